Context: an optimization exercise on an open-source flow, tuned for small area and a short achievable clock period. The choices shown serve that exercise and are no tape-out recipe.
Where RTL was checked, it was by simulation tests only, not by an equivalence proof against the original.
Runs are listed by start time; runs that overlapped did not see each other's results, and the first one shown may already differ from the original design.
Not every run is shown, and edits may drop behaviour that the tests do not exercise.
For runs 1 to 4 and 10, only the layout was checked, not whether the RTL still works.

## flow/design.v

```verilog
`default_nettype none
module fpu_s0 (
    input  logic [4:0] ea,
    input  logic [4:0] eb,
    output logic [4:0] d,
    output logic       e_gt,
    output logic       e_eq
);
    logic [4:0] dab, dba;
    gt5 uecmp(.x(ea), .y(eb), .gt(e_gt));
    sub5 uda(.x(ea), .y(~eb), .s(dab));
    sub5 udb(.x(eb), .y(~ea), .s(dba));
    assign e_eq = ea == eb;
    assign d = e_gt ? dab : dba;
endmodule
module fpu_s1 (
    input  logic [15:0] a,
    input  logic [15:0] b,
    input  logic        sub,
    input  logic [4:0]  d,
    input  logic        e_gt,
    input  logic        e_eq,
    output logic [14:0] sum,
    output logic        gsel,
    output logic [11:0] m0,
    output logic [12:0] m1,
    output logic        c8,
    output logic        st
);
    logic m_gt;
    logic [9:0] ma, mb, msx, mg, ms_eq;
    logic [12:0] shx, sh;
    logic stx, eff_sub;
    logic [14:0] ext_g, ext_s, sum_p, sum_m;
    assign ma = a[9:0];
    assign mb = b[9:0];
    gt10 ucmp(.x(ma), .y(mb), .gt(m_gt));
    assign gsel = e_gt | (e_eq & m_gt);
    assign msx = e_gt ? mb : ma;
    assign shx = {1'b1, msx, 2'b00} >> d;
    always_comb begin
        stx = d > 5'd10;
        for (int j = 0; j < 8; j++)
            if (msx[j] && d > j + 2) stx = 1'b1;
    end
    assign ms_eq = m_gt ? mb : ma;
    assign mg = e_eq ? (m_gt ? ma : mb) : (e_gt ? ma : mb);
    assign sh = e_eq ? {1'b1, ms_eq, 2'b00} : shx;
    assign ext_g = {2'b01, mg, 3'b000};
    assign ext_s = {1'b0, sh, stx};
    add15 uadd(.x(ext_g), .y(ext_s), .s(sum_p));
    sub15 usub(.x(ext_g), .y(~ext_s), .s(sum_m));
    assign eff_sub = a[15] ^ b[15] ^ sub;
    assign sum = eff_sub ? sum_m : sum_p;
    logic [21:0] r0, r1;
    logic [8:0] lo;
    mul_tree mt(.a(ma), .b(mb), .r0, .r1);
    assign lo = {1'b0, r0[7:0]} + {1'b0, r1[7:0]};
    assign c8 = lo[8];
    assign st = |lo[7:0];
    assign m0 = r0[19:8];
    assign m1 = r1[20:8];
endmodule
module fpu_s2 (
    input  logic [15:0] a,
    input  logic [15:0] b,
    input  logic        op_mul,
    input  logic        op_sub,
    input  logic [14:0] sum,
    input  logic        gsel,
    input  logic [11:0] m0,
    input  logic [12:0] m1,
    input  logic        c8,
    input  logic        st,
    output logic [15:0] y
);
    logic sa, sb, sbx;
    logic [4:0] ea, eb, eg;
    logic a_e1, b_e1, a_nan, b_nan, a_inf, b_inf, a_0, b_0;
    logic sg;
    assign sa = a[15];
    assign sb = b[15];
    assign sbx = sb ^ op_sub;
    assign ea = a[14:10];
    assign eb = b[14:10];
    assign a_e1 = &ea;
    assign b_e1 = &eb;
    assign a_nan = a_e1 & (|a[9:0]);
    assign b_nan = b_e1 & (|b[9:0]);
    assign a_inf = a_e1 & ~(|a[9:0]);
    assign b_inf = b_e1 & ~(|b[9:0]);
    assign a_0 = ~(|ea);
    assign b_0 = ~(|eb);
    logic [3:0] nsh;
    logic [14:0] w;
    logic [5:0] exp_a, exp_a1;
    logic [9:0] mt_a, mi_a;
    logic [14:0] mag_add;
    logic ru_a, carry_a, ovf_a, unf_a, cancel;
    assign eg = gsel ? ea : eb;
    assign sg = gsel ? sa : sbx;
    always_comb begin
        nsh = 4'd12;
        for (int i = 2; i <= 14; i++)
            if (sum[i]) nsh = 4'(14 - i);
    end
    assign w = sum << nsh;
    assign exp_a  = {1'b0, eg} + 6'd1 - {2'b00, nsh};
    assign exp_a1 = {1'b0, eg} + 6'd2 - {2'b00, nsh};
    assign ru_a = w[3] & (w[4] | w[2] | w[1] | w[0]);
    assign mt_a = w[13:4];
    inc10 uinca(.x(mt_a), .s(mi_a));
    assign carry_a = ru_a & (&mt_a);
    assign ovf_a = sum[14] & (eg == 5'd30);
    assign unf_a = {1'b0, nsh} > eg;
    assign cancel = sum == 15'd0;
    assign mag_add = unf_a ? 15'd0 :
                     ovf_a ? 15'h7C00 :
                     carry_a ? {exp_a1[4:0], 10'd0} :
                     {exp_a[4:0], ru_a ? mi_a : mt_a};
    logic [13:0] prod;
    logic p21, ru_h, ru_l, carry_h, carry_l;
    logic [9:0] m_h, m_l, mi_h, mi_l;
    logic [14:0] mag_h, mag_l, mag_mul;
    add14 uprod(.x({2'b01, m0}), .y({1'b0, m1}), .ci(c8), .s(prod));
    assign p21 = prod[13];
    assign m_h = prod[12:3];
    assign m_l = prod[11:2];
    inc10 uinch(.x(m_h), .s(mi_h));
    inc10 uincl(.x(m_l), .s(mi_l));
    assign ru_h = prod[2] & (prod[1] | st | prod[5]);
    assign ru_l = prod[1] & (prod[0] | st | prod[4]);
    assign carry_h = ru_h & (&m_h);
    assign carry_l = ru_l & (&m_l);
    logic [5:0] xe;
    logic [4:0] xe13, xe14, xe15;
    logic [14:0] hc, hn, lc, ln;
    assign xe = {1'b0, ea} + {1'b0, eb};
    assign xe13 = 5'(xe - 6'd13);
    assign xe14 = 5'(xe - 6'd14);
    assign xe15 = 5'(xe - 6'd15);
    assign hc = (xe >= 6'd29) ? 15'h3C00 : (xe <= 6'd13) ? 15'd0 : {xe13, 10'd0};
    assign hn = (xe <= 6'd14) ? 15'd0 : (xe >= 6'd45) ? 15'h7C00 : {xe14, 10'd0};
    assign lc = (xe >= 6'd30) ? 15'h3C00 : (xe <= 6'd14) ? 15'd0 : {xe14, 10'd0};
    assign ln = (xe <= 6'd15) ? 15'd0 : (xe >= 6'd46) ? 15'h7C00 : {xe15, 10'd0};
    logic hn_norm, ln_norm;
    assign hn_norm = (xe > 6'd14) & (xe < 6'd45);
    assign ln_norm = (xe > 6'd15) & (xe < 6'd46);
    assign mag_h = carry_h ? hc : {hn[14:10], hn_norm ? (ru_h ? mi_h : m_h) : 10'd0};
    assign mag_l = carry_l ? lc : {ln[14:10], ln_norm ? (ru_l ? mi_l : m_l) : 10'd0};
    assign mag_mul = p21 ? mag_h : mag_l;
    logic nan_r, inf_r, sel_a, sel_b, zero_r, sgn_r;
    logic [14:0] mag;
    assign nan_r = a_nan | b_nan | (~op_mul & a_inf & b_inf & (sa ^ sbx));
    assign inf_r = a_inf | b_inf;
    assign sel_a = ~op_mul & ~a_0 & b_0;
    assign sel_b = ~op_mul & a_0 & ~b_0;
    assign zero_r = op_mul ? (a_0 | b_0) : ((a_0 & b_0) | cancel);
    assign mag = nan_r  ? 15'h7FFF :
                 inf_r  ? 15'h7C00 :
                 sel_a  ? a[14:0] :
                 sel_b  ? b[14:0] :
                 zero_r ? 15'd0 :
                 op_mul ? mag_mul : mag_add;
    assign sgn_r = nan_r  ? 1'b1 :
                   inf_r  ? (op_mul ? sa ^ sb : (a_inf ? sa : sbx)) :
                   sel_a  ? sa ^ op_sub :
                   sel_b  ? sbx :
                   zero_r ? 1'b0 :
                   op_mul ? sa ^ sb : sg;
    assign y = {sgn_r, mag};
endmodule
module mul_tree (input logic [9:0] a, input logic [9:0] b, output logic [21:0] r0, output logic [21:0] r1);
    logic pp_0_0, pp_0_1, pp_0_2, pp_0_3, pp_0_4, pp_0_5, pp_0_6, pp_0_7, pp_0_8, pp_0_9, pp_1_0, pp_1_1, pp_1_2, pp_1_3, pp_1_4, pp_1_5, pp_1_6, pp_1_7, pp_1_8, pp_1_9, pp_2_0, pp_2_1, pp_2_2, pp_2_3, pp_2_4, pp_2_5, pp_2_6, pp_2_7, pp_2_8, pp_2_9, pp_3_0, pp_3_1, pp_3_2, pp_3_3, pp_3_4, pp_3_5, pp_3_6, pp_3_7, pp_3_8, pp_3_9, pp_4_0, pp_4_1, pp_4_2, pp_4_3, pp_4_4, pp_4_5, pp_4_6, pp_4_7, pp_4_8, pp_4_9, pp_5_0, pp_5_1, pp_5_2, pp_5_3, pp_5_4, pp_5_5, pp_5_6, pp_5_7, pp_5_8, pp_5_9, pp_6_0, pp_6_1, pp_6_2, pp_6_3, pp_6_4, pp_6_5, pp_6_6, pp_6_7, pp_6_8, pp_6_9, pp_7_0, pp_7_1, pp_7_2, pp_7_3, pp_7_4, pp_7_5, pp_7_6, pp_7_7, pp_7_8, pp_7_9, pp_8_0, pp_8_1, pp_8_2, pp_8_3, pp_8_4, pp_8_5, pp_8_6, pp_8_7, pp_8_8, pp_8_9, pp_9_0, pp_9_1, pp_9_2, pp_9_3, pp_9_4, pp_9_5, pp_9_6, pp_9_7, pp_9_8, pp_9_9, t1, t2, t3, t4, t5, t6, t7, t8, t9, t10, t11, t12, t13, t14, t15, t16, t17, t18, t19, t20, t21, t22, t23, t24, t25, t26, t27, t28, t29, t30, t31, t32, t33, t34, t35, t36, t37, t38, t39, t40, t41, t42, t43, t44, t45, t46, t47, t48, t49, t50, t51, t52, t53, t54, t55, t56, t57, t58, t59, t60, t61, t62, t63, t64, t65, t66, t67, t68, t69, t70, t71, t72, t73, t74, t75, t76, t77, t78, t79, t80, t81, t82, t83, t84, t85, t86, t87, t88, t89, t90, t91, t92, t93, t94, t95, t96, t97, t98, t99, t100, t101, t102, t103, t104, t105, t106, t107, t108, t109, t110, t111, t112, t113, t114, t115, t116, t117, t118, t119, t120, t121, t122, t123, t124, t125, t126, t127, t128, t129, t130, t131, t132, t133, t134, t135, t136, t137, t138, t139, t140, t141, t142, t143, t144, t145, t146, t147, t148, t149, t150, t151, t152, t153, t154, t155, t156, t157, t158, t159, t160, t161, t162, t163, t164, t165, t166, t167, t168, t169, t170, t171, t172, t173, t174, t175, t176, t177, t178, t179, t180;
    assign pp_0_0 = a[0] & b[0];
    assign pp_0_1 = a[0] & b[1];
    assign pp_0_2 = a[0] & b[2];
    assign pp_0_3 = a[0] & b[3];
    assign pp_0_4 = a[0] & b[4];
    assign pp_0_5 = a[0] & b[5];
    assign pp_0_6 = a[0] & b[6];
    assign pp_0_7 = a[0] & b[7];
    assign pp_0_8 = a[0] & b[8];
    assign pp_0_9 = a[0] & b[9];
    assign pp_1_0 = a[1] & b[0];
    assign pp_1_1 = a[1] & b[1];
    assign pp_1_2 = a[1] & b[2];
    assign pp_1_3 = a[1] & b[3];
    assign pp_1_4 = a[1] & b[4];
    assign pp_1_5 = a[1] & b[5];
    assign pp_1_6 = a[1] & b[6];
    assign pp_1_7 = a[1] & b[7];
    assign pp_1_8 = a[1] & b[8];
    assign pp_1_9 = a[1] & b[9];
    assign pp_2_0 = a[2] & b[0];
    assign pp_2_1 = a[2] & b[1];
    assign pp_2_2 = a[2] & b[2];
    assign pp_2_3 = a[2] & b[3];
    assign pp_2_4 = a[2] & b[4];
    assign pp_2_5 = a[2] & b[5];
    assign pp_2_6 = a[2] & b[6];
    assign pp_2_7 = a[2] & b[7];
    assign pp_2_8 = a[2] & b[8];
    assign pp_2_9 = a[2] & b[9];
    assign pp_3_0 = a[3] & b[0];
    assign pp_3_1 = a[3] & b[1];
    assign pp_3_2 = a[3] & b[2];
    assign pp_3_3 = a[3] & b[3];
    assign pp_3_4 = a[3] & b[4];
    assign pp_3_5 = a[3] & b[5];
    assign pp_3_6 = a[3] & b[6];
    assign pp_3_7 = a[3] & b[7];
    assign pp_3_8 = a[3] & b[8];
    assign pp_3_9 = a[3] & b[9];
    assign pp_4_0 = a[4] & b[0];
    assign pp_4_1 = a[4] & b[1];
    assign pp_4_2 = a[4] & b[2];
    assign pp_4_3 = a[4] & b[3];
    assign pp_4_4 = a[4] & b[4];
    assign pp_4_5 = a[4] & b[5];
    assign pp_4_6 = a[4] & b[6];
    assign pp_4_7 = a[4] & b[7];
    assign pp_4_8 = a[4] & b[8];
    assign pp_4_9 = a[4] & b[9];
    assign pp_5_0 = a[5] & b[0];
    assign pp_5_1 = a[5] & b[1];
    assign pp_5_2 = a[5] & b[2];
    assign pp_5_3 = a[5] & b[3];
    assign pp_5_4 = a[5] & b[4];
    assign pp_5_5 = a[5] & b[5];
    assign pp_5_6 = a[5] & b[6];
    assign pp_5_7 = a[5] & b[7];
    assign pp_5_8 = a[5] & b[8];
    assign pp_5_9 = a[5] & b[9];
    assign pp_6_0 = a[6] & b[0];
    assign pp_6_1 = a[6] & b[1];
    assign pp_6_2 = a[6] & b[2];
    assign pp_6_3 = a[6] & b[3];
    assign pp_6_4 = a[6] & b[4];
    assign pp_6_5 = a[6] & b[5];
    assign pp_6_6 = a[6] & b[6];
    assign pp_6_7 = a[6] & b[7];
    assign pp_6_8 = a[6] & b[8];
    assign pp_6_9 = a[6] & b[9];
    assign pp_7_0 = a[7] & b[0];
    assign pp_7_1 = a[7] & b[1];
    assign pp_7_2 = a[7] & b[2];
    assign pp_7_3 = a[7] & b[3];
    assign pp_7_4 = a[7] & b[4];
    assign pp_7_5 = a[7] & b[5];
    assign pp_7_6 = a[7] & b[6];
    assign pp_7_7 = a[7] & b[7];
    assign pp_7_8 = a[7] & b[8];
    assign pp_7_9 = a[7] & b[9];
    assign pp_8_0 = a[8] & b[0];
    assign pp_8_1 = a[8] & b[1];
    assign pp_8_2 = a[8] & b[2];
    assign pp_8_3 = a[8] & b[3];
    assign pp_8_4 = a[8] & b[4];
    assign pp_8_5 = a[8] & b[5];
    assign pp_8_6 = a[8] & b[6];
    assign pp_8_7 = a[8] & b[7];
    assign pp_8_8 = a[8] & b[8];
    assign pp_8_9 = a[8] & b[9];
    assign pp_9_0 = a[9] & b[0];
    assign pp_9_1 = a[9] & b[1];
    assign pp_9_2 = a[9] & b[2];
    assign pp_9_3 = a[9] & b[3];
    assign pp_9_4 = a[9] & b[4];
    assign pp_9_5 = a[9] & b[5];
    assign pp_9_6 = a[9] & b[6];
    assign pp_9_7 = a[9] & b[7];
    assign pp_9_8 = a[9] & b[8];
    assign pp_9_9 = a[9] & b[9];
    assign t1 = pp_0_9 ^ pp_1_8;
    assign t2 = pp_0_9 & pp_1_8;
    fa3 u_t3 (.x(a[0]), .y(pp_1_9), .z(pp_2_8), .s(t3), .c(t4));
    assign t5 = pp_3_7 ^ pp_4_6;
    assign t6 = pp_3_7 & pp_4_6;
    fa3 u_t7 (.x(a[1]), .y(pp_2_9), .z(pp_3_8), .s(t7), .c(t8));
    assign t9 = pp_4_7 ^ pp_5_6;
    assign t10 = pp_4_7 & pp_5_6;
    fa3 u_t11 (.x(a[2]), .y(pp_3_9), .z(pp_4_8), .s(t11), .c(t12));
    assign t13 = pp_0_6 ^ pp_1_5;
    assign t14 = pp_0_6 & pp_1_5;
    fa3 u_t15 (.x(pp_0_7), .y(pp_1_6), .z(pp_2_5), .s(t15), .c(t16));
    assign t17 = pp_3_4 ^ pp_4_3;
    assign t18 = pp_3_4 & pp_4_3;
    fa3 u_t19 (.x(pp_0_8), .y(pp_1_7), .z(pp_2_6), .s(t19), .c(t20));
    fa3 u_t21 (.x(pp_3_5), .y(pp_4_4), .z(pp_5_3), .s(t21), .c(t22));
    assign t23 = pp_6_2 ^ pp_7_1;
    assign t24 = pp_6_2 & pp_7_1;
    fa3 u_t25 (.x(pp_2_7), .y(pp_3_6), .z(pp_4_5), .s(t25), .c(t26));
    fa3 u_t27 (.x(pp_5_4), .y(pp_6_3), .z(pp_7_2), .s(t27), .c(t28));
    fa3 u_t29 (.x(pp_8_1), .y(pp_9_0), .z(t1), .s(t29), .c(t30));
    fa3 u_t31 (.x(pp_5_5), .y(pp_6_4), .z(pp_7_3), .s(t31), .c(t32));
    fa3 u_t33 (.x(pp_8_2), .y(pp_9_1), .z(b[0]), .s(t33), .c(t34));
    fa3 u_t35 (.x(t2), .y(t3), .z(t5), .s(t35), .c(t36));
    fa3 u_t37 (.x(pp_6_5), .y(pp_7_4), .z(pp_8_3), .s(t37), .c(t38));
    fa3 u_t39 (.x(pp_9_2), .y(b[1]), .z(t4), .s(t39), .c(t40));
    fa3 u_t41 (.x(t6), .y(t7), .z(t9), .s(t41), .c(t42));
    fa3 u_t43 (.x(pp_5_7), .y(pp_6_6), .z(pp_7_5), .s(t43), .c(t44));
    fa3 u_t45 (.x(pp_8_4), .y(pp_9_3), .z(b[2]), .s(t45), .c(t46));
    fa3 u_t47 (.x(t8), .y(t10), .z(t11), .s(t47), .c(t48));
    fa3 u_t49 (.x(a[3]), .y(pp_4_9), .z(pp_5_8), .s(t49), .c(t50));
    fa3 u_t51 (.x(pp_6_7), .y(pp_7_6), .z(pp_8_5), .s(t51), .c(t52));
    fa3 u_t53 (.x(pp_9_4), .y(b[3]), .z(t12), .s(t53), .c(t54));
    fa3 u_t55 (.x(a[4]), .y(pp_5_9), .z(pp_6_8), .s(t55), .c(t56));
    fa3 u_t57 (.x(pp_7_7), .y(pp_8_6), .z(pp_9_5), .s(t57), .c(t58));
    fa3 u_t59 (.x(a[5]), .y(pp_6_9), .z(pp_7_8), .s(t59), .c(t60));
    assign t61 = pp_0_4 ^ pp_1_3;
    assign t62 = pp_0_4 & pp_1_3;
    fa3 u_t63 (.x(pp_0_5), .y(pp_1_4), .z(pp_2_3), .s(t63), .c(t64));
    assign t65 = pp_3_2 ^ pp_4_1;
    assign t66 = pp_3_2 & pp_4_1;
    fa3 u_t67 (.x(pp_2_4), .y(pp_3_3), .z(pp_4_2), .s(t67), .c(t68));
    fa3 u_t69 (.x(pp_5_1), .y(pp_6_0), .z(t13), .s(t69), .c(t70));
    fa3 u_t71 (.x(pp_5_2), .y(pp_6_1), .z(pp_7_0), .s(t71), .c(t72));
    fa3 u_t73 (.x(t14), .y(t15), .z(t17), .s(t73), .c(t74));
    fa3 u_t75 (.x(pp_8_0), .y(t16), .z(t18), .s(t75), .c(t76));
    fa3 u_t77 (.x(t19), .y(t21), .z(t23), .s(t77), .c(t78));
    fa3 u_t79 (.x(t20), .y(t22), .z(t24), .s(t79), .c(t80));
    fa3 u_t81 (.x(t25), .y(t27), .z(t29), .s(t81), .c(t82));
    fa3 u_t83 (.x(t26), .y(t28), .z(t30), .s(t83), .c(t84));
    fa3 u_t85 (.x(t31), .y(t33), .z(t35), .s(t85), .c(t86));
    fa3 u_t87 (.x(t32), .y(t34), .z(t36), .s(t87), .c(t88));
    fa3 u_t89 (.x(t37), .y(t39), .z(t41), .s(t89), .c(t90));
    fa3 u_t91 (.x(t38), .y(t40), .z(t42), .s(t91), .c(t92));
    fa3 u_t93 (.x(t43), .y(t45), .z(t47), .s(t93), .c(t94));
    fa3 u_t95 (.x(t44), .y(t46), .z(t48), .s(t95), .c(t96));
    fa3 u_t97 (.x(t49), .y(t51), .z(t53), .s(t97), .c(t98));
    fa3 u_t99 (.x(b[4]), .y(t50), .z(t52), .s(t99), .c(t100));
    fa3 u_t101 (.x(t54), .y(t55), .z(t57), .s(t101), .c(t102));
    fa3 u_t103 (.x(pp_8_7), .y(pp_9_6), .z(b[5]), .s(t103), .c(t104));
    fa3 u_t105 (.x(t56), .y(t58), .z(t59), .s(t105), .c(t106));
    fa3 u_t107 (.x(a[6]), .y(pp_7_9), .z(pp_8_8), .s(t107), .c(t108));
    fa3 u_t109 (.x(pp_9_7), .y(b[6]), .z(t60), .s(t109), .c(t110));
    fa3 u_t111 (.x(a[7]), .y(pp_8_9), .z(pp_9_8), .s(t111), .c(t112));
    assign t113 = pp_0_3 ^ pp_1_2;
    assign t114 = pp_0_3 & pp_1_2;
    fa3 u_t115 (.x(pp_2_2), .y(pp_3_1), .z(pp_4_0), .s(t115), .c(t116));
    fa3 u_t117 (.x(pp_5_0), .y(t62), .z(t63), .s(t117), .c(t118));
    fa3 u_t119 (.x(t64), .y(t66), .z(t67), .s(t119), .c(t120));
    fa3 u_t121 (.x(t68), .y(t70), .z(t71), .s(t121), .c(t122));
    fa3 u_t123 (.x(t72), .y(t74), .z(t75), .s(t123), .c(t124));
    fa3 u_t125 (.x(t76), .y(t78), .z(t79), .s(t125), .c(t126));
    fa3 u_t127 (.x(t80), .y(t82), .z(t83), .s(t127), .c(t128));
    fa3 u_t129 (.x(t84), .y(t86), .z(t87), .s(t129), .c(t130));
    fa3 u_t131 (.x(t88), .y(t90), .z(t91), .s(t131), .c(t132));
    fa3 u_t133 (.x(t92), .y(t94), .z(t95), .s(t133), .c(t134));
    fa3 u_t135 (.x(t96), .y(t98), .z(t99), .s(t135), .c(t136));
    fa3 u_t137 (.x(t100), .y(t102), .z(t103), .s(t137), .c(t138));
    fa3 u_t139 (.x(t104), .y(t106), .z(t107), .s(t139), .c(t140));
    fa3 u_t141 (.x(b[7]), .y(t108), .z(t110), .s(t141), .c(t142));
    fa3 u_t143 (.x(a[8]), .y(pp_9_9), .z(b[8]), .s(t143), .c(t144));
    assign t145 = pp_0_2 ^ pp_1_1;
    assign t146 = pp_0_2 & pp_1_1;
    fa3 u_t147 (.x(pp_2_1), .y(pp_3_0), .z(t113), .s(t147), .c(t148));
    fa3 u_t149 (.x(t61), .y(t114), .z(t115), .s(t149), .c(t150));
    fa3 u_t151 (.x(t65), .y(t116), .z(t117), .s(t151), .c(t152));
    fa3 u_t153 (.x(t69), .y(t118), .z(t119), .s(t153), .c(t154));
    fa3 u_t155 (.x(t73), .y(t120), .z(t121), .s(t155), .c(t156));
    fa3 u_t157 (.x(t77), .y(t122), .z(t123), .s(t157), .c(t158));
    fa3 u_t159 (.x(t81), .y(t124), .z(t125), .s(t159), .c(t160));
    fa3 u_t161 (.x(t85), .y(t126), .z(t127), .s(t161), .c(t162));
    fa3 u_t163 (.x(t89), .y(t128), .z(t129), .s(t163), .c(t164));
    fa3 u_t165 (.x(t93), .y(t130), .z(t131), .s(t165), .c(t166));
    fa3 u_t167 (.x(t97), .y(t132), .z(t133), .s(t167), .c(t168));
    fa3 u_t169 (.x(t101), .y(t134), .z(t135), .s(t169), .c(t170));
    fa3 u_t171 (.x(t105), .y(t136), .z(t137), .s(t171), .c(t172));
    fa3 u_t173 (.x(t109), .y(t138), .z(t139), .s(t173), .c(t174));
    fa3 u_t175 (.x(t111), .y(t140), .z(t141), .s(t175), .c(t176));
    fa3 u_t177 (.x(t112), .y(t142), .z(t143), .s(t177), .c(t178));
    fa3 u_t179 (.x(a[9]), .y(b[9]), .z(t144), .s(t179), .c(t180));
    assign r0 = {1'b0, 1'b1, t178, t176, t174, t172, t170, t168, t166, t164, t162, t160, t158, t156, t154, t152, t150, t148, t146, pp_2_0, pp_0_1, pp_0_0};
    assign r1 = {1'b0, t180, t179, t177, t175, t173, t171, t169, t167, t165, t163, t161, t159, t157, t155, t153, t151, t149, t147, t145, pp_1_0, 1'b0};
endmodule
module fa3 (input logic x, y, z, output logic s, c);
    assign s = x ^ y ^ z;
    assign c = (x & y) | (x & z) | (y & z);
endmodule
module gt10 (input logic [9:0] x, input logic [9:0] y, output logic gt);
    logic [9:0] p, g;
    logic G1, P1, G2, P2, G3, P3, G4, P4, G5, P5, G6, P6, G7, P7, G8, P8, G9, P9;
    assign p = ~(x ^ y);
    assign g = x & ~y;
    pg_cell u1 (.gh(g[1]), .ph(p[1]), .gl(g[0]), .pl(p[0]), .go(G1), .po(P1));
    pg_cell u2 (.gh(g[3]), .ph(p[3]), .gl(g[2]), .pl(p[2]), .go(G2), .po(P2));
    pg_cell u3 (.gh(g[5]), .ph(p[5]), .gl(g[4]), .pl(p[4]), .go(G3), .po(P3));
    pg_cell u4 (.gh(g[7]), .ph(p[7]), .gl(g[6]), .pl(p[6]), .go(G4), .po(P4));
    pg_cell u5 (.gh(g[9]), .ph(p[9]), .gl(g[8]), .pl(p[8]), .go(G5), .po(P5));
    pg_cell u6 (.gh(G2), .ph(P2), .gl(G1), .pl(P1), .go(G6), .po(P6));
    pg_cell u7 (.gh(G4), .ph(P4), .gl(G3), .pl(P3), .go(G7), .po(P7));
    pg_cell u8 (.gh(G7), .ph(P7), .gl(G6), .pl(P6), .go(G8), .po(P8));
    pg_g u9 (.gh(G5), .ph(P5), .gl(G8), .go(G9));
    assign gt = G9;
endmodule
module gt5 (input logic [4:0] x, input logic [4:0] y, output logic gt);
    logic [4:0] p, g;
    logic G1, P1, G2, P2, G3, P3, G4, P4;
    assign p = ~(x ^ y);
    assign g = x & ~y;
    pg_cell u1 (.gh(g[1]), .ph(p[1]), .gl(g[0]), .pl(p[0]), .go(G1), .po(P1));
    pg_cell u2 (.gh(g[3]), .ph(p[3]), .gl(g[2]), .pl(p[2]), .go(G2), .po(P2));
    pg_cell u3 (.gh(G2), .ph(P2), .gl(G1), .pl(P1), .go(G3), .po(P3));
    pg_g u4 (.gh(g[4]), .ph(p[4]), .gl(G3), .go(G4));
    assign gt = G4;
endmodule
module sub5 (input logic [4:0] x, input logic [4:0] y, output logic [4:0] s);
    logic [4:0] p, g;
    logic G1, P1, G2, P2, G3, P3, G4, P4, G5, P5;
    assign p = x ^ y;
    assign g = x & y;
    logic g0c;
    assign g0c = x[0] | y[0];
    pg_cell u1 (.gh(g[1]), .ph(p[1]), .gl(g0c), .pl(p[0]), .go(G1), .po(P1));
    pg_cell u2 (.gh(g[3]), .ph(p[3]), .gl(g[2]), .pl(p[2]), .go(G2), .po(P2));
    pg_g u3 (.gh(g[2]), .ph(p[2]), .gl(G1), .go(G3));
    pg_cell u4 (.gh(G2), .ph(P2), .gl(G1), .pl(P1), .go(G4), .po(P4));
    pg_g u5 (.gh(g[4]), .ph(p[4]), .gl(G4), .go(G5));
    assign s = p ^ {G4, G3, G1, g0c, 1'b1};
endmodule
module add15 (input logic [14:0] x, input logic [14:0] y, output logic [14:0] s);
    logic [14:0] p, g;
    logic G1, P1, G2, P2, G3, P3, G4, P4, G5, P5, G6, P6, G7, P7, G8, P8, G9, P9, G10, P10, G11, P11, G12, P12, G13, P13, G14, P14, G15, P15, G16, P16, G17, P17, G18, P18, G19, P19, G20, P20, G21, P21, G22, P22, G23, P23, G24, P24, G25, P25, G26, P26, G27, P27, G28, P28;
    assign p = x ^ y;
    assign g = x & y;
    pg_cell u1 (.gh(g[1]), .ph(p[1]), .gl(g[0]), .pl(p[0]), .go(G1), .po(P1));
    pg_cell u2 (.gh(g[3]), .ph(p[3]), .gl(g[2]), .pl(p[2]), .go(G2), .po(P2));
    pg_cell u3 (.gh(g[5]), .ph(p[5]), .gl(g[4]), .pl(p[4]), .go(G3), .po(P3));
    pg_cell u4 (.gh(g[7]), .ph(p[7]), .gl(g[6]), .pl(p[6]), .go(G4), .po(P4));
    pg_cell u5 (.gh(g[9]), .ph(p[9]), .gl(g[8]), .pl(p[8]), .go(G5), .po(P5));
    pg_cell u6 (.gh(g[11]), .ph(p[11]), .gl(g[10]), .pl(p[10]), .go(G6), .po(P6));
    pg_cell u7 (.gh(g[13]), .ph(p[13]), .gl(g[12]), .pl(p[12]), .go(G7), .po(P7));
    pg_g u8 (.gh(g[2]), .ph(p[2]), .gl(G1), .go(G8));
    pg_cell u9 (.gh(G2), .ph(P2), .gl(G1), .pl(P1), .go(G9), .po(P9));
    pg_cell u10 (.gh(g[6]), .ph(p[6]), .gl(G3), .pl(P3), .go(G10), .po(P10));
    pg_cell u11 (.gh(G4), .ph(P4), .gl(G3), .pl(P3), .go(G11), .po(P11));
    pg_cell u12 (.gh(g[10]), .ph(p[10]), .gl(G5), .pl(P5), .go(G12), .po(P12));
    pg_cell u13 (.gh(G6), .ph(P6), .gl(G5), .pl(P5), .go(G13), .po(P13));
    pg_cell u14 (.gh(g[14]), .ph(p[14]), .gl(G7), .pl(P7), .go(G14), .po(P14));
    pg_g u15 (.gh(g[4]), .ph(p[4]), .gl(G9), .go(G15));
    pg_g u16 (.gh(G3), .ph(P3), .gl(G9), .go(G16));
    pg_g u17 (.gh(G10), .ph(P10), .gl(G9), .go(G17));
    pg_cell u18 (.gh(G11), .ph(P11), .gl(G9), .pl(P9), .go(G18), .po(P18));
    pg_cell u19 (.gh(g[12]), .ph(p[12]), .gl(G13), .pl(P13), .go(G19), .po(P19));
    pg_cell u20 (.gh(G7), .ph(P7), .gl(G13), .pl(P13), .go(G20), .po(P20));
    pg_cell u21 (.gh(G14), .ph(P14), .gl(G13), .pl(P13), .go(G21), .po(P21));
    pg_g u22 (.gh(g[8]), .ph(p[8]), .gl(G18), .go(G22));
    pg_g u23 (.gh(G5), .ph(P5), .gl(G18), .go(G23));
    pg_g u24 (.gh(G12), .ph(P12), .gl(G18), .go(G24));
    pg_g u25 (.gh(G13), .ph(P13), .gl(G18), .go(G25));
    pg_g u26 (.gh(G19), .ph(P19), .gl(G18), .go(G26));
    pg_g u27 (.gh(G20), .ph(P20), .gl(G18), .go(G27));
    pg_g u28 (.gh(G21), .ph(P21), .gl(G18), .go(G28));
    assign s = p ^ {G27, G26, G25, G24, G23, G22, G18, G17, G16, G15, G9, G8, G1, g[0], 1'b0};
endmodule
module sub15 (input logic [14:0] x, input logic [14:0] y, output logic [14:0] s);
    logic [14:0] p, g;
    logic G1, P1, G2, P2, G3, P3, G4, P4, G5, P5, G6, P6, G7, P7, G8, P8, G9, P9, G10, P10, G11, P11, G12, P12, G13, P13, G14, P14, G15, P15, G16, P16, G17, P17, G18, P18, G19, P19, G20, P20, G21, P21, G22, P22, G23, P23, G24, P24, G25, P25, G26, P26, G27, P27, G28, P28;
    assign p = x ^ y;
    assign g = x & y;
    logic g0c;
    assign g0c = x[0] | y[0];
    pg_cell u1 (.gh(g[1]), .ph(p[1]), .gl(g0c), .pl(p[0]), .go(G1), .po(P1));
    pg_cell u2 (.gh(g[3]), .ph(p[3]), .gl(g[2]), .pl(p[2]), .go(G2), .po(P2));
    pg_cell u3 (.gh(g[5]), .ph(p[5]), .gl(g[4]), .pl(p[4]), .go(G3), .po(P3));
    pg_cell u4 (.gh(g[7]), .ph(p[7]), .gl(g[6]), .pl(p[6]), .go(G4), .po(P4));
    pg_cell u5 (.gh(g[9]), .ph(p[9]), .gl(g[8]), .pl(p[8]), .go(G5), .po(P5));
    pg_cell u6 (.gh(g[11]), .ph(p[11]), .gl(g[10]), .pl(p[10]), .go(G6), .po(P6));
    pg_cell u7 (.gh(g[13]), .ph(p[13]), .gl(g[12]), .pl(p[12]), .go(G7), .po(P7));
    pg_g u8 (.gh(g[2]), .ph(p[2]), .gl(G1), .go(G8));
    pg_cell u9 (.gh(G2), .ph(P2), .gl(G1), .pl(P1), .go(G9), .po(P9));
    pg_cell u10 (.gh(g[6]), .ph(p[6]), .gl(G3), .pl(P3), .go(G10), .po(P10));
    pg_cell u11 (.gh(G4), .ph(P4), .gl(G3), .pl(P3), .go(G11), .po(P11));
    pg_cell u12 (.gh(g[10]), .ph(p[10]), .gl(G5), .pl(P5), .go(G12), .po(P12));
    pg_cell u13 (.gh(G6), .ph(P6), .gl(G5), .pl(P5), .go(G13), .po(P13));
    pg_cell u14 (.gh(g[14]), .ph(p[14]), .gl(G7), .pl(P7), .go(G14), .po(P14));
    pg_g u15 (.gh(g[4]), .ph(p[4]), .gl(G9), .go(G15));
    pg_g u16 (.gh(G3), .ph(P3), .gl(G9), .go(G16));
    pg_g u17 (.gh(G10), .ph(P10), .gl(G9), .go(G17));
    pg_cell u18 (.gh(G11), .ph(P11), .gl(G9), .pl(P9), .go(G18), .po(P18));
    pg_cell u19 (.gh(g[12]), .ph(p[12]), .gl(G13), .pl(P13), .go(G19), .po(P19));
    pg_cell u20 (.gh(G7), .ph(P7), .gl(G13), .pl(P13), .go(G20), .po(P20));
    pg_cell u21 (.gh(G14), .ph(P14), .gl(G13), .pl(P13), .go(G21), .po(P21));
    pg_g u22 (.gh(g[8]), .ph(p[8]), .gl(G18), .go(G22));
    pg_g u23 (.gh(G5), .ph(P5), .gl(G18), .go(G23));
    pg_g u24 (.gh(G12), .ph(P12), .gl(G18), .go(G24));
    pg_g u25 (.gh(G13), .ph(P13), .gl(G18), .go(G25));
    pg_g u26 (.gh(G19), .ph(P19), .gl(G18), .go(G26));
    pg_g u27 (.gh(G20), .ph(P20), .gl(G18), .go(G27));
    pg_g u28 (.gh(G21), .ph(P21), .gl(G18), .go(G28));
    assign s = p ^ {G27, G26, G25, G24, G23, G22, G18, G17, G16, G15, G9, G8, G1, g0c, 1'b1};
endmodule
module add14 (input logic [13:0] x, input logic [13:0] y, input logic ci, output logic [13:0] s);
    logic [13:0] p, g;
    logic G1, P1, G2, P2, G3, P3, G4, P4, G5, P5, G6, P6, G7, P7, G8, P8, G9, P9, G10, P10, G11, P11, G12, P12, G13, P13, G14, P14, G15, P15, G16, P16, G17, P17, G18, P18, G19, P19, G20, P20, G21, P21, G22, P22, G23, P23, G24, P24, G25, P25;
    assign p = x ^ y;
    assign g = x & y;
    logic g0c;
    pg_g u_cin (.gh(g[0]), .ph(p[0]), .gl(ci), .go(g0c));
    pg_cell u1 (.gh(g[1]), .ph(p[1]), .gl(g0c), .pl(p[0]), .go(G1), .po(P1));
    pg_cell u2 (.gh(g[3]), .ph(p[3]), .gl(g[2]), .pl(p[2]), .go(G2), .po(P2));
    pg_cell u3 (.gh(g[5]), .ph(p[5]), .gl(g[4]), .pl(p[4]), .go(G3), .po(P3));
    pg_cell u4 (.gh(g[7]), .ph(p[7]), .gl(g[6]), .pl(p[6]), .go(G4), .po(P4));
    pg_cell u5 (.gh(g[9]), .ph(p[9]), .gl(g[8]), .pl(p[8]), .go(G5), .po(P5));
    pg_cell u6 (.gh(g[11]), .ph(p[11]), .gl(g[10]), .pl(p[10]), .go(G6), .po(P6));
    pg_cell u7 (.gh(g[13]), .ph(p[13]), .gl(g[12]), .pl(p[12]), .go(G7), .po(P7));
    pg_g u8 (.gh(g[2]), .ph(p[2]), .gl(G1), .go(G8));
    pg_cell u9 (.gh(G2), .ph(P2), .gl(G1), .pl(P1), .go(G9), .po(P9));
    pg_cell u10 (.gh(g[6]), .ph(p[6]), .gl(G3), .pl(P3), .go(G10), .po(P10));
    pg_cell u11 (.gh(G4), .ph(P4), .gl(G3), .pl(P3), .go(G11), .po(P11));
    pg_cell u12 (.gh(g[10]), .ph(p[10]), .gl(G5), .pl(P5), .go(G12), .po(P12));
    pg_cell u13 (.gh(G6), .ph(P6), .gl(G5), .pl(P5), .go(G13), .po(P13));
    pg_g u14 (.gh(g[4]), .ph(p[4]), .gl(G9), .go(G14));
    pg_g u15 (.gh(G3), .ph(P3), .gl(G9), .go(G15));
    pg_g u16 (.gh(G10), .ph(P10), .gl(G9), .go(G16));
    pg_cell u17 (.gh(G11), .ph(P11), .gl(G9), .pl(P9), .go(G17), .po(P17));
    pg_cell u18 (.gh(g[12]), .ph(p[12]), .gl(G13), .pl(P13), .go(G18), .po(P18));
    pg_cell u19 (.gh(G7), .ph(P7), .gl(G13), .pl(P13), .go(G19), .po(P19));
    pg_g u20 (.gh(g[8]), .ph(p[8]), .gl(G17), .go(G20));
    pg_g u21 (.gh(G5), .ph(P5), .gl(G17), .go(G21));
    pg_g u22 (.gh(G12), .ph(P12), .gl(G17), .go(G22));
    pg_g u23 (.gh(G13), .ph(P13), .gl(G17), .go(G23));
    pg_g u24 (.gh(G18), .ph(P18), .gl(G17), .go(G24));
    pg_g u25 (.gh(G19), .ph(P19), .gl(G17), .go(G25));
    assign s = p ^ {G24, G23, G22, G21, G20, G17, G16, G15, G14, G9, G8, G1, g0c, ci};
endmodule
module inc10 (input logic [9:0] x, output logic [9:0] s);
    logic A1, A2, A3, A4, A5, A6, A7, A8, A9, A10, A11, A12, A13, A14, A15;
    and_cell u1 (.a(x[1]), .b(x[0]), .y(A1));
    and_cell u2 (.a(x[3]), .b(x[2]), .y(A2));
    and_cell u3 (.a(x[5]), .b(x[4]), .y(A3));
    and_cell u4 (.a(x[7]), .b(x[6]), .y(A4));
    and_cell u5 (.a(x[9]), .b(x[8]), .y(A5));
    and_cell u6 (.a(x[2]), .b(A1), .y(A6));
    and_cell u7 (.a(A2), .b(A1), .y(A7));
    and_cell u8 (.a(x[6]), .b(A3), .y(A8));
    and_cell u9 (.a(A4), .b(A3), .y(A9));
    and_cell u10 (.a(x[4]), .b(A7), .y(A10));
    and_cell u11 (.a(A3), .b(A7), .y(A11));
    and_cell u12 (.a(A8), .b(A7), .y(A12));
    and_cell u13 (.a(A9), .b(A7), .y(A13));
    and_cell u14 (.a(x[8]), .b(A13), .y(A14));
    and_cell u15 (.a(A5), .b(A13), .y(A15));
    assign s = x ^ {A14, A13, A12, A11, A10, A7, A6, A1, x[0], 1'b1};
endmodule
module pg_cell (input logic gh, ph, gl, pl, output logic go, po);
    assign go = gh | (ph & gl);
    assign po = ph & pl;
endmodule
module pg_g (input logic gh, ph, gl, output logic go);
    assign go = gh | (ph & gl);
endmodule
module and_cell (input logic a, b, output logic y);
    assign y = a & b;
endmodule
module input_16(
    input logic clock, reset,
    input logic [9:0] data_in,
    output logic [15:0] num1, num2,
    output logic [15:0] num1_next, num2_next,
    output logic op_mul, op_sub,
    output logic start,
    output logic sub_now
);
    logic count;
    logic is_a, is_b, is_op;
    assign is_a  = data_in[1:0] == 2'b01;
    assign is_b  = data_in[1:0] == 2'b10;
    assign is_op = data_in[1:0] == 2'b11;
    assign sub_now = is_op ? data_in[3] : op_sub;
    assign num1_next[7:0]  = (is_a && !count) ? data_in[9:2] : num1[7:0];
    assign num1_next[15:8] = (is_a &&  count) ? data_in[9:2] : num1[15:8];
    assign num2_next[7:0]  = (is_b && !count) ? data_in[9:2] : num2[7:0];
    assign num2_next[15:8] = (is_b &&  count) ? data_in[9:2] : num2[15:8];
    always_ff @(posedge clock or posedge reset) begin
        if (reset) begin
            num1 <= 'd0;
            num2 <= 'd0;
            start <= 1'b0;
            count <= 1'b0;
        end
        else begin
            num1 <= num1_next;
            num2 <= num2_next;
            if (is_a || is_b) count <= ~count;
            start <= is_op;
        end
    end
    always_ff @(posedge clock) begin
        if (is_op) begin
            op_mul <= data_in[4];
            op_sub <= data_in[3];
        end
    end
endmodule: input_16
module output_16(
    input logic clock, reset,
    input logic [15:0] ans,
    input logic done_calc,
    output logic [9:0] data_out
);
    logic count;
    logic valid;
    logic [7:0] byte_q;
    assign data_out = {byte_q, valid, valid};
    always_ff @(posedge clock or posedge reset) begin
        if (reset) begin
            byte_q <= 'd0;
            valid <= 1'b0;
            count <= 1'b0;
        end
        else begin
            valid <= done_calc | count;
            count <= done_calc;
            byte_q <= done_calc ? ans[15:8] : count ? ans[7:0] : 8'd0;
        end
    end
endmodule: output_16
module top(
    input logic clock, reset,
    input logic [9:0] inp,
    output logic [9:0] out
);
    logic [15:0] a, b, a_next, b_next, y;
    logic op_mul, op_sub, start;
    logic sub_now;
    input_16 in1(.clock, .reset, .data_in(inp), .num1(a), .num2(b),
                 .num1_next(a_next), .num2_next(b_next),
                 .op_mul, .op_sub, .start, .sub_now);
    logic e_gt, e_gt_d, e_ne, e_eq_d;
    logic [4:0] d, d_d;
    fpu_s0 s0(.ea(a_next[14:10]), .eb(b_next[14:10]), .d(d_d), .e_gt(e_gt_d), .e_eq(e_eq_d));
    always_ff @(posedge clock or posedge reset) begin
        if (reset) begin
            d <= 5'd0;
            e_gt <= 1'b0;
            e_ne <= 1'b0;
        end
        else begin
            d <= d_d;
            e_gt <= e_gt_d;
            e_ne <= ~e_eq_d;
        end
    end
    logic [14:0] sum, sum_d;
    logic gsel, gsel_d;
    logic [11:0] m0, m0_d;
    logic [12:0] m1, m1_d;
    logic c8, c8_d, st, st_d;
    fpu_s1 s1(.a, .b, .sub(sub_now), .d, .e_gt, .e_eq(~e_ne), .sum(sum_d), .gsel(gsel_d),
              .m0(m0_d), .m1(m1_d), .c8(c8_d), .st(st_d));
    always_ff @(posedge clock) begin
        sum  <= sum_d;
        gsel <= gsel_d;
        m0   <= m0_d;
        m1   <= m1_d;
        c8   <= c8_d;
        st   <= st_d;
    end
    fpu_s2 s2(.a, .b, .op_mul, .op_sub, .sum, .gsel, .m0, .m1, .c8, .st, .y);
    output_16 out1(.clock, .reset, .ans(y), .done_calc(start), .data_out(out));
endmodule
```

## flow/run.sh

```bash
#!/bin/bash
# synth_recipe.tcl (not shown) runs the flow's synth.tcl, then flattens the netlist and writes it again
# the make line also repeats each setting of config.mk as NAME=value (left out here)
make -C /OpenROAD-flow-scripts/flow DESIGN_CONFIG=/design/flow/config.mk WORK_HOME=/design/flow/orfs CLKGATE_MAP_FILE= SYNTH_SCRIPT=/design/flow/synth_recipe.tcl finish
```

## flow/config.mk

```make
export PLATFORM = sky130hd
export DESIGN_NAME = top
export DESIGN_NICKNAME = top
export VERILOG_FILES = /design/flow/design.v
export SDC_FILE = /design/flow/constraint.sdc
export NUM_CORES = 4
export LEC_CHECK = 0
export CAP_MARGIN = 20
export CORE_MARGIN = 2
export CORE_UTILIZATION = 40
export SETUP_SLACK_MARGIN = 3.75
export SLEW_MARGIN = 20
export SYNTH_HIERARCHICAL = 1
export SYNTH_MINIMUM_KEEP_SIZE = 0
```

## flow/constraint.sdc

```tcl
create_clock -name core_clock -period 8.0 [get_ports {clock}]
set_input_delay 1.6000 -clock core_clock [delete_from_list [all_inputs] [get_ports {clock}]]
set_output_delay 1.6000 -clock core_clock [all_outputs]
set_load 0.01 [all_outputs]
```

==> reports/qor.yml, run 1 <==
placement:
  pre_cts_slack_ps: 3180
  place_congestion: 0.909
  dpl_cell_area_um2: 13800
  io_buffers: 21
  dp_hpwl_um: 27000
floorplanning:
  io_pins: 22
  die_h_um: 187
  start_util_pct: 40.4
  die_area_um2: 35100
  num_rows: 67
  design.core.area_um2: 33300
  die_w_um: 187
timing:
  fmax_mhz: 242
  worstMarginPinSlew_ps: 856
  period_needed_ps: 4130
  layout_setup_ws_ps: 3870
  whs_ps: 568
  relSlewSlack_pct: 42.7
  finalSetupViolations: 0
  fin_setup_tns_ps: 0
  period_share_pct: 51.6
  hold_violations: 0
  fin_skew_ps: 11.9
  slew_violations: 0
  grt_setup_unrepaired: "yes"
worst_setup_path:
  r2r_end: "sum[14]"
  rrSetupSlack_ps: 3870
  worst_setup_path_start_kind: "flop"
  cp-end-kind: "flop"
  cp_data_arrival_time_ps: 4380
  path_max_fanout: 12
  worstReg2RegStart: "in1.num1[7]"
  worstRegToRegCells: 15
  critPathKind: "reg -> reg"
  crit_required_ps: 8250
route:
  ant_nets: 0
  firstDrtPassIters: 5
  drc: 0
  drtIter0Drc: 845
  vias: 10900
  wire_per_inst_um: 18.8
  viasPerCell: 5.66
  wl_um: 36200
finish:
  diodes: 0
  mostFrequentLayoutCells: "and2_1, ha_1, a21o_1"
  syn_to_final_growth_pct: 8.96
  layout_commonest_cell: "and2_1"
  drive_gt1_share_pct: 14.8
  nNetsFinal: 1671
  stdcell_area_um2: 14600
min_path:
  hold_end: "in1.count"
  holdPathStages: 1
  min_from: "in1.count"
  hp-class: "reg -> reg"
cts:
  cts_buffers: 9
  clk_latency_ps: 360
  cts_root_buffer: "clkbuf_16"
  cts_hold_buf: 0
  clockBufferDepth: 2
  clock_sinks: 96
  cts_tree: "built"
  htreeDepth: 3
  cts.clk_slew.worst_paths_ps: 80
run:
  max-cap-violations: 0
yosys:
  syn_inst: 1456
  yosys_warnings: 11
  syn-cell-area_um2: 13400
  syn-mean-instance-area_um2: 9.23
global_route:
  grt_pass1_wl_um: 57900
  overflow: 0
  grt_pass1_vias: 10700
  track_usage_pct: 20.5
  grt_max_degree: 34
  antenna_found_initial: 0
status:
  status: "no timing/DRC/antenna violations"
worst max-delay path by stage:
| stage | start | endpoint | slack (ps) | depth (start not counted) |
|---|---|---|---|---|
| after floorplan | in1.num2[1] | sum[10] | 4050 | 15 |
| after global placement | in1.num2[7] | sum[14] | 3320 | 15 |
| after detailed placement | in1.num2[7] | sum[14] | 3180 | 15 |
| after CTS | in1.num2[6] | sum[14] | 3710 | 15 |
| after global routing | m1[0] | out1.byte_q[3] | 3630 | 17 |
| final | in1.num1[7] | sum[14] | 3870 | 15 |
metal layers:
metal / part of all wire [%] / track usage (%) / wire length, um / up-vias
li1: - / - / - / 5125
met1: 46 / 27.5 / 16600 / 5352
met4: 2.9 / 6.32 / 1040 / 0
met3: 4.4 / 2.59 / 1580 / 61
met2: 47 / 34.4 / 16900 / 323
met5: 0 / 0 / 0 / -
what timing repair did:
item | in CTS | in global routing
cloned | 1 | 1
pin swaps | 0 | 4
buffers inserted | 0 | 35
resized for setup | 31 | 36
endpoints found under the setup margin | 19 | 15
state kept, by name, summed over array words and instances (netlist names):
| signal | flops |
|---|---|
| in1.num1 | 16 |
| sum | 15 |
| in1.start | 1 |
| e_ne | 1 |
| d | 5 |
| gsel | 1 |
| e_gt | 1 |
| c8 | 1 |
| in1.count | 1 |
| out1.valid | 1 |
| in1.op_mul | 1 |
| out1.byte_q | 8 |
| m0 | 12 |
| st | 1 |
| m1 | 13 |
| out1.count | 1 |
| in1.num2 | 16 |
| in1.op_sub | 1 |
worst max-delay path: stages, from the launching register on:
cell and delay, ps:
dfrtp_4 560, ha_1 310, and2_1 180, and2_1 160
a21o_1 160, a21o_4 260, mux2i_4 260, buf_4 170
mux2_2 340, ha_1 320, a21o_1 200, a21o_1 180
a21o_2 260, a21o_1 210, xor3_1 170, mux2_2 260
per-stage QoR:
stage	utilization, %	instances
global route	44.0	1919
detailed placement	41.5	1866
finish	44.0	1919
global placement	41.5	1866
CTS	42.8	1883
floorplan	-	1467
final cells by class:
| class | instances | area, um^2 |
|---|---|---|
| Tap cell | 448 | 561 |
| Timing Repair inverter | 1 | 5.00 |
| Fill cell | 3261 | 18600 |
| Timing Repair Buffer | 66 | 554 |
| Inverter | 86 | 328 |
| Clock inverter | 5 | 48.8 |
| Sequential cell | 96 | 2240 |
| Multi-Input combinational cell | 1206 | 10600 |
| Clock buffer | 11 | 275 |
Power of run 1 is not shown: default switching activity piles up to over one toggle a cycle in this logic, so the estimate is an artifact.
==> run 2, diff against run 1 <==
--- a/flow/config.mk
+++ b/flow/config.mk
@@ -8,7 +8,7 @@
 export CAP_MARGIN = 20
 export CORE_MARGIN = 2
 export CORE_UTILIZATION = 40
-export SETUP_SLACK_MARGIN = 3.75
+export SETUP_SLACK_MARGIN = 4.25
 export SLEW_MARGIN = 20
 export SYNTH_HIERARCHICAL = 1
 export SYNTH_MINIMUM_KEEP_SIZE = 0
==> run 2 against run 1 <==
Net effect: synthesized area did not move; register-to-register slack improved by 320 ps; die area did not move; cell count rose by 1.3%; wire length rose by 5.2%; clock skew fell by 5.1 ps; sequential cell count did not move; global-route usage rose by 0.88 points.
==> reports/qor.yml, run 2 <==
status:
  status: "no timing/DRC/antenna violations"
worst_setup_path:
  rrSetupSlack_ps: 4190
  crit_required_ps: 8240
  worst_setup_path_start_kind: "flop"
  critPathKind: "reg -> reg"
  worstRegToRegCells: 16
  cp_data_arrival_time_ps: 4050
  r2r_end: "sum[14]"
  worstReg2RegStart: "in1.num2[1]"
  path_max_fanout: 7
  cp-end-kind: "flop"
cts:
  cts_hold_buf: 0
  clk_latency_ps: 360
  cts_tree: "built"
  htreeDepth: 3
  clock_sinks: 96
  clockBufferDepth: 2
  cts_root_buffer: "clkbuf_16"
  cts.clk_slew.worst_paths_ps: 70
  cts_buffers: 9
floorplanning:
  die_h_um: 187
  die_area_um2: 35100
  die_w_um: 187
  start_util_pct: 40.4
  design.core.area_um2: 33300
  num_rows: 67
  io_pins: 22
timing:
  fin_setup_tns_ps: 0
  fmax_mhz: 263
  worstMarginPinSlew_ps: 858
  slew_violations: 0
  fin_skew_ps: 6.81
  hold_violations: 0
  grt_setup_unrepaired: "yes"
  period_needed_ps: 3810
  period_share_pct: 47.6
  finalSetupViolations: 0
  relSlewSlack_pct: 42.8
route:
  wire_per_inst_um: 19.6
  drc: 0
  viasPerCell: 5.66
  ant_nets: 0
  wl_um: 38000
  drtIter0Drc: 847
  firstDrtPassIters: 5
  vias: 11000
placement:
  place_congestion: 0.933
  dp_hpwl_um: 26800
  io_buffers: 21
global_route:
  grt_max_degree: 35
  use_met2_pct: 35.9
  grt_busiest_layer: "met2"
  antenna_found_initial: 0
  grt_pass1_vias: 11000
  grt_pass1_wl_um: 60100
  track_usage_pct: 21.4
  overflow: 0
  grtUsageMet3_pct: 2.14
  grt_use_met1_pct: 28.9
run:
  max-cap-violations: 0
finish:
  nNetsFinal: 1695
  mostFrequentLayoutCells: "and2_1, a21o_1, fa_1"
  drive_gt1_share_pct: 21.6
  utilization_pct: 46.9
  layout_commonest_cell: "and2_1"
  syn_to_final_growth_pct: 16.2
  largestRegisters: "in1.num1 (16), in1.num2 (16), sum (15)"
  diodes: 0
yosys:
  syn-cell-area_um2: 13400
  syn_inst: 1456
  syn-mean-instance-area_um2: 9.23
  yosys_warnings: 11
min_path:
  hold_end: "out1.byte_q[5]"
  hp-class: "reg -> reg"
  holdPathStages: 2
  min_from: "out1.count"
==> run 2: what timing repair did <==
item | in CTS | in global routing
endpoints found under the setup margin | 25 | 23
resized for setup | 121 | 80
setup buffers | 39 | 16
cloned | 3 | 2
pin swaps | 21 | 12
==> run 2: how the worst max path moves through the flow <==
stage	from	end
floorplan	m1[0]	out1.byte_q[3]
global placement	in1.num1[7]	sum[14]
detailed placement	in1.num1[7]	sum[14]
CTS	in1.num2[1]	sum[14]
global route	in1.num2[5]	sum[14]
finish	in1.num2[1]	sum[14]
==> run 2: per-layer routing <==
| layer | up-vias | wire length (um) | share of wire (%) |
|---|---|---|---|
| met4 | 0 | 1410 | 3.7 |
| met5 | - | 0 | 0 |
| met3 | 75 | 1570 | 4.1 |
| li1 | 5171 | - | - |
| met2 | 330 | 17900 | 47 |
| met1 | 5421 | 17100 | 45 |
==> run 2: layout make-up <==
| class | count | area, um^2 |
|---|---|---|
| inverter | 86 | 335 |
| clock inverter | 7 | 78.8 |
| sequential | 96 | 2250 |
| clock buffer | 9 | 225 |
| fill | 3172 | 17700 |
| multi-input combinational | 1207 | 11300 |
| timing repair inverter | 2 | 12.5 |
| timing repair buffer | 88 | 803 |
| tap | 448 | 561 |
==> run 2: stage by stage <==
| stage | cell area, um^2 | std cells | setup WS [ps] | hold WS, ps |
|---|---|---|---|---|
| 2_1_floorplan | 13500 | 1467 | 4250 | 458 |
| 3_3_place_gp | 13800 | 1867 | 3490 | 542 |
| 3_5_place_dp | 13800 | 1867 | 3450 | 557 |
| 4_1_cts | 15100 | 1925 | 4220 | 602 |
| 5_1_grt | 15600 | 1943 | 4130 | 630 |
| 6_report | 15600 | 1943 | 4190 | 588 |
==> run 2: worst max-delay path, stage by stage, from the launching register on <==
cell and delay [ps]:
dfrtp_4 520, inv_4 80, ha_4 190, a21o_1 150, a21o_1 170, a21o_1 180
a21o_4 250, mux2i_4 180, buf_6 160, mux2_4 340, ha_4 230, a21o_1 180
a21o_1 190, a21o_4 210, a21o_1 160, xor3_1 210, mux2_4 270
Power of run 2 is left out for the same reason.
==> run 3, diff against run 2 <==
--- a/flow/config.mk
+++ b/flow/config.mk
@@ -8,7 +8,7 @@
 export CAP_MARGIN = 20
 export CORE_MARGIN = 2
 export CORE_UTILIZATION = 40
-export SETUP_SLACK_MARGIN = 4.25
+export SETUP_SLACK_MARGIN = 4.0
 export SLEW_MARGIN = 20
 export SYNTH_HIERARCHICAL = 1
 export SYNTH_MINIMUM_KEEP_SIZE = 0
==> run 3 against run 2 <==
Net effect: global-route usage decreased by 0.52 points; worst hold slack improved by 4.6 ps; utilization decreased by 1.4 points; non-clock buffer count decreased by 15; worst setup slack got worse by 110 ps; wire length decreased by 3.6%; via count decreased by 1.1%.
==> reports/qor.yml, run 3 <==
timing:
  hold_violations: 0
  finalSetupViolations: 0
  fin_skew_ps: 12.9
  grt_setup_unrepaired: "yes"
  fmax_mhz: 255
  worstMarginPinSlew_ps: 834
  slew_violations: 0
  relSlewSlack_pct: 44.2
  period_share_pct: 49.0
  fin_setup_tns_ps: 0
  period_needed_ps: 3920
worst_setup_path:
  worst_setup_path_start_kind: "flop"
  crit_top_cell: "a21o_1"
  critical_path_buf_inv_count: 1
  critPathKind: "reg -> reg"
  cp-end-kind: "flop"
  r2r_end: "sum[9]"
  worstRegToRegCells: 15
  cp_data_arrival_time_ps: 4170
  critical_path.top_delay_family: "compound AO/OA/AOI/OAI gates"
  cp_num_cells: 15
  startpoint: "in1.num1[1]"
  cpPeakStageDelay_ps: 530
  worstReg2RegStart: "in1.num1[1]"
  rrSetupSlack_ps: 4080
  path_max_fanout: 10
  cp_slowest_cell: "dfrtp_4"
  critPathCapture: "sum[9]"
  crit_chain: "ha_1, a21o_1, a21o_1, a21o_1, a21o_4, buf_4, mux2_2, a32oi_1, ha_4, and2_1, and2_1, a21o_4, a21o_1, xor2_1, mux2_2"
  crit_required_ps: 8250
min_path:
  hp-class: "reg -> reg"
route:
  firstDrtPassIters: 6
  drc: 0
  ant_nets: 0
  wl_um: 36700
  viasPerCell: 5.65
  drtIter0Drc: 791
  wire_per_inst_um: 19.0
  vias: 10900
yosys:
  yosys_warnings: 11
  syn_inst: 1456
  syn-cell-area_um2: 13400
  syn-mean-instance-area_um2: 9.23
cts:
  clockBufferDepth: 2
  htreeDepth: 3
  cts_tree: "built"
  clock_sinks: 96
  cts.clk_slew.worst_paths_ps: 80
  cts_hold_buf: 0
  cts_root_buffer: "clkbuf_16"
  cts_buffers: 9
  clk_latency_ps: 360
placement:
  dpl_cell_area_um2: 13800
  place_congestion: 0.909
  dp_hpwl_um: 27000
  io_buffers: 21
finish:
  syn_to_final_growth_pct: 12.7
  largestRegisters: "in1.num1 (16), in1.num2 (16), sum (15)"
  drive_gt1_share_pct: 18.6
  diodes: 0
  stdcell_area_um2: 15100
  mostFrequentLayoutCells: "and2_1, ha_1, a21o_1"
  layout_commonest_cell: "and2_1"
  nNetsFinal: 1678
global_route:
  grt_max_degree: 34
  track_usage_pct: 20.9
  antenna_found_initial: 0
  overflow: 0
  grt_pass1_wl_um: 58800
  grt_pass1_vias: 10900
floorplanning:
  die_w_um: 187
  io_pins: 22
  num_rows: 67
  start_util_pct: 40.4
  design.core.area_um2: 33300
  die_h_um: 187
  die_area_um2: 35100
run:
  max-cap-violations: 0
status:
  status: "no timing/DRC/antenna violations"
==> run 3: changes by cell type in the layout (fill, tap and decap cells not counted), moves of 4 or more <==
cell and change:
and2_1 +4, buf_4 -6, mux2_4 -19, dfrtp_1 +5, mux2_2 +19, and2_4 -4
ha_4 -8, ha_1 +10, buf_6 -6
==> run 3: layout make-up <==
cell class	instances	area, um^2
Sequential cell	96	2240
Tap cell	448	561
Clock inverter	5	48.8
Clock buffer	11	275
Multi-Input combinational cell	1206	11100
Fill cell	3210	18100
Inverter	86	328
Timing Repair inverter	1	5.00
Timing Repair Buffer	73	621
==> run 3: routing by layer <==
| metal | global-route usage, % | part of all wire [%] |
|---|---|---|
| met4 | 6.75 | 3.2 |
| met5 | 0 | 0 |
| met1 | 27.8 | 46 |
| met3 | 2.65 | 3.7 |
| met2 | 35.2 | 47 |
==> run 3: worst min-delay path by stage <==
stage               startpoint    endpoint  slack, ps  cells past startpoint
floorplan            in1.start  out1.count        460                      0
finish              out1.count  out1.valid        590                      1
global route        out1.count  out1.valid        620                      1
global placement     in1.count   in1.count        550                      1
detailed placement   in1.count   in1.count        550                      1
CTS                  in1.count   in1.count        570                      1
==> run 3: stage by stage <==
| step | util [%] | hold WS, ps | setup slack, ps | instances |
|---|---|---|---|---|
| 5_1_grt | 45.5 | 616 | 3950 | 1926 |
| 3_3_place_gp | 41.5 | 552 | 3320 | 1866 |
| 4_1_cts | 43.5 | 568 | 3960 | 1901 |
| 6_report | 45.5 | 593 | 4080 | 1926 |
| 3_5_place_dp | 41.5 | 550 | 3180 | 1866 |
| 2_1_floorplan | - | 458 | 4050 | 1467 |
==> run 3: repair_timing <==
item / in CTS / in global routing
pin swaps: 3 / 16
resized for setup: 58 / 81
setup endpoints to repair: 19 / 20
cloned: 2 / 0
setup buffers: 17 / 25
Power of run 3 is left out for the same reason.
==> run 4, diff against run 3 <==
--- a/flow/config.mk
+++ b/flow/config.mk
@@ -8,7 +8,7 @@
 export CAP_MARGIN = 20
 export CORE_MARGIN = 2
 export CORE_UTILIZATION = 40
-export SETUP_SLACK_MARGIN = 4.0
+export SETUP_SLACK_MARGIN = 3.5
 export SLEW_MARGIN = 20
 export SYNTH_HIERARCHICAL = 1
 export SYNTH_MINIMUM_KEEP_SIZE = 0
==> run 4 against run 3 <==
Net effect: still clean on timing, DRC and antenna; clock skew is essentially flat; register-to-register slack lost 390 ps; sequential share of layout area grew 0.60 points; via count shrank 2.4%.
==> reports/qor.yml, run 4 <==
yosys:
  yosys_warnings: 11
  syn_inst: 1456
  syn-mean-instance-area_um2: 9.23
  syn-cell-area_um2: 13400
cts:
  cts_hold_buf: 0
  clock_sinks: 96
  cts_buffers: 9
  clockBufferDepth: 2
  htreeDepth: 3
  cts_tree: "built"
  cts.clk_slew.worst_paths_ps: 70
  cts_root_buffer: "clkbuf_16"
  clk_latency_ps: 360
floorplanning:
  die_w_um: 187
  num_rows: 67
  die_h_um: 187
  die_area_um2: 35100
  io_pins: 22
  start_util_pct: 40.4
  design.core.area_um2: 33300
finish:
  mostFrequentLayoutCells: "and2_1, ha_1, a21o_1"
  multi_input_area_um2: 10600
  largestRegisters: "in1.num1 (16), in1.num2 (16), sum (15)"
  stdcell_area_um2: 14300
  final_cells: 1891
  diodes: 0
  nNetsFinal: 1643
  layout_commonest_cell: "and2_1"
  fillCellCount: 3281
  drive_gt1_share_pct: 12.1
  syn_to_final_growth_pct: 6.78
  ff_latch_area_um2: 2210
route:
  drtIter0Drc: 743
  firstDrtPassIters: 5
  drc: 0
  wire_per_inst_um: 18.7
  viasPerCell: 5.62
  wl_um: 35400
  vias: 10600
  ant_nets: 0
worst_setup_path:
  critical_path.top_delay_family: "compound AO/OA/AOI/OAI gates"
  path_max_fanout: 18
  cp_num_cells: 17
  crit_chain: "inv_1, ha_1, a21o_1, a21o_1, a21o_1, a21o_2, mux2_2, nand2_1, a21boi_0, inv_1, ha_1, and2_1, a21o_1, a21o_1, a21o_1, xor3_1, mux2_2"
  crit_required_ps: 8250
  worstRegToRegCells: 17
  cp_data_arrival_time_ps: 4550
  critPathKind: "reg -> reg"
  cpPeakStageDelay_ps: 600
  critical_path_buf_inv_count: 2
  crit_top_cell: "a21o_1"
  cp_slowest_cell: "dfrtp_2"
  worst_setup_path_start_kind: "flop"
  cp-end-kind: "flop"
min_path:
  hp-class: "reg -> reg"
  holdPathStages: 1
timing:
  period_share_pct: 53.8
  fin_skew_ps: 13.3
  worstMarginPinSlew_ps: 863
  finalSetupViolations: 0
  slew_violations: 0
  layout_setup_ws_ps: 3690
  grt_setup_unrepaired: "yes"
  fmax_mhz: 232
  hold_violations: 0
  fin_setup_tns_ps: 0
  relSlewSlack_pct: 42.2
  period_needed_ps: 4310
placement:
  io_buffers: 21
  placedCellCount: 1866
  place_congestion: 0.909
  dp_hpwl_um: 27000
  dpl_cell_area_um2: 13800
  pre_cts_slack_ps: 3180
global_route:
  antenna_found_initial: 0
  grt_pass1_vias: 10700
  overflow: 0
  track_usage_pct: 20.5
  grt_pass1_wl_um: 57800
  grt_max_degree: 34
status:
  status: "no timing/DRC/antenna violations"
run:
  max-cap-violations: 0
-- run 4: cell types whose count changed in the layout (fill, tap and decap cells not counted), moves of 4 or more --
cell,previous run,this run
ha_1,94,108
o221ai_1,2,6
dfrtp_1,35,40
dfrtp_4,11,3
a21o_1,92,98
buf_4,49,18
a21o_4,6,0
o21ai_0,50,58
o221ai_2,4,0
ha_4,14,0
o21ai_1,9,2
-- run 4: final cells by class --
| type | count | share of cell area (%) |
|---|---|---|
| multi-input cells | 1205 | 73.7 |
| repair buffers | 39 | 2.41 |
| repair inverters | 1 | 0.0349 |
| well taps | 448 | 3.91 |
| flip-flops and latches | 96 | 15.4 |
| clock buffers | 11 | 1.92 |
| clock inverters | 5 | 0.340 |
| inverters | 86 | 2.29 |
-- run 4: worst paths after layout --
path	slack (ps)	end	from
min in group asynchronous	1660	in1.start	reset
setup reg to reg	3690	sum[14]	in1.num2[3]
hold reg to reg	570	in1.count	in1.count
hold / removal	570	in1.count	in1.count
max in group asynchronous	5670	in1.num2[7]	reset
setup / recovery	3690	sum[14]	in1.num2[3]
-- run 4: what timing repair did --
action / CTS / global route
resized for setup: 15 / 21
cloned: 1 / 0
setup endpoints to repair: 11 / 14
setup buffers: 0 / 8
pin swaps: 0 / 2
-- run 4: metal layers --
| metal | routed length [um] | vias to the layer above | GRT usage (%) |
|---|---|---|---|
| li1 | - | 5064 | - |
| met1 | 16500 | 5239 | 27.5 |
| met2 | 16500 | 265 | 34.3 |
| met3 | 1420 | 51 | 2.61 |
| met4 | 975 | 0 | 6.44 |
| met5 | 0 | - | 0 |
-- run 4: worst register-to-register path, cell delays in order, from the launching register on --
cell	delay (ps)
dfrtp_2	600
inv_1	90
ha_1	310
a21o_1	160
a21o_1	150
a21o_1	170
a21o_2	290
mux2_2	310
nand2_1	60
a21boi_0	460
inv_1	90
ha_1	350
and2_1	180
a21o_1	180
a21o_1	180
a21o_1	180
xor3_1	170
mux2_2	260
-- run 4: metrics by stage --
stage | hold WS, ps | util, %
after floorplan | 458 | -
after CTS | 568 | 42.6
final | 569 | 43.1
after global routing | 602 | 43.1
after detailed placement | 550 | 41.5
after global placement | 552 | 41.5
Power of run 4 is left out for the same reason.
==> run 5, diff against run 4 <==
--- a/flow/design.v
+++ b/flow/design.v
@@ -22,36 +22,35 @@
     input  logic        e_eq,
     output logic [14:0] sum,
     output logic        gsel,
+    output logic [5:0]  xe,
     output logic [11:0] m0,
     output logic [12:0] m1,
     output logic        c8,
     output logic        st
 );
-    logic m_gt;
-    logic [9:0] ma, mb, msx, mg, ms_eq;
-    logic [12:0] shx, sh;
+    logic c_sub;
+    logic [9:0] ma, mb, msx, mg;
+    logic [12:0] sh;
     logic stx, eff_sub;
     logic [14:0] ext_g, ext_s, sum_p, sum_m;
     assign ma = a[9:0];
     assign mb = b[9:0];
-    gt10 ucmp(.x(ma), .y(mb), .gt(m_gt));
-    assign gsel = e_gt | (e_eq & m_gt);
     assign msx = e_gt ? mb : ma;
-    assign shx = {1'b1, msx, 2'b00} >> d;
+    assign mg  = e_gt ? ma : mb;
+    assign sh  = {1'b1, msx, 2'b00} >> d;
     always_comb begin
         stx = d > 5'd10;
         for (int j = 0; j < 8; j++)
             if (msx[j] && d > j + 2) stx = 1'b1;
     end
-    assign ms_eq = m_gt ? mb : ma;
-    assign mg = e_eq ? (m_gt ? ma : mb) : (e_gt ? ma : mb);
-    assign sh = e_eq ? {1'b1, ms_eq, 2'b00} : shx;
     assign ext_g = {2'b01, mg, 3'b000};
     assign ext_s = {1'b0, sh, stx};
     add15 uadd(.x(ext_g), .y(ext_s), .s(sum_p));
-    sub15 usub(.x(ext_g), .y(~ext_s), .s(sum_m));
+    abs15 usub(.x(ext_g), .y(ext_s), .s(sum_m), .c(c_sub));
     assign eff_sub = a[15] ^ b[15] ^ sub;
     assign sum = eff_sub ? sum_m : sum_p;
+    assign gsel = e_gt | (e_eq & ~c_sub);
+    assign xe = {1'b0, a[14:10]} + {1'b0, b[14:10]};
     logic [21:0] r0, r1;
     logic [8:0] lo;
     mul_tree mt(.a(ma), .b(mb), .r0, .r1);
@@ -68,6 +67,7 @@
     input  logic        op_sub,
     input  logic [14:0] sum,
     input  logic        gsel,
+    input  logic [5:0]  xe,
     input  logic [11:0] m0,
     input  logic [12:0] m1,
     input  logic        c8,
@@ -93,10 +93,8 @@
     assign b_0 = ~(|eb);
     logic [3:0] nsh;
     logic [14:0] w;
-    logic [5:0] exp_a, exp_a1;
-    logic [9:0] mt_a, mi_a;
-    logic [14:0] mag_add;
-    logic ru_a, carry_a, ovf_a, unf_a, cancel;
+    logic [5:0] exp_a;
+    logic ru_a, ovf_a, unf_a, cancel;
     assign eg = gsel ? ea : eb;
     assign sg = gsel ? sa : sbx;
     always_comb begin
@@ -105,69 +103,59 @@
             if (sum[i]) nsh = 4'(14 - i);
     end
     assign w = sum << nsh;
-    assign exp_a  = {1'b0, eg} + 6'd1 - {2'b00, nsh};
-    assign exp_a1 = {1'b0, eg} + 6'd2 - {2'b00, nsh};
+    assign exp_a = {1'b0, eg} + 6'd1 - {2'b00, nsh};
     assign ru_a = w[3] & (w[4] | w[2] | w[1] | w[0]);
-    assign mt_a = w[13:4];
-    inc10 uinca(.x(mt_a), .s(mi_a));
-    assign carry_a = ru_a & (&mt_a);
     assign ovf_a = sum[14] & (eg == 5'd30);
     assign unf_a = {1'b0, nsh} > eg;
     assign cancel = sum == 15'd0;
-    assign mag_add = unf_a ? 15'd0 :
-                     ovf_a ? 15'h7C00 :
-                     carry_a ? {exp_a1[4:0], 10'd0} :
-                     {exp_a[4:0], ru_a ? mi_a : mt_a};
     logic [13:0] prod;
-    logic p21, ru_h, ru_l, carry_h, carry_l;
-    logic [9:0] m_h, m_l, mi_h, mi_l;
-    logic [14:0] mag_h, mag_l, mag_mul;
+    logic p21, rb, pn8, pn12, ru_m, carry_m, quirk, ovf_m, unf_m;
+    logic [9:0] m;
+    logic [4:0] e_m, xe14, xe15;
     add14 uprod(.x({2'b01, m0}), .y({1'b0, m1}), .ci(c8), .s(prod));
     assign p21 = prod[13];
-    assign m_h = prod[12:3];
-    assign m_l = prod[11:2];
-    inc10 uinch(.x(m_h), .s(mi_h));
-    inc10 uincl(.x(m_l), .s(mi_l));
-    assign ru_h = prod[2] & (prod[1] | st | prod[5]);
-    assign ru_l = prod[1] & (prod[0] | st | prod[4]);
-    assign carry_h = ru_h & (&m_h);
-    assign carry_l = ru_l & (&m_l);
-    logic [5:0] xe;
-    logic [4:0] xe13, xe14, xe15;
-    logic [14:0] hc, hn, lc, ln;
-    assign xe = {1'b0, ea} + {1'b0, eb};
-    assign xe13 = 5'(xe - 6'd13);
+    assign m    = p21 ? prod[12:3] : prod[11:2];
+    assign rb   = p21 ? prod[2] : prod[1];
+    assign pn8  = p21 ? prod[1] : prod[0];
+    assign pn12 = p21 ? prod[5] : prod[4];
+    assign ru_m = rb & (pn8 | st | pn12);
+    assign carry_m = ru_m & (&m);
     assign xe14 = 5'(xe - 6'd14);
     assign xe15 = 5'(xe - 6'd15);
-    assign hc = (xe >= 6'd29) ? 15'h3C00 : (xe <= 6'd13) ? 15'd0 : {xe13, 10'd0};
-    assign hn = (xe <= 6'd14) ? 15'd0 : (xe >= 6'd45) ? 15'h7C00 : {xe14, 10'd0};
-    assign lc = (xe >= 6'd30) ? 15'h3C00 : (xe <= 6'd14) ? 15'd0 : {xe14, 10'd0};
-    assign ln = (xe <= 6'd15) ? 15'd0 : (xe >= 6'd46) ? 15'h7C00 : {xe15, 10'd0};
-    logic hn_norm, ln_norm;
-    assign hn_norm = (xe > 6'd14) & (xe < 6'd45);
-    assign ln_norm = (xe > 6'd15) & (xe < 6'd46);
-    assign mag_h = carry_h ? hc : {hn[14:10], hn_norm ? (ru_h ? mi_h : m_h) : 10'd0};
-    assign mag_l = carry_l ? lc : {ln[14:10], ln_norm ? (ru_l ? mi_l : m_l) : 10'd0};
-    assign mag_mul = p21 ? mag_h : mag_l;
-    logic nan_r, inf_r, sel_a, sel_b, zero_r, sgn_r;
+    assign e_m = p21 ? xe14 : xe15;
+    assign quirk = carry_m & (p21 ? xe >= 6'd29 : xe >= 6'd30);
+    assign ovf_m = ~quirk & (p21 ? xe >= 6'd45 : xe >= 6'd46);
+    assign unf_m = p21 ? (xe < 6'd14) | ((xe == 6'd14) & ~carry_m)
+                       : (xe < 6'd15) | ((xe == 6'd15) & ~carry_m);
+    logic [14:0] pre, r15;
+    logic ru, sgn, ovf, unf;
+    assign pre = op_mul ? {e_m, m} : {exp_a[4:0], w[13:4]};
+    assign ru  = op_mul ? ru_m : ru_a;
+    inc15 uinc(.x(pre), .ci(ru), .s(r15));
+    assign sgn = op_mul ? sa ^ sb : sg;
+    assign ovf = op_mul ? ovf_m : ovf_a;
+    assign unf = op_mul ? unf_m : unf_a;
+    logic nan_r, inf_r, sel_a, sel_b, regular, sel_inf, sel_r, sel_q, sgn_r;
     logic [14:0] mag;
     assign nan_r = a_nan | b_nan | (~op_mul & a_inf & b_inf & (sa ^ sbx));
-    assign inf_r = a_inf | b_inf;
-    assign sel_a = ~op_mul & ~a_0 & b_0;
-    assign sel_b = ~op_mul & a_0 & ~b_0;
-    assign zero_r = op_mul ? (a_0 | b_0) : ((a_0 & b_0) | cancel);
-    assign mag = nan_r  ? 15'h7FFF :
-                 inf_r  ? 15'h7C00 :
-                 sel_a  ? a[14:0] :
-                 sel_b  ? b[14:0] :
-                 zero_r ? 15'd0 :
-                 op_mul ? mag_mul : mag_add;
-    assign sgn_r = nan_r  ? 1'b1 :
-                   inf_r  ? (op_mul ? sa ^ sb : (a_inf ? sa : sbx)) :
-                   sel_a  ? sa ^ op_sub :
-                   sel_b  ? sbx :
-                   zero_r ? 1'b0 :
-                   op_mul ? sa ^ sb : sg;
+    assign inf_r = ~nan_r & (a_inf | b_inf);
+    assign sel_a = ~op_mul & ~a_0 & b_0 & ~nan_r & ~inf_r;
+    assign sel_b = ~op_mul & a_0 & ~b_0 & ~nan_r & ~inf_r;
+    assign regular = ~nan_r & ~inf_r & ~a_0 & ~b_0 & (op_mul | ~cancel);
+    assign sel_inf = inf_r | (regular & ovf);
+    assign sel_q = regular & op_mul & quirk;
+    assign sel_r = regular & ~ovf & ~unf & ~(op_mul & quirk);
+    assign mag = ({15{nan_r}} & 15'h7FFF)
+               | ({15{sel_inf}} & 15'h7C00)
+               | ({15{sel_q}} & 15'h3C00)
+               | ({15{sel_a}} & a[14:0])
+               | ({15{sel_b}} & b[14:0])
+               | ({15{sel_r}} & r15);
+    assign sgn_r = nan_r
+                 | (inf_r & (op_mul ? sa ^ sb : (a_inf ? sa : sbx)))
+                 | (sel_a & (sa ^ op_sub))
+                 | (sel_b & sbx)
+                 | (regular & sgn);
     assign y = {sgn_r, mag};
 endmodule
 module mul_tree (input logic [9:0] a, input logic [9:0] b, output logic [21:0] r0, output logic [21:0] r1);
@@ -379,22 +367,6 @@
     assign s = x ^ y ^ z;
     assign c = (x & y) | (x & z) | (y & z);
 endmodule
-module gt10 (input logic [9:0] x, input logic [9:0] y, output logic gt);
-    logic [9:0] p, g;
-    logic G1, P1, G2, P2, G3, P3, G4, P4, G5, P5, G6, P6, G7, P7, G8, P8, G9, P9;
-    assign p = ~(x ^ y);
-    assign g = x & ~y;
-    pg_cell u1 (.gh(g[1]), .ph(p[1]), .gl(g[0]), .pl(p[0]), .go(G1), .po(P1));
-    pg_cell u2 (.gh(g[3]), .ph(p[3]), .gl(g[2]), .pl(p[2]), .go(G2), .po(P2));
-    pg_cell u3 (.gh(g[5]), .ph(p[5]), .gl(g[4]), .pl(p[4]), .go(G3), .po(P3));
-    pg_cell u4 (.gh(g[7]), .ph(p[7]), .gl(g[6]), .pl(p[6]), .go(G4), .po(P4));
-    pg_cell u5 (.gh(g[9]), .ph(p[9]), .gl(g[8]), .pl(p[8]), .go(G5), .po(P5));
-    pg_cell u6 (.gh(G2), .ph(P2), .gl(G1), .pl(P1), .go(G6), .po(P6));
-    pg_cell u7 (.gh(G4), .ph(P4), .gl(G3), .pl(P3), .go(G7), .po(P7));
-    pg_cell u8 (.gh(G7), .ph(P7), .gl(G6), .pl(P6), .go(G8), .po(P8));
-    pg_g u9 (.gh(G5), .ph(P5), .gl(G8), .go(G9));
-    assign gt = G9;
-endmodule
 module gt5 (input logic [4:0] x, input logic [4:0] y, output logic gt);
     logic [4:0] p, g;
     logic G1, P1, G2, P2, G3, P3, G4, P4;
@@ -455,42 +427,45 @@
     pg_g u28 (.gh(G21), .ph(P21), .gl(G18), .go(G28));
     assign s = p ^ {G27, G26, G25, G24, G23, G22, G18, G17, G16, G15, G9, G8, G1, g[0], 1'b0};
 endmodule
-module sub15 (input logic [14:0] x, input logic [14:0] y, output logic [14:0] s);
-    logic [14:0] p, g;
+module abs15 (input logic [14:0] x, input logic [14:0] y, output logic [14:0] s, output logic c);
+    logic [14:0] p, g, t, t1, cg, cp;
     logic G1, P1, G2, P2, G3, P3, G4, P4, G5, P5, G6, P6, G7, P7, G8, P8, G9, P9, G10, P10, G11, P11, G12, P12, G13, P13, G14, P14, G15, P15, G16, P16, G17, P17, G18, P18, G19, P19, G20, P20, G21, P21, G22, P22, G23, P23, G24, P24, G25, P25, G26, P26, G27, P27, G28, P28;
-    assign p = x ^ y;
-    assign g = x & y;
-    logic g0c;
-    assign g0c = x[0] | y[0];
-    pg_cell u1 (.gh(g[1]), .ph(p[1]), .gl(g0c), .pl(p[0]), .go(G1), .po(P1));
+    assign p = x ^ ~y;
+    assign g = x & ~y;
+    pg_cell u1 (.gh(g[1]), .ph(p[1]), .gl(g[0]), .pl(p[0]), .go(G1), .po(P1));
     pg_cell u2 (.gh(g[3]), .ph(p[3]), .gl(g[2]), .pl(p[2]), .go(G2), .po(P2));
     pg_cell u3 (.gh(g[5]), .ph(p[5]), .gl(g[4]), .pl(p[4]), .go(G3), .po(P3));
     pg_cell u4 (.gh(g[7]), .ph(p[7]), .gl(g[6]), .pl(p[6]), .go(G4), .po(P4));
     pg_cell u5 (.gh(g[9]), .ph(p[9]), .gl(g[8]), .pl(p[8]), .go(G5), .po(P5));
     pg_cell u6 (.gh(g[11]), .ph(p[11]), .gl(g[10]), .pl(p[10]), .go(G6), .po(P6));
     pg_cell u7 (.gh(g[13]), .ph(p[13]), .gl(g[12]), .pl(p[12]), .go(G7), .po(P7));
-    pg_g u8 (.gh(g[2]), .ph(p[2]), .gl(G1), .go(G8));
+    pg_cell u8 (.gh(g[2]), .ph(p[2]), .gl(G1), .pl(P1), .go(G8), .po(P8));
     pg_cell u9 (.gh(G2), .ph(P2), .gl(G1), .pl(P1), .go(G9), .po(P9));
     pg_cell u10 (.gh(g[6]), .ph(p[6]), .gl(G3), .pl(P3), .go(G10), .po(P10));
     pg_cell u11 (.gh(G4), .ph(P4), .gl(G3), .pl(P3), .go(G11), .po(P11));
     pg_cell u12 (.gh(g[10]), .ph(p[10]), .gl(G5), .pl(P5), .go(G12), .po(P12));
     pg_cell u13 (.gh(G6), .ph(P6), .gl(G5), .pl(P5), .go(G13), .po(P13));
     pg_cell u14 (.gh(g[14]), .ph(p[14]), .gl(G7), .pl(P7), .go(G14), .po(P14));
-    pg_g u15 (.gh(g[4]), .ph(p[4]), .gl(G9), .go(G15));
-    pg_g u16 (.gh(G3), .ph(P3), .gl(G9), .go(G16));
-    pg_g u17 (.gh(G10), .ph(P10), .gl(G9), .go(G17));
+    pg_cell u15 (.gh(g[4]), .ph(p[4]), .gl(G9), .pl(P9), .go(G15), .po(P15));
+    pg_cell u16 (.gh(G3), .ph(P3), .gl(G9), .pl(P9), .go(G16), .po(P16));
+    pg_cell u17 (.gh(G10), .ph(P10), .gl(G9), .pl(P9), .go(G17), .po(P17));
     pg_cell u18 (.gh(G11), .ph(P11), .gl(G9), .pl(P9), .go(G18), .po(P18));
     pg_cell u19 (.gh(g[12]), .ph(p[12]), .gl(G13), .pl(P13), .go(G19), .po(P19));
     pg_cell u20 (.gh(G7), .ph(P7), .gl(G13), .pl(P13), .go(G20), .po(P20));
     pg_cell u21 (.gh(G14), .ph(P14), .gl(G13), .pl(P13), .go(G21), .po(P21));
-    pg_g u22 (.gh(g[8]), .ph(p[8]), .gl(G18), .go(G22));
-    pg_g u23 (.gh(G5), .ph(P5), .gl(G18), .go(G23));
-    pg_g u24 (.gh(G12), .ph(P12), .gl(G18), .go(G24));
-    pg_g u25 (.gh(G13), .ph(P13), .gl(G18), .go(G25));
-    pg_g u26 (.gh(G19), .ph(P19), .gl(G18), .go(G26));
-    pg_g u27 (.gh(G20), .ph(P20), .gl(G18), .go(G27));
-    pg_g u28 (.gh(G21), .ph(P21), .gl(G18), .go(G28));
-    assign s = p ^ {G27, G26, G25, G24, G23, G22, G18, G17, G16, G15, G9, G8, G1, g0c, 1'b1};
+    pg_cell u22 (.gh(g[8]), .ph(p[8]), .gl(G18), .pl(P18), .go(G22), .po(P22));
+    pg_cell u23 (.gh(G5), .ph(P5), .gl(G18), .pl(P18), .go(G23), .po(P23));
+    pg_cell u24 (.gh(G12), .ph(P12), .gl(G18), .pl(P18), .go(G24), .po(P24));
+    pg_cell u25 (.gh(G13), .ph(P13), .gl(G18), .pl(P18), .go(G25), .po(P25));
+    pg_cell u26 (.gh(G19), .ph(P19), .gl(G18), .pl(P18), .go(G26), .po(P26));
+    pg_cell u27 (.gh(G20), .ph(P20), .gl(G18), .pl(P18), .go(G27), .po(P27));
+    pg_cell u28 (.gh(G21), .ph(P21), .gl(G18), .pl(P18), .go(G28), .po(P28));
+    assign cg = {G27, G26, G25, G24, G23, G22, G18, G17, G16, G15, G9, G8, G1, g[0], 1'b0};
+    assign cp = {P27, P26, P25, P24, P23, P22, P18, P17, P16, P15, P9, P8, P1, p[0], 1'b1};
+    assign t = p ^ cg;
+    assign t1 = p ^ (cg | cp);
+    assign c = G28;
+    assign s = c ? t1 : ~t;
 endmodule
 module add14 (input logic [13:0] x, input logic [13:0] y, input logic ci, output logic [13:0] s);
     logic [13:0] p, g;
@@ -526,24 +501,37 @@
     pg_g u25 (.gh(G19), .ph(P19), .gl(G17), .go(G25));
     assign s = p ^ {G24, G23, G22, G21, G20, G17, G16, G15, G14, G9, G8, G1, g0c, ci};
 endmodule
-module inc10 (input logic [9:0] x, output logic [9:0] s);
-    logic A1, A2, A3, A4, A5, A6, A7, A8, A9, A10, A11, A12, A13, A14, A15;
+module inc15 (input logic [14:0] x, input logic ci, output logic [14:0] s);
+    logic A1, A2, A3, A4, A5, A6, A7, A8, A9, A10, A11, A12, A13, A14, A15, A16, A17, A18, A19, A20, A21, A22, A23, A24, A25, A26, A27, A28;
     and_cell u1 (.a(x[1]), .b(x[0]), .y(A1));
     and_cell u2 (.a(x[3]), .b(x[2]), .y(A2));
     and_cell u3 (.a(x[5]), .b(x[4]), .y(A3));
     and_cell u4 (.a(x[7]), .b(x[6]), .y(A4));
     and_cell u5 (.a(x[9]), .b(x[8]), .y(A5));
-    and_cell u6 (.a(x[2]), .b(A1), .y(A6));
-    and_cell u7 (.a(A2), .b(A1), .y(A7));
-    and_cell u8 (.a(x[6]), .b(A3), .y(A8));
-    and_cell u9 (.a(A4), .b(A3), .y(A9));
-    and_cell u10 (.a(x[4]), .b(A7), .y(A10));
-    and_cell u11 (.a(A3), .b(A7), .y(A11));
-    and_cell u12 (.a(A8), .b(A7), .y(A12));
-    and_cell u13 (.a(A9), .b(A7), .y(A13));
-    and_cell u14 (.a(x[8]), .b(A13), .y(A14));
-    and_cell u15 (.a(A5), .b(A13), .y(A15));
-    assign s = x ^ {A14, A13, A12, A11, A10, A7, A6, A1, x[0], 1'b1};
+    and_cell u6 (.a(x[11]), .b(x[10]), .y(A6));
+    and_cell u7 (.a(x[13]), .b(x[12]), .y(A7));
+    and_cell u8 (.a(x[2]), .b(A1), .y(A8));
+    and_cell u9 (.a(A2), .b(A1), .y(A9));
+    and_cell u10 (.a(x[6]), .b(A3), .y(A10));
+    and_cell u11 (.a(A4), .b(A3), .y(A11));
+    and_cell u12 (.a(x[10]), .b(A5), .y(A12));
+    and_cell u13 (.a(A6), .b(A5), .y(A13));
+    and_cell u14 (.a(x[14]), .b(A7), .y(A14));
+    and_cell u15 (.a(x[4]), .b(A9), .y(A15));
+    and_cell u16 (.a(A3), .b(A9), .y(A16));
+    and_cell u17 (.a(A10), .b(A9), .y(A17));
+    and_cell u18 (.a(A11), .b(A9), .y(A18));
+    and_cell u19 (.a(x[12]), .b(A13), .y(A19));
+    and_cell u20 (.a(A7), .b(A13), .y(A20));
+    and_cell u21 (.a(A14), .b(A13), .y(A21));
+    and_cell u22 (.a(x[8]), .b(A18), .y(A22));
+    and_cell u23 (.a(A5), .b(A18), .y(A23));
+    and_cell u24 (.a(A12), .b(A18), .y(A24));
+    and_cell u25 (.a(A13), .b(A18), .y(A25));
+    and_cell u26 (.a(A19), .b(A18), .y(A26));
+    and_cell u27 (.a(A20), .b(A18), .y(A27));
+    and_cell u28 (.a(A21), .b(A18), .y(A28));
+    assign s = x ^ {(A27 & ci), (A26 & ci), (A25 & ci), (A24 & ci), (A23 & ci), (A22 & ci), (A18 & ci), (A17 & ci), (A16 & ci), (A15 & ci), (A9 & ci), (A8 & ci), (A1 & ci), (x[0] & ci), ci};
 endmodule
 module pg_cell (input logic gh, ph, gl, pl, output logic go, po);
     assign go = gh | (ph & gl);
@@ -646,19 +634,21 @@
     end
     logic [14:0] sum, sum_d;
     logic gsel, gsel_d;
+    logic [5:0] xe, xe_d;
     logic [11:0] m0, m0_d;
     logic [12:0] m1, m1_d;
     logic c8, c8_d, st, st_d;
-    fpu_s1 s1(.a, .b, .sub(sub_now), .d, .e_gt, .e_eq(~e_ne), .sum(sum_d), .gsel(gsel_d),
+    fpu_s1 s1(.a, .b, .sub(sub_now), .d, .e_gt, .e_eq(~e_ne), .sum(sum_d), .gsel(gsel_d), .xe(xe_d),
               .m0(m0_d), .m1(m1_d), .c8(c8_d), .st(st_d));
     always_ff @(posedge clock) begin
         sum  <= sum_d;
         gsel <= gsel_d;
+        xe   <= xe_d;
         m0   <= m0_d;
         m1   <= m1_d;
         c8   <= c8_d;
         st   <= st_d;
     end
-    fpu_s2 s2(.a, .b, .op_mul, .op_sub, .sum, .gsel, .m0, .m1, .c8, .st, .y);
+    fpu_s2 s2(.a, .b, .op_mul, .op_sub, .sum, .gsel, .xe, .m0, .m1, .c8, .st, .y);
     output_16 out1(.clock, .reset, .ans(y), .done_calc(start), .data_out(out));
 endmodule
--- a/flow/config.mk
+++ b/flow/config.mk
@@ -8,7 +8,7 @@
 export CAP_MARGIN = 20
 export CORE_MARGIN = 2
 export CORE_UTILIZATION = 40
-export SETUP_SLACK_MARGIN = 3.5
+export SETUP_SLACK_MARGIN = 3.75
 export SLEW_MARGIN = 20
 export SYNTH_HIERARCHICAL = 1
 export SYNTH_MINIMUM_KEEP_SIZE = 0
==> run 5 against run 4 <==
Net effect: utilization rose by 0.51 points; largest cell class unchanged; first-iteration DRC count grew 18%; non-clock buffer count increased by 10; global-route usage down 0.54 points; still clean.
==> reports/qor.yml, run 5 <==
placement:
  place_congestion: 0.855
  io_buffers: 21
  dpl_cell_area_um2: 13200
  dp_hpwl_um: 24700
cts:
  htreeDepth: 3
  cts_hold_buf: 0
  cts_tree: "built"
  cts_buffers: 9
  cts_root_buffer: "clkbuf_16"
  clk_latency_ps: 370
  cts.clk_slew.worst_paths_ps: 80
  clock_sinks: 102
  clockBufferDepth: 2
worst_setup_path:
  cp_data_arrival_time_ps: 4340
  critPathKind: "reg -> reg"
  cp-end-kind: "flop"
  crit_chain: "ha_1, a21o_1, a21o_1, a21o_4, a21o_4, a21o_4, xor3_4, or4_1, o221ai_2, nor4_4, o21ai_1, and4b_4, a211o_1, a22o_1"
  crit_required_ps: 8240
  path_max_fanout: 15
  worst_setup_path_start_kind: "flop"
  crit_top_cell: "a21o_4"
  cpPeakStageDelay_ps: 580
  cp_slowest_cell: "or4_1"
min_path:
  hp-class: "reg -> reg"
floorplanning:
  start_util_pct: 40.8
  die_w_um: 184
  die_area_um2: 33700
  io_pins: 22
  num_rows: 65
  design.core.area_um2: 31600
  die_h_um: 184
yosys:
  yosys_warnings: 11
  syn_inst: 1365
  syn-cell-area_um2: 12900
  syn-mean-instance-area_um2: 9.46
timing:
  slew_violations: 0
  finalSetupViolations: 0
  fin_skew_ps: 18.9
  period_share_pct: 51.2
  relSlewSlack_pct: 37.9
  fin_setup_tns_ps: 0
  fmax_mhz: 244
  period_needed_ps: 4100
  grt_setup_unrepaired: "yes"
  worstMarginPinSlew_ps: 931
  hold_violations: 0
run:
  max-cap-violations: 0
finish:
  syn_to_final_growth_pct: 6.82
  stdcell_area_um2: 13800
  largestRegisters: "in1.num1 (16), in1.num2 (16), sum (15)"
  utilization_pct: 43.6
  nNetsFinal: 1547
  drive_gt1_share_pct: 15.1
  diodes: 0
  mostFrequentLayoutCells: "and2_1, ha_1, a21o_1"
  layout_commonest_cell: "and2_1"
global_route:
  antenna_found_initial: 0
  grt_pass1_wl_um: 53100
  track_usage_pct: 19.9
  grt_max_degree: 35
  overflow: 0
  grt_pass1_vias: 9787
route:
  drtIter0Drc: 879
  firstDrtPassIters: 5
  ant_nets: 0
  vias: 9846
  wl_um: 32800
  wire_per_inst_um: 18.6
  drc: 0
  viasPerCell: 5.59
status:
  status: "no timing/DRC/antenna violations"
[run 5: critical path: cells and delay by family, from the launching register on]
kind | cells | cell delay, ps
and+or+nand+nor | 3 | 980
DFF | 1 | 310
AOI/OAI and AO/OA | 9 | 1980
xor gates and xnor gates | 1 | 400
adders and majority gates | 1 | 300
[run 5: timing repair]
action	in CTS	in global routing
setup buffers	5	7
resized for setup	27	22
endpoints found under the setup margin	23	18
pin swaps	7	10
gates cloned	2	0
[run 5: per-layer routing]
metal	vias to the layer above	track usage, %	routed length [um]	share of wire (%)
met5	-	0	0	0
li1	4770	-	-	-
met4	0	6.56	900	2.7
met2	213	33.8	15600	48
met3	49	2.73	1550	4.7
met1	4814	26.2	14700	45
[run 5: worst paths after layout]
check / slack (ps) / startpoint / cells after the start / endpoint
setup / recovery: 3900 / m0[0] / 14 / out1.byte_q[4]
hold / removal: 540 / out1.count / 1 / out1.valid
setup reg to reg: 3900 / m0[0] / 14 / out1.byte_q[4]
hold reg to reg: 540 / out1.count / 1 / out1.valid
max in group asynchronous: 5780 / reset / 3 / in1.num2[5]
min in group asynchronous: 1740 / reset / 2 / e_ne
[run 5: area by class of cell]
| cell class | instances | area [um^2] |
|---|---|---|
| Multi-Input combinational cell | 1116 | 9920 |
| Inverter | 77 | 298 |
| Sequential cell | 102 | 2330 |
| Clock inverter | 7 | 87.6 |
| Tap cell | 402 | 503 |
| Fill cell | 3063 | 17800 |
| Clock buffer | 9 | 225 |
| Timing Repair Buffer | 49 | 428 |
[run 5: metrics by stage]
stage,hold slack (ps),std cells,setup slack (ps)
3_3_place_gp,513,1732,3170
4_1_cts,546,1755,3770
2_1_floorplan,458,1377,3900
6_report,538,1762,3900
5_1_grt,578,1762,3640
3_5_place_dp,530,1732,3000
Power of run 5 is left out for the same reason.
==> run 6, diff against run 5 <==
--- a/flow/config.mk
+++ b/flow/config.mk
@@ -8,7 +8,7 @@
 export CAP_MARGIN = 20
 export CORE_MARGIN = 2
 export CORE_UTILIZATION = 40
-export SETUP_SLACK_MARGIN = 3.75
+export SETUP_SLACK_MARGIN = 4.0
 export SLEW_MARGIN = 20
 export SYNTH_HIERARCHICAL = 1
 export SYNTH_MINIMUM_KEEP_SIZE = 0
==> run 6 against run 5 <==
Net effect: utilization grew 1.9 points; via count rose by 3.9%; cell count grew 2.1%; sequential cell count unchanged; count of clock-buffer cells in the layout is the same; global-route usage rose by 0.47 points; wire length rose by 4.3%; design area rose by 4.3%; die area did not move.
==> reports/qor.yml, run 6 <==
floorplanning:
  die_w_um: 184
  num_rows: 65
  io_pins: 22
  design.core.area_um2: 31600
  start_util_pct: 40.8
  die_area_um2: 33700
  die_h_um: 184
yosys:
  syn-cell-area_um2: 12900
  yosys_warnings: 11
  syn_inst: 1365
  syn-mean-instance-area_um2: 9.46
timing:
  slew_violations: 0
  period_needed_ps: 3950
  hold_violations: 0
  finalSetupViolations: 0
  fmax_mhz: 253
  worstMarginPinSlew_ps: 800
  period_share_pct: 49.4
  grt_setup_unrepaired: "yes"
  layout_setup_ws_ps: 4050
  relSlewSlack_pct: 46.7
  fin_skew_ps: 17.5
  fin_setup_tns_ps: 0
cts:
  cts.clk_slew.worst_paths_ps: 90
  clk_latency_ps: 370
  htreeDepth: 3
  clock_sinks: 102
  cts_tree: "built"
  cts_buffers: 9
  cts_root_buffer: "clkbuf_16"
  clockBufferDepth: 2
finish:
  mostFrequentLayoutCells: "and2_1, a21o_1, ha_1"
  diodes: 0
  stdcell_area_um2: 14400
  layout_commonest_cell: "and2_1"
  nNetsFinal: 1584
  drive_gt1_share_pct: 21.0
  syn_to_final_growth_pct: 11.4
  largestRegisters: "in1.num1 (16), in1.num2 (16), sum (15)"
  final_cells: 1799
placement:
  io_buffers: 21
  placedCellCount: 1731
  dpl_cell_area_um2: 13200
  pre_cts_slack_ps: 2970
  dp_hpwl_um: 25000
  place_congestion: 0.909
route:
  wl_um: 34200
  drtIter0Drc: 927
  ant_nets: 0
  vias: 10200
  viasPerCell: 5.69
  firstDrtPassIters: 5
  wire_per_inst_um: 19.0
  drc: 0
min_path:
  hp-class: "reg -> reg"
worst_setup_path:
  critPathKind: "reg -> reg"
  crit_required_ps: 8240
  path_max_fanout: 5
  cp-end-kind: "flop"
  worst_setup_path_start_kind: "flop"
  cp_data_arrival_time_ps: 4190
global_route:
  antenna_found_initial: 0
  overflow: 0
  grt_max_degree: 35
  grt_pass1_vias: 10000
  grt_pass1_wl_um: 54600
  track_usage_pct: 20.4
status:
  status: "no timing/DRC/antenna violations"
run:
  max-cap-violations: 0
## run 6: layer usage
layer  track usage (%)  part of all wire, %
met1              27.7                   47
met4              4.70                  1.5
met2              35.4                   48
met5                 0                    0
met3              1.51                  3.5
## run 6: metrics by stage
| stage | hold slack, ps | utilization [%] |
|---|---|---|
| 2_1_floorplan | 458 | - |
| 3_3_place_gp | 539 | 41.7 |
| 3_5_place_dp | 547 | 41.7 |
| 4_1_cts | 565 | 44.0 |
| 5_1_grt | 593 | 45.5 |
| 6_report | 577 | 45.5 |
## run 6: path summary, 6_finish.rpt
path | from | end | slack (ps) | cells after the start
setup / recovery | m0[0] | out1.byte_q[3] | 4050 | 20
hold / removal | out1.count | out1.valid | 580 | 1
setup reg to reg | m0[0] | out1.byte_q[3] | 4050 | 20
hold reg to reg | out1.count | out1.valid | 580 | 1
max in group asynchronous | reset | in1.num1[9] | 5780 | 3
min in group asynchronous | reset | e_ne | 1740 | 2
## run 6: layout make-up
| class | count | area (um^2) |
|---|---|---|
| Clock buffer | 9 | 225 |
| Tap cell | 402 | 503 |
| Inverter | 77 | 302 |
| Timing Repair Buffer | 82 | 701 |
| Clock inverter | 7 | 93.8 |
| Fill cell | 3002 | 17300 |
| Multi-Input combinational cell | 1120 | 10200 |
| Sequential cell | 102 | 2340 |
## run 6: critical path: stages, from the launching register on
cell and delay, ps:
dfxtp_2 340, ha_4 230, a21o_1 160, a21o_1 180, a21o_1 190, a21o_4 220
a21o_4 230, buf_6 120, xor3_2 310, mux2i_2 230, nor2_1 80, a21oi_2 170
o31ai_4 100, and2_4 180, buf_4 130, and2_1 120, and2_4 160, nand2_4 70
xnor2_2 70, a211o_1 310, a22o_1 210
## run 6: repair_timing
item	CTS	global route
pin swaps	24	19
hold buffers	0	0
resized for setup	50	77
endpoints found under the setup margin	24	25
gates cloned	3	3
setup buffers	30	16
Power of run 6 is left out for the same reason.
==> run 7, diff against run 6 <==
--- a/flow/config.mk
+++ b/flow/config.mk
@@ -8,7 +8,9 @@
 export CAP_MARGIN = 20
 export CORE_MARGIN = 2
 export CORE_UTILIZATION = 40
+export GPL_ROUTABILITY_DRIVEN = 0
 export SETUP_SLACK_MARGIN = 4.0
 export SLEW_MARGIN = 20
 export SYNTH_HIERARCHICAL = 1
 export SYNTH_MINIMUM_KEEP_SIZE = 0
+export TNS_END_PERCENT = 5
==> run 7 against run 6 <==
Net effect: still clean on timing, DRC and antenna; clock skew increased by 1.2 ps; count of clock-buffer cells in the layout unchanged; synthesized area unchanged; sequential share of layout area increased by 0.27 points; wire length decreased by 0.12%; cell count decreased by 0.61%; critical endpoint is now out1.byte_q[1].
==> reports/qor.yml, run 7 <==
status:
  status: "no timing/DRC/antenna violations"
finish:
  multi_input_area_um2: 10100
  drive_gt1_share_pct: 18.5
  ff_latch_area_um2: 2350
  syn_to_final_growth_pct: 10.1
  diodes: 0
  largestRegisters: "in1.num1 (16), in1.num2 (16), sum (15)"
  fillCellCount: 3015
  mostFrequentLayoutCells: "and2_1, a21o_1, ha_1"
  nNetsFinal: 1573
  layout_commonest_cell: "and2_1"
  utilization_pct: 44.9
worst_setup_path:
  critical_path.top_delay_family: "compound AO/OA/AOI/OAI gates"
  cp-end-kind: "flop"
  cpPeakStageDelay_ps: 390
  crit_chain: "ha_4, a21o_1, a21o_1, a21o_1, a21o_4, a21o_4, xor3_4, buf_8, mux2i_4, nor2_1, a211o_1, and2_1, and2_4, and2_4, buf_4, and2_4, nand2_2, xnor2_2, a21o_1, a22o_1"
  crit_top_cell: "a21o_1"
  worst_setup_path_start_kind: "flop"
  crit_required_ps: 8250
  critPathKind: "reg -> reg"
  cp_data_arrival_time_ps: 4360
  path_max_fanout: 6
  critical_path_buf_inv_count: 2
  cp_slowest_cell: "xor3_4"
run:
  max-cap-violations: 0
route:
  drtIter0Drc: 785
  wl_met2_um: 16200
  wl_met1_um: 16100
  viasPerCell: 5.64
  vias: 10100
  firstDrtPassIters: 5
  ant_nets: 0
  highest_layer: "met4"
  wl_um: 34100
  wire_per_inst_um: 19.1
  drc: 0
  dr_wl_met3_um: 1270
placement:
  io_buffers: 21
  dp_hpwl_um: 25000
  pre_cts_slack_ps: 2890
timing:
  slew_violations: 0
  period_share_pct: 51.4
  fin_skew_ps: 18.7
  layout_setup_ws_ps: 3890
  finalSetupViolations: 0
  fin_setup_tns_ps: 0
  grt_setup_unrepaired: "yes"
  period_needed_ps: 4110
  hold_violations: 0
  relSlewSlack_pct: 41.7
  worstMarginPinSlew_ps: 875
  fmax_mhz: 243
cts:
  cts_hold_buf: 0
  clk_latency_ps: 380
  clockBufferDepth: 2
  htreeDepth: 3
  cts_tree: "built"
  clock_sinks: 102
  cts_root_buffer: "clkbuf_16"
  cts_buffers: 9
  cts.clk_slew.worst_paths_ps: 90
yosys:
  syn-mean-instance-area_um2: 9.46
  syn-cell-area_um2: 12900
  syn_inst: 1365
  yosys_warnings: 11
floorplanning:
  start_util_pct: 40.8
  num_rows: 65
  die_area_um2: 33700
  io_pins: 22
  die_h_um: 184
  die_w_um: 184
  design.core.area_um2: 31600
global_route:
  antenna_found_initial: 1
  grt_pass1_vias: 10000
  overflow: 0
  grt_max_degree: 35
  grt_pass1_wl_um: 54200
  track_usage_pct: 20.3
min_path:
  hp-class: "reg -> reg"
run 7: area by class of cell:
type | instances | area share, %
clock buffer | 9 | 1.58
clock inverter | 7 | 0.731
inverter | 77 | 2.12
multi-input combinational | 1117 | 70.8
sequential | 102 | 16.6
tap | 402 | 3.54
timing repair buffer | 74 | 4.71
run 7: metal layers:
| layer | up-vias | track usage (%) |
|---|---|---|
| li1 | 4809 | - |
| met1 | 5028 | 27.5 |
| met2 | 216 | 34.4 |
| met3 | 34 | 2.26 |
| met4 | 0 | 5.73 |
| met5 | - | 0 |
run 7: metrics by stage:
step	hold slack, ps	instances	area, um^2
final	550	1788	14200
after floorplan	458	1377	13000
after global placement	518	1729	13200
after CTS	547	1772	13900
after global routing	593	1788	14200
after detailed placement	525	1729	13200
run 7: path summary, 6_finish.rpt:
kind | slack (ps) | endpoint | cells after the start | from
max | 3890 | out1.byte_q[1] | 20 | m1[0]
min reg2reg | 550 | gsel | 2 | e_ne
min | 550 | gsel | 2 | e_ne
max in group asynchronous | 5820 | in1.num2[6] | 3 | reset
min in group asynchronous | 1710 | d[1] | 2 | reset
max reg2reg | 3890 | out1.byte_q[1] | 20 | m1[0]
run 7: repair_timing:
item | 4_1_cts | 5_1_grt
pin swaps | 17 | 29
gates resized for setup | 52 | 49
endpoints found under the setup margin | 24 | 28
cloned | 2 | 1
buffers inserted | 25 | 15
run 7: worst min-delay path: stages (launching register included):
cell and delay [ps]:
dfrtp_1 370, inv_1 50, a21o_1 100
Power of run 7 is left out for the same reason.
==> run 8, diff against run 7 <==
--- a/flow/config.mk
+++ b/flow/config.mk
@@ -8,8 +8,7 @@
 export CAP_MARGIN = 20
 export CORE_MARGIN = 2
 export CORE_UTILIZATION = 40
-export GPL_ROUTABILITY_DRIVEN = 0
-export SETUP_SLACK_MARGIN = 4.0
+export SETUP_SLACK_MARGIN = 4.25
 export SLEW_MARGIN = 20
 export SYNTH_HIERARCHICAL = 1
 export SYNTH_MINIMUM_KEEP_SIZE = 0
==> run 8 against run 7 <==
Net effect: still clean on timing, DRC and antenna; wire length grew 0.13%; utilization decreased by 1.2 points; clock skew shrank 2.3 ps; count of clock-buffer cells in the layout is 1 higher; first-iteration DRC count increased by 26%; worst hold slack lost 3.7 ps; sequential share of layout area increased by 0.41 points; synthesized cell count unchanged; highest routed layer unchanged.
==> reports/qor.yml, run 8 <==
finish:
  nNetsFinal: 1553
  drive_gt1_share_pct: 15.1
  mostFrequentLayoutCells: "and2_1, a21o_1, ha_1"
  syn_to_final_growth_pct: 7.18
  diodes: 0
  layout_commonest_cell: "and2_1"
  largestRegisters: "in1.num1 (16), in1.num2 (16), sum (15)"
  fillCellCount: 3035
timing:
  fin_setup_tns_ps: 0
  whs_ps: 547
  hold_violations: 0
  slew_violations: 0
  period_needed_ps: 4020
  grt_setup_unrepaired: "yes"
  worstMarginPinSlew_ps: 896
  fmax_mhz: 249
  relSlewSlack_pct: 40.2
  finalSetupViolations: 0
  period_share_pct: 50.3
  fin_skew_ps: 16.5
worst_setup_path:
  worst_setup_path_start_kind: "flop"
  cp-end-kind: "flop"
  r2r_end: "sum[7]"
  critPathKind: "reg -> reg"
  rrSetupSlack_ps: 3980
  critical_path.top_delay_family: "compound AO/OA/AOI/OAI gates"
  critical_path_buf_inv_count: 2
  cp_data_arrival_time_ps: 4330
  critPathCapture: "sum[7]"
  startpoint: "e_gt"
  cp_num_cells: 14
  crit_required_ps: 8310
  path_max_fanout: 34
  cpPeakStageDelay_ps: 580
  worstRegToRegCells: 14
  crit_chain: "mux2_2, mux4_2, nor2_1, a211oi_1, inv_1, ha_1, and2_1, and2_1, a21o_2, a21o_4, buf_6, o211a_1, a2111oi_1, mux2_2"
  worstReg2RegStart: "e_gt"
  cp_slowest_cell: "dfrtp_4"
floorplanning:
  start_util_pct: 40.8
  num_rows: 65
  die_w_um: 184
  die_area_um2: 33700
  die_h_um: 184
  design.core.area_um2: 31600
  io_pins: 22
cts:
  clk_latency_ps: 360
  cts_tree: "built"
  cts_buffers: 9
  cts_hold_buf: 0
  cts.clk_slew.worst_paths_ps: 80
  clockBufferDepth: 2
  clock_sinks: 102
  cts_root_buffer: "clkbuf_16"
  htreeDepth: 3
global_route:
  overflow: 0
  grt_pass1_wl_um: 55400
  antenna_found_initial: 0
  track_usage_pct: 20.8
  grt_pass1_vias: 10100
  grt_max_degree: 35
route:
  drtIter0Drc: 993
  wire_per_inst_um: 19.3
  vias: 10100
  viasPerCell: 5.72
  wl_um: 34200
  firstDrtPassIters: 5
  drc: 0
  ant_nets: 0
min_path:
  hp-class: "reg -> reg"
yosys:
  syn-mean-instance-area_um2: 9.46
  yosys_warnings: 11
  syn-cell-area_um2: 12900
  syn_inst: 1365
run:
  max-cap-violations: 0
placement:
  place_congestion: 0.866
  dp_hpwl_um: 25200
  io_buffers: 21
status:
  status: "no timing/DRC/antenna violations"
-- run 8: area by class of cell --
class / instances / area, um^2 / share of cell area (%)
clock inverter: 6 / 87.6 / 0.633
timing repair buffer: 54 / 465 / 3.36
multi-input combinational: 1117 / 9910 / 71.6
clock buffer: 10 / 229 / 1.65
tap: 402 / 503 / 3.63
sequential: 102 / 2350 / 17.0
inverter: 77 / 298 / 2.15
-- run 8: through the flow --
stage               std cells  utilization [%]  worst slack, ps  area, um^2
finish                   1768             43.8             3980       13800
global route             1768             43.8             3780       13800
CTS                      1762             43.5             3980       13800
detailed placement       1732             41.7             3000       13200
global placement         1732             41.7             3160       13200
floorplan                1377                -             4290       13000
-- run 8: worst min path at each step --
| stage | start | end | slack, ps | cells after the start |
|---|---|---|---|---|
| after floorplan | in1.start | out1.count | 460 | 0 |
| after global placement | out1.count | out1.valid | 530 | 1 |
| after detailed placement | e_ne | gsel | 530 | 2 |
| after CTS | out1.count | out1.valid | 550 | 1 |
| after global routing | out1.count | out1.valid | 560 | 1 |
| final | out1.count | out1.valid | 550 | 1 |
-- run 8: per-layer routing --
metal  global-route usage, %  share of wire [%]  up-vias
met5                       0                  0        -
met4                    6.37                2.7        0
met3                    2.69                4.9       52
met2                    34.3                 46      295
met1                    28.6                 46     4985
li1                        -                  -     4778
-- run 8: timing repair --
item                       CTS  global route
setup endpoints to repair   29            30
buffers inserted            11             6
pin swaps                   13             0
gates resized for setup     42             9
cloned                       3             0
Power of run 8 is left out for the same reason.
==> run 9, diff against run 8 <==
--- a/flow/config.mk
+++ b/flow/config.mk
@@ -8,7 +8,7 @@
 export CAP_MARGIN = 20
 export CORE_MARGIN = 2
 export CORE_UTILIZATION = 40
-export SETUP_SLACK_MARGIN = 4.25
+export SETUP_SLACK_MARGIN = 4.0
 export SLEW_MARGIN = 20
 export SYNTH_HIERARCHICAL = 1
 export SYNTH_MINIMUM_KEEP_SIZE = 0
==> run 9 against run 8 <==
Net effect: via count is 0.31% lower; register-to-register slack better by 30 ps; non-clock buffer count is 14 higher; cell count is 0.85% higher; worst hold slack better by 20 ps; first-iteration DRC count is 11% lower; largest cell class unchanged; highest routed layer unchanged.
==> reports/qor.yml, run 9 <==
status:
  status: "no timing/DRC/antenna violations"
timing:
  slew_violations: 0
  hold_violations: 0
  relSlewSlack_pct: 46.6
  worstMarginPinSlew_ps: 802
  fin_skew_ps: 16.9
  whs_ps: 567
  fin_setup_tns_ps: 0
  period_share_pct: 49.9
  fmax_mhz: 251
  grt_setup_unrepaired: "yes"
  finalSetupViolations: 0
  period_needed_ps: 3990
worst_setup_path:
  path_max_fanout: 8
  critical_path.top_delay_family: "multiplexers"
  crit_top_cell: "and2_1"
  critPathKind: "reg -> reg"
  cp-end-kind: "flop"
  cpPeakStageDelay_ps: 490
  cp_data_arrival_time_ps: 4310
  critical_path_buf_inv_count: 2
  cp_slowest_cell: "dfrtp_4"
  crit_chain: "buf_12, mux2i_2, mux2_4, mux2_4, o21ai_1, o2bb2ai_1, inv_1, ha_1, and2_1, and2_1, and2_2, and2_1, o211a_1, a2111oi_1, mux2_2"
  crit_required_ps: 8320
  worst_setup_path_start_kind: "flop"
floorplanning:
  io_pins: 22
  die_area_um2: 33700
  die_w_um: 184
  num_rows: 65
  design.core.area_um2: 31600
  start_util_pct: 40.8
  die_h_um: 184
finish:
  layout_commonest_cell: "and2_1"
  largestRegisters: "in1.num1 (16), in1.num2 (16), sum (15)"
  syn_to_final_growth_pct: 8.54
  utilization_pct: 44.3
  drive_gt1_share_pct: 16.8
  nNetsFinal: 1568
  mostFrequentLayoutCells: "and2_1, a21o_1, ha_1"
  fillCellCount: 3034
  diodes: 0
min_path:
  hp-class: "reg -> reg"
route:
  firstDrtPassIters: 5
  ant_nets: 0
  drc: 0
  vias: 10100
  wl_um: 33700
  viasPerCell: 5.65
  wire_per_inst_um: 18.9
  drtIter0Drc: 879
cts:
  cts.clk_slew.worst_paths_ps: 90
  htreeDepth: 3
  cts_tree: "built"
  clk_latency_ps: 370
  clock_sinks: 102
  clockBufferDepth: 2
  cts_root_buffer: "clkbuf_16"
  cts_buffers: 9
placement:
  io_buffers: 21
  dp_hpwl_um: 25000
  place_congestion: 0.909
yosys:
  syn_inst: 1365
  syn-mean-instance-area_um2: 9.46
  syn-cell-area_um2: 12900
  yosys_warnings: 11
global_route:
  grt_max_degree: 35
  antenna_found_initial: 0
  grt_pass1_vias: 10000
  track_usage_pct: 20.4
  overflow: 0
  grt_pass1_wl_um: 54500
run:
  max-cap-violations: 0
-- run 9: cell types whose count changed in the layout (fill, tap and decap cells not counted), moves of 3 or more --
| cell | change |
|---|---|
| o21ai_0 | -4 |
| clkinv_8 | +3 |
| and2_1 | -3 |
| o21ai_1 | +4 |
| buf_4 | +13 |
-- run 9: final cells by class --
type	count	area [um^2]	area share [%]
tap	402	503	3.59
clock inverter	7	93.8	0.669
multi-input combinational	1118	9960	71.1
timing repair buffer	68	583	4.16
clock buffer	9	225	1.61
inverter	77	298	2.12
sequential	102	2350	16.8
-- run 9: per-stage QoR --
| stage | worst slack [ps] | cell area [um^2] | std cells |
|---|---|---|---|
| after floorplan | 4010 | 13000 | 1377 |
| after global placement | 3140 | 13200 | 1731 |
| after detailed placement | 2970 | 13200 | 1731 |
| after CTS | 3900 | 13800 | 1772 |
| after global routing | 3870 | 14000 | 1783 |
| final | 4010 | 14000 | 1783 |
-- run 9: path summary, 6_finish.rpt --
kind,start,to,slack [ps],cells after the start
max,e_gt,sum[12],4010,15
min reg2reg,in1.count,in1.count,570,1
min,in1.count,in1.count,570,1
max reg2reg,e_gt,sum[12],4010,15
min in group asynchronous,reset,e_ne,1730,2
max in group asynchronous,reset,in1.num1[9],5790,3
-- run 9: timing repair --
action / 4_1_cts / 5_1_grt
hold buffers: 0 / 0
cloned: 3 / 1
resized for setup: 46 / 24
setup endpoints to repair: 24 / 25
pin swaps: 22 / 9
hold endpoints to repair: 0 / 0
setup buffers: 22 / 10
-- run 9: per-layer routing --
metal	routed length [um]	vias to the layer above	GRT usage (%)	share of wire [%]
met5	0	-	0	0
met4	488	0	4.77	1.5
met3	1080	28	1.55	3.2
met2	16300	230	35.2	49
met1	15700	5000	27.7	47
li1	-	4821	-	-
-- run 9: worst register-to-register path: cells and delay by family, from the launching register on --
kind | cells | cell delay, ps
simple gates | 4 | 830
buf+inv | 2 | 220
compound gates | 4 | 980
flops | 1 | 490
mux | 4 | 1040
fa+ha+maj | 1 | 370
Power of run 9 is left out for the same reason.
==> run 10, diff against run 9 <==
--- a/flow/design.v
+++ b/flow/design.v
@@ -18,38 +18,34 @@
     input  logic [15:0] b,
     input  logic        sub,
     input  logic [4:0]  d,
-    input  logic        e_gt,
-    input  logic        e_eq,
+    input  logic        gsel,
     output logic [14:0] sum,
-    output logic        gsel,
     output logic [5:0]  xe,
     output logic [11:0] m0,
     output logic [12:0] m1,
     output logic        c8,
     output logic        st
 );
-    logic c_sub;
-    logic [9:0] ma, mb, msx, mg;
+    logic [9:0] ma, mb, ms, mg;
     logic [12:0] sh;
-    logic stx, eff_sub;
+    logic sticky, eff_sub;
     logic [14:0] ext_g, ext_s, sum_p, sum_m;
     assign ma = a[9:0];
     assign mb = b[9:0];
-    assign msx = e_gt ? mb : ma;
-    assign mg  = e_gt ? ma : mb;
-    assign sh  = {1'b1, msx, 2'b00} >> d;
+    assign mg = gsel ? ma : mb;
+    assign ms = gsel ? mb : ma;
+    assign sh = {1'b1, ms, 2'b00} >> d;
     always_comb begin
-        stx = d > 5'd10;
+        sticky = d > 5'd10;
         for (int j = 0; j < 8; j++)
-            if (msx[j] && d > j + 2) stx = 1'b1;
+            if (ms[j] && d > j + 2) sticky = 1'b1;
     end
     assign ext_g = {2'b01, mg, 3'b000};
-    assign ext_s = {1'b0, sh, stx};
+    assign ext_s = {1'b0, sh, sticky};
     add15 uadd(.x(ext_g), .y(ext_s), .s(sum_p));
-    abs15 usub(.x(ext_g), .y(ext_s), .s(sum_m), .c(c_sub));
+    sub15 usub(.x(ext_g), .y(~ext_s), .s(sum_m));
     assign eff_sub = a[15] ^ b[15] ^ sub;
     assign sum = eff_sub ? sum_m : sum_p;
-    assign gsel = e_gt | (e_eq & ~c_sub);
     assign xe = {1'b0, a[14:10]} + {1'b0, b[14:10]};
     logic [21:0] r0, r1;
     logic [8:0] lo;
@@ -427,45 +423,59 @@
     pg_g u28 (.gh(G21), .ph(P21), .gl(G18), .go(G28));
     assign s = p ^ {G27, G26, G25, G24, G23, G22, G18, G17, G16, G15, G9, G8, G1, g[0], 1'b0};
 endmodule
-module abs15 (input logic [14:0] x, input logic [14:0] y, output logic [14:0] s, output logic c);
-    logic [14:0] p, g, t, t1, cg, cp;
+module sub15 (input logic [14:0] x, input logic [14:0] y, output logic [14:0] s);
+    logic [14:0] p, g;
     logic G1, P1, G2, P2, G3, P3, G4, P4, G5, P5, G6, P6, G7, P7, G8, P8, G9, P9, G10, P10, G11, P11, G12, P12, G13, P13, G14, P14, G15, P15, G16, P16, G17, P17, G18, P18, G19, P19, G20, P20, G21, P21, G22, P22, G23, P23, G24, P24, G25, P25, G26, P26, G27, P27, G28, P28;
-    assign p = x ^ ~y;
-    assign g = x & ~y;
-    pg_cell u1 (.gh(g[1]), .ph(p[1]), .gl(g[0]), .pl(p[0]), .go(G1), .po(P1));
+    assign p = x ^ y;
+    assign g = x & y;
+    logic g0c;
+    assign g0c = x[0] | y[0];
+    pg_cell u1 (.gh(g[1]), .ph(p[1]), .gl(g0c), .pl(p[0]), .go(G1), .po(P1));
     pg_cell u2 (.gh(g[3]), .ph(p[3]), .gl(g[2]), .pl(p[2]), .go(G2), .po(P2));
     pg_cell u3 (.gh(g[5]), .ph(p[5]), .gl(g[4]), .pl(p[4]), .go(G3), .po(P3));
     pg_cell u4 (.gh(g[7]), .ph(p[7]), .gl(g[6]), .pl(p[6]), .go(G4), .po(P4));
     pg_cell u5 (.gh(g[9]), .ph(p[9]), .gl(g[8]), .pl(p[8]), .go(G5), .po(P5));
     pg_cell u6 (.gh(g[11]), .ph(p[11]), .gl(g[10]), .pl(p[10]), .go(G6), .po(P6));
     pg_cell u7 (.gh(g[13]), .ph(p[13]), .gl(g[12]), .pl(p[12]), .go(G7), .po(P7));
-    pg_cell u8 (.gh(g[2]), .ph(p[2]), .gl(G1), .pl(P1), .go(G8), .po(P8));
+    pg_g u8 (.gh(g[2]), .ph(p[2]), .gl(G1), .go(G8));
     pg_cell u9 (.gh(G2), .ph(P2), .gl(G1), .pl(P1), .go(G9), .po(P9));
     pg_cell u10 (.gh(g[6]), .ph(p[6]), .gl(G3), .pl(P3), .go(G10), .po(P10));
     pg_cell u11 (.gh(G4), .ph(P4), .gl(G3), .pl(P3), .go(G11), .po(P11));
     pg_cell u12 (.gh(g[10]), .ph(p[10]), .gl(G5), .pl(P5), .go(G12), .po(P12));
     pg_cell u13 (.gh(G6), .ph(P6), .gl(G5), .pl(P5), .go(G13), .po(P13));
     pg_cell u14 (.gh(g[14]), .ph(p[14]), .gl(G7), .pl(P7), .go(G14), .po(P14));
-    pg_cell u15 (.gh(g[4]), .ph(p[4]), .gl(G9), .pl(P9), .go(G15), .po(P15));
-    pg_cell u16 (.gh(G3), .ph(P3), .gl(G9), .pl(P9), .go(G16), .po(P16));
-    pg_cell u17 (.gh(G10), .ph(P10), .gl(G9), .pl(P9), .go(G17), .po(P17));
+    pg_g u15 (.gh(g[4]), .ph(p[4]), .gl(G9), .go(G15));
+    pg_g u16 (.gh(G3), .ph(P3), .gl(G9), .go(G16));
+    pg_g u17 (.gh(G10), .ph(P10), .gl(G9), .go(G17));
     pg_cell u18 (.gh(G11), .ph(P11), .gl(G9), .pl(P9), .go(G18), .po(P18));
     pg_cell u19 (.gh(g[12]), .ph(p[12]), .gl(G13), .pl(P13), .go(G19), .po(P19));
     pg_cell u20 (.gh(G7), .ph(P7), .gl(G13), .pl(P13), .go(G20), .po(P20));
     pg_cell u21 (.gh(G14), .ph(P14), .gl(G13), .pl(P13), .go(G21), .po(P21));
-    pg_cell u22 (.gh(g[8]), .ph(p[8]), .gl(G18), .pl(P18), .go(G22), .po(P22));
-    pg_cell u23 (.gh(G5), .ph(P5), .gl(G18), .pl(P18), .go(G23), .po(P23));
-    pg_cell u24 (.gh(G12), .ph(P12), .gl(G18), .pl(P18), .go(G24), .po(P24));
-    pg_cell u25 (.gh(G13), .ph(P13), .gl(G18), .pl(P18), .go(G25), .po(P25));
-    pg_cell u26 (.gh(G19), .ph(P19), .gl(G18), .pl(P18), .go(G26), .po(P26));
-    pg_cell u27 (.gh(G20), .ph(P20), .gl(G18), .pl(P18), .go(G27), .po(P27));
-    pg_cell u28 (.gh(G21), .ph(P21), .gl(G18), .pl(P18), .go(G28), .po(P28));
-    assign cg = {G27, G26, G25, G24, G23, G22, G18, G17, G16, G15, G9, G8, G1, g[0], 1'b0};
-    assign cp = {P27, P26, P25, P24, P23, P22, P18, P17, P16, P15, P9, P8, P1, p[0], 1'b1};
-    assign t = p ^ cg;
-    assign t1 = p ^ (cg | cp);
-    assign c = G28;
-    assign s = c ? t1 : ~t;
+    pg_g u22 (.gh(g[8]), .ph(p[8]), .gl(G18), .go(G22));
+    pg_g u23 (.gh(G5), .ph(P5), .gl(G18), .go(G23));
+    pg_g u24 (.gh(G12), .ph(P12), .gl(G18), .go(G24));
+    pg_g u25 (.gh(G13), .ph(P13), .gl(G18), .go(G25));
+    pg_g u26 (.gh(G19), .ph(P19), .gl(G18), .go(G26));
+    pg_g u27 (.gh(G20), .ph(P20), .gl(G18), .go(G27));
+    pg_g u28 (.gh(G21), .ph(P21), .gl(G18), .go(G28));
+    assign s = p ^ {G27, G26, G25, G24, G23, G22, G18, G17, G16, G15, G9, G8, G1, g0c, 1'b1};
+endmodule
+module cmp10 (input logic [9:0] x, input logic [9:0] y, output logic gt, output logic eq);
+    logic [9:0] p, g;
+    logic G1, P1, G2, P2, G3, P3, G4, P4, G5, P5, G6, P6, G7, P7, G8, P8, G9, P9;
+    assign p = ~(x ^ y);
+    assign g = x & ~y;
+    pg_cell u1 (.gh(g[1]), .ph(p[1]), .gl(g[0]), .pl(p[0]), .go(G1), .po(P1));
+    pg_cell u2 (.gh(g[3]), .ph(p[3]), .gl(g[2]), .pl(p[2]), .go(G2), .po(P2));
+    pg_cell u3 (.gh(g[5]), .ph(p[5]), .gl(g[4]), .pl(p[4]), .go(G3), .po(P3));
+    pg_cell u4 (.gh(g[7]), .ph(p[7]), .gl(g[6]), .pl(p[6]), .go(G4), .po(P4));
+    pg_cell u5 (.gh(g[9]), .ph(p[9]), .gl(g[8]), .pl(p[8]), .go(G5), .po(P5));
+    pg_cell u6 (.gh(G2), .ph(P2), .gl(G1), .pl(P1), .go(G6), .po(P6));
+    pg_cell u7 (.gh(G4), .ph(P4), .gl(G3), .pl(P3), .go(G7), .po(P7));
+    pg_cell u8 (.gh(G7), .ph(P7), .gl(G6), .pl(P6), .go(G8), .po(P8));
+    pg_cell u9 (.gh(G5), .ph(P5), .gl(G8), .pl(P8), .go(G9), .po(P9));
+    assign gt = G9;
+    assign eq = P9;
 endmodule
 module add14 (input logic [13:0] x, input logic [13:0] y, input logic ci, output logic [13:0] s);
     logic [13:0] p, g;
@@ -550,13 +560,16 @@
     output logic [15:0] num1_next, num2_next,
     output logic op_mul, op_sub,
     output logic start,
-    output logic sub_now
+    output logic sub_now,
+    output logic hi_a, hi_b
 );
     logic count;
     logic is_a, is_b, is_op;
     assign is_a  = data_in[1:0] == 2'b01;
     assign is_b  = data_in[1:0] == 2'b10;
     assign is_op = data_in[1:0] == 2'b11;
+    assign hi_a = is_a && count;
+    assign hi_b = is_b && count;
     assign sub_now = is_op ? data_in[3] : op_sub;
     assign num1_next[7:0]  = (is_a && !count) ? data_in[9:2] : num1[7:0];
     assign num1_next[15:8] = (is_a &&  count) ? data_in[9:2] : num1[15:8];
@@ -613,36 +626,44 @@
 );
     logic [15:0] a, b, a_next, b_next, y;
     logic op_mul, op_sub, start;
-    logic sub_now;
+    logic sub_now, hi_a, hi_b;
     input_16 in1(.clock, .reset, .data_in(inp), .num1(a), .num2(b),
                  .num1_next(a_next), .num2_next(b_next),
-                 .op_mul, .op_sub, .start, .sub_now);
+                 .op_mul, .op_sub, .start, .sub_now, .hi_a, .hi_b);
     logic e_gt, e_gt_d, e_ne, e_eq_d;
     logic [4:0] d, d_d;
     fpu_s0 s0(.ea(a_next[14:10]), .eb(b_next[14:10]), .d(d_d), .e_gt(e_gt_d), .e_eq(e_eq_d));
+    logic [9:0] mx, my;
+    logic mgt_x, meq_x, m_gt, m_gt_d;
+    assign mx = {inp[3:2], hi_a ? a[7:0] : b[7:0]};
+    assign my = hi_a ? b[9:0] : a[9:0];
+    cmp10 ucm(.x(mx), .y(my), .gt(mgt_x), .eq(meq_x));
+    assign m_gt_d = hi_a ? mgt_x : hi_b ? ~(mgt_x | meq_x) : m_gt;
     always_ff @(posedge clock or posedge reset) begin
         if (reset) begin
             d <= 5'd0;
             e_gt <= 1'b0;
             e_ne <= 1'b0;
+            m_gt <= 1'b0;
         end
         else begin
             d <= d_d;
             e_gt <= e_gt_d;
             e_ne <= ~e_eq_d;
+            m_gt <= m_gt_d;
         end
     end
+    logic gsel;
+    assign gsel = e_gt | (~e_ne & m_gt);
     logic [14:0] sum, sum_d;
-    logic gsel, gsel_d;
     logic [5:0] xe, xe_d;
     logic [11:0] m0, m0_d;
     logic [12:0] m1, m1_d;
     logic c8, c8_d, st, st_d;
-    fpu_s1 s1(.a, .b, .sub(sub_now), .d, .e_gt, .e_eq(~e_ne), .sum(sum_d), .gsel(gsel_d), .xe(xe_d),
+    fpu_s1 s1(.a, .b, .sub(sub_now), .d, .gsel, .sum(sum_d), .xe(xe_d),
               .m0(m0_d), .m1(m1_d), .c8(c8_d), .st(st_d));
     always_ff @(posedge clock) begin
         sum  <= sum_d;
-        gsel <= gsel_d;
         xe   <= xe_d;
         m0   <= m0_d;
         m1   <= m1_d;
==> run 10 against run 9 <==
Net effect: still clean on timing, DRC and antenna; count of clock-buffer cells in the layout is the same; worst setup slack lost 51 ps; die area grew 0.13%; synthesized cell count shrank 2.1%; clock skew grew 4.1 ps; utilization shrank 0.71 points; maximum frequency shrank 1.3%; sequential share of layout area shrank 0.062 points; worst hold slack gained 24 ps.
==> reports/qor.yml, run 10 <==
cts:
  clk_latency_ps: 380
  clockBufferDepth: 2
  cts_buffers: 9
  cts_tree: "built"
  cts.clk_slew.worst_paths_ps: 90
  cts_root_buffer: "clkbuf_16"
  clock_sinks: 102
  htreeDepth: 3
finish:
  layout_commonest_cell: "and2_1"
  largestRegisters: "in1.num1 (16), in1.num2 (16), sum (15)"
  diodes: 0
  nNetsFinal: 1536
  drive_gt1_share_pct: 15.2
  mostFrequentLayoutCells: "and2_1, a21o_1, ha_1"
  syn_to_final_growth_pct: 6.95
timing:
  slew_violations: 0
  fin_setup_tns_ps: 0
  grt_setup_unrepaired: "yes"
  finalSetupViolations: 0
  worstMarginPinSlew_ps: 954
  fin_skew_ps: 21.0
  fmax_mhz: 248
  period_needed_ps: 4040
  period_share_pct: 50.5
  relSlewSlack_pct: 36.4
  hold_violations: 0
global_route:
  track_usage_pct: 20.2
  overflow: 0
  grt_pass1_wl_um: 53300
  grt_max_degree: 35
  grt_pass1_vias: 9903
  antenna_found_initial: 0
worst_setup_path:
  critical_path_buf_inv_count: 3
  worst_setup_path_start_kind: "input port"
  cp_slowest_cell: "clkdlybuf4s50_1"
  critical_path.top_delay_family: "buffers and inverters"
  crit_required_ps: 8270
  crit_chain: "clkdlybuf4s50_1, inv_1, ha_1, nand2_4, buf_4, mux2_2, ha_1, a21o_1, a21o_1, xor3_1, mux2_2"
  cp-end-kind: "flop"
  cpPeakStageDelay_ps: 500
  critPathKind: "in -> reg"
  cp_data_arrival_time_ps: 4310
  path_max_fanout: 8
  rrSetupSlack_ps: 3980
yosys:
  syn-cell-area_um2: 12900
  yosys_warnings: 11
  syn_inst: 1337
  syn-mean-instance-area_um2: 9.67
floorplanning:
  io_pins: 22
  start_util_pct: 40.8
  die_w_um: 184
  die_area_um2: 33800
  die_h_um: 184
  num_rows: 65
  design.core.area_um2: 31700
route:
  ant_nets: 0
  firstDrtPassIters: 5
  drtIter0Drc: 602
  drc: 0
  vias: 9724
  viasPerCell: 5.58
  wl_um: 33000
  wire_per_inst_um: 18.9
placement:
  place_congestion: 0.870
  dp_hpwl_um: 24000
  io_buffers: 21
run:
  max-cap-violations: 0
min_path:
  hp-class: "reg -> reg"
status:
  status: "no timing/DRC/antenna violations"
run 10: cell type report:
| type | instances | area (um^2) |
|---|---|---|
| Timing Repair inverter | 1 | 7.51 |
| Multi-Input combinational cell | 1089 | 9890 |
| Tap cell | 402 | 503 |
| Clock buffer | 9 | 225 |
| Fill cell | 3054 | 17900 |
| Clock inverter | 7 | 98.8 |
| Inverter | 79 | 302 |
| Timing Repair Buffer | 54 | 493 |
| Sequential cell | 102 | 2310 |
run 10: through the flow:
stage | setup slack (ps) | hold slack [ps] | util (%) | instance area (um^2) | cells
2_1_floorplan | 4010 | 458 | - | 13000 | 1348
3_3_place_gp | 3090 | 543 | 41.6 | 13200 | 1702
3_5_place_dp | 3000 | 558 | 41.6 | 13200 | 1702
4_1_cts | 3900 | 595 | 43.5 | 13800 | 1742
5_1_grt | 3810 | 629 | 43.6 | 13800 | 1743
6_report | 3960 | 591 | 43.6 | 13800 | 1743
run 10: worst paths after layout:
path,startpoint,to,cells past startpoint
worst min-delay path,out1.count,out1.byte_q[5],2
worst max-delay path,inp[1],d[4],11
max in group asynchronous,reset,in1.num2[15],3
worst max register to register,m_gt,sum[10],12
worst min register to register,out1.count,out1.byte_q[5],2
min in group asynchronous,reset,e_ne,2
run 10: tightest hold or removal path, cell delays in order (launching register included):
cell and delay (ps):
dfrtp_1 430, nand2_1 70, o21ai_0 60
run 10: what timing repair did:
action | in CTS | in global routing
cloned | 3 | 0
buffers inserted | 21 | 1
resized for setup | 22 | 4
endpoints found under the setup margin | 16 | 22
hold buffers | 0 | 0
pin swaps | 17 | 4
run 10: layer usage:
metal | GRT usage [%] | up-vias | part of all wire (%)
met2 | 34.9 | 218 | 48
met5 | 0 | - | 0
li1 | - | 4630 | -
met4 | 6.02 | 0 | 2.2
met3 | 2.22 | 54 | 3.4
met1 | 26.6 | 4822 | 46
Power of run 10 is left out for the same reason.
==> run 11, diff against run 10 <==
==> flow/design.v: back to that of run 5 <==
--- a/flow/config.mk
+++ b/flow/config.mk
@@ -8,6 +8,7 @@
 export CAP_MARGIN = 20
 export CORE_MARGIN = 2
 export CORE_UTILIZATION = 40
+export PLACE_DENSITY = 0.7
 export SETUP_SLACK_MARGIN = 4.0
 export SLEW_MARGIN = 20
 export SYNTH_HIERARCHICAL = 1
==> run 11 against run 10 <==
Net effect: sequential cell count is the same; synthesized area shrank 0.14%; maximum frequency shrank 2.2%; worst setup slack got worse by 92 ps; wire length up 2.4%; worst hold slack got worse by 36 ps; die area fell by 0.13%; critical path depth up 5; utilization rose by 1.1 points; via count increased by 6.5%; count of clock-buffer cells in the layout is the same; non-clock buffer count rose by 16.
==> reports/qor.yml, run 11 <==
worst_setup_path:
  critPathCapture: "out1.byte_q[2]"
  crit_chain: "ha_4, a21o_1, a21o_1, a21o_1, a21o_4, a21o_1, xor3_4, or4_4, o221ai_4, nor4_4, buf_4, buf_6, o21ai_4, and4b_4, a211o_1, a22o_1"
  worstReg2RegStart: "m1[0]"
  r2r_end: "out1.byte_q[2]"
  startpoint: "m1[0]"
  cpPeakStageDelay_ps: 580
  worstRegToRegCells: 16
  critPathKind: "reg -> reg"
  cp-end-kind: "flop"
  worst_setup_path_start_kind: "flop"
  crit_top_cell: "a21o_1"
  rrSetupSlack_ps: 3870
  path_max_fanout: 7
  crit_required_ps: 8240
  cp_data_arrival_time_ps: 4370
  cp_slowest_cell: "or4_4"
global_route:
  antenna_found_initial: 0
  grt_pass1_wl_um: 54300
  grt_busiest_layer: "met2"
  grt_max_degree: 35
  grt_pass1_vias: 10300
  overflow: 0
  use_met2_pct: 34.3
  track_usage_pct: 20.1
  grt_use_met1_pct: 26.6
  grtUsageMet3_pct: 2.30
placement:
  io_buffers: 21
  place_congestion: 0.869
  placedCellCount: 1729
  dpl_cell_area_um2: 13200
  dp_hpwl_um: 24200
timing:
  period_share_pct: 51.7
  grt_setup_unrepaired: "yes"
  worstMarginPinSlew_ps: 857
  hold_violations: 0
  fmax_mhz: 242
  slew_violations: 0
  relSlewSlack_pct: 42.9
  fin_setup_tns_ps: 0
  period_needed_ps: 4130
  fin_skew_ps: 20.1
  finalSetupViolations: 0
run:
  max-cap-violations: 0
finish:
  utilization_pct: 44.7
  syn_to_final_growth_pct: 9.40
  largestRegisters: "in1.num1 (16), in1.num2 (16), sum (15)"
  stdcell_area_um2: 14100
  diodes: 0
  layout_commonest_cell: "and2_1"
  drive_gt1_share_pct: 17.5
  fillCellCount: 2923
  mostFrequentLayoutCells: "and2_1, a21o_1, ha_1"
  nNetsFinal: 1569
  final_cells: 1784
cts:
  cts_root_buffer: "clkbuf_16"
  clk_latency_ps: 370
  cts.clk_slew.worst_paths_ps: 90
  cts_tree: "built"
  cts_buffers: 9
  htreeDepth: 3
  clock_sinks: 102
  clockBufferDepth: 2
floorplanning:
  start_util_pct: 40.8
  design.core.area_um2: 31600
  die_w_um: 184
  io_pins: 22
  die_h_um: 184
  die_area_um2: 33700
  num_rows: 65
status:
  status: "no timing/DRC/antenna violations"
yosys:
  syn-mean-instance-area_um2: 9.46
  syn_inst: 1365
  syn-cell-area_um2: 12900
  yosys_warnings: 11
route:
  vias: 10400
  wire_per_inst_um: 19.0
  viasPerCell: 5.81
  ant_nets: 0
  drc: 0
  wl_um: 33800
  drtIter0Drc: 880
  firstDrtPassIters: 5
min_path:
  hp-class: "reg -> reg"
run 11: final cells by class:
class | count | area (um^2) | area share, %
tap | 402 | 503 | 3.56
multi-input combinational | 1117 | 10000 | 71.0
timing repair buffer | 70 | 611 | 4.32
clock buffer | 9 | 225 | 1.59
sequential | 102 | 2350 | 16.6
clock inverter | 7 | 109 | 0.770
inverter | 77 | 298 | 2.11
run 11: metal layers:
layer	routed length, um	share of wire [%]	vias up
met4	894	2.6	0
li1	-	-	4819
met3	2020	6.0	52
met5	0	0	-
met2	16000	47	362
met1	14900	44	5124
run 11: worst min path at each step:
stage | end | depth (start not counted) | slack [ps] | start
after floorplan | out1.count | 0 | 460 | in1.start
after global placement | out1.valid | 1 | 520 | out1.count
after detailed placement | gsel | 2 | 530 | e_ne
after CTS | gsel | 2 | 550 | e_ne
after global routing | out1.valid | 1 | 590 | out1.count
final | out1.valid | 1 | 550 | out1.count
run 11: timing repair:
| action | CTS | global route |
|---|---|---|
| cloned | 3 | 0 |
| setup endpoints to repair | 24 | 29 |
| hold buffers | 0 | 0 |
| resized for setup | 42 | 35 |
| pin swaps | 23 | 16 |
| buffers inserted | 21 | 15 |
run 11: worst max-delay path, delay by kind of cell (launching register included):
kind                       cells  cell delay, ps
AOI/OAI and AO/OA              9            1800
and+or+nand+nor                3             930
adders and majority gates      1             230
xor gates and xnor gates       1             420
buffers and inverters          2             270
DFF                            1             340
run 11: through the flow:
step,hold slack (ps),setup slack (ps)
global route,594,3750
finish,555,3870
global placement,518,3220
CTS,553,3820
floorplan,458,4010
detailed placement,529,2970
Power of run 11 is left out for the same reason.
==> run 12, diff against run 11 <==
--- a/flow/config.mk
+++ b/flow/config.mk
@@ -8,9 +8,8 @@
 export CAP_MARGIN = 20
 export CORE_MARGIN = 2
 export CORE_UTILIZATION = 40
-export PLACE_DENSITY = 0.7
 export SETUP_SLACK_MARGIN = 4.0
 export SLEW_MARGIN = 20
 export SYNTH_HIERARCHICAL = 1
 export SYNTH_MINIMUM_KEEP_SIZE = 0
-export TNS_END_PERCENT = 5
+export TNS_END_PERCENT = 20
==> run 12 against run 11 <==
Net effect: synthesized area unchanged; non-clock buffer count increased by 2; wire length increased by 0.13%; first-iteration DRC count decreased by 2.4%; count of clock-buffer cells in the layout unchanged; utilization increased by 0.18 points; via count decreased by 2.6%; clock skew decreased by 2.2 ps; worst setup slack improved by 160 ps; highest routed layer unchanged.
==> reports/qor.yml, run 12 <==
finish:
  fillCellCount: 3011
  stdcell_area_um2: 14200
  diodes: 0
  mostFrequentLayoutCells: "and2_1, a21o_1, ha_1"
  layout_commonest_cell: "and2_1"
  largestRegisters: "in1.num1 (16), in1.num2 (16), sum (15)"
  drive_gt1_share_pct: 19.0
  syn_to_final_growth_pct: 9.84
  nNetsFinal: 1573
timing:
  slew_violations: 0
  worstMarginPinSlew_ps: 820
  layout_setup_ws_ps: 4030
  period_needed_ps: 3970
  hold_violations: 0
  fin_skew_ps: 17.9
  fin_setup_tns_ps: 0
  fmax_mhz: 252
  period_share_pct: 49.6
  grt_setup_unrepaired: "yes"
  relSlewSlack_pct: 45.3
  finalSetupViolations: 0
floorplanning:
  design.core.area_um2: 31600
  num_rows: 65
  die_h_um: 184
  io_pins: 22
  die_w_um: 184
  die_area_um2: 33700
  start_util_pct: 40.8
cts:
  clk_latency_ps: 370
  clock_sinks: 102
  cts_tree: "built"
  clockBufferDepth: 2
  cts.clk_slew.worst_paths_ps: 90
  htreeDepth: 3
  cts_root_buffer: "clkbuf_16"
  cts_buffers: 9
  cts_hold_buf: 0
worst_setup_path:
  crit_top_cell: "a21o_1"
  worst_setup_path_start_kind: "flop"
  cp_data_arrival_time_ps: 4250
  cp_slowest_cell: "or4_1"
  crit_chain: "ha_4, a21o_1, a21o_1, a21o_1, a21o_4, a21o_4, xor3_4, or4_1, o221ai_4, nor4_4, o211ai_2, o21ai_1, and4b_4, buf_4, a21o_1, a22o_1"
  cpPeakStageDelay_ps: 610
  critPathKind: "reg -> reg"
  path_max_fanout: 11
  crit_required_ps: 8280
  cp-end-kind: "flop"
run:
  max-cap-violations: 0
global_route:
  grt_max_degree: 35
  overflow: 0
  track_usage_pct: 20.4
  antenna_found_initial: 0
  grt_pass1_wl_um: 54600
  grt_pass1_vias: 10000
route:
  drtIter0Drc: 859
  viasPerCell: 5.64
  wl_um: 33900
  wire_per_inst_um: 18.9
  firstDrtPassIters: 5
  drc: 0
  ant_nets: 0
  vias: 10100
placement:
  place_congestion: 0.909
  io_buffers: 21
  dpl_cell_area_um2: 13200
  dp_hpwl_um: 25000
  pre_cts_slack_ps: 2970
yosys:
  syn-mean-instance-area_um2: 9.46
  syn_inst: 1365
  syn-cell-area_um2: 12900
  yosys_warnings: 11
status:
  status: "no timing/DRC/antenna violations"
min_path:
  hp-class: "reg -> reg"
## run 12: critical path, delay by kind of cell, from the launching register on
family	cells	cell delay [ps]
compound gates	10	1600
simple gates	3	1140
xor+xnor	1	410
flops	1	340
fa+ha+maj	1	230
buf+inv	1	150
## run 12: routing by layer
layer	vias to the layer above	global-route usage [%]	share of wire, %
li1	4827	-	-
met1	5000	27.7	47
met2	224	35.4	48
met3	36	1.55	3.1
met4	0	4.77	1.6
met5	-	0	0
## run 12: layout make-up
| cell class | instances | area, um^2 | area share (%) |
|---|---|---|---|
| Multi-Input combinational cell | 1119 | 10100 | 71.2 |
| Sequential cell | 102 | 2340 | 16.5 |
| Timing Repair Buffer | 72 | 618 | 4.36 |
| Tap cell | 402 | 503 | 3.55 |
| Inverter | 77 | 302 | 2.13 |
| Clock buffer | 9 | 225 | 1.59 |
| Clock inverter | 7 | 93.8 | 0.661 |
## run 12: repair_timing
item,CTS,global route
endpoints found under the setup margin,24,25
gates cloned,3,2
pin swaps,22,18
setup buffers,26,10
resized for setup,49,49
hold endpoints to repair,0,0
## run 12: final timing paths
kind	cells after the start	endpoint	startpoint	slack, ps
max	16	out1.byte_q[1]	m0[0]	4030
min	1	in1.count	in1.count	570
max reg2reg	16	out1.byte_q[1]	m0[0]	4030
min reg2reg	1	in1.count	in1.count	570
max in group asynchronous	3	in1.num1[9]	reset	5790
min in group asynchronous	2	e_gt	reset	1730
## run 12: per-stage QoR
| step | instances | hold WS (ps) | utilization [%] |
|---|---|---|---|
| 2_1_floorplan | 1377 | 458 | - |
| 4_1_cts | 1776 | 565 | 43.9 |
| 5_1_grt | 1788 | 593 | 44.8 |
| 3_3_place_gp | 1731 | 539 | 41.7 |
| 3_5_place_dp | 1731 | 547 | 41.7 |
| 6_report | 1788 | 567 | 44.8 |
Power of run 12 is left out for the same reason.
==> run 13, diff against run 12 <==
--- a/flow/config.mk
+++ b/flow/config.mk
@@ -8,8 +8,8 @@
 export CAP_MARGIN = 20
 export CORE_MARGIN = 2
 export CORE_UTILIZATION = 40
-export SETUP_SLACK_MARGIN = 4.0
+export SETUP_SLACK_MARGIN = 3.75
 export SLEW_MARGIN = 20
 export SYNTH_HIERARCHICAL = 1
 export SYNTH_MINIMUM_KEEP_SIZE = 0
-export TNS_END_PERCENT = 20
+export TNS_END_PERCENT = 5
==> run 13 against run 12 <==
Net effect: synthesized area unchanged; worst setup slack worse by 170 ps; worst hold slack worse by 28 ps; maximum frequency down 4.1%; register-to-register slack worse by 170 ps; critical path depth down 1; sequential share of layout area up 0.50 points; clock skew up 1.5 ps; critical path type unchanged; critical endpoint is now out1.byte_q[4]; largest cell class unchanged.
==> reports/qor.yml, run 13 <==
status:
  status: "no timing/DRC/antenna violations"
floorplanning:
  start_util_pct: 40.8
  design.core.area_um2: 31600
  die_w_um: 184
  num_rows: 65
  io_pins: 22
  die_area_um2: 33700
  die_h_um: 184
placement:
  dp_hpwl_um: 24700
  place_congestion: 0.855
  io_buffers: 21
finish:
  multi_input_area_um2: 9890
  ff_latch_area_um2: 2330
  fillCellCount: 3072
  largestRegisters: "in1.num1 (16), in1.num2 (16), sum (15)"
  drive_gt1_share_pct: 14.2
  syn_to_final_growth_pct: 6.25
  diodes: 0
  mostFrequentLayoutCells: "and2_1, ha_1, a21o_1"
  nNetsFinal: 1542
  layout_commonest_cell: "and2_1"
global_route:
  grt_pass1_wl_um: 53100
  grt_max_degree: 35
  grtUsageMet3_pct: 2.73
  antenna_found_initial: 0
  use_met2_pct: 33.8
  grt_busiest_layer: "met2"
  grt_use_met1_pct: 26.2
  grt_pass1_vias: 9785
  overflow: 0
  track_usage_pct: 19.9
yosys:
  syn-mean-instance-area_um2: 9.46
  yosys_warnings: 11
  syn_inst: 1365
  syn-cell-area_um2: 12900
timing:
  period_share_pct: 51.7
  finalSetupViolations: 0
  relSlewSlack_pct: 37.5
  period_needed_ps: 4140
  slew_violations: 0
  grt_setup_unrepaired: "yes"
  hold_violations: 0
  fmax_mhz: 242
  fin_setup_tns_ps: 0
  fin_skew_ps: 19.4
  worstMarginPinSlew_ps: 938
route:
  ant_nets: 0
  drtIter0Drc: 901
  viasPerCell: 5.62
  drc: 0
  wl_um: 32800
  wire_per_inst_um: 18.6
  vias: 9868
  firstDrtPassIters: 5
cts:
  htreeDepth: 3
  clk_latency_ps: 370
  cts_tree: "built"
  cts_buffers: 9
  cts.clk_slew.worst_paths_ps: 80
  cts_root_buffer: "clkbuf_16"
  clockBufferDepth: 2
  clock_sinks: 102
  cts_hold_buf: 0
worst_setup_path:
  crit_required_ps: 8240
  worst_setup_path_start_kind: "flop"
  cp_data_arrival_time_ps: 4380
  path_max_fanout: 15
  cp-end-kind: "flop"
  critPathKind: "reg -> reg"
min_path:
  hp-class: "reg -> reg"
run:
  max-cap-violations: 0
run 13: cell count changes in the layout (fill, tap and decap cells not counted), moves of 5 or more:
cell | previous run | this run
and2_1 | 169 | 175
a2111oi_1 | 5 | 10
a2111oi_2 | 8 | 3
and2_4 | 7 | 2
o21ai_0 | 23 | 28
buf_4 | 49 | 21
run 13: critical path: stages (launching register included):
cell and delay [ps]:
dfxtp_1 310, ha_1 320, a21o_1 180, a21o_1 200, a21o_4 220, a21o_4 250
a21o_4 230, xor3_2 500, mux2_2 260, nand4_1 140, nor4_4 270, o211ai_2 140
o21ai_1 130, and4b_4 290, a211o_1 310, a22o_1 240
run 13: metrics by stage:
stage / std cells / cell area, um^2 / util [%] / setup WS [ps] / hold slack [ps]
2_1_floorplan: 1377 / 13000 / - / 3900 / 458
3_3_place_gp: 1732 / 13200 / 41.7 / 3170 / 513
3_5_place_dp: 1732 / 13200 / 41.7 / 3000 / 530
4_1_cts: 1754 / 13600 / 43.1 / 3710 / 546
5_1_grt: 1757 / 13700 / 43.4 / 3640 / 578
6_report: 1757 / 13700 / 43.4 / 3860 / 539
run 13: final cells by class:
type | count | share of cell area [%]
multi-input combinational | 1116 | 72.1
clock inverter | 7 | 0.638
sequential | 102 | 17.0
inverter | 77 | 2.12
timing repair buffer | 44 | 2.84
clock buffer | 9 | 1.64
tap | 402 | 3.67
run 13: what timing repair did:
item,4_1_cts,5_1_grt
gates cloned,2,0
gates resized for setup,26,13
setup buffers,4,3
setup endpoints to repair,23,20
pin swaps,7,4
hold endpoints to repair,0,0
run 13: path summary, 6_finish.rpt:
path                            startpoint        endpoint  slack, ps  depth (start not counted)
max in group asynchronous            reset     in1.num1[5]       5790                          3
min in group asynchronous            reset            e_ne       1730                          2
worst min register to register  out1.count      out1.valid        540                          1
worst max-delay path                 m0[0]  out1.byte_q[4]       3860                         15
worst min-delay path            out1.count      out1.valid        540                          1
worst max register to register       m0[0]  out1.byte_q[4]       3860                         15
run 13: metal layers:
layer  vias up  part of all wire (%)
met2       225                    47
met3        45                   4.3
met1      4835                    46
met4         0                   2.6
li1       4763                     -
met5         -                     0
Power of run 13 is left out for the same reason.

==> separate check: timing with driven ports <==
The results above use ideal ports. As a check the final layouts listed here were re-extracted and re-timed, cells and wires unchanged. Step 1: set_driving_cell puts a clkbuf_16 on clock and a buf_2 on each other input, an assumption about the parent block. Step 2, shift: input delay + t, output delay - t, t = (earliest + latest rising clock arrival at the registers) / 2. This alone moves slack from input paths to output paths. Three values: no drivers, after step 1, after step 2; two values: the first two.
run	t (ns)	slack for setup (ns)	hold WS [ns]
run 1	0.397	3.872 / 3.872 / 3.644	0.568 / 0.568 / 0.568
run 2	0.396	4.192 / 4.192 / 4.174	0.588 / 0.588 / 0.588
run 3	0.399	4.081 / 4.081 / 3.708	0.593 / 0.593 / 0.593
run 4	0.395	3.695 / 3.695 / 3.645	0.569 / 0.569 / 0.569
run 5	0.408	3.902 / 3.902 / 3.676	0.538 / 0.538 / 0.538
run 6	0.403	4.052 / 4.052 / 3.785	0.577 / 0.577 / 0.577
run 7	0.412	3.891 / 3.891 / 3.692	0.550 / 0.550 / 0.550
run 8	0.398	3.979 / 3.979 / 3.688	0.547 / 0.547 / 0.547
run 9	0.403	4.011 / 4.011 / 3.748	0.567 / 0.567 / 0.567
run 10	0.419	3.960 / 3.979 / 3.564	0.591 / 0.591 / 0.591
run 11	0.408	3.868 / 3.868 / 3.670	0.555 / 0.555 / 0.555
run 12	0.402	4.032 / 4.032 / 3.745	0.567 / 0.567 / 0.567
run 13	0.408	3.862 / 3.862 / 3.678	0.539 / 0.539 / 0.539
After both steps every run listed still meets setup and hold. The setup slack of run 10, which loses most, moves by +0.019 ns with the drivers and by -0.396 ns with both steps.
